What follows belongs to an exercise in optimizing a design on an open flow for a short achievable clock period and few clock cycles per item; a production flow would make more cautious choices. At most, simulation tests tie the RTL to the original design; equivalence was not proved. The runs stand in the order in which they began. Some may have run side by side, so a run need not build on the results above it, and the first need not be the original design. The series may have gaps, and a smaller design here may also do less where the tests do not look. Only the layout flow was run in runs 5 to 7, 9 to 11, 13, 14, 16 and 18; the RTL was not checked for function there. Power figures rest on the tool's default switching activity, not on a simulated workload.

--- flow/run.sh ---
#!/bin/bash
# synth_recipe.tcl (not shown) runs the flow's synth.tcl, then flattens the netlist and writes it again
# the make line also repeats each setting of config.mk as NAME=value (left out here)
make -C /OpenROAD-flow-scripts/flow DESIGN_CONFIG=/design/flow/config.mk WORK_HOME=/design/flow/orfs CLKGATE_MAP_FILE= SYNTH_SCRIPT=/design/flow/synth_recipe.tcl finish
--- flow/config.mk ---
export PLATFORM = sky130hd
export DESIGN_NAME = CPU
export DESIGN_NICKNAME = CPU
export VERILOG_FILES = /design/flow/design.v
export SDC_FILE = /design/flow/constraint.sdc
export NUM_CORES = 4
export LEC_CHECK = 0
export CAP_MARGIN = 20
export CORE_MARGIN = 2
export CORE_UTILIZATION = 40
export SLEW_MARGIN = 20
--- flow/constraint.sdc ---
create_clock -name core_clock -period 7.0 [get_ports {clk}]
set_input_delay 1.4000 -clock core_clock [delete_from_list [all_inputs] [get_ports {clk}]]
set_output_delay 1.4000 -clock core_clock [all_outputs]
set_load 0.01 [all_outputs]
--- flow/design.v ---
module reg_load (a, b, load, clk);
	parameter n = 16;
	input [n-1:0] a;
	input load, clk;
	output logic [n-1:0] b;
	always @ (posedge clk) begin
		if (load) 
			b <= a;
	end
endmodule
module decoder (a, b);
	parameter n = 3;
	parameter m = 8;
	input [n-1:0] a;
	output [m-1:0] b;
	assign b = 1 << a; 
endmodule 
module mux_8in (a0, a1, a2, a3, a4, a5, a6, a7, sel, b);
	parameter k = 16; 
	input [k-1:0] a0, a1, a2, a3, a4, a5, a6, a7; 
	input [7:0] sel;
	output [k-1:0] b;
	assign b = ({k{sel[0]}} & a0) |
			 ({k{sel[1]}} & a1) |
			 ({k{sel[2]}} & a2) |
			 ({k{sel[3]}} & a3) |
			 ({k{sel[4]}} & a4) |
			 ({k{sel[5]}} & a5) |
			 ({k{sel[6]}} & a6) |
			 ({k{sel[7]}} & a7) ;
endmodule  
module regfile (data_in, writenum, write, readnum, clk, data_out, reg_out);
	input [15:0] data_in;
	input [2:0] writenum, readnum;
	input write, clk;
	output logic [15:0] data_out;
	logic [7:0] write_dec_out, read_dec_out, load;
	output logic [127:0] reg_out;
	decoder #(3,8) Dec1 (writenum, write_dec_out);
	decoder #(3,8) Dec2 (readnum, read_dec_out);
	genvar i;  
	generate 
		for (i = 0; i < 8; i = i + 1) begin: Regs
			reg_load #(16) Reg (.clk (clk), .load (load [i]), .a (data_in), .b (reg_out [((1+i)*16)-1 : i*16]));
		end
	endgenerate 
	mux_8in # (16) Mux (
	.sel (read_dec_out), 
	.b (data_out),
	.a0 (reg_out [15:0]),
	.a1 (reg_out [31:16]),
	.a2 (reg_out [47:32]),
	.a3 (reg_out [63:48]),
	.a4 (reg_out [79:64]),
	.a5 (reg_out [95:80]),
	.a6 (reg_out [111:96]),
	.a7 (reg_out [127:112])
	);
	always_comb begin  
		load = write_dec_out & {8{write}};
	end
endmodule
module shifter (in,shift,sout);
	input [15:0] in;
	input [1:0] shift;
	output logic [15:0] sout;
	always_comb begin
		case (shift)
			2'b00: sout = in;
			2'b01: sout = in << 1;
			2'b10: sout = in >> 1;
			2'b11: sout = {in[15], in[15:1]};  
			default: sout = 16'b0; 
		endcase
	end
endmodule 
module Mubi_adder (a, b, cin, cout, s);
	parameter n = 8;
	input [n-1:0] a, b;
	input cin;
	output logic [n-1:0] s;
	output logic cout;
	assign {cout, s} = a + b + cin; 
endmodule 
module AddSubOvf (a, b, sub, s, ovf);
	parameter n = 8;
	input [n-1:0] a, b;
	input sub;  
	output logic [n-1:0] s;
	output logic ovf;  
	logic c1, c2;  
	assign ovf = c1 ^ c2;   
	Mubi_adder # (1) as (a[n-1],b[n-1]^sub, c1, c2, s[n-1]);  
	Mubi_adder # (n-1) ai (a[n-2:0], b[n-2:0]^{n-1{sub}}, sub, c1, s[n-2:0]);  
endmodule
module alu (Ain, Bin, ALUop, out, Z, V, N);
	input [15:0] Ain, Bin;
	input [1:0] ALUop;
	output logic [15:0] out;
	output logic Z, V, N;  
	logic [15:0] add_sub_out, and_out, notB_out;  
	logic [3:0] ALUop_1hot;  
	AddSubOvf #(16) add_sub_ovf (
	.a (Ain), 
	.b (Bin), 
	.sub (ALUop_1hot[1]), 
	.s (add_sub_out), 
	.ovf (V)
	);
	assign and_out = Ain & Bin;
	assign notB_out = ~Bin;
	assign N = out[15]; 
	assign Z = (out == 16'b0); 
	decoder #(2, 4) dec (.a(ALUop), .b(ALUop_1hot)); 
	always_comb begin
		case (ALUop_1hot)
			4'b0001: out = add_sub_out;
			4'b0010: out = add_sub_out;
			4'b0100: out = and_out;
			4'b1000: out = notB_out;
			default: out = 16'b0; 
		endcase
	end
endmodule
module Ins_Dec (in, nsel, ALUop, sximm5, sximm8, shift, readnum, writenum, opcode, op, branch_condition);
	input [15:0] in; 
	input [2:0] nsel; 
	output logic [1:0] ALUop, shift, op; 
	output logic [15:0] sximm5, sximm8; 
	output logic [2:0] readnum, writenum, opcode, branch_condition;
	logic [2:0] Rn, Rd, Rm, mux_out; 
	logic [4:0] imm5; 
	logic [7:0] imm8; 
	assign Rm = in[2:0]; 
	assign Rd = in[7:5];
	assign Rn = in[10:8];
	assign shift = in[4:3];
	assign imm8 = in[7:0];
	assign imm5 = in[4:0];
	assign ALUop = in[12:11];
	assign op = in[12:11];
	assign opcode = in[15:13]; 
	assign readnum = mux_out;
	assign writenum = mux_out;
	assign branch_condition = in[10:8]; 
	always_comb begin
		case (nsel)
			3'b001: mux_out = Rn;
			3'b010: mux_out = Rd;
			3'b100: mux_out = Rm; 
			default: mux_out = 3'b0; 
		endcase
	end
	assign sximm5 = $signed({imm5, 11'b0}) >>> 11; 
	assign sximm8 = $signed({imm8, 8'b0}) >>> 8; 
endmodule
module Datapath (clk, readnum, vsel, loada, loadb, shift, asel, bsel, ALUop, loadc, loads,
				writenum, write, mdata, sximm8, PC, sximm5, status_out, datapath_out, reg_out);
	input clk;
	input [2:0] readnum, writenum;
	input loada, loadb,  loadc, loads, write;
	input [1:0] ALUop, shift, vsel, asel, bsel; 
 	input [15:0] mdata, sximm8, sximm5;
	input [7:0] PC;
	output logic [2:0] status_out;
	output logic [15:0] datapath_out;
	output logic [127:0] reg_out; 
	logic [15:0] data_in, data_out, a_out, b_out, ALU_out, sout, Ain, Bin;
	logic Z, V, N; 
	always_comb begin
		case (vsel)
			2'b00: data_in = datapath_out;
			2'b01: data_in = mdata;
			2'b10: data_in = sximm8;
			2'b11: data_in = {8'b0, PC};
			default: data_in = 16'b0; 
		endcase
	end
	regfile RF (data_in, writenum, write, readnum, clk, data_out, reg_out);
	reg_load #(16) REG_A (data_out, a_out, loada, clk);  
	reg_load #(16) REG_B (data_out, b_out, loadb, clk);
	reg_load #(16) REG_C (ALU_out, datapath_out, loadc, clk);
	reg_load #(3) REG_S ({Z, V, N}, status_out, loads, clk);  
	shifter SF (b_out, shift, sout); 
	always_comb begin
		case (asel)
			2'b00: Ain = a_out;
			2'b01: Ain = 16'b0;
			2'b10: Ain = {8'b0, PC};
			default: Ain = 16'b0; 
		endcase
	end
	always_comb begin
		case (bsel)
			2'b00: Bin = sout;
			2'b01: Bin = sximm5;
			2'b10: Bin = sximm8; 
			default: Bin = 16'b0; 
		endcase
	end
	alu ALU (Ain, Bin, ALUop, ALU_out, Z, V, N);
endmodule
module FSM (clk, rst, w, opcode, op, loada, loadb, loadc, asel, bsel, loads, write, vsel, nsel, load_pc, load_ir, addr_sel, mem_cmd, load_addr, Z, V, N, branch_condition, sel_pc, ALUop_zero);
    input clk, rst;
    input [2:0] opcode, branch_condition;
    input [1:0] op;
    input Z, V, N; 
    output logic w, loada, loadb, loadc, loads, write, load_pc, load_ir, addr_sel, load_addr, ALUop_zero;
    output logic [2:0] nsel;
    output logic [1:0] vsel, mem_cmd, asel, bsel, sel_pc;
    enum {
        decode,
        move_save,
        read_rm_load_b,
        shift_b,
        feedback_save_rd,
        read_rn_load_a,
        add_and_ab,
        sub_ab, 
        reset, 
        if1, 
        if2, 
        update_pc, 
        add_a_sximm5, 
        load_data_addr,
        get_mem_data,
        save_mem_rd, 
        read_rd_load_b, 
        b_to_output,
        write_mem, 
        halt,
        BEQ,  
        BNE,
        BLT, 
        BLE,
        compute_branch_pc, 
        update_branch_pc,
        reload_branch_pc, 
        dummy2, 
        BL
    } state;
    always_ff @ (posedge clk) begin
        if (rst) begin
            loada <= 0;
            loadb <= 0;
            loadc <= 0;
            loads <= 0;
            asel <= 2'b0;
            bsel <= 2'b0;
            vsel <= 2'b0;
            nsel <= 3'b0; 
            addr_sel <= 0;
            write <= 0; 
            w <= 0;
            ALUop_zero <= 0; 
            sel_pc <= 2'b0;
            load_pc <= 1;
            load_ir <= 0;
            load_addr <= 0;
            mem_cmd <= 2'b00;
            state <= reset;
        end
        else begin
            case (state)
                reset: 
                begin
                    loada <= 0;
                    loadb <= 0;
                    loadc <= 0;
                    loads <= 0;
                    asel <= 2'b0;
                    bsel <= 2'b0;
                    vsel <= 2'b0;
                    nsel <= 3'b0; 
                    addr_sel <= 0;
                    write <= 0; 
                    w <= 0;
                    ALUop_zero <= 0; 
                    sel_pc <= 2'b0;
                    load_pc <= 1;
                    load_ir <= 0;
                    load_addr <= 0;
                    mem_cmd <= 2'b00;  
                    state <= if1; 
                end
                if1:
                begin
                    loada <= 0;
                    loadb <= 0;
                    loadc <= 0;
                    loads <= 0;
                    asel <= 2'b0;
                    bsel <= 2'b0;
                    vsel <= 2'b0;
                    nsel <= 3'b0; 
                    write <= 0; 
                    w <= 0;
                    ALUop_zero <= 0; 
                    sel_pc <= 2'b01;
                    load_pc <= 0; 
                    addr_sel <= 1;
                    load_addr <= 0;
                    mem_cmd <= 2'b01;  
                    state <= if2;
                end
                if2:
                begin
                    load_ir <= 1;
                    state <= update_pc;
                end
                update_pc:
                begin
                    load_pc <= 1; 
                    load_ir <= 0; 
                    mem_cmd <= 2'b00;  
                    state <= decode;
                end
                decode:
                begin
                    load_pc <= 0; 
                    w <= 0;
                    if ({opcode, op} == 5'b11010)
                        state <= move_save;
                    else if ({opcode, op} == 5'b01100 || {opcode, op} == 5'b10000)
                        state <= read_rn_load_a;
                    else if (opcode == 3'b111)
                        state <= halt;
                    else if ({opcode, branch_condition} == 6'b001000)  
                        state <= compute_branch_pc;
                    else if ({opcode, branch_condition} == 6'b001001)
                        state <= BEQ;
                    else if ({opcode, branch_condition} == 6'b001010)
                        state <= BNE;
                    else if ({opcode, branch_condition} == 6'b001011)
                        state <= BLT;
                    else if ({opcode, branch_condition} == 6'b001100)
                        state <= BLE;
                    else if ({opcode, op} == 5'b01011)
                        state <= BL; 
                    else if ({opcode, op} == 5'b01000)  
                        state <= read_rd_load_b; 
                    else 
                        state <= read_rm_load_b;
                end
                move_save:  
                begin
                    nsel <= 3'b001;
                    write <= 1;
                    vsel <= 2'b10; 
                    state <= if1;
                end
                read_rm_load_b:
                begin
                    nsel <= 3'b100;
                    loadb <= 1;
                    if ({opcode, op} == 5'b11000 || {opcode, op} == 5'b10111)
                        state <= shift_b; 
                    else 
                        state <= read_rn_load_a;
                end
                shift_b:
                begin
                    loadb <= 0;
                    bsel <= 2'b0;
                    asel <= 2'b01;
                    loadc <= 1;
                    state <= feedback_save_rd;
                end
                feedback_save_rd:
                begin
                    vsel <= 2'b0;
                    nsel <= 3'b010;
                    write <= 1;
                    loadc <= 0;
                    state <= if1;
                end
                read_rn_load_a: 
                begin
                    nsel <= 3'b001;
                    loada <= 1;
                    loadb <= 0;
                    if ({opcode,op} == 5'b10101)
                        state <= sub_ab;
                    else if ({opcode, op} == 5'b01100 || {opcode, op} == 5'b10000)
                        state <= add_a_sximm5;
                    else
                        state <= add_and_ab;
                end
                add_and_ab:
                begin
                    loada <= 0;
                    asel <= 2'b00;
                    bsel <= 2'b0;
                    loadc <= 1;
                    state <= feedback_save_rd;
                end
                sub_ab:
                begin
                    loada <= 0;
                    asel <= 2'b0;
                    bsel <= 2'b0;
                    loadc <= 1;
                    loads <= 1;
                    state <= if1;
                end
                add_a_sximm5:
                begin
                    loada <= 0;
                    asel <= 2'b0;
                    bsel <= 2'b01;
                    loadc <= 1;
                    state <= load_data_addr; 
                end
                load_data_addr:
                begin
                    loadc <= 0;
                    load_addr <= 1;
                    addr_sel <= 0;  
                    mem_cmd <= 2'b00;  
                    if ({opcode,op} == 5'b10000)
                        state <= read_rd_load_b;
                    else if ({opcode,op} == 5'b01100)
                        state <= get_mem_data; 
                end
                get_mem_data:
                begin
                    load_addr <= 0;
                    state <= save_mem_rd; 
                end
                save_mem_rd:
                begin
                    mem_cmd <= 2'b01; 
                    vsel <= 2'b01;
                    nsel <= 3'b010;
                    write <= 1;
                    state <= if1;
                end
                read_rd_load_b:
                begin
                    nsel <= 3'b010;
                    loadb <= 1;
                    load_addr <= 0;
                    if ({opcode, op} == 5'b01000)
                        vsel <= 2'b11; 
                    state <= b_to_output;
                end
                b_to_output:  
                begin
                    loadb <= 0;
                    asel <= 2'b01;  
                    bsel <= 2'b0;
                    loadc <= 1;
                    if ({opcode, op} == 5'b01000)
                        state <= reload_branch_pc;
                    else 
                        state <= write_mem;
                end
                write_mem:  
                begin
                    loadc <= 0;
                    addr_sel <= 0;
                    mem_cmd <= 2'b10;
                    state <= if1; 
                end 
                halt:
                begin
                    w <= 1; 
                    sel_pc <= 2'b0;
                    state <= halt;
                end
                compute_branch_pc: 
                begin
                    write <= 0;
                    asel <= 2'b10;
                    bsel <= 2'b10; 
                    state <= update_branch_pc;
                end
                update_branch_pc:
                begin
                    loadc <= 1;
                    state <= reload_branch_pc;
                end
                reload_branch_pc:
                begin
                    sel_pc <= 2'b10;
                    loadc <= 0;
                    load_pc <= 1;
                    state <= dummy2;
                end
                dummy2:
                begin
                    load_pc <= 0; 
                    state <= if1; 
                end
                BEQ:
                begin
                    if (Z == 1) 
                        state <= compute_branch_pc;
                    else 
                        state <= if1; 
                end
                BNE:
                begin
                    if (Z == 0) 
                        state <= compute_branch_pc;
                    else 
                        state <= if1;
                end
                BLT:
                begin
                    if (N != V)
                        state <= compute_branch_pc;
                    else 
                        state <= if1;
                end
                BLE:
                begin
                    if (N != V || Z == 1)
                        state <= compute_branch_pc;
                    else 
                        state <= if1; 
                end
                BL:  
                begin
                    vsel <= 2'b11;  
                    write <= 1;
                    nsel <= 3'b001;  
                    ALUop_zero <= 1;
                    state <= compute_branch_pc;
                end
            endcase 
        end
    end
endmodule 
module CPU (clk, reset, in, out, N, V, Z, w, mem_cmd, mem_addr, reg_out);
	input clk, reset; 
	input [15:0] in;
	output logic [15:0] out;
	output logic N, V, Z, w;
	output logic [1:0] mem_cmd;  
	output logic [8:0] mem_addr; 
	output logic [127:0] reg_out; 
	logic [15:0] ins_out;
	logic [1:0] ALUop, shift, op, vsel, sel_pc, asel, bsel, ALUop_dp;
	logic [15:0] sximm5, sximm8;
	logic [2:0] readnum, writenum, opcode, nsel, branch_condition;
	logic loada, loadb, loadc, loads, write, load_pc, load_ir, addr_sel, load_addr, ALUop_zero;
	logic [8:0] pc_out, next_pc, data_addr_out, data_addr_in; 
	reg_load ins_reg (
		.a (in), 
		.b (ins_out), 
		.load (load_ir), 
		.clk (clk)
	);  
	Ins_Dec ins_dec (
		.in (ins_out),
		.nsel (nsel),
		.ALUop (ALUop),
		.sximm5 (sximm5),
		.sximm8 (sximm8),
		.shift (shift),
		.readnum (readnum),
		.writenum (writenum),
		.opcode (opcode),
		.op (op), 
		.branch_condition (branch_condition)
	);
	FSM fsm (
		.clk (clk),
		.rst (reset),
		.w (w),
		.opcode (opcode),
		.op (op),
		.loada (loada),
		.loadb (loadb),
		.loadc (loadc),
		.loads (loads),
		.asel (asel),
		.bsel (bsel),
		.vsel (vsel),
		.nsel (nsel),
		.write (write),
		.load_ir (load_ir),
		.load_pc (load_pc),
		.addr_sel (addr_sel),
		.mem_cmd (mem_cmd),
		.load_addr (load_addr), 
		.Z (Z), 
		.V (V), 
		.N (N), 
		.branch_condition (branch_condition),
		.sel_pc (sel_pc),
		.ALUop_zero (ALUop_zero)
	);
	Datapath datapath (
		.clk (clk),
		.readnum (readnum),
		.vsel (vsel),
		.loada (loada),
		.loadb (loadb),
		.shift (shift),
		.asel (asel),
		.bsel (bsel),
		.ALUop (ALUop_dp),
		.loadc (loadc),
		.loads (loads),
		.writenum (writenum),
		.write (write),
		.mdata (in),
		.sximm8 (sximm8),
		.sximm5 (sximm5),
		.PC (pc_out[7:0]),
		.status_out ({Z, V, N}),
		.datapath_out (out),
		.reg_out (reg_out)
	);
	always_ff @(posedge clk) begin
		if (load_pc) 
			pc_out <= next_pc; 
	end
	always_comb begin : pc_mux
		case (sel_pc)
			2'b00: next_pc = 9'b0;
			2'b01: next_pc = pc_out + 9'b000000001;
			2'b10: next_pc = out[8:0];  
			default: next_pc = 9'b0; 
		endcase
	end
	always_comb begin : addr_mux
		case (addr_sel)
			1'b0: mem_addr = data_addr_out;
			1'b1: mem_addr = pc_out; 
			default: mem_addr = 9'b0; 
		endcase
	end
	assign data_addr_in = out[8:0]; 
	always_ff @ (posedge clk) begin
		if (reset)
			data_addr_out <= 9'b0;
		else if (load_addr)
			data_addr_out <= data_addr_in; 
	end
	always_comb begin: ALUop_Mux
		case (ALUop_zero)
			1'b0: ALUop_dp = ALUop;
			1'b1: ALUop_dp = 2'b0; 
			default: ALUop_dp = 2'b0; 
		endcase
	end
endmodule
==> impl_metrics.ini, run 1 <==
[cts]
clock_tree.htree_level_count = 1
ctsResizeCount = 0
cts_setup_buffers = 0
cts.reportedPaths.clkPinSlew_ns = 0.06
clock_tree.buffer_depth = 3
tritoncts = yes
clk_latency_ns = 0.54
clock_tree.root_cell = sky130_fd_sc_hd__clkbuf_16
cts_sinks = 242
cts_hold_buffers = 0
numCtsBuffers = 27

[logic_synthesis]
ys.flop_type = sky130_fd_sc_hd__edfxtp_1
ys_seq_elements = 242
synth_enable_flop_cells = 204
distinct_cell_type_count_of_the_synthesized_netlist = 71
synth.net_count = 1174
syn_inst = 1137
synth_top_area_frac = 0.4893
synth-seq-area-share = 0.5501
most_common_cell_in_the_synthesized_netlist = sky130_fd_sc_hd__edfxtp_1
ys_async_sr_fraction = 0
ys_top_cells_by_area = sky130_fd_sc_hd__edfxtp_1, sky130_fd_sc_hd__dfxtp_1, sky130_fd_sc_hd__nor2_1
synthTopCellsByCount = sky130_fd_sc_hd__edfxtp_1, sky130_fd_sc_hd__nor2_1, sky130_fd_sc_hd__a21oi_1, sky130_fd_sc_hd__nand2_1, sky130_fd_sc_hd__o21ai_0
ys.warnings.count = 10
synth_area_mm2 = 0.01252
synthDominantAreaCellType = sky130_fd_sc_hd__edfxtp_1
post_synth.cell_area_avg_um2 = 11.01

[global_route]
grt_antenna_before_repair = 0
grt_pass1_vias = 9904
grt_start_max_net_pins = 59
gr_util_all_layers = 0.2553
overflow = 0
grt_pass1_wl_um = 64000

[timing]
fin_worst_skew_ns = 0.008645
report.final.slew_viol_count = 0
period_share = 0.8857
max_slew_margin = 0.2165
rsz_0062_raised_after_global_routing = no
hold_vio_cnt_final = 0
finalSetupTns_ns = 0
finalSetupViolations = 0
tightest_slew_ns = 1.175
fmaxAchievable_ghz = 0.1613
min_period_ns = 6.200

[route]
drt_first_pass_iters = 5
via_count_of_the_routed_design = 10300
first_drt_iteration_drcs = 1032
route.final.wire_length_um = 43160
detail-route-antenna-nets = 0
drc = 0
avgRoutedWirePerCell_um = 25.39
routed_via_density = 6.059

[power_and_ir_drop]
internal-power_w = 0.003153
clkPwrFrac = 0.290
post-layout-total-power_w = 0.004862
netSwitchingFraction = 0.3515
power.density_cell_area_mw_per_mm2 = 313.4
share_comb_of_total_power = 0.314
netSwitchingPower_w = 0.001709
power_leakage_nw = 5.238
irDropWorstVdd_mv = 0.1879
p_seq_frac = 0.396

[setup_path]
cp_data_required_time_ns = 7.34
cp-end-kind = flip-flop
worstSetupStartpointType = flip-flop
worst-r2r-cell-count = 19
timing.setup.critical_path_class = reg2reg
worstPathMaxFanout = 16
timing.critical_path.arrival_ns = 6.54

[floorplan]
die_area_mm2 = 0.03273
floorplan.rows = 64
core_area_mm2 = 0.03067
die_x_um = 180.9
floorplan.initialDensity = 0.4082
io_pins = 177
die_height_um = 180.9

[final_layout]
final_nets = 1324
area_delta_synth_final_pct = 23.94
fillerInstances = 2725
post_route_cells_drive_above_1_share = 0.08206
layoutNonFillerInstCount = 1700
antennaDiodeCount = 0

[place]
detailedPlacementHpwl_um = 30740
place_congestion = 0.9172
dp_cells = 1653
place.port_buffers = 176

[worst_hold_path]
min_delay_path_depth = 2
hold_path_class = reg2reg

[status]
run_status = complete, no violations

[job]
drv_cap = 0
==> stage by stage <==
step / worst slack (ns) / hold WS (ns) / utilization / instance area [um^2]
final: 0.8001 / 0.4689 / 0.5059 / 15520
after global routing: 0.4512 / 0.5028 / 0.5059 / 15520
after CTS: 0.8116 / 0.4734 / 0.5058 / 15510
after detailed placement: 0.8383 / 0.4645 / 0.4777 / 14650
after global placement: 1.064 / 0.4568 / 0.4777 / 14650
after floorplan: 1.804 / 0.4561 / - / 12520
==> kinds of logic after synthesis <==
kind of cell / Yosys count / synth area share
buffers and inverters: 99 / 0.03098
adder cells (fa/ha/maj): 20 / 0.02099
flip-flops: 242 / 0.5501
XOR/XNOR: 36 / 0.02518
AO/OA/AOI/OAI: 332 / 0.1771
multiplexers: 73 / 0.06936
AND/OR/NAND/NOR: 335 / 0.1263
==> area by class of cell <==
type                       instances  area [um^2]  share of cell area
multi-input combinational        796         5256              0.3388
timing repair buffer             201         1947              0.1255
clock buffer                      33        698.2             0.04500
inverter                          19        71.32            0.004596
sequential                       242         6887              0.4438
tap                              396        495.5             0.03193
clock inverter                    13        161.4             0.01040
==> power groups by stage <==
| stage | clock [W] | combinational [W] | sequential [W] |
|---|---|---|---|
| 6_report | 0.00141 | 0.00153 | 0.00192 |
| 3_5_place_dp | 0 | 0.00149 | 0.00195 |
| 3_3_place_gp | 0 | 0.00150 | 0.00195 |
| 4_1_cts | 0.00143 | 0.00151 | 0.00192 |
| 5_1_grt | 0.00149 | 0.00165 | 0.00194 |
| 2_1_floorplan | 0 | 0.00105 | 0.00187 |
==> critical path, cell delays in order (launching register included) <==
cell,delay (ns)
sky130_fd_sc_hd__dfxtp_1,0.61
sky130_fd_sc_hd__or2_0,0.47
sky130_fd_sc_hd__nor2_1,0.19
sky130_fd_sc_hd__a221oi_1,0.56
sky130_fd_sc_hd__xnor2_1,0.13
sky130_fd_sc_hd__ha_1,0.36
sky130_fd_sc_hd__o21ai_0,0.15
sky130_fd_sc_hd__nand2_1,0.11
sky130_fd_sc_hd__a21oi_1,0.06
sky130_fd_sc_hd__a311oi_1,0.41
sky130_fd_sc_hd__o21ai_0,0.24
sky130_fd_sc_hd__o21ai_0,0.20
sky130_fd_sc_hd__a21oi_1,0.14
sky130_fd_sc_hd__fa_1,0.55
sky130_fd_sc_hd__a211oi_1,0.12
sky130_fd_sc_hd__a211o_1,0.25
sky130_fd_sc_hd__a2111o_1,0.37
sky130_fd_sc_hd__a2111o_1,0.29
sky130_fd_sc_hd__or4b_1,0.50
sky130_fd_sc_hd__nor4_1,0.29
==> layout by cell type (no fill, tap or decap), drive strengths merged, types with 34 or more instances in the layout <==
master | synthesis | routed
nor2 | 123 | 123
a22oi | 55 | 55
dfxtp | 38 | 38
a21oi | 84 | 84
nand2 | 77 | 77
clkbuf | 63 | 34
edfxtp | 204 | 204
mux2i | 35 | 35
clkdlybuf4s50 | 0 | 176
o21ai | 67 | 67
==> path summary, 6_finish.rpt <==
| path | start | to | slack, ns |
|---|---|---|---|
| max | fsm.bsel[1]$_SDFFE_PP0P_ | datapath.REG_S.b[2]$_DFFE_PP_ | 0.80 |
| min | fsm.mem_cmd[1]$_SDFFE_PP0P_ | fsm.mem_cmd[1]$_SDFFE_PP0P_ | 0.47 |
| max reg2reg | fsm.bsel[1]$_SDFFE_PP0P_ | datapath.REG_S.b[2]$_DFFE_PP_ | 0.80 |
| min reg2reg | fsm.mem_cmd[1]$_SDFFE_PP0P_ | fsm.mem_cmd[1]$_SDFFE_PP0P_ | 0.47 |
==> flip-flops by register name, indices dropped and copies added (netlist names), 2 cells and up <==
register and flops:
ins_reg.b 16, fsm.nsel 3, fsm.vsel 2, data_addr_out 9
datapath.RF.Regs.Reg.b 128, fsm.state 5, fsm.asel 2, fsm.mem_cmd 2
datapath.REG_C.b 16, datapath.REG_S.b 3, fsm.bsel 2, datapath.REG_A.b 16
datapath.REG_B.b 16, fsm.sel_pc 2, pc_out 9
==> per-layer routing <==
layer	GRT usage	routed length (um)
met4	0.04645	625
met3	0.06753	4270
met2	0.4120	20090
met5	0	0
met1	0.3497	18170
Testbench counts, summed over its fixed seeds: cycles 50,165, instrs 6,884.
==> run 2: changes to the inputs <==
==> flow/design.v (replaced) <==
module CPU (clk, reset, in, out, N, V, Z, w, mem_cmd, mem_addr, reg_out);
	input clk, reset;
	input [15:0] in;
	output logic [15:0] out;
	output logic N, V, Z, w;
	output logic [1:0] mem_cmd;
	output logic [8:0] mem_addr;
	output logic [127:0] reg_out;
	logic [15:0] R [0:7];
	logic halted;
	logic [8:0] fa;         
	logic [8:0] ia;         
	logic       inv;        
	logic [15:0] IR;
	logic        IRv;
	logic [8:0]  tgt;       
	logic [7:0]  pp;        
	logic       ldwb;
	logic [2:0] ld_rd;
	genvar gi;
	generate
		for (gi = 0; gi < 8; gi = gi + 1) begin : g_ro
			assign reg_out[gi*16 +: 16] = R[gi];
		end
	endgenerate
	wire [2:0] opcode = IR[15:13];
	wire [1:0] op     = IR[12:11];
	wire [2:0] rn     = IR[10:8];
	wire [2:0] rd     = IR[7:5];
	wire [2:0] rm     = IR[2:0];
	wire [1:0] sh     = IR[4:3];
	wire ex      = IRv & ~halted & ~ldwb;
	wire is_movi = (opcode == 3'b110) & (op == 2'b10);
	wire is_movr = (opcode == 3'b110) & (op != 2'b10);
	wire is_alu  = (opcode == 3'b101);
	wire is_cmp  = is_alu & (op == 2'b01);
	wire is_ldr  = (opcode == 3'b011);
	wire is_str  = (opcode == 3'b100);
	wire is_b    = (opcode == 3'b001);
	wire is_bl   = (opcode == 3'b010) & op[0];
	wire is_bx   = (opcode == 3'b010) & ~op[0];
	wire is_halt = (opcode == 3'b111);
	wire [15:0] rn_v = R[rn];
	wire [15:0] rd_v = R[rd];
	wire [15:0] rm_v = R[rm];
	function automatic [15:0] shf(input [15:0] x, input [1:0] s);
		case (s)
			2'b00: shf = x;
			2'b01: shf = {x[14:0], 1'b0};
			2'b10: shf = {1'b0, x[15:1]};
			default: shf = {x[15], x[15:1]};
		endcase
	endfunction
	wire [15:0] bv = shf(rm_v, sh);
	wire [15:0] sum  = rn_v + bv;
	wire [15:0] diff = rn_v - bv;
	logic [15:0] res;
	always_comb begin
		if (is_movi)               res = {{8{IR[7]}}, IR[7:0]};
		else if (is_movr)          res = bv;
		else if (op == 2'b10)      res = rn_v & bv;
		else if (op == 2'b11)      res = ~bv;
		else                       res = sum;
	end
	logic cond;
	always_comb begin
		case (rn)
			3'b000: cond = 1'b1;
			3'b001: cond = Z;
			3'b010: cond = ~Z;
			3'b011: cond = N ^ V;
			3'b100: cond = (N ^ V) | Z;
			default: cond = 1'b0;
		endcase
	end
	wire take_b  = ex & ((is_b & cond) | is_bl);
	wire take_bx = ex & is_bx;
	wire do_ldr  = ex & is_ldr;
	wire do_str  = ex & is_str;
	wire [8:0] saddr = rn_v[8:0] + {{4{IR[4]}}, IR[4:0]};
	always_comb begin
		if (do_ldr | do_str) mem_addr = saddr;
		else if (take_b)     mem_addr = tgt;
		else if (take_bx)    mem_addr = rd_v[8:0];
		else                 mem_addr = fa;
	end
	assign mem_cmd = do_str ? 2'b10 : 2'b01;
	assign out = shf(rd_v, sh);
	assign w = halted | (IRv & ~ldwb & is_halt);
	logic       we;
	logic [2:0] wa;
	logic [15:0] wd;
	always_comb begin
		we = 1'b0; wa = rd; wd = res;
		if (ldwb) begin
			we = 1'b1; wa = ld_rd; wd = in;
		end else if (ex) begin
			if (is_movi)               begin we = 1'b1; wa = rn; end
			else if (is_movr)          begin we = 1'b1; wa = rd; end
			else if (is_alu & ~is_cmp) begin we = 1'b1; wa = rd; end
			else if (is_bl)            begin we = 1'b1; wa = rn; wd = {8'b0, pp}; end
		end
	end
	always_ff @(posedge clk) begin
		if (we) R[wa] <= wd;
		if (ex & is_cmp) begin
			N <= diff[15];
			Z <= (diff == 16'b0);
			V <= (rn_v[15] ^ bv[15]) & (diff[15] ^ rn_v[15]);
		end
	end
	wire [7:0] in_p   = ia[7:0] + 8'd1;
	wire [8:0] in_tgt = {1'b0, in_p} + {in[7], in[7:0]};
	always_ff @(posedge clk) begin
		if (reset) begin
			fa     <= 9'd0;
			inv    <= 1'b0;
			IRv    <= 1'b0;
			ldwb   <= 1'b0;
			halted <= 1'b0;
		end else begin
			ldwb <= do_ldr;
			if (ex & is_halt) halted <= 1'b1;
			if (do_str) begin
				inv <= 1'b0;
				IRv <= 1'b0;
				if (inv) fa <= ia;
			end else if (do_ldr) begin
				inv <= 1'b0;
				IRv <= inv;
			end else if (take_b | take_bx) begin
				fa  <= mem_addr + 9'd1;
				inv <= 1'b1;
				IRv <= 1'b0;
			end else begin
				fa  <= fa + 9'd1;
				inv <= 1'b1;
				if (!ldwb) IRv <= inv;
			end
		end
	end
	always_ff @(posedge clk) begin
		if (do_ldr) ld_rd <= rd;
		if (!(do_str | do_ldr | take_b | take_bx)) ia <= fa;
		else if (take_b | take_bx) ia <= mem_addr;
		if (~ldwb) begin
			IR  <= in;
			tgt <= in_tgt;
			pp  <= in_p;
		end
	end
endmodule
==> run 2 against run 1 <==
Net effect:
- routed wire length grew 6.3%
- count of clock-buffer cells in the layout fell by 15
- register-to-register slack improved by 0.78 ns
- synthesized area rose by 6.4%
- final cell count rose by 1.1%
- largest cell class is now multi-input gates
- highest routed layer unchanged
==> impl_metrics.ini, run 2 <==
[route]
route.final.wire_length_um = 45870
via_count_of_the_routed_design = 10560
routed_via_density = 6.144
first_drt_iteration_drcs = 1148
drc = 0
detail-route-antenna-nets = 0
drt_first_pass_iters = 6
avgRoutedWirePerCell_um = 26.69

[setup_path]
r2r-end = R[5][11]$_DFFE_PP_
cp_data_required_time_ns = 5.60
timing.critical_path.arrival_ns = 4.54
crit_chain = mux4_2 -> mux2i_1 -> inv_1 -> ha_1 -> fa_1 -> a21o_1 -> a21oi_1 -> o21bai_1 -> a21oi_1 -> o21bai_1 -> a21oi_1 -> xor3_1 -> o21ai_0 -> clkdlybuf4s50_1
worstPathMaxFanout = 11
timing.setup.critical_path_class = reg2out
rrSetupSlack_ns = 1.58
cp-endpoint = mem_addr[8]
critical-path-max-stage-delay_ns = 0.56
worst-r2r-cell-count = 18
cp-end-kind = output port
critical-path-slowest-cell = sky130_fd_sc_hd__dfxtp_2
critPathMostFrequentCell = sky130_fd_sc_hd__a21oi_1
worstSetupStartpointType = flip-flop

[floorplan]
floorplan.initialDensity = 0.4075
die_height_um = 186.5
core_area_mm2 = 0.03270
die_area_mm2 = 0.03479
io_pins = 177
floorplan.rows = 66
die_x_um = 186.5

[global_route]
grt_start_max_net_pins = 50
grt_pass1_wl_um = 68340
gr_util_all_layers = 0.2636
overflow = 0
grt_antenna_before_repair = 1
grt_pass1_vias = 10300

[final_layout]
most-common-layout-cells = sky130_fd_sc_hd__edfxtp_1, sky130_fd_sc_hd__clkdlybuf4s50_1, sky130_fd_sc_hd__mux4_2, sky130_fd_sc_hd__nand2_1, sky130_fd_sc_hd__a21oi_1
fillerInstances = 2933
final_nets = 1337
antennaDiodeCount = 0
area_delta_synth_final_pct = 21.54
top_regs = R: 128 flops, IR: 16 flops
registers.top_by_ff_count = R
largest_register_ff_count = 128
utilization = 0.4953
post_route_cells_drive_above_1_share = 0.1864

[timing]
finalSetupTns_ns = 0
rsz_0062_raised_after_global_routing = no
period_share = 0.8491
hold_vio_cnt_final = 0
min_period_ns = 5.944
finalSetupViolations = 0
fin_worst_skew_ns = 0.01117
max_slew_margin = 0.2514
fmaxAchievable_ghz = 0.1682
tightest_slew_ns = 1.111
report.final.slew_viol_count = 0

[logic_synthesis]
syn_inst = 1112
synth_top_area_frac = 0.3966
most_common_cell_in_the_synthesized_netlist = sky130_fd_sc_hd__edfxtp_1
ys_top_cells_by_area = sky130_fd_sc_hd__edfxtp_1, sky130_fd_sc_hd__mux4_2, sky130_fd_sc_hd__ha_1
synthDominantAreaCellType = sky130_fd_sc_hd__edfxtp_1
synth_enable_flop_cells = 176
synthTopCellsByCount = sky130_fd_sc_hd__edfxtp_1, sky130_fd_sc_hd__mux4_2, sky130_fd_sc_hd__nand2_1, sky130_fd_sc_hd__nor2_1, sky130_fd_sc_hd__a21oi_1
ys.warnings.count = 1
distinct_cell_type_count_of_the_synthesized_netlist = 79
ys.flop_type = sky130_fd_sc_hd__edfxtp_1
ys_seq_elements = 198
synth-seq-area-share = 0.4296
post_synth.cell_area_avg_um2 = 11.98
ys_async_sr_fraction = 0
synth.net_count = 1185
synth_area_mm2 = 0.01333

[status]
run_status = complete, no violations

[power_and_ir_drop]
power_leakage_nw = 5.745
irDropWorstVdd_mv = 0.1464
power.density_cell_area_mw_per_mm2 = 211.3

[cts]
clk_latency_ns = 0.45
tritoncts = yes
numCtsBuffers = 17
clock_tree.buffer_depth = 2
cts_hold_buffers = 0
cts_sinks = 198
cts_setup_buffers = 0
clock_tree.root_cell = sky130_fd_sc_hd__clkbuf_16
cts.reportedPaths.clkPinSlew_ns = 0.08
ctsResizeCount = 0
clock_tree.htree_level_count = 4

[place]
detailedPlacementHpwl_um = 34060
place.port_buffers = 176
place_congestion = 0.9634

[job]
drv_cap = 0

[worst_hold_path]
hold_path_class = reg2reg
run 2: cell types whose count changed after synthesis, sizes merged, moves of 10 or more:
cell    delta
o21bai    +10
ha        +34
a22oi     -52
nor2      -37
dfxtp     -16
clkbuf    -18
mux4      +88
a221oi    -15
xnor2     +11
mux2      +17
edfxtp    -28
and2      -15
inv       +27
run 2: worst min path at each step:
stage,startpoint,endpoint,slack [ns],cells after the start
after floorplan,fa[3]$_SDFFE_PP0P_,fa[3]$_SDFFE_PP0P_,0.43,2
after global routing,fa[3]$_SDFFE_PP0P_,fa[3]$_SDFFE_PP0P_,0.52,2
after global placement,fa[3]$_SDFFE_PP0P_,fa[3]$_SDFFE_PP0P_,0.48,2
after detailed placement,fa[3]$_SDFFE_PP0P_,fa[3]$_SDFFE_PP0P_,0.48,2
after CTS,fa[3]$_SDFFE_PP0P_,fa[3]$_SDFFE_PP0P_,0.50,2
final,fa[3]$_SDFFE_PP0P_,fa[3]$_SDFFE_PP0P_,0.50,2
run 2: layer usage:
metal / up-vias / wire, um / global-route usage
met5: - / 0 / 0
met4: 0 / 1195 / 0.08425
met2: 539 / 21280 / 0.4129
met3: 64 / 3836 / 0.04984
li1: 4629 / - / -
met1: 5330 / 19560 / 0.3719
run 2: area by class of cell:
cell class | instances | area [um^2] | share of cell area
Clock inverter | 14 | 187.7 | 0.01159
Sequential cell | 198 | 5731 | 0.3538
Timing Repair Buffer | 204 | 1972 | 0.1217
Multi-Input combinational cell | 799 | 7159 | 0.4420
Inverter | 44 | 165.2 | 0.01020
Clock buffer | 18 | 429.2 | 0.02650
Tap cell | 442 | 553.0 | 0.03414
run 2: power breakdown:
part	leakage, nW	switching (W)	internal [W]
combinational	3.59	0.000528	0.000378
sequential	1.85	0.0000648	0.00141
clock	0.302	0.000497	0.000548
run 2: cells by family after synthesis:
family,after synthesis,synth area share
DFF,198,0.4296
adders and majority gates,55,0.05389
muxes,181,0.2305
buffers and inverters,115,0.03596
and+or+nand+nor,252,0.08844
xor gates and xnor gates,48,0.03267
AOI/OAI and AO/OA,263,0.1289
run 2: stage by stage:
step | power (W) | instances | hold slack (ns) | cell area (um^2) | setup WS, ns
floorplan | 0.002082 | 1112 | 0.4319 | 13330 | 1.272
global placement | 0.002378 | 1687 | 0.4766 | 15580 | 1.574
detailed placement | 0.002385 | 1687 | 0.4762 | 15580 | 1.546
CTS | 0.003419 | 1719 | 0.4979 | 16200 | 1.046
global route | 0.003563 | 1719 | 0.5239 | 16200 | 0.7511
finish | 0.003423 | 1719 | 0.5022 | 16200 | 1.056
run 2: worst max-delay path, delay by kind of cell (launching register included):
kind            cells  cell delay [ns]
compound gates      7             1.18
xor+xnor            1             0.26
fa+ha+maj           2             0.66
buf+inv             2             0.66
flops               1             0.56
mux                 2             0.77
Testbench counts for the RTL of run 2, summed over its fixed seeds: cycles 9,396, instrs 6,884.
==> run 3: changes to the inputs <==
==> flow/design.v (replaced) <==
module CPU (clk, reset, in, out, N, V, Z, w, mem_cmd, mem_addr, reg_out);
	input clk, reset;
	input [15:0] in;
	output logic [15:0] out;
	output logic N, V, Z, w;
	output logic [1:0] mem_cmd;
	output logic [8:0] mem_addr;
	output logic [127:0] reg_out;
	logic [15:0] R [0:7];
	logic halted;
	logic [8:0] MA;         
	logic       MST;        
	logic       FT;         
	logic       W;
	logic [8:0] fa;         
	logic [8:0] ia;         
	logic       inv;        
	logic [15:0] IR;
	logic        IRv;
	logic [15:0] A;         
	logic [15:0] B;         
	logic [15:0] SD;        
	logic [8:0]  SADDR;     
	logic [8:0]  TGT;       
	logic [7:0]  PP;        
	logic        TK;        
	logic       ldwb;
	logic [2:0] ld_rd;
	assign mem_addr = MA;
	assign mem_cmd  = MST ? 2'b10 : 2'b01;
	assign out      = SD;
	assign w        = W;
	genvar gi;
	generate
		for (gi = 0; gi < 8; gi = gi + 1) begin : g_ro
			assign reg_out[gi*16 +: 16] = R[gi];
		end
	endgenerate
	function automatic [15:0] shf(input [15:0] x, input [1:0] s);
		case (s)
			2'b00: shf = x;
			2'b01: shf = {x[14:0], 1'b0};
			2'b10: shf = {1'b0, x[15:1]};
			default: shf = {x[15], x[15:1]};
		endcase
	endfunction
	function automatic cond_true(input [2:0] c, input n, input v, input z);
		case (c)
			3'b000: cond_true = 1'b1;
			3'b001: cond_true = z;
			3'b010: cond_true = ~z;
			3'b011: cond_true = n ^ v;
			3'b100: cond_true = (n ^ v) | z;
			default: cond_true = 1'b0;
		endcase
	endfunction
	wire [2:0] e_opc = IR[15:13];
	wire [1:0] e_op  = IR[12:11];
	wire [2:0] e_rn  = IR[10:8];
	wire [2:0] e_rd  = IR[7:5];
	wire [2:0] e_rm  = IR[2:0];
	wire exE     = IRv & ~ldwb & ~halted;
	wire e_movi  = (e_opc == 3'b110) & (e_op == 2'b10);
	wire e_movr  = (e_opc == 3'b110) & (e_op != 2'b10);
	wire e_alu   = (e_opc == 3'b101);
	wire e_cmp   = e_alu & (e_op == 2'b01);
	wire e_ldr   = (e_opc == 3'b011);
	wire e_str   = (e_opc == 3'b100);
	wire e_bl    = (e_opc == 3'b010) & e_op[0];
	wire e_bx    = (e_opc == 3'b010) & ~e_op[0];
	wire e_halt  = (e_opc == 3'b111);
	wire e_redir = TK | e_bx;           
	wire [15:0] sum  = A + B;
	wire [15:0] diff = A - B;
	logic [15:0] res;
	always_comb begin
		if (e_movi)              res = {{8{IR[7]}}, IR[7:0]};
		else if (e_movr)         res = B;
		else if (e_op == 2'b10)  res = A & B;
		else if (e_op == 2'b11)  res = ~B;
		else                     res = sum;
	end
	wire c_n = diff[15];
	wire c_z = (diff == 16'b0);
	wire c_v = (A[15] ^ B[15]) & (diff[15] ^ A[15]);
	logic       e_we;
	logic [2:0] e_wa;
	logic [15:0] e_wd;
	always_comb begin
		e_we = 1'b0; e_wa = e_rd; e_wd = res;
		if (exE) begin
			if (e_movi)                begin e_we = 1'b1; e_wa = e_rn; end
			else if (e_movr)           begin e_we = 1'b1; end
			else if (e_alu & ~e_cmp)   begin e_we = 1'b1; end
			else if (e_bl)             begin e_we = 1'b1; e_wa = e_rn; e_wd = {8'b0, PP}; end
		end
	end
	wire f_n = (exE & e_cmp) ? c_n : N;
	wire f_v = (exE & e_cmp) ? c_v : V;
	wire f_z = (exE & e_cmp) ? c_z : Z;
	wire squash  = exE & (e_str | e_redir);
	wire from_in = ~ldwb & ~squash;
	wire halted_n = halted | (exE & e_halt);
	wire ldwb_n   = exE & e_ldr;
	wire [2:0] d_rn = in[10:8];
	wire [2:0] d_rd = in[7:5];
	wire [2:0] d_rm = in[2:0];
	wire [1:0] d_sh = in[4:3];
	function automatic [15:0] rd_fwd(input [2:0] a);
		rd_fwd = (e_we && e_wa == a) ? e_wd : R[a];
	endfunction
	wire [15:0] d_a  = rd_fwd(d_rn);
	wire [15:0] d_b  = shf(rd_fwd(d_rm), d_sh);
	wire [15:0] d_sd = shf(rd_fwd(d_rd), d_sh);
	wire [8:0]  d_saddr = d_a[8:0] + {{4{in[4]}}, in[4:0]};
	wire [7:0]  d_pp  = ia[7:0] + 8'd1;
	wire [8:0]  d_tgt = {1'b0, d_pp} + {in[7], in[7:0]};
	wire [2:0]  d_opc = in[15:13];
	wire [1:0]  d_op  = in[12:11];
	wire d_mem  = (d_opc == 3'b011) | (d_opc == 3'b100);
	wire d_str  = (d_opc == 3'b100);
	wire d_bx   = (d_opc == 3'b010) & ~d_op[0];
	wire d_tk   = ((d_opc == 3'b001) & cond_true(d_rn, f_n, f_v, f_z)) | ((d_opc == 3'b010) & d_op[0]);
	wire d_halt = (d_opc == 3'b111);
	wire p_a  = (e_rn == ld_rd);
	wire p_b  = (e_rm == ld_rd);
	wire p_sd = (e_rd == ld_rd);
	wire [15:0] s_a  = p_a  ? in : A;
	wire [15:0] s_b  = p_b  ? shf(in, IR[4:3]) : B;
	wire [15:0] s_sd = p_sd ? shf(in, IR[4:3]) : SD;
	wire [8:0]  s_saddr = p_a ? in[8:0] + {{4{IR[4]}}, IR[4:0]} : SADDR;
	logic        x_exec, x_mem, x_str, x_redir, x_halt;
	logic [8:0]  x_addr;
	always_comb begin
		if (ldwb) begin
			x_exec  = IRv & ~halted;
			x_mem   = e_ldr | e_str;
			x_str   = e_str;
			x_redir = TK | e_bx;
			x_halt  = e_halt;
			x_addr  = (e_ldr | e_str) ? s_saddr : TK ? TGT : s_sd[8:0];
		end else begin
			x_exec  = from_in & inv & ~ldwb_n & ~halted_n;
			x_mem   = d_mem;
			x_str   = d_str;
			x_redir = d_tk | d_bx;
			x_halt  = d_halt;
			x_addr  = d_mem ? d_saddr : d_tk ? d_tgt : d_sd[8:0];
		end
	end
	wire x_need = x_exec & (x_mem | x_redir);
	always_ff @(posedge clk) begin
		if (reset) begin
			MA     <= 9'd0;
			MST    <= 1'b0;
			FT     <= 1'b1;
			fa     <= 9'd1;
			inv    <= 1'b0;
			IRv    <= 1'b0;
			ldwb   <= 1'b0;
			halted <= 1'b0;
			W      <= 1'b0;
		end else begin
			inv    <= FT;
			ia     <= MA;
			ldwb   <= ldwb_n;
			halted <= halted_n;
			W      <= halted_n | (x_exec & x_halt);
			MST    <= x_exec & x_str;
			if (ldwb) IRv <= IRv;
			else if (squash) IRv <= 1'b0;
			else IRv <= inv;
			if (exE & e_ldr) begin
				MA <= fa;            fa <= fa + 9'd1;  FT <= 1'b1;
			end else if (exE & e_str) begin
				MA <= inv ? ia : fa; fa <= inv ? fa : fa + 9'd1; FT <= 1'b1;
			end else if (exE & e_redir) begin
				MA <= MA + 9'd1;     fa <= MA + 9'd2;  FT <= 1'b1;
			end else if (x_need) begin
				MA <= x_addr;                          FT <= ~x_mem;
			end else begin
				MA <= fa;            fa <= fa + 9'd1;  FT <= 1'b1;
			end
		end
	end
	always_ff @(posedge clk) begin
		if (e_we) R[e_wa] <= e_wd;
		if (ldwb) R[ld_rd] <= in;
		if (exE & e_cmp) begin
			N <= c_n; V <= c_v; Z <= c_z;
		end
		if (ldwb_n) ld_rd <= e_rd;
		if (ldwb) begin
			A <= s_a; B <= s_b; SD <= s_sd; SADDR <= s_saddr;
		end else begin
			IR <= in;
			A <= d_a; B <= d_b; SD <= d_sd; SADDR <= d_saddr;
			TGT <= d_tgt; PP <= d_pp; TK <= d_tk;
		end
	end
endmodule
--- a/flow/config.mk
+++ b/flow/config.mk
@@ -5,7 +5,10 @@
 export SDC_FILE = /design/flow/constraint.sdc
 export NUM_CORES = 4
 export LEC_CHECK = 0
+export ABC_CLOCK_PERIOD_IN_PS = 2500
 export CAP_MARGIN = 20
 export CORE_MARGIN = 2
 export CORE_UTILIZATION = 40
+export SETUP_SLACK_MARGIN = 4.5
 export SLEW_MARGIN = 20
+export TNS_END_PERCENT = 100
==> run 3 against run 2 <==
Net effect:
- still clean
- clock power rose by 63%
- utilization rose by 8.2 points
- non-clock buffer count rose by 338
- worst setup slack improved by 1.5 ns
- via count rose by 63%
- hold slack got worse by 0.049 ns
- register-to-register slack improved by 1.0 ns
- critical path type is now reg2reg
- critical endpoint is now MA[1]$_SDFF_PP0_
- largest cell class unchanged
- largest power group unchanged
==> impl_metrics.ini, run 3 <==
[floorplan]
die_area_mm2 = 0.04765
die_x_um = 218.3
die_height_um = 218.3
floorplan.initialDensity = 0.4048
floorplan.rows = 78
core_area_mm2 = 0.04538
io_pins = 177

[logic_synthesis]
synth-seq-area-share = 0.3983
ys_top_cells_by_area = sky130_fd_sc_hd__edfxtp_1, sky130_fd_sc_hd__mux4_2, sky130_fd_sc_hd__dfxtp_1
synth_top_area_frac = 0.3482
synthTopCellsByCount = sky130_fd_sc_hd__edfxtp_1, sky130_fd_sc_hd__nand2_1, sky130_fd_sc_hd__o21ai_0, sky130_fd_sc_hd__a21oi_1, sky130_fd_sc_hd__nor2_1
syn_inst = 1758
synth.net_count = 1841
ys.flop_type = sky130_fd_sc_hd__edfxtp_1
synth_enable_flop_cells = 213
post_synth.cell_area_avg_um2 = 10.45
distinct_cell_type_count_of_the_synthesized_netlist = 98
synth_area_mm2 = 0.01837
ys_seq_elements = 259
most_common_cell_in_the_synthesized_netlist = sky130_fd_sc_hd__edfxtp_1
ys.warnings.count = 1
synthDominantAreaCellType = sky130_fd_sc_hd__edfxtp_1
ys_async_sr_fraction = 0

[timing]
final.hold.worst_slack_ns = 0.4531
finalSetupTns_ns = 0
fin_worst_skew_ns = 0.02802
tightest_slew_ns = 1.148
min_period_ns = 4.399
fmaxAchievable_ghz = 0.2273
max_slew_margin = 0.2349
rsz_0062_raised_after_global_routing = yes
period_share = 0.6284
finalSetupViolations = 0
report.final.slew_viol_count = 0
hold_vio_cnt_final = 0

[setup_path]
cp-end-kind = flip-flop
crit_chain = buf_6 -> buf_6 -> ha_4 -> fa_2 -> nand2b_4 -> a21oi_4 -> o2111a_2 -> a2111oi_4 -> a311o_1 -> or4b_4 -> o31ai_4 -> o211a_4 -> buf_12 -> nand3_4 -> buf_6 -> mux2i_1 -> a211oi_2 -> o221a_1
cpLargestDelayFamily = compound AO/OA/AOI/OAI gates
critical-path-max-stage-delay_ns = 0.53
critical_path.startpoint = B[0]$_DFFE_PP_
worstPathMaxFanout = 6
timing.critical_path.arrival_ns = 4.88
cp_data_required_time_ns = 7.48
worstSetupStartpointType = flip-flop
timing.critical_path.buf_inv = 4
reg2reg_from = B[0]$_DFFE_PP_
critPathMostFrequentCell = sky130_fd_sc_hd__buf_6
critical-path-slowest-cell = sky130_fd_sc_hd__edfxtp_1
timing.setup.critical_path_class = reg2reg

[global_route]
overflow = 0
grt_start_max_net_pins = 94
grt_antenna_before_repair = 2
gr_util_all_layers = 0.2903
grt_pass1_vias = 16500
grt_pass1_wl_um = 104200

[cts]
clock_tree.buffer_depth = 3
tritoncts = yes
clock_tree.root_cell = sky130_fd_sc_hd__clkbuf_16
cts_sinks = 259
clock_tree.htree_level_count = 2
cts.reportedPaths.clkPinSlew_ns = 0.06
numCtsBuffers = 34
clk_latency_ns = 0.56

[final_layout]
utilization = 0.5771
final_nets = 2295
antennaDiodeCount = 0
largest_register_ff_count = 128
area_delta_synth_final_pct = 42.59
most-common-layout-cells = sky130_fd_sc_hd__buf_4, sky130_fd_sc_hd__edfxtp_1, sky130_fd_sc_hd__buf_6, sky130_fd_sc_hd__nand2_1, sky130_fd_sc_hd__nor2_1
registers.top_by_ff_count = R
final_common_cell = sky130_fd_sc_hd__buf_4
post_route_cells_drive_above_1_share = 0.4242

[route]
routed_via_density = 6.077
via_count_of_the_routed_design = 17230
route.final.wire_length_um = 72260
first_drt_iteration_drcs = 1722
avgRoutedWirePerCell_um = 25.49
drc = 0
drt_first_pass_iters = 7
detail-route-antenna-nets = 0

[power_and_ir_drop]
power.density_cell_area_mw_per_mm2 = 199.7
irDropWorstVdd_mv = 0.1727
power_leakage_nw = 10.37

[place]
detailedPlacementHpwl_um = 45620
place_congestion = 0.8993
place.port_buffers = 176

[status]
run_status = complete, no violations

[worst_hold_path]
hold_path.startpoint = FT$_SDFF_PP1_
hold_path_class = reg2reg

[job]
drv_cap = 0
-- run 3: cell count changes in the layout (fill, tap and decap cells not counted), sizes merged, moves of 24 or more --
cell,previous run,this run
clkbuf,18,50
dfxtp,22,46
edfxtp,176,213
buf,28,519
nand2,84,144
nor2,86,133
nor2b,8,34
a21oi,81,136
clkdlybuf4s50,176,4
mux2i,38,93
o21ai,65,144
nand3,13,41
-- run 3: per-stage QoR --
step	cells	worst slack, ns	power [W]	cell area [um^2]
6_report	2835	2.601	0.005231	26190
5_1_grt	2835	2.464	0.005410	26190
4_1_cts	2772	2.697	0.005088	25090
3_5_place_dp	2442	1.530	0.003203	21070
3_3_place_gp	2442	1.604	0.003186	21070
2_1_floorplan	1758	2.350	0.002830	19120
-- run 3: repair_timing --
item,in CTS,in global routing
pin swaps,86,49
gates resized for setup,942,147
setup endpoints to repair,517,478
buffers inserted,262,58
gates cloned,9,4
hold buffers,0,0
-- run 3: area by class of cell --
cell class | count | area [um^2]
repair buffers | 542 | 5077
multi-input cells | 1312 | 11720
clock buffers | 43 | 904.6
well taps | 600 | 750.7
inverters | 63 | 239.0
flip-flops and latches | 259 | 7373
fillers | 3673 | 19190
clock inverters | 16 | 126.4
-- run 3: kinds of logic after synthesis --
logic type	count (synthesis)	synth area share
muxes	220	0.1880
adders and majority gates	65	0.04632
xor gates and xnor gates	78	0.03719
DFF	259	0.3983
buffers and inverters	189	0.04053
AOI/OAI and AO/OA	459	0.1576
and+or+nand+nor	488	0.1320
-- run 3: power breakdown --
part,switching (W),internal [W]
clock network,0.000733,0.000956
logic,0.000927,0.000701
registers,0.0000845,0.00183
-- run 3: final timing paths --
kind                                          to  slack (ns)  cells past startpoint
worst max-delay path            MA[1]$_SDFF_PP0_        2.60                     18
worst min-delay path              inv$_SDFF_PP0_        0.45                      1
worst max register to register  MA[1]$_SDFF_PP0_        2.60                     18
worst min register to register    inv$_SDFF_PP0_        0.45                      1
-- run 3: layer usage --
layer | vias to the layer above | wire length (um) | GRT usage
li1 | 7596 | - | -
met1 | 8489 | 29160 | 0.3969
met2 | 964 | 33210 | 0.4519
met3 | 176 | 6799 | 0.05832
met4 | 4 | 3065 | 0.1168
met5 | - | 22 | 0
Testbench counts for the RTL of run 3, summed over its fixed seeds: cycles 9,396, instrs 6,884.
==> run 4: changes to the inputs <==
==> flow/config.mk (replaced) <==
export PLATFORM = sky130hd
export DESIGN_NAME = CPU
export DESIGN_NICKNAME = CPU
export VERILOG_FILES = /design/flow/design.v
export SDC_FILE = /design/flow/constraint.sdc
export NUM_CORES = 4
export LEC_CHECK = 0
export ABC_CLOCK_PERIOD_IN_PS = 3000
export CAP_MARGIN = 20
export CORE_MARGIN = 2
export CORE_UTILIZATION = 40
export SETUP_SLACK_MARGIN = 4.0
export SLEW_MARGIN = 20
export TNS_END_PERCENT = 100
==> run 4 against run 3 <==
Net effect:
- still clean
- via count decreased by 4.1%
- register-to-register slack worse by 0.23 ns
- first-iteration DRC count is 5.2% lower
- largest cell class unchanged
- largest power group unchanged
- highest routed layer is now met4
==> impl_metrics.ini, run 4 <==
[setup_path]
worst-r2r-cell-count = 25
cp_data_required_time_ns = 7.47
worstSetupStartpointType = flip-flop
timing.critical_path.arrival_ns = 5.09
rrSetupSlack_ns = 2.38
worstPathMaxFanout = 3
cp-end-kind = flip-flop
critical-path-max-stage-delay_ns = 0.43
timing.critical_path.buf_inv = 4
reg2reg_from = IR[11]$_DFFE_PN_
r2r-end = MA[8]$_SDFF_PP0_
critical_path.startpoint = IR[11]$_DFFE_PN_
cpLargestDelayFamily = compound AO/OA/AOI/OAI gates
timing.setup.critical_path_class = reg2reg
critical-path-slowest-cell = sky130_fd_sc_hd__edfxtp_1

[cts]
cts_sinks = 259
clock_tree.root_cell = sky130_fd_sc_hd__clkbuf_16
clock_tree.buffer_depth = 3
cts.reportedPaths.clkPinSlew_ns = 0.06
cts_hold_buffers = 0
clk_latency_ns = 0.60
numCtsBuffers = 31
clock_tree.htree_level_count = 1
tritoncts = yes

[timing]
setup_ws_ns = 2.376
hold_vio_cnt_final = 0
fin_worst_skew_ns = 0.02546
max_slew_margin = 0.2544
fmaxAchievable_ghz = 0.2163
tightest_slew_ns = 1.117
report.final.slew_viol_count = 0
finalSetupViolations = 0
min_period_ns = 4.624
rsz_0062_raised_after_global_routing = yes
period_share = 0.6606
final.hold.worst_slack_ns = 0.4429
finalSetupTns_ns = 0

[logic_synthesis]
ys.warnings.count = 1
synth_top_area_frac = 0.3482
ys_async_sr_fraction = 0
ys_top_cells_by_area = sky130_fd_sc_hd__edfxtp_1, sky130_fd_sc_hd__mux4_2, sky130_fd_sc_hd__dfxtp_1
syn_inst = 1758
synth_area_mm2 = 0.01837
synthTopCellsByCount = sky130_fd_sc_hd__edfxtp_1, sky130_fd_sc_hd__nand2_1, sky130_fd_sc_hd__o21ai_0, sky130_fd_sc_hd__a21oi_1, sky130_fd_sc_hd__nor2_1
post_synth.cell_area_avg_um2 = 10.45
synth-seq-area-share = 0.3983
synthDominantAreaCellType = sky130_fd_sc_hd__edfxtp_1
most_common_cell_in_the_synthesized_netlist = sky130_fd_sc_hd__edfxtp_1
ys.flop_type = sky130_fd_sc_hd__edfxtp_1
ys_seq_elements = 259
synth.net_count = 1841
distinct_cell_type_count_of_the_synthesized_netlist = 98
synth_enable_flop_cells = 213

[route]
first_drt_iteration_drcs = 1633
avgRoutedWirePerCell_um = 25.09
via_count_of_the_routed_design = 16520
drc = 0
drt_first_pass_iters = 6
detail-route-antenna-nets = 0
routed_via_density = 6.122
route.final.wire_length_um = 67700

[power_and_ir_drop]
irDropWorstVdd_mv = 0.2094
power.density_cell_area_mw_per_mm2 = 205.5
power_leakage_nw = 9.670

[floorplan]
io_pins = 177
die_area_mm2 = 0.04765
floorplan.rows = 78
core_area_mm2 = 0.04538
die_height_um = 218.3
floorplan.initialDensity = 0.4048
die_x_um = 218.3

[global_route]
grt_antenna_before_repair = 0
busiest_layer = met2
overflow = 0
grt_pass1_vias = 15300
gr_util_all_layers = 0.2702
grt_pass1_wl_um = 97550
grt.met1_usage = 0.3824
grt.met2_usage = 0.4255
grt.met3_usage = 0.03869
grt_start_max_net_pins = 60

[worst_hold_path]
hold_path.startpoint = FT$_SDFF_PP1_
min_delay_path_depth = 1
hold_end = inv$_SDFF_PP0_
hold_path_class = reg2reg

[place]
place_congestion = 0.9018
place.port_buffers = 176
detailedPlace.worstSlack_ns = 1.699
dp_cells = 2450
detailedPlacementHpwl_um = 45160

[status]
run_status = complete, no violations

[final_layout]
post_route_cells_drive_above_1_share = 0.3046
largest_register_ff_count = 128
area_delta_synth_final_pct = 36.46
antennaDiodeCount = 0
layoutNonFillerInstCount = 2698
most-common-layout-cells = sky130_fd_sc_hd__edfxtp_1, sky130_fd_sc_hd__buf_4, sky130_fd_sc_hd__nand2_1, sky130_fd_sc_hd__nor2_1, sky130_fd_sc_hd__clkdlybuf4s50_1
final_nets = 2158
registers.top_by_ff_count = R
final_common_cell = sky130_fd_sc_hd__edfxtp_1

[job]
drv_cap = 0
run 4: per-layer routing:
layer	wire length, um	vias up
li1	-	7315
met4	2368	0
met3	5584	137
met2	31580	850
met1	28170	8215
met5	0	-
run 4: worst max-delay path by stage:
stage,slack [ns],cells after the start,to
final,2.38,25,MA[8]$_SDFF_PP0_
after global placement,1.72,17,MA[8]$_SDFF_PP0_
after floorplan,2.35,20,MA[8]$_SDFF_PP0_
after detailed placement,1.70,17,MA[8]$_SDFF_PP0_
after CTS,2.52,25,MA[8]$_SDFF_PP0_
after global routing,2.19,23,MA[8]$_SDFF_PP0_
run 4: metrics by stage:
stage | area, um^2 | total power, W | util
floorplan | 18830 | 0.002797 | -
global placement | 20920 | 0.003164 | 0.4611
detailed placement | 20920 | 0.003175 | 0.4611
CTS | 23600 | 0.005024 | 0.5201
global route | 25070 | 0.005341 | 0.5523
finish | 25070 | 0.005152 | 0.5523
run 4: area by class of cell:
class / instances / area, um^2
Clock buffer: 39 / 827.0
Timing Repair Buffer: 409 / 4050
Multi-Input combinational cell: 1311 / 11640
Clock inverter: 17 / 209.0
Sequential cell: 259 / 7348
Fill cell: 3802 / 20320
Inverter: 63 / 239.0
Tap cell: 600 / 750.7
run 4: cell families after synthesis:
logic type | count (synthesis) | synth area share
AO/OA/AOI/OAI | 459 | 0.1576
flip-flops | 259 | 0.3983
XOR/XNOR | 78 | 0.03719
adder cells (fa/ha/maj) | 65 | 0.04632
buffers and inverters | 189 | 0.04053
multiplexers | 220 | 0.1880
AND/OR/NAND/NOR | 488 | 0.1320
run 4: where the power goes:
| part | leakage, nW | switching [W] | internal, W |
|---|---|---|---|
| clock network | 0.494 | 0.000684 | 0.000984 |
| registers | 2.44 | 0.0000893 | 0.00183 |
| logic | 6.73 | 0.000889 | 0.000677 |
run 4: timing repair:
action | CTS | global route
pin swaps | 40 | 55
buffers inserted | 100 | 84
cloned | 6 | 2
endpoints found under the setup margin | 325 | 310
hold endpoints to repair | 0 | 0
gates resized for setup | 238 | 183
==> run 5: changes to the inputs <==
==> flow/design.v (replaced) <==
module CPU (clk, reset, in, out, N, V, Z, w, mem_cmd, mem_addr, reg_out);
	input clk, reset;
	input [15:0] in;
	output logic [15:0] out;
	output logic N, V, Z, w;
	output logic [1:0] mem_cmd;
	output logic [8:0] mem_addr;
	output logic [127:0] reg_out;
	logic [15:0] R [0:7];
	logic halted;
	logic [8:0] MA;         
	logic       MST;        
	logic       FT;         
	logic       W;
	logic [8:0] fa;         
	logic [8:0] ia;         
	logic       inv;        
	logic [15:0] IR;
	logic        IRv;
	logic [15:0] A;         
	logic [15:0] B;         
	logic [15:0] SD;        
	logic [8:0]  TGT;       
	logic [7:0]  PP;        
	logic        TK;        
	logic E_LDR, E_STR, E_REDIR, E_CMP, E_HALT, E_WE, E_WSLOW;
	logic [2:0] E_WA;
	logic [8:0] E_FV;       
	logic       ldwb;       
	logic       STL;        
	logic [2:0] ld_rd;
	assign mem_addr = MA;
	assign mem_cmd  = MST ? 2'b10 : 2'b01;
	assign out      = SD;
	assign w        = W;
	genvar gi;
	generate
		for (gi = 0; gi < 8; gi = gi + 1) begin : g_ro
			assign reg_out[gi*16 +: 16] = R[gi];
		end
	endgenerate
	function automatic [15:0] shf(input [15:0] x, input [1:0] s);
		case (s)
			2'b00: shf = x;
			2'b01: shf = {x[14:0], 1'b0};
			2'b10: shf = {1'b0, x[15:1]};
			default: shf = {x[15], x[15:1]};
		endcase
	endfunction
	function automatic cond_true(input [2:0] c, input lt, input z);
		case (c)
			3'b000: cond_true = 1'b1;
			3'b001: cond_true = z;
			3'b010: cond_true = ~z;
			3'b011: cond_true = lt;
			3'b100: cond_true = lt | z;
			default: cond_true = 1'b0;
		endcase
	endfunction
	wire [2:0] e_opc = IR[15:13];
	wire [1:0] e_op  = IR[12:11];
	wire e_movi = (e_opc == 3'b110) & (e_op == 2'b10);
	wire e_movr = (e_opc == 3'b110) & (e_op != 2'b10);
	wire e_bl   = (e_opc == 3'b010) & e_op[0];
	wire [15:0] diff = A - B;
	logic [15:0] sum;
	ks_add #(16) u_sum (.a(A), .b(B), .cin(1'b0), .s(sum), .cout());
	logic [15:0] dif2;
	logic dif_c;
	ks_add #(16) u_lt (.a(A), .b(~B), .cin(1'b1), .s(dif2), .cout(dif_c));
	logic [15:0] e_wd;
	always_comb begin
		if (e_movi)              e_wd = {{8{IR[7]}}, IR[7:0]};
		else if (e_bl)           e_wd = {8'b0, PP};
		else if (e_movr)         e_wd = B;
		else if (e_op == 2'b10)  e_wd = A & B;
		else if (e_op == 2'b11)  e_wd = ~B;
		else                     e_wd = sum;
	end
	wire c_z  = (A == B);
	wire c_lt = dif2[15] ^ ((A[15] ^ B[15]) & (dif2[15] ^ A[15]));
	wire f_z  = E_CMP ? c_z  : Z;
	wire f_lt = E_CMP ? c_lt : (N ^ V);
	wire halted_n = halted | E_HALT;
	wire squash   = E_STR | E_REDIR;
	wire hold     = ldwb | STL;
	wire [2:0] d_rn = in[10:8];
	wire [2:0] d_rd = in[7:5];
	wire [2:0] d_rm = in[2:0];
	wire [1:0] d_sh = in[4:3];
	function automatic [15:0] rd_fwd(input [2:0] a);
		rd_fwd = (E_WE && E_WA == a) ? e_wd : R[a];
	endfunction
	function automatic [8:0] rd_fast(input [2:0] a);
		rd_fast = (E_WE && E_WA == a) ? E_FV : R[a][8:0];
	endfunction
	wire [2:0] d_opc = in[15:13];
	wire [1:0] d_op  = in[12:11];
	wire d_ldr  = (d_opc == 3'b011);
	wire d_str  = (d_opc == 3'b100);
	wire d_mem  = d_ldr | d_str;
	wire d_bx   = (d_opc == 3'b010) & ~d_op[0];
	wire d_bl   = (d_opc == 3'b010) & d_op[0];
	wire d_halt = (d_opc == 3'b111);
	wire d_movi = (d_opc == 3'b110) & (d_op == 2'b10);
	wire d_movr = (d_opc == 3'b110) & (d_op != 2'b10);
	wire d_alu  = (d_opc == 3'b101);
	wire d_cmp  = d_alu & (d_op == 2'b01);
	wire d_tk   = ((d_opc == 3'b001) & cond_true(d_rn, f_lt, f_z)) | d_bl;
	wire [15:0] d_a  = rd_fwd(d_rn);
	wire [15:0] d_b  = shf(rd_fwd(d_rm), d_sh);
	wire [15:0] d_sd = shf(rd_fwd(d_rd), d_sh);
	function automatic [8:0] add_im5(input [8:0] r, input [4:0] im);
		logic [5:0] lo;
		logic [3:0] hi;
		lo = {1'b0, r[4:0]} + {1'b0, im};
		if (lo[5] == im[4])  hi = r[8:5];
		else if (lo[5])      hi = r[8:5] + 4'd1;
		else                 hi = r[8:5] - 4'd1;
		add_im5 = {hi, lo[4:0]};
	endfunction
	logic [8:0] d_sk [0:7];
	generate
		for (gi = 0; gi < 8; gi = gi + 1) begin : g_sk
			assign d_sk[gi] = add_im5(R[gi][8:0], in[4:0]);
		end
	endgenerate
	wire [8:0] d_sf = add_im5(E_FV, in[4:0]);
	wire [8:0]  d_saddr = (E_WE && E_WA == d_rn) ? d_sf : d_sk[d_rn];
	wire [8:0]  d_bxt   = rd_fast(d_rd);
	wire [7:0]  d_pp  = ia[7:0] + 8'd1;
	logic [8:0] d_tgt;
	ks_add #(9) u_tgt (.a({1'b0, d_pp}), .b({in[7], in[7:0]}), .cin(1'b0), .s(d_tgt), .cout());
	wire d_dep = E_WSLOW & ((d_mem & (E_WA == d_rn)) | (d_bx & (E_WA == d_rd)));
	wire [2:0] h_rn = IR[10:8];
	wire [2:0] h_rd = IR[7:5];
	wire [2:0] h_rm = IR[2:0];
	wire p_a  = ldwb & (h_rn == ld_rd);
	wire p_b  = ldwb & (h_rm == ld_rd);
	wire p_sd = ldwb & (h_rd == ld_rd);
	wire [15:0] h_a  = p_a  ? in : A;
	wire [15:0] h_b  = p_b  ? shf(in, IR[4:3]) : B;
	wire [15:0] h_sd = p_sd ? shf(in, IR[4:3]) : SD;
	wire h_ldr  = (e_opc == 3'b011);
	wire h_str  = (e_opc == 3'b100);
	wire h_mem  = h_ldr | h_str;
	wire h_bx   = (e_opc == 3'b010) & ~e_op[0];
	wire h_halt = (e_opc == 3'b111);
	wire h_cmp  = (e_opc == 3'b101) & (e_op == 2'b01);
	wire h_wslow = e_movr | ((e_opc == 3'b101) & (e_op != 2'b01));
	wire h_we   = h_wslow | e_movi | e_bl;
	wire [2:0] h_wa = (e_movi | e_bl) ? h_rn : h_rd;
	wire [8:0] h_fv = e_bl ? {1'b0, PP} : {IR[7], IR[7:0]};
	wire [8:0] h_saddr = h_a[8:0] + {{4{IR[4]}}, IR[4:0]};
	logic        x_exec, x_ldr, x_str, x_mem, x_redir, x_halt, x_cmp, x_we, x_wslow, x_stl;
	logic [2:0]  x_wa;
	logic [8:0]  x_fv, x_maddr, x_raddr;
	always_comb begin
		if (hold) begin
			x_exec  = IRv & ~halted;
			x_stl   = 1'b0;
			x_ldr   = h_ldr;
			x_str   = h_str;
			x_mem   = h_mem;
			x_redir = TK | h_bx;
			x_halt  = h_halt;
			x_cmp   = h_cmp;
			x_we    = h_we;
			x_wslow = h_wslow;
			x_wa    = h_wa;
			x_fv    = h_fv;
			x_maddr = h_saddr;
			x_raddr = TK ? TGT : h_sd[8:0];
		end else begin
			x_exec  = inv & ~squash & ~E_LDR & ~halted_n & ~d_dep;
			x_stl   = inv & ~squash & ~E_LDR & ~halted_n & d_dep;
			x_ldr   = d_ldr;
			x_str   = d_str;
			x_mem   = d_mem;
			x_redir = d_tk | d_bx;
			x_halt  = d_halt;
			x_cmp   = d_cmp;
			x_wslow = d_movr | (d_alu & ~d_cmp);
			x_we    = x_wslow | d_movi | d_bl;
			x_wa    = (d_movi | d_bl) ? d_rn : d_rd;
			x_fv    = d_bl ? {1'b0, d_pp} : {in[7], in[7:0]};
			x_maddr = d_saddr;
			x_raddr = d_tk ? d_tgt : d_bxt;
		end
	end
	always_ff @(posedge clk) begin
		if (reset) begin
			MA      <= 9'd0;
			MST     <= 1'b0;
			FT      <= 1'b1;
			fa      <= 9'd1;
			inv     <= 1'b0;
			IRv     <= 1'b0;
			ldwb    <= 1'b0;
			STL     <= 1'b0;
			halted  <= 1'b0;
			W       <= 1'b0;
			E_LDR   <= 1'b0;
			E_STR   <= 1'b0;
			E_REDIR <= 1'b0;
			E_CMP   <= 1'b0;
			E_HALT  <= 1'b0;
			E_WE    <= 1'b0;
			E_WSLOW <= 1'b0;
		end else begin
			inv     <= FT;
			ia      <= MA;
			ldwb    <= E_LDR;
			STL     <= x_stl;
			halted  <= halted_n;
			W       <= halted_n | (x_exec & x_halt);
			MST     <= x_exec & x_str;
			E_LDR   <= x_exec & x_ldr;
			E_STR   <= x_exec & x_str;
			E_REDIR <= x_exec & x_redir;
			E_CMP   <= x_exec & x_cmp;
			E_HALT  <= x_exec & x_halt;
			E_WE    <= x_exec & x_we;
			E_WSLOW <= x_exec & x_wslow;
			if (!hold) IRv <= inv & ~squash;
			MA <= ma_n;
			fa <= fa_n;
			FT <= ~x_memop;
		end
	end
	wire x_exec_h = hold & IRv & ~halted;
	wire sel_d    = ~hold & inv & ~squash & ~E_LDR & ~halted_n & ~d_dep;
	wire x_memop  = (sel_d & d_mem) | (x_exec_h & h_mem);
	logic [8:0] ma_early, ma_n, fa_n;
	always_comb begin
		if (E_LDR)                        ma_early = fa;
		else if (E_STR)                   ma_early = inv ? ia : fa;
		else if (E_REDIR)                 ma_early = MA + 9'd1;
		else if (x_exec_h & h_mem)        ma_early = h_saddr;
		else if (x_exec_h & TK)           ma_early = TGT;
		else if (x_exec_h & h_bx)         ma_early = h_sd[8:0];
		else if (x_stl)                   ma_early = MA;
		else                              ma_early = fa;
		if (sel_d & d_mem)                ma_n = d_saddr;
		else if (sel_d & d_tk)            ma_n = d_tgt;
		else if (sel_d & d_bx)            ma_n = d_bxt;
		else                              ma_n = ma_early;
		if (E_REDIR)                      fa_n = MA + 9'd2;
		else if ((E_STR & inv) | x_stl | (x_exec_h & (h_mem | TK | h_bx)) | (sel_d & (d_mem | d_tk | d_bx)))
		                                  fa_n = fa;
		else                              fa_n = fa + 9'd1;
	end
	always_ff @(posedge clk) begin
		if (E_WE) R[E_WA] <= e_wd;
		if (ldwb) R[ld_rd] <= in;
		if (E_CMP) begin
			N <= diff[15];
			V <= (A[15] ^ B[15]) & (diff[15] ^ A[15]);
			Z <= c_z;
		end
		E_WA <= x_wa;
		E_FV <= x_fv;
		if (E_LDR) ld_rd <= IR[7:5];
		if (hold) begin
			A <= h_a; B <= h_b; SD <= h_sd;
		end else begin
			IR <= in;
			A <= d_a; B <= d_b; SD <= d_sd;
			TGT <= d_tgt; PP <= d_pp; TK <= d_tk;
		end
	end
endmodule
module ks_add #(parameter W = 16) (
	input  [W-1:0] a, b,
	input          cin,
	output [W-1:0] s,
	output         cout
);
	localparam L = $clog2(W) + 1;
	logic [W-1:0] g [0:L];
	logic [W-1:0] p [0:L];
	wire  [W-1:0] p0 = a ^ b;
	genvar i, k;
	generate
		for (i = 0; i < W; i = i + 1) begin : g_init
			if (i == 0) begin : g_c0
				assign g[0][i] = (a[i] & b[i]) | (p0[i] & cin);
			end else begin : g_cn
				assign g[0][i] = a[i] & b[i];
			end
			assign p[0][i] = p0[i];
		end
		for (k = 0; k < L; k = k + 1) begin : g_lvl
			for (i = 0; i < W; i = i + 1) begin : g_bit
				if (i >= (1 << k)) begin : g_op
					assign g[k+1][i] = g[k][i] | (p[k][i] & g[k][i - (1 << k)]);
					assign p[k+1][i] = p[k][i] & p[k][i - (1 << k)];
				end else begin : g_pass
					assign g[k+1][i] = g[k][i];
					assign p[k+1][i] = p[k][i];
				end
			end
		end
	endgenerate
	assign s[0] = p0[0] ^ cin;
	generate
		for (i = 1; i < W; i = i + 1) begin : g_sum
			assign s[i] = p0[i] ^ g[L][i-1];
		end
	endgenerate
	assign cout = g[L][W-1];
endmodule
==> flow/config.mk (replaced) <==
export PLATFORM = sky130hd
export DESIGN_NAME = CPU
export DESIGN_NICKNAME = CPU
export VERILOG_FILES = /design/flow/design.v
export SDC_FILE = /design/flow/constraint.sdc
export NUM_CORES = 4
export LEC_CHECK = 0
export ABC_CLOCK_PERIOD_IN_PS = 2500
export CAP_MARGIN = 20
export CORE_MARGIN = 2
export CORE_UTILIZATION = 40
export SETUP_SLACK_MARGIN = 4.5
export SLEW_MARGIN = 20
export TNS_END_PERCENT = 100
==> run 5 against run 4 <==
Net effect:
- utilization grew 5.4 points
- synthesized cell count grew 39%
- clock power grew 17%
- routed wire length increased by 79%
- sequential cell count grew 10
- register-to-register slack gained 0.72 ns
- hold slack worse by 0.00062 ns
- fmax rose by 16%
- sequential share of layout area down 7.3 points
- die area increased by 23%
- critical path type is now in2reg
- largest cell class unchanged
==> impl_metrics.ini, run 5 <==
[final_layout]
area_used_by_sequential_logic_in_the_layout_mm2 = 0.007512
multi_input_gate_area_in_the_final_layout_mm2 = 0.01743
fillerInstances = 4564
largest_register_ff_count = 128
registers.top_by_ff_count = R
final_common_cell = sky130_fd_sc_hd__buf_4
final_nets = 3135
most-common-layout-cells = sky130_fd_sc_hd__buf_4, sky130_fd_sc_hd__nand2_1, sky130_fd_sc_hd__edfxtp_1, sky130_fd_sc_hd__nor2_1, sky130_fd_sc_hd__buf_6
area_delta_synth_final_pct = 50.28
final_cell_area_mm2 = 0.03411
layoutNonFillerInstCount = 3764
post_route_cells_drive_above_1_share = 0.4564

[logic_synthesis]
synth_enable_flop_cells = 206
synth.net_count = 2599
ys.warnings.count = 8
ys_async_sr_fraction = 0
distinct_cell_type_count_of_the_synthesized_netlist = 90
syn_inst = 2445
synth_area_mm2 = 0.02270
synthTopCellsByCount = sky130_fd_sc_hd__nand2_1, sky130_fd_sc_hd__a21oi_1, sky130_fd_sc_hd__edfxtp_1, sky130_fd_sc_hd__nor2_1, sky130_fd_sc_hd__o21ai_0
most_common_cell_in_the_synthesized_netlist = sky130_fd_sc_hd__nand2_1
ys_top_cells_by_area = sky130_fd_sc_hd__edfxtp_1, sky130_fd_sc_hd__mux4_2, sky130_fd_sc_hd__ha_1
ys_seq_elements = 269
synthDominantAreaCellType = sky130_fd_sc_hd__edfxtp_1
ys.flop_type = sky130_fd_sc_hd__edfxtp_1
post_synth.cell_area_avg_um2 = 9.282
synth_top_area_frac = 0.2726
synth-seq-area-share = 0.3281

[route]
route.final.wire_length_um = 121000
drt_first_pass_iters = 6
drc = 0
via_count_of_the_routed_design = 25350
avgRoutedWirePerCell_um = 32.14
first_drt_iteration_drcs = 3964
routed_via_density = 6.734
detail-route-antenna-nets = 0

[worst_hold_path]
hold_path_class = reg2reg

[floorplan]
die_area_mm2 = 0.05866
core_area_mm2 = 0.05628
die_x_um = 242.2
floorplan.initialDensity = 0.4033
die_height_um = 242.2
floorplan.rows = 87
io_pins = 177

[timing]
setup_ws_ns = 3.013
fmaxAchievable_ghz = 0.2508
finalSetupViolations = 0
max_slew_margin = 0.1349
report.final.slew_viol_count = 0
tightest_slew_ns = 1.293
fin_worst_skew_ns = 0.03564
hold_vio_cnt_final = 0
rsz_0062_raised_after_global_routing = yes
finalSetupTns_ns = 0
min_period_ns = 3.987
period_share = 0.5695

[cts]
clock_tree.htree_level_count = 2
tritoncts = yes
clock_tree.root_cell = sky130_fd_sc_hd__clkbuf_16
clock_tree.buffer_depth = 3
cts_hold_buffers = 0
cts_sinks = 269
cts.reportedPaths.clkPinSlew_ns = 0.06
numCtsBuffers = 34
clk_latency_ns = 0.58

[global_route]
overflow = 0
grt_antenna_before_repair = 4
grt_start_max_net_pins = 71
gr_util_all_layers = 0.3939
grt_pass1_vias = 23510
grt_pass1_wl_um = 167900

[place]
dp_cells = 3255
place.port_buffers = 176
detailedPlace.worstSlack_ns = 1.770
place_congestion = 1.001
detailedPlacementHpwl_um = 76530
dpl_cell_area_mm2 = 0.02597

[setup_path]
cpLargestDelayFamily = compound AO/OA/AOI/OAI gates
timing.setup.critical_path_class = in2reg
critical-path-max-stage-delay_ns = 0.35
worstSetupStartpointType = input pin
critical-path-slowest-cell = sky130_fd_sc_hd__a2111oi_2
timing.critical_path.arrival_ns = 4.45
critPathMostFrequentCell = sky130_fd_sc_hd__a21o_1
crit_chain = buf_16 -> ha_4 -> a211oi_4 -> o21bai_2 -> a21o_1 -> inv_2 -> ha_4 -> a21o_1 -> a21o_1 -> o221ai_2 -> mux2i_1 -> nand3_1 -> a2111oi_2 -> o21ai_2 -> a221oi_2 -> a211oi_1
timing.critical_path.buf_inv = 2
worstPathMaxFanout = 6
cp-end-kind = flip-flop
cp_data_required_time_ns = 7.46

[power_and_ir_drop]
power_leakage_nw = 13.58
internal-power_w = 0.004092
netSwitchingFraction = 0.3510
share_comb_of_total_power = 0.375
clkPwrFrac = 0.311
p_seq_frac = 0.314
netSwitchingPower_w = 0.002213
irDropWorstVdd_mv = 0.1682
power.density_cell_area_mw_per_mm2 = 184.9

[job]
drv_cap = 0

[status]
run_status = complete, no violations
-- run 5: cell types whose count changed after synthesis, sizes merged, moves of 20 or more --
cell    previous run  this run
a211oi            33        57
a21o              17        45
a21oi            136       224
a221oi             6        26
clkbuf            95       140
ha                60       114
inv               62        97
mux2i             93        73
nand2            144       252
nor2             132       198
nor3              21        42
o21ai            143       174
xnor2             55        86
-- run 5: power by group through the flow --
stage               registers (W)  clock network (W)  logic (W)
detailed placement        0.00202                  0    0.00150
global route              0.00199            0.00199    0.00245
global placement          0.00202                  0    0.00148
finish                    0.00198            0.00196    0.00237
CTS                       0.00197            0.00194    0.00203
floorplan                 0.00196                  0    0.00103
-- run 5: stage by stage --
step | util | hold slack, ns | total power (W)
floorplan | - | 0.4138 | 0.002992
global placement | 0.4614 | 0.4162 | 0.003491
detailed placement | 0.4615 | 0.4278 | 0.003513
CTS | 0.5728 | 0.4457 | 0.005941
global route | 0.6060 | 0.4661 | 0.006431
finish | 0.6061 | 0.4423 | 0.006305
-- run 5: final timing paths --
path | cells past startpoint | to | slack, ns | start
worst min register to register | 1 | inv$_SDFF_PP0_ | 0.44 | FT$_SDFF_PP1_
worst max register to register | 22 | MA[4]$_SDFFE_PP0P_ | 3.10 | B[1]$_DFFE_PP_
worst max-delay path | 16 | MA[8]$_SDFFE_PP0P_ | 3.01 | in[1]
worst min-delay path | 1 | inv$_SDFF_PP0_ | 0.44 | FT$_SDFF_PP1_
-- run 5: what timing repair did --
item                                   4_1_cts  5_1_grt
gates resized for setup                   1205      308
gates cloned                                23        1
pin swaps                                  115      116
setup buffers                              334       88
endpoints found under the hold margin        0        0
setup endpoints to repair                  493      433
-- run 5: layout make-up --
| cell class | count | area share |
|---|---|---|
| Clock inverter | 18 | 0.007190 |
| Multi-Input combinational cell | 1901 | 0.5111 |
| Timing Repair inverter | 1 | 0.0002201 |
| Inverter | 99 | 0.01174 |
| Timing Repair Buffer | 675 | 0.1939 |
| Antenna cell | 2 | 0.0001467 |
| Tap cell | 756 | 0.02773 |
| Clock buffer | 43 | 0.02777 |
| Sequential cell | 269 | 0.2202 |
-- run 5: kinds of logic after synthesis --
group | Yosys count | synth area share
adders and majority gates | 136 | 0.08225
buffers and inverters | 278 | 0.04730
xor gates and xnor gates | 121 | 0.04669
AOI/OAI and AO/OA | 742 | 0.2082
muxes | 207 | 0.1468
DFF | 269 | 0.3281
and+or+nand+nor | 692 | 0.1406
-- run 5: per-layer routing --
layer,up-vias,wire (um),GRT usage
li1,10320,-,-
met1,12340,45090,0.5252
met2,2166,50140,0.5691
met3,519,17040,0.1240
met4,4,8686,0.2115
met5,-,25,0
==> run 6: changes to the inputs <==
--- a/flow/design.v
+++ b/flow/design.v
@@ -15,6 +15,9 @@
 	logic [8:0] fa;         
 	logic [8:0] ia;         
 	logic       inv;        
+	logic        SBV;
+	logic [8:0]  SBA;
+	logic [15:0] SBD;       
 	logic [15:0] IR;
 	logic        IRv;
 	logic [15:0] A;         
@@ -23,15 +26,17 @@
 	logic [8:0]  TGT;       
 	logic [7:0]  PP;        
 	logic        TK;        
+	logic [8:0]  RT;        
 	logic E_LDR, E_STR, E_REDIR, E_CMP, E_HALT, E_WE, E_WSLOW;
 	logic [2:0] E_WA;
 	logic [8:0] E_FV;       
 	logic       ldwb;       
+	logic       LDF;        
 	logic       STL;        
 	logic [2:0] ld_rd;
 	assign mem_addr = MA;
 	assign mem_cmd  = MST ? 2'b10 : 2'b01;
-	assign out      = SD;
+	assign out      = SBD;
 	assign w        = W;
 	genvar gi;
 	generate
@@ -57,6 +62,15 @@
 			default: cond_true = 1'b0;
 		endcase
 	endfunction
+	function automatic [8:0] add_im5(input [8:0] r, input [4:0] im);
+		logic [5:0] lo;
+		logic [3:0] hi;
+		lo = {1'b0, r[4:0]} + {1'b0, im};
+		if (lo[5] == im[4])  hi = r[8:5];
+		else if (lo[5])      hi = r[8:5] + 4'd1;
+		else                 hi = r[8:5] - 4'd1;
+		add_im5 = {hi, lo[4:0]};
+	endfunction
 	wire [2:0] e_opc = IR[15:13];
 	wire [1:0] e_op  = IR[12:11];
 	wire e_movi = (e_opc == 3'b110) & (e_op == 2'b10);
@@ -66,8 +80,7 @@
 	logic [15:0] sum;
 	ks_add #(16) u_sum (.a(A), .b(B), .cin(1'b0), .s(sum), .cout());
 	logic [15:0] dif2;
-	logic dif_c;
-	ks_add #(16) u_lt (.a(A), .b(~B), .cin(1'b1), .s(dif2), .cout(dif_c));
+	ks_add #(16) u_lt (.a(A), .b(~B), .cin(1'b1), .s(dif2), .cout());
 	logic [15:0] e_wd;
 	always_comb begin
 		if (e_movi)              e_wd = {{8{IR[7]}}, IR[7:0]};
@@ -81,8 +94,12 @@
 	wire c_lt = dif2[15] ^ ((A[15] ^ B[15]) & (dif2[15] ^ A[15]));
 	wire f_z  = E_CMP ? c_z  : Z;
 	wire f_lt = E_CMP ? c_lt : (N ^ V);
+	wire [8:0] e_saddr = add_im5(A[8:0], IR[4:0]);
+	wire       sbv_n   = E_STR | (SBV & ~MST);
+	wire [8:0] sba_n   = E_STR ? e_saddr : SBA;
+	wire [15:0] ldd = LDF ? SBD : in;
 	wire halted_n = halted | E_HALT;
-	wire squash   = E_STR | E_REDIR;
+	wire squash   = MST | E_REDIR;
 	wire hold     = ldwb | STL;
 	wire [2:0] d_rn = in[10:8];
 	wire [2:0] d_rd = in[7:5];
@@ -98,7 +115,6 @@
 	wire [1:0] d_op  = in[12:11];
 	wire d_ldr  = (d_opc == 3'b011);
 	wire d_str  = (d_opc == 3'b100);
-	wire d_mem  = d_ldr | d_str;
 	wire d_bx   = (d_opc == 3'b010) & ~d_op[0];
 	wire d_bl   = (d_opc == 3'b010) & d_op[0];
 	wire d_halt = (d_opc == 3'b111);
@@ -110,15 +126,6 @@
 	wire [15:0] d_a  = rd_fwd(d_rn);
 	wire [15:0] d_b  = shf(rd_fwd(d_rm), d_sh);
 	wire [15:0] d_sd = shf(rd_fwd(d_rd), d_sh);
-	function automatic [8:0] add_im5(input [8:0] r, input [4:0] im);
-		logic [5:0] lo;
-		logic [3:0] hi;
-		lo = {1'b0, r[4:0]} + {1'b0, im};
-		if (lo[5] == im[4])  hi = r[8:5];
-		else if (lo[5])      hi = r[8:5] + 4'd1;
-		else                 hi = r[8:5] - 4'd1;
-		add_im5 = {hi, lo[4:0]};
-	endfunction
 	logic [8:0] d_sk [0:7];
 	generate
 		for (gi = 0; gi < 8; gi = gi + 1) begin : g_sk
@@ -131,19 +138,18 @@
 	wire [7:0]  d_pp  = ia[7:0] + 8'd1;
 	logic [8:0] d_tgt;
 	ks_add #(9) u_tgt (.a({1'b0, d_pp}), .b({in[7], in[7:0]}), .cin(1'b0), .s(d_tgt), .cout());
-	wire d_dep = E_WSLOW & ((d_mem & (E_WA == d_rn)) | (d_bx & (E_WA == d_rd)));
+	wire d_dep = E_WSLOW & ((d_ldr & (E_WA == d_rn)) | (d_bx & (E_WA == d_rd)));
 	wire [2:0] h_rn = IR[10:8];
 	wire [2:0] h_rd = IR[7:5];
 	wire [2:0] h_rm = IR[2:0];
 	wire p_a  = ldwb & (h_rn == ld_rd);
 	wire p_b  = ldwb & (h_rm == ld_rd);
 	wire p_sd = ldwb & (h_rd == ld_rd);
-	wire [15:0] h_a  = p_a  ? in : A;
-	wire [15:0] h_b  = p_b  ? shf(in, IR[4:3]) : B;
-	wire [15:0] h_sd = p_sd ? shf(in, IR[4:3]) : SD;
+	wire [15:0] h_a  = p_a  ? ldd : A;
+	wire [15:0] h_b  = p_b  ? shf(ldd, IR[4:3]) : B;
+	wire [15:0] h_sd = p_sd ? shf(ldd, IR[4:3]) : SD;
 	wire h_ldr  = (e_opc == 3'b011);
 	wire h_str  = (e_opc == 3'b100);
-	wire h_mem  = h_ldr | h_str;
 	wire h_bx   = (e_opc == 3'b010) & ~e_op[0];
 	wire h_halt = (e_opc == 3'b111);
 	wire h_cmp  = (e_opc == 3'b101) & (e_op == 2'b01);
@@ -151,17 +157,18 @@
 	wire h_we   = h_wslow | e_movi | e_bl;
 	wire [2:0] h_wa = (e_movi | e_bl) ? h_rn : h_rd;
 	wire [8:0] h_fv = e_bl ? {1'b0, PP} : {IR[7], IR[7:0]};
-	wire [8:0] h_saddr = h_a[8:0] + {{4{IR[4]}}, IR[4:0]};
-	logic        x_exec, x_ldr, x_str, x_mem, x_redir, x_halt, x_cmp, x_we, x_wslow, x_stl;
+	wire [8:0] h_saddr = add_im5(h_a[8:0], IR[4:0]);
+	wire x_exec_h = hold & IRv & ~halted;
+	wire sel_d    = ~hold & inv & ~squash & ~E_LDR & ~halted_n & ~d_dep;
+	wire x_stl    = ~hold & inv & ~squash & ~E_LDR & ~halted_n & d_dep;
+	wire x_exec   = x_exec_h | sel_d;
+	logic        x_ldr, x_str, x_redir, x_halt, x_cmp, x_we, x_wslow;
 	logic [2:0]  x_wa;
-	logic [8:0]  x_fv, x_maddr, x_raddr;
+	logic [8:0]  x_fv, x_raddr;
 	always_comb begin
 		if (hold) begin
-			x_exec  = IRv & ~halted;
-			x_stl   = 1'b0;
 			x_ldr   = h_ldr;
 			x_str   = h_str;
-			x_mem   = h_mem;
 			x_redir = TK | h_bx;
 			x_halt  = h_halt;
 			x_cmp   = h_cmp;
@@ -169,14 +176,10 @@
 			x_wslow = h_wslow;
 			x_wa    = h_wa;
 			x_fv    = h_fv;
-			x_maddr = h_saddr;
 			x_raddr = TK ? TGT : h_sd[8:0];
 		end else begin
-			x_exec  = inv & ~squash & ~E_LDR & ~halted_n & ~d_dep;
-			x_stl   = inv & ~squash & ~E_LDR & ~halted_n & d_dep;
 			x_ldr   = d_ldr;
 			x_str   = d_str;
-			x_mem   = d_mem;
 			x_redir = d_tk | d_bx;
 			x_halt  = d_halt;
 			x_cmp   = d_cmp;
@@ -184,10 +187,34 @@
 			x_we    = x_wslow | d_movi | d_bl;
 			x_wa    = (d_movi | d_bl) ? d_rn : d_rd;
 			x_fv    = d_bl ? {1'b0, d_pp} : {in[7], in[7:0]};
-			x_maddr = d_saddr;
 			x_raddr = d_tk ? d_tgt : d_bxt;
 		end
 	end
+	wire x_drain = x_exec & sbv_n & (x_str | x_redir | x_halt);
+	wire d_drain = sel_d & sbv_n & (d_str | d_tk | d_bx | d_halt);
+	logic [8:0] ma_early, ma_n, fa_n;
+	always_comb begin
+		if (E_LDR)                             ma_early = fa;
+		else if (MST & E_REDIR)                ma_early = RT;
+		else if (MST)                          ma_early = inv ? ia : fa;
+		else if (E_REDIR)                      ma_early = MA + 9'd1;
+		else if (x_exec_h & h_ldr)             ma_early = h_saddr;
+		else if (x_exec_h & SBV & (h_str | TK | h_bx | h_halt)) ma_early = SBA;
+		else if (x_exec_h & TK)                ma_early = TGT;
+		else if (x_exec_h & h_bx)              ma_early = h_sd[8:0];
+		else if (x_stl)                        ma_early = MA;
+		else                                   ma_early = fa;
+		if (sel_d & d_ldr)                     ma_n = d_saddr;
+		else if (d_drain)                      ma_n = sba_n;
+		else if (sel_d & d_tk)                 ma_n = d_tgt;
+		else if (sel_d & d_bx)                 ma_n = d_bxt;
+		else                                   ma_n = ma_early;
+		if (MST & E_REDIR)                     fa_n = RT + 9'd1;
+		else if (E_REDIR)                      fa_n = MA + 9'd2;
+		else if ((MST & inv) | x_stl | (x_exec & (x_ldr | x_drain | x_redir)))
+		                                       fa_n = fa;
+		else                                   fa_n = fa + 9'd1;
+	end
 	always_ff @(posedge clk) begin
 		if (reset) begin
 			MA      <= 9'd0;
@@ -200,6 +227,7 @@
 			STL     <= 1'b0;
 			halted  <= 1'b0;
 			W       <= 1'b0;
+			SBV     <= 1'b0;
 			E_LDR   <= 1'b0;
 			E_STR   <= 1'b0;
 			E_REDIR <= 1'b0;
@@ -213,8 +241,9 @@
 			ldwb    <= E_LDR;
 			STL     <= x_stl;
 			halted  <= halted_n;
-			W       <= halted_n | (x_exec & x_halt);
-			MST     <= x_exec & x_str;
+			W       <= halted_n | (x_exec & x_halt & ~x_drain);
+			MST     <= x_drain;
+			SBV     <= sbv_n;
 			E_LDR   <= x_exec & x_ldr;
 			E_STR   <= x_exec & x_str;
 			E_REDIR <= x_exec & x_redir;
@@ -225,41 +254,25 @@
 			if (!hold) IRv <= inv & ~squash;
 			MA <= ma_n;
 			fa <= fa_n;
-			FT <= ~x_memop;
+			FT <= ~(x_exec & (x_ldr | x_drain));
 		end
 	end
-	wire x_exec_h = hold & IRv & ~halted;
-	wire sel_d    = ~hold & inv & ~squash & ~E_LDR & ~halted_n & ~d_dep;
-	wire x_memop  = (sel_d & d_mem) | (x_exec_h & h_mem);
-	logic [8:0] ma_early, ma_n, fa_n;
-	always_comb begin
-		if (E_LDR)                        ma_early = fa;
-		else if (E_STR)                   ma_early = inv ? ia : fa;
-		else if (E_REDIR)                 ma_early = MA + 9'd1;
-		else if (x_exec_h & h_mem)        ma_early = h_saddr;
-		else if (x_exec_h & TK)           ma_early = TGT;
-		else if (x_exec_h & h_bx)         ma_early = h_sd[8:0];
-		else if (x_stl)                   ma_early = MA;
-		else                              ma_early = fa;
-		if (sel_d & d_mem)                ma_n = d_saddr;
-		else if (sel_d & d_tk)            ma_n = d_tgt;
-		else if (sel_d & d_bx)            ma_n = d_bxt;
-		else                              ma_n = ma_early;
-		if (E_REDIR)                      fa_n = MA + 9'd2;
-		else if ((E_STR & inv) | x_stl | (x_exec_h & (h_mem | TK | h_bx)) | (sel_d & (d_mem | d_tk | d_bx)))
-		                                  fa_n = fa;
-		else                              fa_n = fa + 9'd1;
-	end
 	always_ff @(posedge clk) begin
 		if (E_WE) R[E_WA] <= e_wd;
-		if (ldwb) R[ld_rd] <= in;
+		if (ldwb) R[ld_rd] <= ldd;
 		if (E_CMP) begin
 			N <= diff[15];
 			V <= (A[15] ^ B[15]) & (diff[15] ^ A[15]);
 			Z <= c_z;
 		end
+		if (E_STR) begin
+			SBA <= e_saddr;
+			SBD <= SD;
+		end
+		LDF <= SBV & (SBA == MA);
 		E_WA <= x_wa;
 		E_FV <= x_fv;
+		RT <= x_raddr;
 		if (E_LDR) ld_rd <= IR[7:5];
 		if (hold) begin
 			A <= h_a; B <= h_b; SD <= h_sd;
==> run 6 against run 5 <==
Net effect:
- synthesized cell count up 12%
- clock skew barely moved
- sequential power increased by 15%
==> impl_metrics.ini, run 6 <==
[route]
routed_via_density = 6.599
drt_first_pass_iters = 9
avgRoutedWirePerCell_um = 33.25
via_count_of_the_routed_design = 27330
drc = 0
detail-route-antenna-nets = 0
top_layer_used = met5
met2_length_um = 58530
wirelength_met1_um = 49630
first_drt_iteration_drcs = 3635
route.met3.wl_um = 16730
route.final.wire_length_um = 137700

[timing]
finalSetupTns_ns = 0
rsz_0062_raised_after_global_routing = yes
period_share = 0.6108
min_period_ns = 4.276
hold_vio_cnt_final = 0
fin_worst_skew_ns = 0.03565
report.final.slew_viol_count = 0
tightest_slew_ns = 1.085
fmaxAchievable_ghz = 0.2339
max_slew_margin = 0.2689
finalSetupViolations = 0
setup_ws_ns = 2.724

[global_route]
grt_pass1_vias = 25490
gr_util_all_layers = 0.4009
grt_pass1_wl_um = 189300
grt_antenna_before_repair = 11
overflow = 0
grt_start_max_net_pins = 52

[power_and_ir_drop]
irDropWorstVdd_mv = 0.1719
power.density_cell_area_mw_per_mm2 = 186.8
power_leakage_nw = 14.27

[final_layout]
post_route_cells_drive_above_1_share = 0.3980
utilization = 0.5734
registers.top_by_ff_count = R
final_cell_area_mm2 = 0.03610
area_delta_synth_final_pct = 41.97
most-common-layout-cells = sky130_fd_sc_hd__buf_4, sky130_fd_sc_hd__nand2_1, sky130_fd_sc_hd__edfxtp_1, sky130_fd_sc_hd__buf_6, sky130_fd_sc_hd__nor2_1
largest_register_ff_count = 128
final_common_cell = sky130_fd_sc_hd__buf_4
final_nets = 3429

[floorplan]
die_area_mm2 = 0.06561
io_pins = 177
die_x_um = 256.2
floorplan.rows = 92
floorplan.initialDensity = 0.4039
core_area_mm2 = 0.06297
die_height_um = 256.2

[logic_synthesis]
synth_top_area_frac = 0.2621
synthDominantAreaCellType = sky130_fd_sc_hd__edfxtp_1
most_common_cell_in_the_synthesized_netlist = sky130_fd_sc_hd__nand2_1
distinct_cell_type_count_of_the_synthesized_netlist = 108
syn_inst = 2738
synth_enable_flop_cells = 222
ys.warnings.count = 8
ys_seq_elements = 306
synth_area_mm2 = 0.02543
ys_top_cells_by_area = sky130_fd_sc_hd__edfxtp_1, sky130_fd_sc_hd__mux4_2, sky130_fd_sc_hd__dfxtp_1
synth.net_count = 2902
ys_async_sr_fraction = 0
post_synth.cell_area_avg_um2 = 9.288
synth-seq-area-share = 0.3282
synthTopCellsByCount = sky130_fd_sc_hd__nand2_1, sky130_fd_sc_hd__edfxtp_1, sky130_fd_sc_hd__o21ai_0, sky130_fd_sc_hd__a21oi_1, sky130_fd_sc_hd__nor2_1
ys.flop_type = sky130_fd_sc_hd__edfxtp_1

[setup_path]
reg2reg_from = ld_rd[0]$_DFFE_PP_
timing.critical_path.arrival_ns = 4.75
r2r-end = MA[8]$_SDFFE_PP0P_
cp_data_required_time_ns = 7.47
worstPathMaxFanout = 3
timing.setup.critical_path_class = in2reg
cp-end-kind = flip-flop
worst-r2r-cell-count = 16
worstSetupStartpointType = input pin
rrSetupSlack_ns = 2.84

[place]
detailedPlace.worstSlack_ns = 1.536
place_congestion = 1.009
dpl_cell_area_mm2 = 0.02853
place.port_buffers = 176
detailedPlacementHpwl_um = 90040

[cts]
tritoncts = yes
cts_hold_buffers = 0
clock_tree.root_cell = sky130_fd_sc_hd__clkbuf_16
clock_tree.buffer_depth = 3
clk_latency_ns = 0.58
cts.reportedPaths.clkPinSlew_ns = 0.06
numCtsBuffers = 38
cts_sinks = 306
clock_tree.htree_level_count = 2

[worst_hold_path]
hold_end = SBD[14]$_DFFE_PP_
min_delay_path_depth = 0
hold_path.startpoint = SD[14]$_DFFE_PP_
hold_path_class = reg2reg

[status]
run_status = complete, no violations

[job]
drv_cap = 0
==> run 6: per-stage QoR <==
step                hold slack [ns]  cells  power [W]
global placement             0.4051   3624   0.003955
finish                       0.4244   4142   0.006746
CTS                          0.4279   4031   0.006398
floorplan                    0.4003   2738   0.003383
global route                 0.4398   4141   0.006912
detailed placement           0.4068   3624   0.003969
==> run 6: how the worst max path moves through the flow <==
stage	start	end	cells after the start
after floorplan	in[2]	MA[8]$_SDFFE_PP0P_	17
after global placement	in[4]	MA[7]$_SDFFE_PP0P_	14
after detailed placement	in[4]	MA[7]$_SDFFE_PP0P_	14
after CTS	in[2]	MA[8]$_SDFFE_PP0P_	17
after global routing	in[2]	MA[8]$_SDFFE_PP0P_	17
final	in[2]	MA[8]$_SDFFE_PP0P_	17
==> run 6: cells by family after synthesis <==
group,after synthesis,share of synthesized area
adders and majority gates,147,0.07960
xor gates and xnor gates,136,0.04684
muxes,234,0.1460
AOI/OAI and AO/OA,812,0.2055
DFF,306,0.3282
and+or+nand+nor,777,0.1417
buffers and inverters,326,0.05215
==> run 6: repair_timing <==
| action | 4_1_cts | 5_1_grt |
|---|---|---|
| setup endpoints to repair | 491 | 433 |
| gates cloned | 14 | 3 |
| setup buffers | 324 | 106 |
| gates resized for setup | 1172 | 261 |
| pin swaps | 124 | 110 |
==> run 6: final cells by class <==
| cell class | count | area, um^2 |
|---|---|---|
| fill | 5334 | 26860 |
| tap | 846 | 1059 |
| sequential | 306 | 8392 |
| clock buffer | 48 | 1030 |
| antenna | 2 | 5.005 |
| inverter | 116 | 469.2 |
| clock inverter | 21 | 252.7 |
| multi-input combinational | 2110 | 18250 |
| timing repair buffer | 693 | 6648 |
==> run 6: critical path, cell delays in order <==
cell	delay (ns)
sky130_fd_sc_hd__buf_12	0.11
sky130_fd_sc_hd__buf_12	0.12
sky130_fd_sc_hd__mux2_4	0.28
sky130_fd_sc_hd__mux2_4	0.28
sky130_fd_sc_hd__ha_4	0.28
sky130_fd_sc_hd__o21ai_2	0.05
sky130_fd_sc_hd__o21bai_1	0.19
sky130_fd_sc_hd__a21oi_2	0.11
sky130_fd_sc_hd__ha_1	0.32
sky130_fd_sc_hd__nor2b_1	0.14
sky130_fd_sc_hd__a211o_1	0.28
sky130_fd_sc_hd__a21oi_2	0.13
sky130_fd_sc_hd__mux2i_1	0.25
sky130_fd_sc_hd__mux2i_2	0.13
sky130_fd_sc_hd__o311ai_2	0.29
sky130_fd_sc_hd__a21oi_2	0.12
sky130_fd_sc_hd__a211o_1	0.25
==> run 6: layer usage <==
| layer | vias up | global-route usage |
|---|---|---|
| met1 | 13310 | 0.4996 |
| met2 | 2103 | 0.5949 |
| met3 | 583 | 0.1056 |
| met4 | 12 | 0.3021 |
| met5 | - | 0 |
| li1 | 11330 | - |
==> run 6: power breakdown <==
part | internal, W | switching, W | leakage [nW]
clock | 0.00123 | 0.000872 | 0.614
sequential | 0.00212 | 0.000152 | 2.82
combinational | 0.00104 | 0.00133 | 10.8
==> run 7: changes to the inputs <==
==> flow/config.mk (replaced) <==
export PLATFORM = sky130hd
export DESIGN_NAME = CPU
export DESIGN_NICKNAME = CPU
export VERILOG_FILES = /design/flow/design.v
export SDC_FILE = /design/flow/constraint.sdc
export NUM_CORES = 4
export LEC_CHECK = 0
export ABC_CLOCK_PERIOD_IN_PS = 2000
export CAP_MARGIN = 20
export CORE_MARGIN = 2
export CORE_UTILIZATION = 40
export SETUP_SLACK_MARGIN = 3.8
export SLEW_MARGIN = 20
export TNS_END_PERCENT = 100
==> run 7 against run 6 <==
Net effect:
- highest routed layer is now met4
- synthesized cell count is the same
- utilization shrank 5.6 points
- non-clock buffer count down 257
- worst setup slack improved by 0.048 ns
- critical path depth decreased by 1
- sequential cell count is the same
- critical path type unchanged
- largest power group is now registers
- hold slack got worse by 0.0062 ns
==> impl_metrics.ini, run 7 <==
[power_and_ir_drop]
irDropWorstVdd_mv = 0.1743
post-layout-total-power_w = 0.006250
power.density_cell_area_mw_per_mm2 = 192.0
power_leakage_nw = 12.29

[logic_synthesis]
synthTopCellsByCount = sky130_fd_sc_hd__nand2_1, sky130_fd_sc_hd__edfxtp_1, sky130_fd_sc_hd__o21ai_0, sky130_fd_sc_hd__a21oi_1, sky130_fd_sc_hd__nor2_1
synth_top_area_frac = 0.2621
ys_top_cells_by_area = sky130_fd_sc_hd__edfxtp_1, sky130_fd_sc_hd__mux4_2, sky130_fd_sc_hd__dfxtp_1
ys.flop_type = sky130_fd_sc_hd__edfxtp_1
ys_async_sr_fraction = 0
ys.warnings.count = 8
synth_area_mm2 = 0.02543
synth.net_count = 2902
synth_enable_flop_cells = 222
synthDominantAreaCellType = sky130_fd_sc_hd__edfxtp_1
most_common_cell_in_the_synthesized_netlist = sky130_fd_sc_hd__nand2_1
synth-seq-area-share = 0.3282
syn_inst = 2738
ys_seq_elements = 306
distinct_cell_type_count_of_the_synthesized_netlist = 108
post_synth.cell_area_avg_um2 = 9.288

[setup_path]
cp_data_required_time_ns = 7.51
rrSetupSlack_ns = 2.82
cp-end-kind = flip-flop
timing.critical_path.arrival_ns = 4.74
cp-endpoint = MA[8]$_SDFFE_PP0P_
reg2reg_from = IR[9]$_DFFE_PP_
worstPathMaxFanout = 10
worstSetupStartpointType = input pin
worst-r2r-cell-count = 16
timing.setup.critical_path_class = in2reg
critical_path.startpoint = in[3]
r2r-end = MA[8]$_SDFFE_PP0P_

[timing]
max_slew_margin = 0.2302
report.final.slew_viol_count = 0
finalSetupTns_ns = 0
tightest_slew_ns = 1.155
fin_worst_skew_ns = 0.04034
hold_vio_cnt_final = 0
min_period_ns = 4.228
fmaxAchievable_ghz = 0.2365
finalSetupViolations = 0
rsz_0062_raised_after_global_routing = yes
period_share = 0.6040
setup_ws_ns = 2.772

[global_route]
gr_util_all_layers = 0.3608
grt_antenna_before_repair = 3
grt_start_max_net_pins = 59
overflow = 0
grt_pass1_vias = 24120
grt_pass1_wl_um = 173200

[final_layout]
registers.top_by_ff_count = R
final_common_cell = sky130_fd_sc_hd__nand2_1
fillerInstances = 5669
post_route_cells_drive_above_1_share = 0.2444
layoutNonFillerInstCount = 3884
most-common-layout-cells = sky130_fd_sc_hd__nand2_1, sky130_fd_sc_hd__edfxtp_1, sky130_fd_sc_hd__buf_4, sky130_fd_sc_hd__o21ai_0, sky130_fd_sc_hd__a21oi_1
largest_register_ff_count = 128
area_delta_synth_final_pct = 28.03
final_nets = 3170

[floorplan]
floorplan.initialDensity = 0.4039
core_area_mm2 = 0.06297
io_pins = 177
die_x_um = 256.2
die_area_mm2 = 0.06561
floorplan.rows = 92
die_height_um = 256.2

[status]
run_status = complete, no violations

[place]
detailedPlacementHpwl_um = 88570
place.port_buffers = 176
place_congestion = 1.071
detailedPlace.worstSlack_ns = 1.683
dp_cells = 3620

[cts]
numCtsBuffers = 37
clk_latency_ns = 0.60
cts_hold_buffers = 0
clock_tree.htree_level_count = 2
clock_tree.buffer_depth = 3
clock_tree.root_cell = sky130_fd_sc_hd__clkbuf_16
cts_sinks = 306
tritoncts = yes
cts.reportedPaths.clkPinSlew_ns = 0.06

[route]
via_count_of_the_routed_design = 25550
route.final.wire_length_um = 122700
drt_first_pass_iters = 9
first_drt_iteration_drcs = 3845
routed_via_density = 6.577
drc = 0
detail-route-antenna-nets = 0
avgRoutedWirePerCell_um = 31.58

[worst_hold_path]
hold_path.startpoint = SD[14]$_DFFE_PP_
hold_path_class = reg2reg

[job]
drv_cap = 0
## run 7: worst min-delay path by stage
| stage | to | cells past startpoint | slack (ns) |
|---|---|---|---|
| after floorplan | SBD[10]$_DFFE_PP_ | 0 | 0.40 |
| after global placement | SBD[12]$_DFFE_PP_ | 0 | 0.41 |
| after detailed placement | SBD[14]$_DFFE_PP_ | 0 | 0.40 |
| after CTS | SBD[14]$_DFFE_PP_ | 0 | 0.42 |
| after global routing | SBD[14]$_DFFE_PP_ | 0 | 0.42 |
| final | SBD[14]$_DFFE_PP_ | 0 | 0.42 |
## run 7: worst max-delay path: stages
cell and delay (ns):
sky130_fd_sc_hd__buf_8 0.15, sky130_fd_sc_hd__mux2_4 0.29, sky130_fd_sc_hd__mux2_4 0.29, sky130_fd_sc_hd__ha_4 0.27, sky130_fd_sc_hd__o21ai_2 0.05, sky130_fd_sc_hd__o21bai_1 0.18
sky130_fd_sc_hd__a21oi_2 0.10, sky130_fd_sc_hd__ha_1 0.32, sky130_fd_sc_hd__nor2b_1 0.14, sky130_fd_sc_hd__a211o_1 0.28, sky130_fd_sc_hd__a21oi_2 0.16, sky130_fd_sc_hd__mux2i_2 0.26
sky130_fd_sc_hd__mux2i_2 0.31, sky130_fd_sc_hd__o311ai_1 0.12, sky130_fd_sc_hd__a21oi_1 0.27, sky130_fd_sc_hd__a211o_1 0.13
## run 7: kinds of logic (layout without fill, tap and decap cells)
group / count (synthesis) / after routing / synth area share
mux: 234 / 234 / 0.1460
simple gates: 777 / 779 / 0.1417
compound gates: 812 / 813 / 0.2055
flops: 306 / 306 / 0.3282
buf+inv: 326 / 617 / 0.05215
fa+ha+maj: 147 / 147 / 0.07960
other cells: 0 / 6 / 0
xor+xnor: 136 / 136 / 0.04684
## run 7: cell type report
cell class	instances	area, um^2	area share
clock buffer	48	988.4	0.03036
inverter	116	445.4	0.01368
sequential	306	8373	0.2572
timing repair buffer	436	4184	0.1285
tap	846	1059	0.03251
clock inverter	17	203.9	0.006264
multi-input combinational	2109	17290	0.5311
antenna	6	15.01	0.0004611
## run 7: stage by stage
stage	util	hold WS [ns]	area, um^2
2_1_floorplan	-	0.4003	25760
3_3_place_gp	0.4461	0.4080	28090
3_5_place_dp	0.4461	0.4045	28090
4_1_cts	0.4985	0.4176	31390
5_1_grt	0.5169	0.4235	32550
6_report	0.5171	0.4182	32560
## run 7: layer usage
metal | vias to the layer above | global-route usage | part of all wire
met2 | 1898 | 0.5501 | 0.43
met4 | 0 | 0.2424 | 0.084
met1 | 12390 | 0.4648 | 0.38
li1 | 10790 | - | -
met5 | - | 0 | 0
met3 | 470 | 0.07001 | 0.11
## run 7: power breakdown
group | switching [W] | total, W | internal, W
registers | 0.000174 | 0.00229 | 0.00212
clock network | 0.000869 | 0.00196 | 0.00109
logic | 0.00118 | 0.00200 | 0.000822
## run 7: repair_timing
action / CTS / global route
setup buffers: 133 / 53
gates cloned: 5 / 1
endpoints found under the setup margin: 181 / 108
pin swaps: 79 / 81
resized for setup: 252 / 171
hold endpoints to repair: 0 / 0
==> run 8: changes to the inputs <==
==> flow/design.v (replaced) <==
module CPU (clk, reset, in, out, N, V, Z, w, mem_cmd, mem_addr, reg_out);
	input clk, reset;
	input [15:0] in;
	output logic [15:0] out;
	output logic N, V, Z, w;
	output logic [1:0] mem_cmd;
	output logic [8:0] mem_addr;
	output logic [127:0] reg_out;
	logic [15:0] R [0:7];
	logic halted;
	logic [8:0] MA;         
	logic       MST;        
	logic       FT;         
	logic       W;
	logic [8:0] fa;         
	logic [8:0] ia;         
	logic       inv;        
	logic [15:0] IR;
	logic        IRv;
	logic [15:0] A;         
	logic [15:0] B;         
	logic [15:0] SD;        
	logic [8:0]  TGT;       
	logic [7:0]  PP;        
	logic        TK;        
	logic E_LDR, E_STR, E_REDIR, E_CMP, E_HALT, E_WE, E_WSLOW;
	logic [2:0] E_WA;
	logic [8:0] E_FV;       
	logic       ldwb;       
	logic       STL;        
	logic [2:0] ld_rd;
	assign mem_addr = MA;
	assign mem_cmd  = MST ? 2'b10 : 2'b01;
	assign out      = SD;
	assign w        = W;
	genvar gi;
	generate
		for (gi = 0; gi < 8; gi = gi + 1) begin : g_ro
			assign reg_out[gi*16 +: 16] = R[gi];
		end
	endgenerate
	function automatic [15:0] shf(input [15:0] x, input [1:0] s);
		case (s)
			2'b00: shf = x;
			2'b01: shf = {x[14:0], 1'b0};
			2'b10: shf = {1'b0, x[15:1]};
			default: shf = {x[15], x[15:1]};
		endcase
	endfunction
	function automatic cond_true(input [2:0] c, input lt, input z);
		case (c)
			3'b000: cond_true = 1'b1;
			3'b001: cond_true = z;
			3'b010: cond_true = ~z;
			3'b011: cond_true = lt;
			3'b100: cond_true = lt | z;
			default: cond_true = 1'b0;
		endcase
	endfunction
	wire [2:0] e_opc = IR[15:13];
	wire [1:0] e_op  = IR[12:11];
	wire e_movi = (e_opc == 3'b110) & (e_op == 2'b10);
	wire e_movr = (e_opc == 3'b110) & (e_op != 2'b10);
	wire e_bl   = (e_opc == 3'b010) & e_op[0];
	wire [15:0] diff = A - B;
	logic [15:0] e_wd;
	always_comb begin
		if (e_movi)              e_wd = {{8{IR[7]}}, IR[7:0]};
		else if (e_bl)           e_wd = {8'b0, PP};
		else if (e_movr)         e_wd = B;
		else if (e_op == 2'b10)  e_wd = A & B;
		else if (e_op == 2'b11)  e_wd = ~B;
		else                     e_wd = A + B;
	end
	wire c_z  = (A == B);
	wire c_lt = ($signed(A) < $signed(B));
	wire f_z  = E_CMP ? c_z  : Z;
	wire f_lt = E_CMP ? c_lt : (N ^ V);
	wire halted_n = halted | E_HALT;
	wire squash   = E_STR | E_REDIR;
	wire hold     = ldwb | STL;
	wire [2:0] d_rn = in[10:8];
	wire [2:0] d_rd = in[7:5];
	wire [2:0] d_rm = in[2:0];
	wire [1:0] d_sh = in[4:3];
	function automatic [15:0] rd_fwd(input [2:0] a);
		rd_fwd = (E_WE && E_WA == a) ? e_wd : R[a];
	endfunction
	function automatic [8:0] rd_fast(input [2:0] a);
		rd_fast = (E_WE && E_WA == a) ? E_FV : R[a][8:0];
	endfunction
	wire [2:0] d_opc = in[15:13];
	wire [1:0] d_op  = in[12:11];
	wire d_ldr  = (d_opc == 3'b011);
	wire d_str  = (d_opc == 3'b100);
	wire d_mem  = d_ldr | d_str;
	wire d_bx   = (d_opc == 3'b010) & ~d_op[0];
	wire d_bl   = (d_opc == 3'b010) & d_op[0];
	wire d_halt = (d_opc == 3'b111);
	wire d_movi = (d_opc == 3'b110) & (d_op == 2'b10);
	wire d_movr = (d_opc == 3'b110) & (d_op != 2'b10);
	wire d_alu  = (d_opc == 3'b101);
	wire d_cmp  = d_alu & (d_op == 2'b01);
	wire d_tk   = ((d_opc == 3'b001) & cond_true(d_rn, f_lt, f_z)) | d_bl;
	wire [15:0] d_a  = rd_fwd(d_rn);
	wire [15:0] d_b  = shf(rd_fwd(d_rm), d_sh);
	wire [15:0] d_sd = shf(rd_fwd(d_rd), d_sh);
	wire [8:0]  d_saddr = rd_fast(d_rn) + {{4{in[4]}}, in[4:0]};
	wire [8:0]  d_bxt   = rd_fast(d_rd);
	wire [7:0]  d_pp  = ia[7:0] + 8'd1;
	wire [8:0]  d_tgt = {1'b0, d_pp} + {in[7], in[7:0]};
	wire d_dep = E_WSLOW & ((d_mem & (E_WA == d_rn)) | (d_bx & (E_WA == d_rd)));
	wire [2:0] h_rn = IR[10:8];
	wire [2:0] h_rd = IR[7:5];
	wire [2:0] h_rm = IR[2:0];
	wire p_a  = ldwb & (h_rn == ld_rd);
	wire p_b  = ldwb & (h_rm == ld_rd);
	wire p_sd = ldwb & (h_rd == ld_rd);
	wire [15:0] h_a  = p_a  ? in : A;
	wire [15:0] h_b  = p_b  ? shf(in, IR[4:3]) : B;
	wire [15:0] h_sd = p_sd ? shf(in, IR[4:3]) : SD;
	wire h_ldr  = (e_opc == 3'b011);
	wire h_str  = (e_opc == 3'b100);
	wire h_mem  = h_ldr | h_str;
	wire h_bx   = (e_opc == 3'b010) & ~e_op[0];
	wire h_halt = (e_opc == 3'b111);
	wire h_cmp  = (e_opc == 3'b101) & (e_op == 2'b01);
	wire h_wslow = e_movr | ((e_opc == 3'b101) & (e_op != 2'b01));
	wire h_we   = h_wslow | e_movi | e_bl;
	wire [2:0] h_wa = (e_movi | e_bl) ? h_rn : h_rd;
	wire [8:0] h_fv = e_bl ? {1'b0, PP} : {IR[7], IR[7:0]};
	wire [8:0] h_saddr = h_a[8:0] + {{4{IR[4]}}, IR[4:0]};
	logic        x_exec, x_ldr, x_str, x_mem, x_redir, x_halt, x_cmp, x_we, x_wslow, x_stl;
	logic [2:0]  x_wa;
	logic [8:0]  x_fv, x_maddr, x_raddr;
	always_comb begin
		if (hold) begin
			x_exec  = IRv & ~halted;
			x_stl   = 1'b0;
			x_ldr   = h_ldr;
			x_str   = h_str;
			x_mem   = h_mem;
			x_redir = TK | h_bx;
			x_halt  = h_halt;
			x_cmp   = h_cmp;
			x_we    = h_we;
			x_wslow = h_wslow;
			x_wa    = h_wa;
			x_fv    = h_fv;
			x_maddr = h_saddr;
			x_raddr = TK ? TGT : h_sd[8:0];
		end else begin
			x_exec  = inv & ~squash & ~E_LDR & ~halted_n & ~d_dep;
			x_stl   = inv & ~squash & ~E_LDR & ~halted_n & d_dep;
			x_ldr   = d_ldr;
			x_str   = d_str;
			x_mem   = d_mem;
			x_redir = d_tk | d_bx;
			x_halt  = d_halt;
			x_cmp   = d_cmp;
			x_wslow = d_movr | (d_alu & ~d_cmp);
			x_we    = x_wslow | d_movi | d_bl;
			x_wa    = (d_movi | d_bl) ? d_rn : d_rd;
			x_fv    = d_bl ? {1'b0, d_pp} : {in[7], in[7:0]};
			x_maddr = d_saddr;
			x_raddr = d_tk ? d_tgt : d_bxt;
		end
	end
	always_ff @(posedge clk) begin
		if (reset) begin
			MA      <= 9'd0;
			MST     <= 1'b0;
			FT      <= 1'b1;
			fa      <= 9'd1;
			inv     <= 1'b0;
			IRv     <= 1'b0;
			ldwb    <= 1'b0;
			STL     <= 1'b0;
			halted  <= 1'b0;
			W       <= 1'b0;
			E_LDR   <= 1'b0;
			E_STR   <= 1'b0;
			E_REDIR <= 1'b0;
			E_CMP   <= 1'b0;
			E_HALT  <= 1'b0;
			E_WE    <= 1'b0;
			E_WSLOW <= 1'b0;
		end else begin
			inv     <= FT;
			ia      <= MA;
			ldwb    <= E_LDR;
			STL     <= x_stl;
			halted  <= halted_n;
			W       <= halted_n | (x_exec & x_halt);
			MST     <= x_exec & x_str;
			E_LDR   <= x_exec & x_ldr;
			E_STR   <= x_exec & x_str;
			E_REDIR <= x_exec & x_redir;
			E_CMP   <= x_exec & x_cmp;
			E_HALT  <= x_exec & x_halt;
			E_WE    <= x_exec & x_we;
			E_WSLOW <= x_exec & x_wslow;
			if (!hold) IRv <= inv & ~squash;
			if (E_LDR) begin
				MA <= fa;            fa <= fa + 9'd1;  FT <= 1'b1;
			end else if (E_STR) begin
				MA <= inv ? ia : fa; fa <= inv ? fa : fa + 9'd1; FT <= 1'b1;
			end else if (E_REDIR) begin
				MA <= MA + 9'd1;     fa <= MA + 9'd2;  FT <= 1'b1;
			end else if (x_stl) begin
				MA <= MA;                              FT <= 1'b1;
			end else if (x_exec & x_mem) begin
				MA <= x_maddr;                         FT <= 1'b0;
			end else if (x_exec & x_redir) begin
				MA <= x_raddr;                         FT <= 1'b1;
			end else begin
				MA <= fa;            fa <= fa + 9'd1;  FT <= 1'b1;
			end
		end
	end
	always_ff @(posedge clk) begin
		if (E_WE) R[E_WA] <= e_wd;
		if (ldwb) R[ld_rd] <= in;
		if (E_CMP) begin
			N <= diff[15];
			V <= (A[15] ^ B[15]) & (diff[15] ^ A[15]);
			Z <= c_z;
		end
		E_WA <= x_wa;
		E_FV <= x_fv;
		if (E_LDR) ld_rd <= IR[7:5];
		if (hold) begin
			A <= h_a; B <= h_b; SD <= h_sd;
		end else begin
			IR <= in;
			A <= d_a; B <= d_b; SD <= d_sd;
			TGT <= d_tgt; PP <= d_pp; TK <= d_tk;
		end
	end
endmodule
==> flow/config.mk (replaced) <==
export PLATFORM = sky130hd
export DESIGN_NAME = CPU
export DESIGN_NICKNAME = CPU
export VERILOG_FILES = /design/flow/design.v
export SDC_FILE = /design/flow/constraint.sdc
export NUM_CORES = 4
export LEC_CHECK = 0
export ABC_CLOCK_PERIOD_IN_PS = 2500
export CAP_MARGIN = 20
export CORE_MARGIN = 2
export CORE_UTILIZATION = 40
export SETUP_SLACK_MARGIN = 4.5
export SLEW_MARGIN = 20
export TNS_END_PERCENT = 100
==> run 8 against run 7 <==
Net effect:
- final area is 8.3% lower
- clock power down 9%
- critical path type unchanged
- synthesized area down 22%
- combinational power hardly changed
- register-to-register slack better by 0.48 ns
- via count is 16% lower
- critical endpoint is now MA[5]$_SDFFE_PP0N_
- global-route usage down 1.4 points
- clock skew down 0.029 ns
- sequential cell count down 37
- first-iteration DRC count fell by 22%
- fmax rose by 9.0%
- highest routed layer is now met5
- largest cell class unchanged
==> impl_metrics.ini, run 8 <==
[global_route]
overflow = 0
grt_antenna_before_repair = 4
gr_util_all_layers = 0.3473
grt_pass1_vias = 19990
grt_pass1_wl_um = 131600
grt_start_max_net_pins = 59

[route]
avgRoutedWirePerCell_um = 28.33
detail-route-antenna-nets = 0
first_drt_iteration_drcs = 3000
drc = 0
drt_first_pass_iters = 6
routed_via_density = 6.479
via_count_of_the_routed_design = 21410
route.final.wire_length_um = 93640

[logic_synthesis]
synthTopCellsByCount = sky130_fd_sc_hd__nand2_1, sky130_fd_sc_hd__edfxtp_1, sky130_fd_sc_hd__nor2_1, sky130_fd_sc_hd__o21ai_0, sky130_fd_sc_hd__a21oi_1
synth_enable_flop_cells = 206
ys.flop_type = sky130_fd_sc_hd__edfxtp_1
synthDominantAreaCellType = sky130_fd_sc_hd__edfxtp_1
ys_async_sr_fraction = 0
distinct_cell_type_count_of_the_synthesized_netlist = 83
post_synth.cell_area_avg_um2 = 9.261
ys.warnings.count = 1
synth-seq-area-share = 0.3777
synth_area_mm2 = 0.01972
synth_top_area_frac = 0.3137
ys_top_cells_by_area = sky130_fd_sc_hd__edfxtp_1, sky130_fd_sc_hd__mux4_2, sky130_fd_sc_hd__dfxtp_1
ys_seq_elements = 269
synth.net_count = 2211
most_common_cell_in_the_synthesized_netlist = sky130_fd_sc_hd__nand2_1
syn_inst = 2129

[timing]
fin_worst_skew_ns = 0.01130
finalSetupTns_ns = 0
max_slew_margin = 0.2216
tightest_slew_ns = 1.168
final.hold.worst_slack_ns = 0.4378
finalSetupViolations = 0
fmaxAchievable_ghz = 0.2578
period_share = 0.5542
min_period_ns = 3.879
report.final.slew_viol_count = 0
hold_vio_cnt_final = 0
rsz_0062_raised_after_global_routing = yes

[cts]
clock_tree.buffer_depth = 3
tritoncts = yes
clock_tree.root_cell = sky130_fd_sc_hd__clkbuf_16
clock_tree.htree_level_count = 1
cts.reportedPaths.clkPinSlew_ns = 0.07
clk_latency_ns = 0.61
numCtsBuffers = 31
cts_sinks = 269

[setup_path]
worst-r2r-cell-count = 15
cp-end-kind = flip-flop
worstSetupStartpointType = input pin
r2r-end = MA[5]$_SDFFE_PP0N_
timing.setup.critical_path_class = in2reg
critical_path.startpoint = in[8]
timing.critical_path.arrival_ns = 4.36
reg2reg_from = ld_rd[0]$_DFFE_PP_
rrSetupSlack_ns = 3.30
cp-endpoint = MA[5]$_SDFFE_PP0N_
worstPathMaxFanout = 5
cp_data_required_time_ns = 7.48

[power_and_ir_drop]
irDropWorstVdd_mv = 0.2251
power.density_cell_area_mw_per_mm2 = 193.2
power_leakage_nw = 11.67

[job]
drv_cap = 0

[floorplan]
core_area_mm2 = 0.04885
die_area_mm2 = 0.05109
floorplan.rows = 81
floorplan.initialDensity = 0.4036
io_pins = 177
die_x_um = 226.0
die_height_um = 226.0

[final_layout]
layoutNonFillerInstCount = 3305
registers.top_by_ff_count = R
area_delta_synth_final_pct = 51.46
final_nets = 2697
most-common-layout-cells = sky130_fd_sc_hd__buf_4, sky130_fd_sc_hd__nand2_1, sky130_fd_sc_hd__edfxtp_1, sky130_fd_sc_hd__nor2_1, sky130_fd_sc_hd__buf_6
post_route_cells_drive_above_1_share = 0.4651
final_common_cell = sky130_fd_sc_hd__buf_4
largest_register_ff_count = 128

[worst_hold_path]
hold_path_class = reg2reg

[place]
place_congestion = 0.9873
detailedPlacementHpwl_um = 58460
place.port_buffers = 176
dp_cells = 2838

[status]
run_status = complete, no violations
[run 8: per-layer routing]
| layer | routed length, um | track usage | up-vias |
|---|---|---|---|
| met4 | 6379 | 0.1902 | 2 |
| met3 | 11540 | 0.06609 | 413 |
| met1 | 34570 | 0.4618 | 10300 |
| li1 | - | - | 8989 |
| met5 | 8 | 0.006843 | - |
| met2 | 41150 | 0.5341 | 1706 |
[run 8: kinds of logic after synthesis]
group | Yosys count | synth area share
AO/OA/AOI/OAI | 635 | 0.1974
XOR/XNOR | 55 | 0.02443
adder cells (fa/ha/maj) | 64 | 0.04213
buffers and inverters | 235 | 0.04588
flip-flops | 269 | 0.3777
multiplexers | 180 | 0.1534
AND/OR/NAND/NOR | 691 | 0.1591
[run 8: what timing repair did]
action                     4_1_cts  5_1_grt
setup buffers                  303       83
hold buffers                     0        0
pin swaps                      136      104
setup endpoints to repair      502      442
cloned                          16        4
gates resized for setup       1166      272
[run 8: final cells by class]
type                    instances  area [um^2]
repair buffers                626         6088
diodes                          3        7.507
well taps                     664        830.8
multi-input cells            1627        14100
clock buffers                  34        787.0
fillers                      3874        18980
inverters                      60        247.7
clock inverters                22        289.0
flip-flops and latches        269         7517
[run 8: worst max-delay path, cell delays in order]
cell	delay (ns)
sky130_fd_sc_hd__buf_12	0.12
sky130_fd_sc_hd__buf_12	0.14
sky130_fd_sc_hd__buf_6	0.11
sky130_fd_sc_hd__mux4_2	0.52
sky130_fd_sc_hd__nand2_2	0.13
sky130_fd_sc_hd__nand3_4	0.17
sky130_fd_sc_hd__o21a_4	0.18
sky130_fd_sc_hd__ha_4	0.26
sky130_fd_sc_hd__o21ai_2	0.11
sky130_fd_sc_hd__o21ba_4	0.18
sky130_fd_sc_hd__o22ai_4	0.18
sky130_fd_sc_hd__xnor2_2	0.10
sky130_fd_sc_hd__a211oi_2	0.25
sky130_fd_sc_hd__o21bai_1	0.14
sky130_fd_sc_hd__o21ai_1	0.09
sky130_fd_sc_hd__a31oi_1	0.17
sky130_fd_sc_hd__a21oi_1	0.09
[run 8: worst min path at each step]
stage | start | end | slack (ns) | depth (start not counted)
3_5_place_dp | FT$_SDFF_PP1_ | inv$_SDFF_PP0_ | 0.43 | 1
3_3_place_gp | FT$_SDFF_PP1_ | inv$_SDFF_PP0_ | 0.42 | 1
4_1_cts | FT$_SDFF_PP1_ | inv$_SDFF_PP0_ | 0.44 | 1
5_1_grt | FT$_SDFF_PP1_ | inv$_SDFF_PP0_ | 0.48 | 1
2_1_floorplan | FT$_SDFF_PP1_ | inv$_SDFF_PP0_ | 0.41 | 1
6_report | FT$_SDFF_PP1_ | inv$_SDFF_PP0_ | 0.44 | 1
[run 8: report_power, final]
part           switching [W]  total, W  internal, W
clock network       0.000732   0.00179      0.00106
registers           0.000108   0.00197      0.00186
logic                0.00106   0.00200     0.000946
[run 8: through the flow]
step / util / total power [W] / area, um^2 / worst slack, ns
after floorplan: - / 0.002815 / 20630 / 2.888
after global placement: 0.4605 / 0.003218 / 22500 / 1.974
after detailed placement: 0.4610 / 0.003231 / 22520 / 1.891
after CTS: 0.5744 / 0.005447 / 28060 / 3.284
after global routing: 0.6113 / 0.005914 / 29860 / 3.054
final: 0.6114 / 0.005770 / 29860 / 3.121
Testbench counts for the RTL of run 8, summed over its fixed seeds: cycles 9,405, instrs 6,884.
==> run 9: changes to the inputs <==
==> flow/design.v (replaced) <==
module CPU (clk, reset, in, out, N, V, Z, w, mem_cmd, mem_addr, reg_out);
	input clk, reset;
	input [15:0] in;
	output logic [15:0] out;
	output logic N, V, Z, w;
	output logic [1:0] mem_cmd;
	output logic [8:0] mem_addr;
	output logic [127:0] reg_out;
	logic [15:0] R [0:7];
	logic halted;
	logic [8:0] MAS, MAT, MAO;
	logic       SEL_S, SEL_T;
	wire  [8:0] MA = SEL_S ? MAS : SEL_T ? MAT : MAO;
	logic       MST;        
	logic       FT;         
	logic       W;
	logic [8:0] fa;         
	logic [8:0] ia;         
	logic       inv;        
	logic        SBV;
	logic [8:0]  SBA;
	logic [15:0] SBD;       
	logic [15:0] IR;
	logic        IRv;
	logic [15:0] A;         
	logic [15:0] B;         
	logic [15:0] SD;        
	logic [8:0]  TGT;       
	logic [7:0]  PP;        
	logic        TK;        
	logic [8:0]  RT;        
	logic E_LDR, E_STR, E_REDIR, E_CMP, E_HALT, E_WE, E_WSLOW;
	logic [2:0] E_WA;
	logic [8:0] E_FV;       
	logic       ldwb;       
	logic       LDF;        
	logic       STL;        
	logic [2:0] ld_rd;
	assign mem_addr = MA;
	assign mem_cmd  = MST ? 2'b10 : 2'b01;
	assign out      = SBD;
	assign w        = W;
	genvar gi;
	generate
		for (gi = 0; gi < 8; gi = gi + 1) begin : g_ro
			assign reg_out[gi*16 +: 16] = R[gi];
		end
	endgenerate
	function automatic [15:0] shf(input [15:0] x, input [1:0] s);
		case (s)
			2'b00: shf = x;
			2'b01: shf = {x[14:0], 1'b0};
			2'b10: shf = {1'b0, x[15:1]};
			default: shf = {x[15], x[15:1]};
		endcase
	endfunction
	function automatic cond_true(input [2:0] c, input lt, input z);
		case (c)
			3'b000: cond_true = 1'b1;
			3'b001: cond_true = z;
			3'b010: cond_true = ~z;
			3'b011: cond_true = lt;
			3'b100: cond_true = lt | z;
			default: cond_true = 1'b0;
		endcase
	endfunction
	wire [2:0] e_opc = IR[15:13];
	wire [1:0] e_op  = IR[12:11];
	wire e_movi = (e_opc == 3'b110) & (e_op == 2'b10);
	wire e_movr = (e_opc == 3'b110) & (e_op != 2'b10);
	wire e_bl   = (e_opc == 3'b010) & e_op[0];
	wire [15:0] diff = A - B;
	logic [15:0] sum;
	ks_add #(16) u_sum (.a(A), .b(B), .cin(1'b0), .s(sum), .cout());
	logic [15:0] dif2;
	ks_add #(16) u_lt (.a(A), .b(~B), .cin(1'b1), .s(dif2), .cout());
	logic [15:0] e_wd;
	always_comb begin
		if (e_movi)              e_wd = {{8{IR[7]}}, IR[7:0]};
		else if (e_bl)           e_wd = {8'b0, PP};
		else if (e_movr)         e_wd = B;
		else if (e_op == 2'b10)  e_wd = A & B;
		else if (e_op == 2'b11)  e_wd = ~B;
		else                     e_wd = sum;
	end
	wire c_z  = (A == B);
	wire c_lt = dif2[15] ^ ((A[15] ^ B[15]) & (dif2[15] ^ A[15]));
	wire f_z  = E_CMP ? c_z  : Z;
	wire f_lt = E_CMP ? c_lt : (N ^ V);
	logic [8:0] e_saddr;
	add_im5 u_es (.r(A[8:0]), .im(IR[4:0]), .s(e_saddr));
	wire       sbv_n   = E_STR | (SBV & ~MST);
	wire [8:0] sba_n   = E_STR ? e_saddr : SBA;
	wire [15:0] ldd = LDF ? SBD : in;
	wire halted_n = halted | E_HALT;
	wire squash   = MST | E_REDIR;
	wire hold     = ldwb | STL;
	wire [2:0] d_rn = in[10:8];
	wire [2:0] d_rd = in[7:5];
	wire [2:0] d_rm = in[2:0];
	wire [1:0] d_sh = in[4:3];
	function automatic [15:0] rd_fwd(input [2:0] a);
		rd_fwd = (E_WE && E_WA == a) ? e_wd : R[a];
	endfunction
	function automatic [8:0] rd_fast(input [2:0] a);
		rd_fast = (E_WE && E_WA == a) ? E_FV : R[a][8:0];
	endfunction
	wire [2:0] d_opc = in[15:13];
	wire [1:0] d_op  = in[12:11];
	wire d_ldr  = (d_opc == 3'b011);
	wire d_str  = (d_opc == 3'b100);
	wire d_bx   = (d_opc == 3'b010) & ~d_op[0];
	wire d_bl   = (d_opc == 3'b010) & d_op[0];
	wire d_halt = (d_opc == 3'b111);
	wire d_movi = (d_opc == 3'b110) & (d_op == 2'b10);
	wire d_movr = (d_opc == 3'b110) & (d_op != 2'b10);
	wire d_alu  = (d_opc == 3'b101);
	wire d_cmp  = d_alu & (d_op == 2'b01);
	wire d_tk   = ((d_opc == 3'b001) & cond_true(d_rn, f_lt, f_z)) | d_bl;
	wire [15:0] d_a  = rd_fwd(d_rn);
	wire [15:0] d_b  = shf(rd_fwd(d_rm), d_sh);
	wire [15:0] d_sd = shf(rd_fwd(d_rd), d_sh);
	logic [8:0] d_sk [0:8];
	generate
		for (gi = 0; gi < 9; gi = gi + 1) begin : g_sk
			wire [8:0] base = (gi == 8) ? E_FV : R[gi % 8][8:0];
			add_im5 u_sk (.r(base), .im(in[4:0]), .s(d_sk[gi]));
		end
	endgenerate
	wire [8:0] d_sf = d_sk[8];
	wire d_fwn = E_WE & (E_WA == d_rn);
	logic [8:0] d_saddr;
	always_comb begin
		d_saddr = {9{d_fwn}} & d_sf;
		for (int k = 0; k < 8; k = k + 1)
			d_saddr = d_saddr | ({9{~d_fwn & (d_rn == k)}} & d_sk[k]);
	end
	wire [8:0]  d_bxt   = rd_fast(d_rd);
	wire [7:0]  d_pp  = ia[7:0] + 8'd1;
	logic [8:0] d_tgt;
	ks_add #(9) u_tgt (.a({1'b0, d_pp}), .b({in[7], in[7:0]}), .cin(1'b0), .s(d_tgt), .cout());
	wire d_dep = E_WSLOW & ((d_ldr & (E_WA == d_rn)) | (d_bx & (E_WA == d_rd)));
	wire [2:0] h_rn = IR[10:8];
	wire [2:0] h_rd = IR[7:5];
	wire [2:0] h_rm = IR[2:0];
	wire p_a  = ldwb & (h_rn == ld_rd);
	wire p_b  = ldwb & (h_rm == ld_rd);
	wire p_sd = ldwb & (h_rd == ld_rd);
	wire [15:0] h_a  = p_a  ? ldd : A;
	wire [15:0] h_b  = p_b  ? shf(ldd, IR[4:3]) : B;
	wire [15:0] h_sd = p_sd ? shf(ldd, IR[4:3]) : SD;
	wire h_ldr  = (e_opc == 3'b011);
	wire h_str  = (e_opc == 3'b100);
	wire h_bx   = (e_opc == 3'b010) & ~e_op[0];
	wire h_halt = (e_opc == 3'b111);
	wire h_cmp  = (e_opc == 3'b101) & (e_op == 2'b01);
	wire h_wslow = e_movr | ((e_opc == 3'b101) & (e_op != 2'b01));
	wire h_we   = h_wslow | e_movi | e_bl;
	wire [2:0] h_wa = (e_movi | e_bl) ? h_rn : h_rd;
	wire [8:0] h_fv = e_bl ? {1'b0, PP} : {IR[7], IR[7:0]};
	wire ld_dep = ldwb & ((h_ldr & p_a) | (h_bx & p_sd));
	logic [8:0] a_saddr;
	add_im5 u_hs (.r(A[8:0]), .im(IR[4:0]), .s(a_saddr));
	wire x_exec_h = hold & IRv & ~halted & ~ld_dep;
	wire sel_d    = ~hold & inv & ~squash & ~E_LDR & ~halted_n & ~d_dep;
	wire x_stl    = (~hold & inv & ~squash & ~E_LDR & ~halted_n & d_dep) | (hold & IRv & ~halted & ld_dep);
	wire x_exec   = x_exec_h | sel_d;
	logic        x_ldr, x_str, x_redir, x_halt, x_cmp, x_we, x_wslow;
	logic [2:0]  x_wa;
	logic [8:0]  x_fv, x_raddr;
	always_comb begin
		if (hold) begin
			x_ldr   = h_ldr;
			x_str   = h_str;
			x_redir = TK | h_bx;
			x_halt  = h_halt;
			x_cmp   = h_cmp;
			x_we    = h_we;
			x_wslow = h_wslow;
			x_wa    = h_wa;
			x_fv    = h_fv;
			x_raddr = TK ? TGT : SD[8:0];
		end else begin
			x_ldr   = d_ldr;
			x_str   = d_str;
			x_redir = d_tk | d_bx;
			x_halt  = d_halt;
			x_cmp   = d_cmp;
			x_wslow = d_movr | (d_alu & ~d_cmp);
			x_we    = x_wslow | d_movi | d_bl;
			x_wa    = (d_movi | d_bl) ? d_rn : d_rd;
			x_fv    = d_bl ? {1'b0, d_pp} : {in[7], in[7:0]};
			x_raddr = d_tk ? d_tgt : d_bxt;
		end
	end
	wire x_drain = x_exec & sbv_n & (x_str | x_redir | x_halt);
	wire d_drain = sel_d & sbv_n & (d_str | d_tk | d_bx | d_halt);
	logic [8:0] ma_early, mao_n, fa_n;
	wire sel_s_n = (sel_d & d_ldr) | (x_exec_h & h_ldr);
	wire sel_t_n = sel_d & d_tk & ~d_drain;
	wire [8:0] mas_n = hold ? (STL ? a_saddr : MAS) : d_saddr;
	always_comb begin
		if (E_LDR)                             ma_early = fa;
		else if (MST & E_REDIR)                ma_early = RT;
		else if (MST)                          ma_early = inv ? ia : fa;
		else if (E_REDIR)                      ma_early = MA + 9'd1;
		else if (x_exec_h & SBV & (h_str | TK | h_bx | h_halt)) ma_early = SBA;
		else if (x_exec_h & TK)                ma_early = TGT;
		else if (x_exec_h & h_bx)              ma_early = SD[8:0];
		else if (x_stl)                        ma_early = MA;
		else                                   ma_early = fa;
		if (d_drain)                           mao_n = sba_n;
		else if (sel_d & d_bx)                 mao_n = d_bxt;
		else                                   mao_n = ma_early;
		if (MST & E_REDIR)                     fa_n = RT + 9'd1;
		else if (E_REDIR)                      fa_n = MA + 9'd2;
		else if ((MST & inv) | x_stl | (x_exec & (x_ldr | x_drain | x_redir)))
		                                       fa_n = fa;
		else                                   fa_n = fa + 9'd1;
	end
	always_ff @(posedge clk) begin
		if (reset) begin
			MAO     <= 9'd0;
			SEL_S   <= 1'b0;
			SEL_T   <= 1'b0;
			MST     <= 1'b0;
			FT      <= 1'b1;
			fa      <= 9'd1;
			inv     <= 1'b0;
			IRv     <= 1'b0;
			ldwb    <= 1'b0;
			STL     <= 1'b0;
			halted  <= 1'b0;
			W       <= 1'b0;
			SBV     <= 1'b0;
			E_LDR   <= 1'b0;
			E_STR   <= 1'b0;
			E_REDIR <= 1'b0;
			E_CMP   <= 1'b0;
			E_HALT  <= 1'b0;
			E_WE    <= 1'b0;
			E_WSLOW <= 1'b0;
		end else begin
			inv     <= FT;
			ia      <= MA;
			ldwb    <= E_LDR;
			STL     <= x_stl;
			halted  <= halted_n;
			W       <= halted_n | (x_exec & x_halt & ~x_drain);
			MST     <= x_drain;
			SBV     <= sbv_n;
			E_LDR   <= x_exec & x_ldr;
			E_STR   <= x_exec & x_str;
			E_REDIR <= x_exec & x_redir;
			E_CMP   <= x_exec & x_cmp;
			E_HALT  <= x_exec & x_halt;
			E_WE    <= x_exec & x_we;
			E_WSLOW <= x_exec & x_wslow;
			if (!hold) IRv <= inv & ~squash;
			MAO <= mao_n;
			SEL_S <= sel_s_n;
			SEL_T <= sel_t_n;
			fa <= fa_n;
			FT <= ~(x_exec & (x_ldr | x_drain));
		end
	end
	always_ff @(posedge clk) begin
		if (E_WE) R[E_WA] <= e_wd;
		if (ldwb) R[ld_rd] <= ldd;
		if (E_CMP) begin
			N <= diff[15];
			V <= (A[15] ^ B[15]) & (diff[15] ^ A[15]);
			Z <= c_z;
		end
		if (E_STR) begin
			SBA <= e_saddr;
			SBD <= SD;
		end
		LDF <= SBV & (SBA == MA);
		E_WA <= x_wa;
		E_FV <= x_fv;
		RT <= x_raddr;
		MAS <= mas_n;
		MAT <= d_tgt;
		if (E_LDR) ld_rd <= IR[7:5];
		if (hold) begin
			A <= h_a; B <= h_b; SD <= h_sd;
		end else begin
			IR <= in;
			A <= d_a; B <= d_b; SD <= d_sd;
			TGT <= d_tgt; PP <= d_pp; TK <= d_tk;
		end
	end
endmodule
module ks_add #(parameter W = 16) (
	input  [W-1:0] a, b,
	input          cin,
	output [W-1:0] s,
	output         cout
);
	localparam L = $clog2(W) + 1;
	logic [W-1:0] g [0:L];
	logic [W-1:0] p [0:L];
	wire  [W-1:0] p0 = a ^ b;
	genvar i, k;
	generate
		for (i = 0; i < W; i = i + 1) begin : g_init
			if (i == 0) begin : g_c0
				assign g[0][i] = (a[i] & b[i]) | (p0[i] & cin);
			end else begin : g_cn
				assign g[0][i] = a[i] & b[i];
			end
			assign p[0][i] = p0[i];
		end
		for (k = 0; k < L; k = k + 1) begin : g_lvl
			for (i = 0; i < W; i = i + 1) begin : g_bit
				if (i >= (1 << k)) begin : g_op
					assign g[k+1][i] = g[k][i] | (p[k][i] & g[k][i - (1 << k)]);
					assign p[k+1][i] = p[k][i] & p[k][i - (1 << k)];
				end else begin : g_pass
					assign g[k+1][i] = g[k][i];
					assign p[k+1][i] = p[k][i];
				end
			end
		end
	endgenerate
	assign s[0] = p0[0] ^ cin;
	generate
		for (i = 1; i < W; i = i + 1) begin : g_sum
			assign s[i] = p0[i] ^ g[L][i-1];
		end
	endgenerate
	assign cout = g[L][W-1];
endmodule
module add_im5 (
	input  [8:0] r,
	input  [4:0] im,
	output [8:0] s
);
	wire [4:0] lo;
	wire       c5;
	ks_add #(5) u_lo (.a(r[4:0]), .b(im), .cin(1'b0), .s(lo), .cout(c5));
	wire [3:0] hp = r[8:5] + 4'd1;
	wire [3:0] hm = r[8:5] - 4'd1;
	assign s = {(c5 == im[4]) ? r[8:5] : c5 ? hp : hm, lo};
endmodule
==> run 9 against run 8 <==
Net effect:
- non-clock buffer count grew 66
- critical path type is now reg2reg
- clock power grew 17%
- power grew 23%
==> impl_metrics.ini, run 9 <==
[timing]
hold_vio_cnt_final = 0
period_share = 0.5909
max_slew_margin = 0.2622
min_period_ns = 4.136
report.final.slew_viol_count = 0
finalSetupTns_ns = 0
finalSetupViolations = 0
fmaxAchievable_ghz = 0.2418
fin_worst_skew_ns = 0.01853
tightest_slew_ns = 1.095
rsz_0062_raised_after_global_routing = yes

[floorplan]
floorplan.rows = 93
floorplan.initialDensity = 0.4025
die_height_um = 258.2
die_area_mm2 = 0.06668
io_pins = 177
core_area_mm2 = 0.06423
die_x_um = 258.2

[setup_path]
worst-r2r-cell-count = 20
r2r-end = MAO[0]$_SDFF_PP0_
worstSetupStartpointType = flip-flop
cp_data_required_time_ns = 7.51
reg2reg_from = A[1]$_DFFE_PP_
worstPathMaxFanout = 4
cp-end-kind = flip-flop
timing.critical_path.arrival_ns = 4.64
timing.setup.critical_path_class = reg2reg
rrSetupSlack_ns = 2.86

[logic_synthesis]
distinct_cell_type_count_of_the_synthesized_netlist = 103
synth_enable_flop_cells = 249
ys_seq_elements = 326
synth.net_count = 2854
synthTopCellsByCount = sky130_fd_sc_hd__edfxtp_1, sky130_fd_sc_hd__a21oi_1, sky130_fd_sc_hd__nand2_1, sky130_fd_sc_hd__nor2_1, sky130_fd_sc_hd__o21ai_0
ys.warnings.count = 11
syn_inst = 2699
post_synth.cell_area_avg_um2 = 9.578
most_common_cell_in_the_synthesized_netlist = sky130_fd_sc_hd__edfxtp_1
ys_async_sr_fraction = 0
ys_top_cells_by_area = sky130_fd_sc_hd__edfxtp_1, sky130_fd_sc_hd__mux4_2, sky130_fd_sc_hd__dfxtp_1
ys.flop_type = sky130_fd_sc_hd__edfxtp_1
synthDominantAreaCellType = sky130_fd_sc_hd__edfxtp_1
synth-seq-area-share = 0.3489
synth_area_mm2 = 0.02585
synth_top_area_frac = 0.2892

[cts]
clock_tree.root_cell = sky130_fd_sc_hd__clkbuf_16
cts_sinks = 326
numCtsBuffers = 39
clock_tree.htree_level_count = 2
cts.reportedPaths.clkPinSlew_ns = 0.06
clk_latency_ns = 0.59
clock_tree.buffer_depth = 3
tritoncts = yes
cts_hold_buffers = 0

[job]
drv_cap = 0

[route]
detail-route-antenna-nets = 0
first_drt_iteration_drcs = 3361
via_count_of_the_routed_design = 26810
avgRoutedWirePerCell_um = 31.76
route.final.wire_length_um = 130900
routed_via_density = 6.505
drt_first_pass_iters = 5
drc = 0

[global_route]
grt_antenna_before_repair = 0
grt_pass1_vias = 25540
overflow = 0
gr_util_all_layers = 0.3757
grt_start_max_net_pins = 49
grt_pass1_wl_um = 181900

[final_layout]
post_route_cells_drive_above_1_share = 0.4434
most-common-layout-cells = sky130_fd_sc_hd__buf_4, sky130_fd_sc_hd__edfxtp_1, sky130_fd_sc_hd__nand2_1, sky130_fd_sc_hd__nor2_1, sky130_fd_sc_hd__buf_6
multi_input_gate_area_in_the_final_layout_mm2 = 0.01936
final_nets = 3395
area_used_by_sequential_logic_in_the_layout_mm2 = 0.009032
final_common_cell = sky130_fd_sc_hd__buf_4
registers.top_by_ff_count = R
antennaDiodeCount = 0
fillerInstances = 5368
largest_register_ff_count = 128
area_delta_synth_final_pct = 46.07

[place]
place_congestion = 1.020
place.port_buffers = 176
detailedPlacementHpwl_um = 86600

[power_and_ir_drop]
post-layout-total-power_w = 0.007074
power_leakage_nw = 14.86
power.density_cell_area_mw_per_mm2 = 187.3
irDropWorstVdd_mv = 0.1677

[worst_hold_path]
min_delay_path_depth = 0
hold_end = SBD[14]$_DFFE_PP_
hold_path.startpoint = SD[14]$_DFFE_PP_
hold_path_class = reg2reg

[status]
run_status = complete, no violations
==> run 9: where the power goes <==
group / leakage, nW / switching, W / internal, W
Clock: 0.610 / 0.000889 / 0.00121
Combinational: 11.2 / 0.00135 / 0.00115
Sequential: 3.06 / 0.000178 / 0.00229
==> run 9: repair_timing <==
item                                     CTS  global route
pin swaps                                160           158
buffers inserted                         343            90
gates cloned                              14             2
endpoints found under the setup margin   580           413
resized for setup                       1165           314
==> run 9: how the worst max path moves through the flow <==
stage          slack, ns            from                 end
6_report            2.86  A[1]$_DFFE_PP_   MAO[0]$_SDFF_PP0_
5_1_grt             2.81  A[1]$_DFFE_PP_  fa[5]$_SDFFE_PP0P_
4_1_cts             2.92  A[1]$_DFFE_PP_   MAO[3]$_SDFF_PP0_
3_5_place_dp        2.16           in[8]   MAO[1]$_SDFF_PP0_
3_3_place_gp        2.24           in[8]   MAO[1]$_SDFF_PP0_
2_1_floorplan       3.37           in[1]    MAS[8]$_DFFE_PP_
==> run 9: critical path, stage by stage (launching register included) <==
cell,delay (ns)
sky130_fd_sc_hd__edfxtp_1,0.48
sky130_fd_sc_hd__ha_4,0.32
sky130_fd_sc_hd__nor2b_4,0.12
sky130_fd_sc_hd__o21a_1,0.11
sky130_fd_sc_hd__o21ai_1,0.06
sky130_fd_sc_hd__a21oi_1,0.16
sky130_fd_sc_hd__o21a_1,0.16
sky130_fd_sc_hd__o21ai_1,0.07
sky130_fd_sc_hd__nand2b_1,0.20
sky130_fd_sc_hd__a2111oi_4,0.12
sky130_fd_sc_hd__fa_2,0.40
sky130_fd_sc_hd__nand2b_4,0.16
sky130_fd_sc_hd__o221a_4,0.12
sky130_fd_sc_hd__a311oi_4,0.36
sky130_fd_sc_hd__a311oi_4,0.17
sky130_fd_sc_hd__buf_4,0.18
sky130_fd_sc_hd__o311ai_4,0.37
sky130_fd_sc_hd__buf_6,0.19
sky130_fd_sc_hd__buf_6,0.12
sky130_fd_sc_hd__o211ai_1,0.08
sky130_fd_sc_hd__o2bb2ai_1,0.14
==> run 9: logic make-up (layout without fill, tap and decap cells) <==
logic type / count (synthesis) / count (layout) / synth area share
AND/OR/NAND/NOR: 778 / 778 / 0.1446
flip-flops: 326 / 326 / 0.3489
XOR/XNOR: 133 / 133 / 0.04506
buffers and inverters: 285 / 852 / 0.04443
AO/OA/AOI/OAI: 792 / 792 / 0.1997
multiplexers: 248 / 248 / 0.1443
adder cells (fa/ha/maj): 137 / 137 / 0.07299
==> run 9: through the flow <==
stage	hold slack, ns	util	area (um^2)	setup WS (ns)	std cells
2_1_floorplan	0.4003	-	27390	3.370	2699
3_3_place_gp	0.4036	0.4580	29420	2.236	3604
3_5_place_dp	0.4072	0.4586	29460	2.160	3605
4_1_cts	0.4210	0.5535	35550	2.923	4029
5_1_grt	0.4334	0.5879	37760	2.807	4121
6_report	0.4206	0.5879	37760	2.864	4121
==> run 9: area by class of cell <==
class	count	area share
repair buffers	692	0.1767
well taps	855	0.02833
flip-flops and latches	326	0.2392
inverters	93	0.009874
clock buffers	50	0.02800
multi-input cells	2088	0.5127
clock inverters	17	0.005202
==> run 9: routing by layer <==
metal  GRT usage  up-vias  wire (um)
met5           0        -          0
li1            -    11250          -
met1      0.4726    13200      48340
met2      0.6075     1843      59750
met4      0.2312        0      10330
met3     0.06054      520      12480
==> run 10: changes to the inputs <==
--- a/flow/design.v
+++ b/flow/design.v
@@ -72,8 +72,8 @@
 	wire [15:0] diff = A - B;
 	logic [15:0] sum;
 	ks_add #(16) u_sum (.a(A), .b(B), .cin(1'b0), .s(sum), .cout());
-	logic [15:0] dif2;
-	ks_add #(16) u_lt (.a(A), .b(~B), .cin(1'b1), .s(dif2), .cout());
+	logic c_z, c_lt;
+	cmp16 u_cmp (.a(A), .b(B), .eq(c_z), .lt(c_lt));
 	logic [15:0] e_wd;
 	always_comb begin
 		if (e_movi)              e_wd = {{8{IR[7]}}, IR[7:0]};
@@ -83,8 +83,6 @@
 		else if (e_op == 2'b11)  e_wd = ~B;
 		else                     e_wd = sum;
 	end
-	wire c_z  = (A == B);
-	wire c_lt = dif2[15] ^ ((A[15] ^ B[15]) & (dif2[15] ^ A[15]));
 	wire f_z  = E_CMP ? c_z  : Z;
 	wire f_lt = E_CMP ? c_lt : (N ^ V);
 	logic [8:0] e_saddr;
@@ -340,7 +338,36 @@
 	wire [4:0] lo;
 	wire       c5;
 	ks_add #(5) u_lo (.a(r[4:0]), .b(im), .cin(1'b0), .s(lo), .cout(c5));
-	wire [3:0] hp = r[8:5] + 4'd1;
-	wire [3:0] hm = r[8:5] - 4'd1;
-	assign s = {(c5 == im[4]) ? r[8:5] : c5 ? hp : hm, lo};
+	wire [3:0] h = r[8:5];
+	wire [3:0] hp = {h[3] ^ (&h[2:0]), h[2] ^ (&h[1:0]), h[1] ^ h[0], ~h[0]};
+	wire [3:0] hm = {h[3] ^ ~(|h[2:0]), h[2] ^ ~(|h[1:0]), h[1] ^ ~h[0], ~h[0]};
+	wire up = c5 & ~im[4];
+	wire dn = ~c5 & im[4];
+	assign s = {({4{up}} & hp) | ({4{dn}} & hm) | ({4{~up & ~dn}} & h), lo};
+endmodule
+module cmp16 (
+	input  [15:0] a, b,
+	output        eq, lt
+);
+	logic [15:0] l [0:4];
+	logic [15:0] e [0:4];
+	genvar i, k;
+	generate
+		for (i = 0; i < 16; i = i + 1) begin : g_leaf
+			if (i == 15) begin : g_sign
+				assign l[0][i] = a[i] & ~b[i];
+			end else begin : g_mag
+				assign l[0][i] = ~a[i] & b[i];
+			end
+			assign e[0][i] = ~(a[i] ^ b[i]);
+		end
+		for (k = 0; k < 4; k = k + 1) begin : g_lvl
+			for (i = 0; i < (16 >> (k + 1)); i = i + 1) begin : g_node
+				assign l[k+1][i] = l[k][2*i+1] | (e[k][2*i+1] & l[k][2*i]);
+				assign e[k+1][i] = e[k][2*i+1] & e[k][2*i];
+			end
+		end
+	endgenerate
+	assign eq = e[4][0];
+	assign lt = l[4][0];
 endmodule
==> flow/config.mk (replaced) <==
export PLATFORM = sky130hd
export DESIGN_NAME = CPU
export DESIGN_NICKNAME = CPU
export VERILOG_FILES = /design/flow/design.v
export SDC_FILE = /design/flow/constraint.sdc
export NUM_CORES = 4
export LEC_CHECK = 0
export ABC_CLOCK_PERIOD_IN_PS = 2000
export CAP_MARGIN = 20
export CORE_MARGIN = 2
export CORE_UTILIZATION = 40
export SETUP_SLACK_MARGIN = 3.8
export SLEW_MARGIN = 20
export TNS_END_PERCENT = 100
==> run 10 against run 9 <==
Net effect:
- sequential share of layout area is 2.7 points higher
- final area is 10% lower
- worst setup slack better by 0.49 ns
- power is 8.0% lower
- clock power hardly changed
- combinational power is 21% lower
- sequential cell count stayed put
- critical path depth is 5 lower
- fmax is 13% higher
- critical path type is now in2reg
- critical endpoint is now MAS[6]$_DFFE_PP_
==> impl_metrics.ini, run 10 <==
[status]
run_status = complete, no violations

[worst_hold_path]
hold_path_class = reg2reg

[final_layout]
final_nets = 3270
largest_register_ff_count = 128
post_route_cells_drive_above_1_share = 0.2508
layoutNonFillerInstCount = 3956
final_common_cell = sky130_fd_sc_hd__edfxtp_1
final_cell_area_mm2 = 0.03395
most-common-layout-cells = sky130_fd_sc_hd__edfxtp_1, sky130_fd_sc_hd__nand2_1, sky130_fd_sc_hd__buf_4, sky130_fd_sc_hd__nor2_1, sky130_fd_sc_hd__a21oi_1
area_delta_synth_final_pct = 30.61
registers.top_by_ff_count = R
fillerInstances = 5618
utilization = 0.5276

[route]
avgRoutedWirePerCell_um = 29.99
route.final.wire_length_um = 118600
routed_via_density = 6.499
via_count_of_the_routed_design = 25710
drt_first_pass_iters = 6
detail-route-antenna-nets = 0
drc = 0
first_drt_iteration_drcs = 3498

[floorplan]
core_area_mm2 = 0.06435
io_pins = 177
die_area_mm2 = 0.06704
die_height_um = 258.9
floorplan.rows = 93
die_x_um = 258.9
floorplan.initialDensity = 0.4040

[timing]
period_share = 0.5211
min_period_ns = 3.648
rsz_0062_raised_after_global_routing = yes
finalSetupViolations = 0
hold_vio_cnt_final = 0
tightest_slew_ns = 1.162
fin_worst_skew_ns = 0.02866
finalSetupTns_ns = 0
fmaxAchievable_ghz = 0.2741
max_slew_margin = 0.2253
report.final.slew_viol_count = 0

[place]
detailedPlacementHpwl_um = 78790
place.port_buffers = 176
dp_cells = 3646
place_congestion = 0.9639
dpl_cell_area_mm2 = 0.02896

[setup_path]
critical-path-max-stage-delay_ns = 0.56
timing.critical_path.arrival_ns = 3.93
crit_chain = buf_16 -> ha_4 -> a21o_1 -> a21oi_2 -> nor2b_1 -> o21ai_1 -> nand2b_1 -> ha_4 -> a22oi_2 -> o21ai_1 -> o21ai_2 -> o22ai_1 -> or4_1 -> nor2_1 -> a21oi_1
rrSetupSlack_ns = 3.68
timing.critical_path.buf_inv = 1
timing.setup.critical_path_class = in2reg
critical-path-slowest-cell = sky130_fd_sc_hd__or4_1
cpLargestDelayFamily = compound AO/OA/AOI/OAI gates
cp_data_required_time_ns = 7.28
cp-end-kind = flip-flop
worstSetupStartpointType = input pin
worstPathMaxFanout = 6

[power_and_ir_drop]
irDropWorstVdd_mv = 0.1675
post-layout-total-power_w = 0.006507
power_leakage_nw = 12.93
power.density_cell_area_mw_per_mm2 = 191.7

[logic_synthesis]
synthTopCellsByCount = sky130_fd_sc_hd__nand2_1, sky130_fd_sc_hd__edfxtp_1, sky130_fd_sc_hd__a21oi_1, sky130_fd_sc_hd__nor2_1, sky130_fd_sc_hd__o21ai_0
synth.net_count = 2955
post_synth.cell_area_avg_um2 = 9.436
ys.flop_type = sky130_fd_sc_hd__edfxtp_1
most_common_cell_in_the_synthesized_netlist = sky130_fd_sc_hd__nand2_1
distinct_cell_type_count_of_the_synthesized_netlist = 94
ys.warnings.count = 14
synthDominantAreaCellType = sky130_fd_sc_hd__edfxtp_1
synth_top_area_frac = 0.2876
ys_seq_elements = 326
synth-seq-area-share = 0.3469
synth_enable_flop_cells = 249
ys_async_sr_fraction = 0
syn_inst = 2755
synth_area_mm2 = 0.02599
ys_top_cells_by_area = sky130_fd_sc_hd__edfxtp_1, sky130_fd_sc_hd__mux4_2, sky130_fd_sc_hd__ha_1

[global_route]
grt_pass1_wl_um = 168000
overflow = 0
grt_pass1_vias = 24180
grt_start_max_net_pins = 83
grt_antenna_before_repair = 5
gr_util_all_layers = 0.3412

[cts]
cts_hold_buffers = 0
clock_tree.root_cell = sky130_fd_sc_hd__clkbuf_16
cts_sinks = 326
numCtsBuffers = 38
cts.reportedPaths.clkPinSlew_ns = 0.07
clk_latency_ns = 0.58
tritoncts = yes
clock_tree.buffer_depth = 3
clock_tree.htree_level_count = 2

[job]
drv_cap = 0
## run 10: cell types whose count changed after synthesis, sizes merged, moves of 9 or more
cell    change
o21ai      +44
mux2        +9
fa         -11
xnor2      -28
a221oi     +20
clkbuf     +19
ha         +56
buf        -21
mux2i      -30
a21o       -13
inv        +43
a21oi      -13
nor2b      +11
## run 10: final cells by class
cell class	instances	area [um^2]	share of cell area
Timing Repair inverter	1	5.005	0.0001474
Inverter	138	556.8	0.01640
Clock inverter	17	211.5	0.006228
Tap cell	855	1070	0.03151
Multi-Input combinational cell	2102	17410	0.5128
Sequential cell	326	9026	0.2659
Timing Repair Buffer	463	4634	0.1365
Clock buffer	51	1031	0.03037
Antenna cell	3	7.507	0.0002211
## run 10: power breakdown
part           switching (W)  internal [W]  leakage (nW)
sequential          0.000160       0.00230          3.05
combinational        0.00113      0.000849          9.27
clock               0.000884       0.00119         0.607
## run 10: kinds of logic after synthesis
logic type                 after synthesis  share of synthesized area
and+or+nand+nor                        774                     0.1404
AOI/OAI and AO/OA                      813                     0.2011
muxes                                  228                     0.1367
buffers and inverters                  328                    0.04876
xor gates and xnor gates               104                    0.03504
DFF                                    326                     0.3469
adders and majority gates              182                    0.09107
## run 10: repair_timing
action | in CTS | in global routing
resized for setup | 269 | 123
gates cloned | 14 | 4
setup endpoints to repair | 271 | 120
setup buffers | 159 | 60
pin swaps | 67 | 57
## run 10: layer usage
layer	GRT usage	vias to the layer above	share of wire
li1	-	10960	-
met1	0.4469	12460	0.38
met2	0.5169	1866	0.43
met3	0.08514	425	0.12
met4	0.1874	6	0.069
met5	0	-	0.00039
## run 10: per-stage QoR
step           worst slack [ns]  hold slack (ns)
2_1_floorplan             3.306           0.4003
3_3_place_gp              2.077           0.4037
4_1_cts                   3.453           0.4105
5_1_grt                   3.281           0.4296
6_report                  3.352           0.4130
3_5_place_dp              2.059           0.4045
## run 10: worst paths after layout
path                                        from                  to  depth (start not counted)
worst max register to register    B[9]$_DFFE_PP_  fa[8]$_SDFFE_PP0P_                          9
worst max-delay path                       in[1]    MAS[6]$_DFFE_PP_                         15
worst min-delay path            SD[12]$_DFFE_PP_   SBD[12]$_DFFE_PP_                          0
worst min register to register  SD[12]$_DFFE_PP_   SBD[12]$_DFFE_PP_                          0
==> run 11: changes to the inputs <==
--- a/flow/design.v
+++ b/flow/design.v
@@ -33,6 +33,9 @@
 	logic [2:0] E_WA;
 	logic [8:0] E_FV;       
 	logic       ldwb;       
+	logic       BV;
+	logic [8:0] BPC, BTGT;
+	logic       PF;
 	logic       LDF;        
 	logic       STL;        
 	logic [2:0] ld_rd;
@@ -54,6 +57,23 @@
 			default: shf = {x[15], x[15:1]};
 		endcase
 	endfunction
+	function automatic [8:0] inc9(input [8:0] x);
+		logic c;
+		c = 1'b1;
+		for (int i = 0; i < 9; i = i + 1) begin
+			inc9[i] = x[i] ^ c;
+			c = c & x[i];
+		end
+	endfunction
+	function automatic [8:0] inc9b(input [8:0] x);
+		logic c;
+		c = 1'b1;
+		inc9b[0] = x[0];
+		for (int i = 1; i < 9; i = i + 1) begin
+			inc9b[i] = x[i] ^ c;
+			c = c & x[i];
+		end
+	endfunction
 	function automatic cond_true(input [2:0] c, input lt, input z);
 		case (c)
 			3'b000: cond_true = 1'b1;
@@ -181,27 +201,37 @@
 		end else begin
 			x_ldr   = d_ldr;
 			x_str   = d_str;
-			x_redir = d_tk | d_bx;
+			x_redir = PF ? ~d_tk : (d_tk | d_bx);
 			x_halt  = d_halt;
 			x_cmp   = d_cmp;
 			x_wslow = d_movr | (d_alu & ~d_cmp);
 			x_we    = x_wslow | d_movi | d_bl;
 			x_wa    = (d_movi | d_bl) ? d_rn : d_rd;
 			x_fv    = d_bl ? {1'b0, d_pp} : {in[7], in[7:0]};
-			x_raddr = d_tk ? d_tgt : d_bxt;
+			x_raddr = PF ? ia_p1 : d_tk ? d_tgt : d_bxt;
 		end
 	end
 	wire x_drain = x_exec & sbv_n & (x_str | x_redir | x_halt);
-	wire d_drain = sel_d & sbv_n & (d_str | d_tk | d_bx | d_halt);
+	wire [8:0] ia_p1 = inc9(ia);
+	wire [8:0] ma_p1 = inc9(MA);
+	wire [8:0] ma_p2 = inc9b(MA);
+	wire [8:0] rt_p1 = inc9(RT);
+	wire [8:0] btgt_p1 = inc9(BTGT);
+	wire [8:0] fa_p1 = inc9(fa);
+	wire d_miss  = PF & ~d_tk;          
+	wire d_drain = sel_d & sbv_n & (d_str | d_halt | (PF ? ~d_tk : (d_tk | d_bx)));
+	wire pred_hit = FT & BV & (MA == BPC);
+	wire seq = ~E_REDIR & ~(MST & inv) & ~x_stl & ~(x_exec & (x_ldr | x_drain | x_redir));
+	wire pf_n = pred_hit & seq;
 	logic [8:0] ma_early, mao_n, fa_n;
 	wire sel_s_n = (sel_d & d_ldr) | (x_exec_h & h_ldr);
-	wire sel_t_n = sel_d & d_tk & ~d_drain;
+	wire sel_t_n = sel_d & d_tk & ~PF & ~d_drain;
 	wire [8:0] mas_n = hold ? (STL ? a_saddr : MAS) : d_saddr;
 	always_comb begin
 		if (E_LDR)                             ma_early = fa;
 		else if (MST & E_REDIR)                ma_early = RT;
 		else if (MST)                          ma_early = inv ? ia : fa;
-		else if (E_REDIR)                      ma_early = MA + 9'd1;
+		else if (E_REDIR)                      ma_early = ma_p1;
 		else if (x_exec_h & SBV & (h_str | TK | h_bx | h_halt)) ma_early = SBA;
 		else if (x_exec_h & TK)                ma_early = TGT;
 		else if (x_exec_h & h_bx)              ma_early = SD[8:0];
@@ -209,12 +239,15 @@
 		else                                   ma_early = fa;
 		if (d_drain)                           mao_n = sba_n;
 		else if (sel_d & d_bx)                 mao_n = d_bxt;
+		else if (sel_d & d_miss)               mao_n = ia_p1;
+		else if (pf_n)                         mao_n = BTGT;
 		else                                   mao_n = ma_early;
-		if (MST & E_REDIR)                     fa_n = RT + 9'd1;
-		else if (E_REDIR)                      fa_n = MA + 9'd2;
+		if (MST & E_REDIR)                     fa_n = rt_p1;
+		else if (E_REDIR)                      fa_n = ma_p2;
 		else if ((MST & inv) | x_stl | (x_exec & (x_ldr | x_drain | x_redir)))
 		                                       fa_n = fa;
-		else                                   fa_n = fa + 9'd1;
+		else if (pf_n)                         fa_n = btgt_p1;
+		else                                   fa_n = fa_p1;
 	end
 	always_ff @(posedge clk) begin
 		if (reset) begin
@@ -231,6 +264,8 @@
 			halted  <= 1'b0;
 			W       <= 1'b0;
 			SBV     <= 1'b0;
+			BV      <= 1'b0;
+			PF      <= 1'b0;
 			E_LDR   <= 1'b0;
 			E_STR   <= 1'b0;
 			E_REDIR <= 1'b0;
@@ -247,6 +282,10 @@
 			W       <= halted_n | (x_exec & x_halt & ~x_drain);
 			MST     <= x_drain;
 			SBV     <= sbv_n;
+			PF      <= pf_n;
+			if (sel_d & (d_opc == 3'b001) & d_tk & ~PF & in[7]) begin
+				BV <= 1'b1;
+			end
 			E_LDR   <= x_exec & x_ldr;
 			E_STR   <= x_exec & x_str;
 			E_REDIR <= x_exec & x_redir;
@@ -278,6 +317,10 @@
 		E_WA <= x_wa;
 		E_FV <= x_fv;
 		RT <= x_raddr;
+		if (sel_d & (d_opc == 3'b001) & d_tk & ~PF & in[7]) begin
+			BPC  <= ia;
+			BTGT <= d_tgt;
+		end
 		MAS <= mas_n;
 		MAT <= d_tgt;
 		if (E_LDR) ld_rd <= IR[7:5];
==> run 11 against run 10 <==
Net effect:
- still clean on timing, DRC and antenna
- count of clock-buffer cells in the layout is 8 higher
- power increased by 13%
- critical path depth shrank 3
- sequential power increased by 7%
- register-to-register slack worse by 0.42 ns
- routed wire length rose by 13%
- synthesized area grew 3.6%
- global-route usage grew 3.2 points
- synthesized cell count grew 2.0%
- clock power grew 12%
- combinational power up 22%
==> impl_metrics.ini, run 11 <==
[final_layout]
largest_register_ff_count = 128
post_route_cells_drive_above_1_share = 0.3181
registers.top_by_ff_count = R
antennaDiodeCount = 0
final_nets = 3421
utilization = 0.5503
final_cell_area_mm2 = 0.03682
final_common_cell = sky130_fd_sc_hd__edfxtp_1
most-common-layout-cells = sky130_fd_sc_hd__edfxtp_1, sky130_fd_sc_hd__buf_4, sky130_fd_sc_hd__nor2_1, sky130_fd_sc_hd__nand2_1, sky130_fd_sc_hd__a21oi_1
area_delta_synth_final_pct = 36.79

[global_route]
grt_antenna_before_repair = 6
gr_util_all_layers = 0.3731
grt_pass1_vias = 25320
grt_start_max_net_pins = 66
overflow = 0
grt_pass1_wl_um = 186900

[route]
route.final.wire_length_um = 133500
drc = 0
first_drt_iteration_drcs = 3597
detail-route-antenna-nets = 0
drt_first_pass_iters = 8
via_count_of_the_routed_design = 26830
avgRoutedWirePerCell_um = 32.63
routed_via_density = 6.556

[floorplan]
io_pins = 177
die_height_um = 263.4
core_area_mm2 = 0.06692
floorplan.initialDensity = 0.4023
die_x_um = 263.4
die_area_mm2 = 0.06939
floorplan.rows = 95

[timing]
hold_vio_cnt_final = 0
finalSetupTns_ns = 0
rsz_0062_raised_after_global_routing = yes
period_share = 0.5337
tightest_slew_ns = 1.111
finalSetupViolations = 0
fmaxAchievable_ghz = 0.2677
fin_worst_skew_ns = 0.01999
max_slew_margin = 0.2593
min_period_ns = 3.736
report.final.slew_viol_count = 0

[cts]
clock_tree.root_cell = sky130_fd_sc_hd__clkbuf_16
tritoncts = yes
cts_sinks = 346
cts.reportedPaths.clkPinSlew_ns = 0.06
clock_tree.buffer_depth = 3
clk_latency_ns = 0.60
clock_tree.htree_level_count = 2
numCtsBuffers = 43

[worst_hold_path]
hold_path_class = reg2reg
min_delay_path_depth = 0
hold_path.startpoint = SD[14]$_DFFE_PP_
hold_end = SBD[14]$_DFFE_PP_

[logic_synthesis]
ys.flop_type = sky130_fd_sc_hd__edfxtp_1
syn_inst = 2810
synth.net_count = 3046
distinct_cell_type_count_of_the_synthesized_netlist = 90
ys.warnings.count = 14
ys_seq_elements = 346
synth_enable_flop_cells = 267
synth-seq-area-share = 0.3566
post_synth.cell_area_avg_um2 = 9.580
synthDominantAreaCellType = sky130_fd_sc_hd__edfxtp_1
synthTopCellsByCount = sky130_fd_sc_hd__edfxtp_1, sky130_fd_sc_hd__a21oi_1, sky130_fd_sc_hd__nor2_1, sky130_fd_sc_hd__nand2_1, sky130_fd_sc_hd__o21ai_0
synth_area_mm2 = 0.02692
synth_top_area_frac = 0.2978
most_common_cell_in_the_synthesized_netlist = sky130_fd_sc_hd__edfxtp_1
ys_top_cells_by_area = sky130_fd_sc_hd__edfxtp_1, sky130_fd_sc_hd__ha_1, sky130_fd_sc_hd__mux4_2
ys_async_sr_fraction = 0

[setup_path]
critPathMostFrequentCell = sky130_fd_sc_hd__o211ai_1
timing.critical_path.arrival_ns = 4.03
timing.setup.critical_path_class = reg2reg
reg2reg_from = A[0]$_DFFE_PP_
worstPathMaxFanout = 3
critical-path-max-stage-delay_ns = 0.58
rrSetupSlack_ns = 3.26
cp-end-kind = flip-flop
r2r-end = B[14]$_DFFE_PP_
worst-r2r-cell-count = 12
worstSetupStartpointType = flip-flop
crit_chain = ha_4 -> fa_2 -> nand2b_4 -> a221o_1 -> a211oi_2 -> o211ai_1 -> a2111oi_1 -> or3_4 -> o21ai_4 -> nor2_1 -> a21oi_1 -> o211ai_1
cp_data_required_time_ns = 7.29
critical-path-slowest-cell = sky130_fd_sc_hd__o211ai_1

[power_and_ir_drop]
irDropWorstVdd_mv = 0.1977
post-layout-total-power_w = 0.007364
power.density_cell_area_mw_per_mm2 = 200.0
power_leakage_nw = 14.27

[place]
place.port_buffers = 176
place_congestion = 0.9821
dpl_cell_area_mm2 = 0.02993
detailedPlacementHpwl_um = 93660

[job]
drv_cap = 0

[status]
run_status = complete, no violations
-- run 11: cell types whose count changed in the layout (fill, tap and decap cells not counted), sizes merged, moves of 22 or more --
cell and delta:
ha +36, mux2i +23, nor2 +22, a21oi +31, buf +78, nand2 -28, xnor2 -23
-- run 11: worst max path at each step --
stage,start,to,slack (ns),cells after the start
floorplan,in[1],MAS[6]$_DFFE_PP_,3.26,12
global placement,in[15],MAO[5]$_SDFF_PP0_,1.90,11
detailed placement,in[15],MAO[5]$_SDFF_PP0_,1.82,11
CTS,in[11],MAO[0]$_SDFF_PP0_,3.25,13
global route,A[2]$_DFFE_PP_,B[13]$_DFFE_PP_,3.24,15
finish,A[0]$_DFFE_PP_,B[14]$_DFFE_PP_,3.26,12
-- run 11: cell families (layout without fill, tap and decap cells) --
family          Yosys count  count (layout)  synth area share
simple gates            752             752            0.1300
mux                     256             256            0.1423
flops                   346             346            0.3566
fa+ha+maj               218             218            0.1047
compound gates          809             809            0.1883
buf+inv                 337             746           0.04825
xor+xnor                 92              92           0.02993
-- run 11: layer usage --
metal,vias up,wire (um),GRT usage
li1,11250,-,-
met1,13170,51100,0.4953
met2,1981,57710,0.5645
met3,425,16840,0.1010
met4,4,7841,0.1765
met5,-,27,0
-- run 11: area by class of cell --
type	count	area [um^2]
clock inverter	20	180.2
timing repair buffer	530	5268
inverter	137	545.5
fill	5789	30100
tap	873	1092
clock buffer	59	1260
sequential	346	9608
multi-input combinational	2127	18870
-- run 11: worst max-delay path, delay by kind of cell (launching register included) --
kind | cells | cell delay [ns]
compound gates | 7 | 1.95
fa+ha+maj | 2 | 0.46
flops | 1 | 0.52
simple gates | 3 | 0.48
-- run 11: through the flow --
| stage | worst slack (ns) | hold WS, ns | cells |
|---|---|---|---|
| floorplan | 3.264 | 0.4003 | 2810 |
| global placement | 1.901 | 0.4058 | 3723 |
| detailed placement | 1.821 | 0.4074 | 3723 |
| CTS | 3.251 | 0.4205 | 4031 |
| global route | 3.236 | 0.4398 | 4092 |
| finish | 3.264 | 0.4188 | 4092 |
-- run 11: timing repair --
action	in CTS	in global routing
endpoints found under the setup margin	317	205
hold buffers	0	0
endpoints found under the hold margin	0	0
setup buffers	220	60
gates resized for setup	493	236
pin swaps	165	142
cloned	9	0
-- run 11: where the power goes --
| part | internal, W | switching [W] |
|---|---|---|
| Clock | 0.00134 | 0.000982 |
| Sequential | 0.00244 | 0.000199 |
| Combinational | 0.00106 | 0.00135 |
| Total | 0.00483 | 0.00253 |
==> run 12: changes to the inputs <==
--- a/flow/design.v
+++ b/flow/design.v
@@ -33,9 +33,6 @@
 	logic [2:0] E_WA;
 	logic [8:0] E_FV;       
 	logic       ldwb;       
-	logic       BV;
-	logic [8:0] BPC, BTGT;
-	logic       PF;
 	logic       LDF;        
 	logic       STL;        
 	logic [2:0] ld_rd;
@@ -57,23 +54,6 @@
 			default: shf = {x[15], x[15:1]};
 		endcase
 	endfunction
-	function automatic [8:0] inc9(input [8:0] x);
-		logic c;
-		c = 1'b1;
-		for (int i = 0; i < 9; i = i + 1) begin
-			inc9[i] = x[i] ^ c;
-			c = c & x[i];
-		end
-	endfunction
-	function automatic [8:0] inc9b(input [8:0] x);
-		logic c;
-		c = 1'b1;
-		inc9b[0] = x[0];
-		for (int i = 1; i < 9; i = i + 1) begin
-			inc9b[i] = x[i] ^ c;
-			c = c & x[i];
-		end
-	endfunction
 	function automatic cond_true(input [2:0] c, input lt, input z);
 		case (c)
 			3'b000: cond_true = 1'b1;
@@ -201,37 +181,27 @@
 		end else begin
 			x_ldr   = d_ldr;
 			x_str   = d_str;
-			x_redir = PF ? ~d_tk : (d_tk | d_bx);
+			x_redir = d_tk | d_bx;
 			x_halt  = d_halt;
 			x_cmp   = d_cmp;
 			x_wslow = d_movr | (d_alu & ~d_cmp);
 			x_we    = x_wslow | d_movi | d_bl;
 			x_wa    = (d_movi | d_bl) ? d_rn : d_rd;
 			x_fv    = d_bl ? {1'b0, d_pp} : {in[7], in[7:0]};
-			x_raddr = PF ? ia_p1 : d_tk ? d_tgt : d_bxt;
+			x_raddr = d_tk ? d_tgt : d_bxt;
 		end
 	end
 	wire x_drain = x_exec & sbv_n & (x_str | x_redir | x_halt);
-	wire [8:0] ia_p1 = inc9(ia);
-	wire [8:0] ma_p1 = inc9(MA);
-	wire [8:0] ma_p2 = inc9b(MA);
-	wire [8:0] rt_p1 = inc9(RT);
-	wire [8:0] btgt_p1 = inc9(BTGT);
-	wire [8:0] fa_p1 = inc9(fa);
-	wire d_miss  = PF & ~d_tk;          
-	wire d_drain = sel_d & sbv_n & (d_str | d_halt | (PF ? ~d_tk : (d_tk | d_bx)));
-	wire pred_hit = FT & BV & (MA == BPC);
-	wire seq = ~E_REDIR & ~(MST & inv) & ~x_stl & ~(x_exec & (x_ldr | x_drain | x_redir));
-	wire pf_n = pred_hit & seq;
+	wire d_drain = sel_d & sbv_n & (d_str | d_tk | d_bx | d_halt);
 	logic [8:0] ma_early, mao_n, fa_n;
 	wire sel_s_n = (sel_d & d_ldr) | (x_exec_h & h_ldr);
-	wire sel_t_n = sel_d & d_tk & ~PF & ~d_drain;
+	wire sel_t_n = sel_d & d_tk & ~d_drain;
 	wire [8:0] mas_n = hold ? (STL ? a_saddr : MAS) : d_saddr;
 	always_comb begin
 		if (E_LDR)                             ma_early = fa;
 		else if (MST & E_REDIR)                ma_early = RT;
 		else if (MST)                          ma_early = inv ? ia : fa;
-		else if (E_REDIR)                      ma_early = ma_p1;
+		else if (E_REDIR)                      ma_early = MA + 9'd1;
 		else if (x_exec_h & SBV & (h_str | TK | h_bx | h_halt)) ma_early = SBA;
 		else if (x_exec_h & TK)                ma_early = TGT;
 		else if (x_exec_h & h_bx)              ma_early = SD[8:0];
@@ -239,15 +209,12 @@
 		else                                   ma_early = fa;
 		if (d_drain)                           mao_n = sba_n;
 		else if (sel_d & d_bx)                 mao_n = d_bxt;
-		else if (sel_d & d_miss)               mao_n = ia_p1;
-		else if (pf_n)                         mao_n = BTGT;
 		else                                   mao_n = ma_early;
-		if (MST & E_REDIR)                     fa_n = rt_p1;
-		else if (E_REDIR)                      fa_n = ma_p2;
+		if (MST & E_REDIR)                     fa_n = RT + 9'd1;
+		else if (E_REDIR)                      fa_n = MA + 9'd2;
 		else if ((MST & inv) | x_stl | (x_exec & (x_ldr | x_drain | x_redir)))
 		                                       fa_n = fa;
-		else if (pf_n)                         fa_n = btgt_p1;
-		else                                   fa_n = fa_p1;
+		else                                   fa_n = fa + 9'd1;
 	end
 	always_ff @(posedge clk) begin
 		if (reset) begin
@@ -264,8 +231,6 @@
 			halted  <= 1'b0;
 			W       <= 1'b0;
 			SBV     <= 1'b0;
-			BV      <= 1'b0;
-			PF      <= 1'b0;
 			E_LDR   <= 1'b0;
 			E_STR   <= 1'b0;
 			E_REDIR <= 1'b0;
@@ -282,10 +247,6 @@
 			W       <= halted_n | (x_exec & x_halt & ~x_drain);
 			MST     <= x_drain;
 			SBV     <= sbv_n;
-			PF      <= pf_n;
-			if (sel_d & (d_opc == 3'b001) & d_tk & ~PF & in[7]) begin
-				BV <= 1'b1;
-			end
 			E_LDR   <= x_exec & x_ldr;
 			E_STR   <= x_exec & x_str;
 			E_REDIR <= x_exec & x_redir;
@@ -317,10 +278,6 @@
 		E_WA <= x_wa;
 		E_FV <= x_fv;
 		RT <= x_raddr;
-		if (sel_d & (d_opc == 3'b001) & d_tk & ~PF & in[7]) begin
-			BPC  <= ia;
-			BTGT <= d_tgt;
-		end
 		MAS <= mas_n;
 		MAT <= d_tgt;
 		if (E_LDR) ld_rd <= IR[7:5];
@@ -339,7 +296,12 @@
 	output [W-1:0] s,
 	output         cout
 );
-	localparam L = $clog2(W) + 1;
+	function automatic integer lg(input integer n);
+		lg = 0;
+		for (int i = 0; i < 16; i = i + 1)
+			if ((1 << i) < n) lg = i + 1;
+	endfunction
+	localparam L = lg(W) + 1;
 	logic [W-1:0] g [0:L];
 	logic [W-1:0] p [0:L];
 	wire  [W-1:0] p0 = a ^ b;
==> run 12 against run 11 <==
Net effect:
- clock power decreased by about 10%
- sequential cell count down 20
- register-to-register slack gained 0.42 ns
- hold slack worse by 0.0058 ns
- utilization decreased by 2.3 points
- first-iteration DRC count decreased by 2.8%
- power fell by 12%
- still clean
- global-route usage is 3.2 points lower
- clock skew grew 0.0087 ns
- worst setup slack better by 0.088 ns
- combinational power down 18%
- sequential power shrank 7%
- highest routed layer unchanged
==> impl_metrics.ini, run 12 <==
[route]
detail-route-antenna-nets = 0
via_count_of_the_routed_design = 25710
route.final.wire_length_um = 118600
first_drt_iteration_drcs = 3498
routed_via_density = 6.499
drc = 0
drt_first_pass_iters = 6
avgRoutedWirePerCell_um = 29.99

[worst_hold_path]
hold_path_class = reg2reg
hold_path.startpoint = SD[12]$_DFFE_PP_

[floorplan]
die_height_um = 258.9
die_x_um = 258.9
core_area_mm2 = 0.06435
floorplan.initialDensity = 0.4040
die_area_mm2 = 0.06704
io_pins = 177
floorplan.rows = 93

[setup_path]
critical-path-slowest-cell = sky130_fd_sc_hd__or4_1
worstSetupStartpointType = input pin
cp-endpoint = MAS[6]$_DFFE_PP_
timing.setup.critical_path_class = in2reg
worst-r2r-cell-count = 9
crit_chain = buf_16 -> ha_4 -> a21o_1 -> a21oi_2 -> nor2b_1 -> o21ai_1 -> nand2b_1 -> ha_4 -> a22oi_2 -> o21ai_1 -> o21ai_2 -> o22ai_1 -> or4_1 -> nor2_1 -> a21oi_1
timing.critical_path.arrival_ns = 3.93
cp_data_required_time_ns = 7.28
r2r-end = fa[8]$_SDFFE_PP0P_
worstPathMaxFanout = 6
cp-end-kind = flip-flop
critical_path.startpoint = in[1]
critical-path-max-stage-delay_ns = 0.56
rrSetupSlack_ns = 3.68
reg2reg_from = B[9]$_DFFE_PP_

[final_layout]
multi_input_gate_area_in_the_final_layout_mm2 = 0.01741
final_common_cell = sky130_fd_sc_hd__edfxtp_1
fillerInstances = 5618
post_route_cells_drive_above_1_share = 0.2508
final_nets = 3270
largest_register_ff_count = 128
utilization = 0.5276
area_delta_synth_final_pct = 30.61
final_cell_area_mm2 = 0.03395
most-common-layout-cells = sky130_fd_sc_hd__edfxtp_1, sky130_fd_sc_hd__nand2_1, sky130_fd_sc_hd__buf_4, sky130_fd_sc_hd__nor2_1, sky130_fd_sc_hd__a21oi_1
registers.top_by_ff_count = R
area_used_by_sequential_logic_in_the_layout_mm2 = 0.009026

[logic_synthesis]
synthTopCellsByCount = sky130_fd_sc_hd__nand2_1, sky130_fd_sc_hd__edfxtp_1, sky130_fd_sc_hd__a21oi_1, sky130_fd_sc_hd__nor2_1, sky130_fd_sc_hd__o21ai_0
ys_seq_elements = 326
ys_async_sr_fraction = 0
synthDominantAreaCellType = sky130_fd_sc_hd__edfxtp_1
synth_area_mm2 = 0.02599
ys.flop_type = sky130_fd_sc_hd__edfxtp_1
synth-seq-area-share = 0.3469
distinct_cell_type_count_of_the_synthesized_netlist = 94
ys_top_cells_by_area = sky130_fd_sc_hd__edfxtp_1, sky130_fd_sc_hd__mux4_2, sky130_fd_sc_hd__ha_1
synth_enable_flop_cells = 249
syn_inst = 2755
post_synth.cell_area_avg_um2 = 9.436
ys.warnings.count = 14
synth_top_area_frac = 0.2876
most_common_cell_in_the_synthesized_netlist = sky130_fd_sc_hd__nand2_1
synth.net_count = 2955

[cts]
tritoncts = yes
numCtsBuffers = 38
clock_tree.buffer_depth = 3
clk_latency_ns = 0.58
clock_tree.htree_level_count = 2
clock_tree.root_cell = sky130_fd_sc_hd__clkbuf_16
cts_hold_buffers = 0
cts_sinks = 326
cts.reportedPaths.clkPinSlew_ns = 0.07

[power_and_ir_drop]
post-layout-total-power_w = 0.006507
internal-power_w = 0.004337
p_seq_frac = 0.377
clkPwrFrac = 0.319
power.density_cell_area_mw_per_mm2 = 191.7
netSwitchingPower_w = 0.002170
power_leakage_nw = 12.93
netSwitchingFraction = 0.3335
share_comb_of_total_power = 0.304
irDropWorstVdd_mv = 0.1675

[timing]
min_period_ns = 3.648
fmaxAchievable_ghz = 0.2741
finalSetupTns_ns = 0
fin_worst_skew_ns = 0.02866
max_slew_margin = 0.2253
finalSetupViolations = 0
period_share = 0.5211
tightest_slew_ns = 1.162
rsz_0062_raised_after_global_routing = yes
report.final.slew_viol_count = 0
hold_vio_cnt_final = 0
setup_ws_ns = 3.352

[global_route]
grt_pass1_wl_um = 168000
grt_start_max_net_pins = 83
gr_util_all_layers = 0.3412
grt_pass1_vias = 24180
grt_antenna_before_repair = 5
overflow = 0

[status]
run_status = complete, no violations

[place]
place.port_buffers = 176
dpl_cell_area_mm2 = 0.02896
place_congestion = 0.9639
detailedPlace.worstSlack_ns = 2.059
detailedPlacementHpwl_um = 78790

[job]
drv_cap = 0
run 12: cell types whose count changed in the layout (fill, tap and decap cells not counted), sizes merged, moves of 12 or more:
cell,delta
ha,-36
edfxtp,-18
and3,-12
a211oi,+13
nor2b,+12
buf,-78
mux2i,-23
nor2,-22
nand2,+28
xnor2,+23
a21oi,-31
o21ai,-16
run 12: critical path, delay by kind of cell:
family | cells | cell delay (ns)
AO/OA/AOI/OAI | 8 | 1.01
AND/OR/NAND/NOR | 4 | 0.90
adder cells (fa/ha/maj) | 2 | 0.49
buffers and inverters | 1 | 0.13
run 12: metal layers:
metal  share of wire  vias to the layer above  global-route usage
met1            0.38                    12460              0.4469
met3            0.12                      425             0.08514
li1                -                    10960                   -
met2            0.43                     1866              0.5169
met5         0.00039                        -                   0
met4           0.069                        6              0.1874
run 12: stage by stage:
stage / cells / hold WS, ns
4_1_cts: 3887 / 0.4105
6_report: 3956 / 0.4130
5_1_grt: 3954 / 0.4296
3_3_place_gp: 3644 / 0.4037
2_1_floorplan: 2755 / 0.4003
3_5_place_dp: 3646 / 0.4045
run 12: power by group through the flow:
stage	clock network [W]	registers, W	logic [W]
finish	0.00208	0.00246	0.00198
global route	0.00214	0.00247	0.00209
CTS	0.00208	0.00245	0.00179
detailed placement	0	0.00250	0.00151
global placement	0	0.00250	0.00148
floorplan	0	0.00241	0.00106
run 12: worst min path at each step:
stage                   endpoint  cells after the start
3_3_place_gp   SBD[13]$_DFFE_PP_                      0
3_5_place_dp   SBD[12]$_DFFE_PP_                      0
5_1_grt        SBD[12]$_DFFE_PP_                      0
2_1_floorplan  SBD[10]$_DFFE_PP_                      0
6_report       SBD[12]$_DFFE_PP_                      0
4_1_cts        SBD[12]$_DFFE_PP_                      0
run 12: cells by family (layout without fill, tap and decap cells):
kind of cell / Yosys count / after routing / synth area share
adder cells (fa/ha/maj): 182 / 182 / 0.09107
flip-flops: 326 / 326 / 0.3469
XOR/XNOR: 104 / 104 / 0.03504
other: 0 / 3 / 0
AO/OA/AOI/OAI: 813 / 813 / 0.2011
buffers and inverters: 328 / 670 / 0.04876
multiplexers: 228 / 228 / 0.1367
AND/OR/NAND/NOR: 774 / 775 / 0.1404
run 12: final cells by class:
type / instances / area share
multi-input cells: 2102 / 0.5128
repair inverters: 1 / 0.0001474
clock buffers: 51 / 0.03037
repair buffers: 463 / 0.1365
flip-flops and latches: 326 / 0.2659
clock inverters: 17 / 0.006228
well taps: 855 / 0.03151
diodes: 3 / 0.0002211
inverters: 138 / 0.01640
run 12: what timing repair did:
item | 4_1_cts | 5_1_grt
resized for setup | 269 | 123
pin swaps | 67 | 57
buffers inserted | 159 | 60
cloned | 14 | 4
endpoints found under the setup margin | 271 | 120
Testbench counts for the RTL of run 12, summed over its fixed seeds: cycles 9,102, instrs 6,884.
==> run 13: changes to the inputs <==
--- a/flow/design.v
+++ b/flow/design.v
@@ -33,6 +33,9 @@
 	logic [2:0] E_WA;
 	logic [8:0] E_FV;       
 	logic       ldwb;       
+	logic       BV;
+	logic [8:0] BPC, BTGT;
+	logic       PF;
 	logic       LDF;        
 	logic       STL;        
 	logic [2:0] ld_rd;
@@ -54,6 +57,23 @@
 			default: shf = {x[15], x[15:1]};
 		endcase
 	endfunction
+	function automatic [8:0] inc9(input [8:0] x);
+		logic c;
+		c = 1'b1;
+		for (int i = 0; i < 9; i = i + 1) begin
+			inc9[i] = x[i] ^ c;
+			c = c & x[i];
+		end
+	endfunction
+	function automatic [8:0] inc9b(input [8:0] x);
+		logic c;
+		c = 1'b1;
+		inc9b[0] = x[0];
+		for (int i = 1; i < 9; i = i + 1) begin
+			inc9b[i] = x[i] ^ c;
+			c = c & x[i];
+		end
+	endfunction
 	function automatic cond_true(input [2:0] c, input lt, input z);
 		case (c)
 			3'b000: cond_true = 1'b1;
@@ -100,9 +120,6 @@
 	function automatic [15:0] rd_fwd(input [2:0] a);
 		rd_fwd = (E_WE && E_WA == a) ? e_wd : R[a];
 	endfunction
-	function automatic [8:0] rd_fast(input [2:0] a);
-		rd_fast = (E_WE && E_WA == a) ? E_FV : R[a][8:0];
-	endfunction
 	wire [2:0] d_opc = in[15:13];
 	wire [1:0] d_op  = in[12:11];
 	wire d_ldr  = (d_opc == 3'b011);
@@ -118,22 +135,23 @@
 	wire [15:0] d_a  = rd_fwd(d_rn);
 	wire [15:0] d_b  = shf(rd_fwd(d_rm), d_sh);
 	wire [15:0] d_sd = shf(rd_fwd(d_rd), d_sh);
-	logic [8:0] d_sk [0:8];
+	logic [8:0] R9 [0:7];
+	logic [8:0] d_sk [0:7];
 	generate
-		for (gi = 0; gi < 9; gi = gi + 1) begin : g_sk
-			wire [8:0] base = (gi == 8) ? E_FV : R[gi % 8][8:0];
-			add_im5 u_sk (.r(base), .im(in[4:0]), .s(d_sk[gi]));
+		for (gi = 0; gi < 8; gi = gi + 1) begin : g_sk
+			assign R9[gi] = (E_WE && E_WA == gi) ? E_FV : R[gi][8:0];
+			add_im5 u_sk (.r(R9[gi]), .im(in[4:0]), .s(d_sk[gi]));
 		end
 	endgenerate
-	wire [8:0] d_sf = d_sk[8];
-	wire d_fwn = E_WE & (E_WA == d_rn);
-	logic [8:0] d_saddr;
+	logic [8:0] d_saddr, d_bxt;
 	always_comb begin
-		d_saddr = {9{d_fwn}} & d_sf;
-		for (int k = 0; k < 8; k = k + 1)
-			d_saddr = d_saddr | ({9{~d_fwn & (d_rn == k)}} & d_sk[k]);
+		d_saddr = 9'd0;
+		d_bxt = 9'd0;
+		for (int k = 0; k < 8; k = k + 1) begin
+			d_saddr = d_saddr | ({9{d_rn == k}} & d_sk[k]);
+			d_bxt = d_bxt | ({9{d_rd == k}} & R9[k]);
+		end
 	end
-	wire [8:0]  d_bxt   = rd_fast(d_rd);
 	wire [7:0]  d_pp  = ia[7:0] + 8'd1;
 	logic [8:0] d_tgt;
 	ks_add #(9) u_tgt (.a({1'b0, d_pp}), .b({in[7], in[7:0]}), .cin(1'b0), .s(d_tgt), .cout());
@@ -181,27 +199,37 @@
 		end else begin
 			x_ldr   = d_ldr;
 			x_str   = d_str;
-			x_redir = d_tk | d_bx;
+			x_redir = PF ? ~d_tk : (d_tk | d_bx);
 			x_halt  = d_halt;
 			x_cmp   = d_cmp;
 			x_wslow = d_movr | (d_alu & ~d_cmp);
 			x_we    = x_wslow | d_movi | d_bl;
 			x_wa    = (d_movi | d_bl) ? d_rn : d_rd;
 			x_fv    = d_bl ? {1'b0, d_pp} : {in[7], in[7:0]};
-			x_raddr = d_tk ? d_tgt : d_bxt;
+			x_raddr = PF ? ia_p1 : d_tk ? d_tgt : d_bxt;
 		end
 	end
 	wire x_drain = x_exec & sbv_n & (x_str | x_redir | x_halt);
-	wire d_drain = sel_d & sbv_n & (d_str | d_tk | d_bx | d_halt);
+	wire [8:0] ia_p1 = inc9(ia);
+	wire [8:0] ma_p1 = inc9(MA);
+	wire [8:0] ma_p2 = inc9b(MA);
+	wire [8:0] rt_p1 = inc9(RT);
+	wire [8:0] btgt_p1 = inc9(BTGT);
+	wire [8:0] fa_p1 = inc9(fa);
+	wire d_miss  = PF & ~d_tk;          
+	wire d_drain = sel_d & sbv_n & (d_str | d_halt | (PF ? ~d_tk : (d_tk | d_bx)));
+	wire pred_hit = FT & BV & (MA == BPC);
+	wire seq = ~E_REDIR & ~(MST & inv) & ~x_stl & ~(x_exec & (x_ldr | x_drain | x_redir));
+	wire pf_n = pred_hit & seq;
 	logic [8:0] ma_early, mao_n, fa_n;
 	wire sel_s_n = (sel_d & d_ldr) | (x_exec_h & h_ldr);
-	wire sel_t_n = sel_d & d_tk & ~d_drain;
+	wire sel_t_n = sel_d & d_tk & ~PF & ~d_drain;
 	wire [8:0] mas_n = hold ? (STL ? a_saddr : MAS) : d_saddr;
 	always_comb begin
 		if (E_LDR)                             ma_early = fa;
 		else if (MST & E_REDIR)                ma_early = RT;
 		else if (MST)                          ma_early = inv ? ia : fa;
-		else if (E_REDIR)                      ma_early = MA + 9'd1;
+		else if (E_REDIR)                      ma_early = ma_p1;
 		else if (x_exec_h & SBV & (h_str | TK | h_bx | h_halt)) ma_early = SBA;
 		else if (x_exec_h & TK)                ma_early = TGT;
 		else if (x_exec_h & h_bx)              ma_early = SD[8:0];
@@ -209,12 +237,15 @@
 		else                                   ma_early = fa;
 		if (d_drain)                           mao_n = sba_n;
 		else if (sel_d & d_bx)                 mao_n = d_bxt;
+		else if (sel_d & d_miss)               mao_n = ia_p1;
+		else if (pf_n)                         mao_n = BTGT;
 		else                                   mao_n = ma_early;
-		if (MST & E_REDIR)                     fa_n = RT + 9'd1;
-		else if (E_REDIR)                      fa_n = MA + 9'd2;
+		if (MST & E_REDIR)                     fa_n = rt_p1;
+		else if (E_REDIR)                      fa_n = ma_p2;
 		else if ((MST & inv) | x_stl | (x_exec & (x_ldr | x_drain | x_redir)))
 		                                       fa_n = fa;
-		else                                   fa_n = fa + 9'd1;
+		else if (pf_n)                         fa_n = btgt_p1;
+		else                                   fa_n = fa_p1;
 	end
 	always_ff @(posedge clk) begin
 		if (reset) begin
@@ -231,6 +262,8 @@
 			halted  <= 1'b0;
 			W       <= 1'b0;
 			SBV     <= 1'b0;
+			BV      <= 1'b0;
+			PF      <= 1'b0;
 			E_LDR   <= 1'b0;
 			E_STR   <= 1'b0;
 			E_REDIR <= 1'b0;
@@ -247,6 +280,10 @@
 			W       <= halted_n | (x_exec & x_halt & ~x_drain);
 			MST     <= x_drain;
 			SBV     <= sbv_n;
+			PF      <= pf_n;
+			if (sel_d & (d_opc == 3'b001) & d_tk & ~PF & in[7]) begin
+				BV <= 1'b1;
+			end
 			E_LDR   <= x_exec & x_ldr;
 			E_STR   <= x_exec & x_str;
 			E_REDIR <= x_exec & x_redir;
@@ -278,6 +315,10 @@
 		E_WA <= x_wa;
 		E_FV <= x_fv;
 		RT <= x_raddr;
+		if (sel_d & (d_opc == 3'b001) & d_tk & ~PF & in[7]) begin
+			BPC  <= ia;
+			BTGT <= d_tgt;
+		end
 		MAS <= mas_n;
 		MAT <= d_tgt;
 		if (E_LDR) ld_rd <= IR[7:5];
==> run 13 against run 12 <==
Net effect:
- clock power rose by 13%
- register-to-register slack lost 0.63 ns
- final area grew 8.0%
- routed wire length is 5.7% higher
- fmax shrank 7.6%
- power rose by 11%
- hold slack better by 0.0056 ns
- combinational power up 11%
- critical path depth is the same
- largest cell class unchanged
==> impl_metrics.ini, run 13 <==
[status]
run_status = complete, no violations

[cts]
clock_tree.buffer_depth = 3
cts_sinks = 346
tritoncts = yes
numCtsBuffers = 43
clk_latency_ns = 0.62
cts.reportedPaths.clkPinSlew_ns = 0.06
clock_tree.htree_level_count = 2
clock_tree.root_cell = sky130_fd_sc_hd__clkbuf_16

[logic_synthesis]
distinct_cell_type_count_of_the_synthesized_netlist = 95
most_common_cell_in_the_synthesized_netlist = sky130_fd_sc_hd__nor2_1
ys_top_cells_by_area = sky130_fd_sc_hd__edfxtp_1, sky130_fd_sc_hd__mux4_2, sky130_fd_sc_hd__ha_1
ys_async_sr_fraction = 0
xor_xnor_portion_of_the_synthesized_cell_area = 0.03291
post_synth.cell_area_avg_um2 = 9.889
ys.warnings.count = 16
ys.flop_type = sky130_fd_sc_hd__edfxtp_1
synth-compound-area-share = 0.1671
synth_enable_flop_cells = 267
synth_area_mm2 = 0.02821
synth.mux.area_fraction = 0.1986
ys_seq_elements = 346
synth.net_count = 3077
synth_top_family_by_area = multiplexers
synth_fa_ha_area_frac = 0.09428
synthDominantAreaCellType = sky130_fd_sc_hd__edfxtp_1
syn_inst = 2853
synthesized_area_fraction_occupied_by_and_or_nand_nor_cells = 0.1133
synth_top_area_frac = 0.2842
synthTopCellsByCount = sky130_fd_sc_hd__nor2_1, sky130_fd_sc_hd__edfxtp_1, sky130_fd_sc_hd__a21oi_1, sky130_fd_sc_hd__nand2_1, sky130_fd_sc_hd__ha_1
synth-seq-area-share = 0.3402

[timing]
tightest_slew_ns = 1.160
hold_vio_cnt_final = 0
finalSetupTns_ns = 0
rsz_0062_raised_after_global_routing = yes
finalSetupViolations = 0
report.final.slew_viol_count = 0
min_period_ns = 3.948
fin_worst_skew_ns = 0.03857
period_share = 0.5641
max_slew_margin = 0.2266
fmaxAchievable_ghz = 0.2533

[setup_path]
timing.critical_path.buf_inv = 3
crit_chain = buf_8 -> nand4b_1 -> buf_4 -> mux2i_2 -> inv_1 -> ha_1 -> a21o_1 -> a21oi_2 -> o21bai_1 -> a21o_1 -> ha_1 -> a222oi_1 -> o221ai_1 -> o21ai_1 -> a31oi_1
timing.setup.critical_path_class = reg2reg
critical-path-slowest-cell = sky130_fd_sc_hd__a222oi_1
worst-r2r-cell-count = 15
rrSetupSlack_ns = 3.05
critical-path-max-stage-delay_ns = 0.60
critical_path.startpoint = E_WA[2]$_DFF_P_
cp-end-kind = flip-flop
cpLargestDelayFamily = compound AO/OA/AOI/OAI gates
timing.critical_path.arrival_ns = 4.24
r2r-end = MAS[8]$_DFFE_PP_
cp-endpoint = MAS[8]$_DFFE_PP_
cp_data_required_time_ns = 7.29
worstSetupStartpointType = flip-flop
worstPathMaxFanout = 7
reg2reg_from = E_WA[2]$_DFF_P_
timing.critical_path.depth = 15

[route]
avgRoutedWirePerCell_um = 30.37
drc = 0
via_count_of_the_routed_design = 26400
route.final.wire_length_um = 125400
drt_first_pass_iters = 8
detail-route-antenna-nets = 0
first_drt_iteration_drcs = 3842
routed_via_density = 6.394

[place]
detailedPlacementHpwl_um = 87250
place_congestion = 0.9736
place.port_buffers = 176
dp_cells = 3825

[floorplan]
die_x_um = 269.6
die_area_mm2 = 0.07267
io_pins = 177
floorplan.initialDensity = 0.4036
core_area_mm2 = 0.06991
floorplan.rows = 97
die_height_um = 269.6

[final_layout]
area_delta_synth_final_pct = 29.97
layoutNonFillerInstCount = 4129
utilization = 0.5246
post_route_cells_drive_above_1_share = 0.2981
most-common-layout-cells = sky130_fd_sc_hd__edfxtp_1, sky130_fd_sc_hd__nor2_1, sky130_fd_sc_hd__a21oi_1, sky130_fd_sc_hd__buf_4, sky130_fd_sc_hd__nand2_1
largest_register_ff_count = 128
fillerInstances = 6173
final_common_cell = sky130_fd_sc_hd__edfxtp_1
final_nets = 3377
registers.top_by_ff_count = R

[power_and_ir_drop]
post-layout-total-power_w = 0.007198
power.density_cell_area_mw_per_mm2 = 196.3
irDropWorstVdd_mv = 0.2000
power_leakage_nw = 14.24

[global_route]
grt_pass1_vias = 25050
overflow = 0
grt_pass1_wl_um = 176000
grt_antenna_before_repair = 6
grt_start_max_net_pins = 87
gr_util_all_layers = 0.3279

[worst_hold_path]
hold_path.startpoint = SD[11]$_DFFE_PP_
hold_path_class = reg2reg

[job]
drv_cap = 0
==> run 13: cell count changes in the layout (fill, tap and decap cells not counted), sizes merged, moves of 35 or more <==
cell,delta
a21oi,+36
inv,+35
mux2,+66
mux2i,+67
nand2,-52
nor2,+42
==> run 13: final cells by class <==
class,count,area (um^2),area share
antenna,2,5.005,0.0001365
clock buffer,55,1212,0.03306
clock inverter,24,275.3,0.007506
inverter,170,663.1,0.01808
multi-input combinational,2132,19190,0.5233
sequential,346,9625,0.2625
tap,940,1176,0.03207
timing repair buffer,460,4523,0.1233
==> run 13: how the worst min path moves through the flow <==
| stage | depth (start not counted) | slack [ns] | to |
|---|---|---|---|
| after CTS | 0 | 0.42 | SBD[11]$_DFFE_PP_ |
| after detailed placement | 0 | 0.41 | SBD[11]$_DFFE_PP_ |
| final | 0 | 0.42 | SBD[11]$_DFFE_PP_ |
| after global placement | 0 | 0.41 | SBD[11]$_DFFE_PP_ |
| after floorplan | 0 | 0.40 | SBD[10]$_DFFE_PP_ |
| after global routing | 0 | 0.42 | SBD[10]$_DFFE_PP_ |
==> run 13: kinds of logic after synthesis <==
logic type	count (synthesis)
buf+inv	376
xor+xnor	106
flops	346
mux	389
fa+ha+maj	206
simple gates	691
compound gates	739
==> run 13: through the flow <==
| step | worst slack [ns] | area, um^2 | hold WS (ns) |
|---|---|---|---|
| 5_1_grt | 3.025 | 36670 | 0.4223 |
| 2_1_floorplan | 3.262 | 28740 | 0.4003 |
| 4_1_cts | 3.158 | 35120 | 0.4208 |
| 3_5_place_dp | 1.954 | 31020 | 0.4062 |
| 3_3_place_gp | 1.890 | 30980 | 0.4051 |
| 6_report | 3.052 | 36670 | 0.4186 |
==> run 13: repair_timing <==
item / 4_1_cts / 5_1_grt
hold buffers: 0 / 0
gates cloned: 5 / 4
setup buffers: 146 / 67
setup endpoints to repair: 296 / 146
pin swaps: 72 / 105
resized for setup: 358 / 194
==> run 13: power by group <==
| group | internal, W | leakage, nW | switching [W] |
|---|---|---|---|
| clock network | 0.00136 | 0.721 | 0.00101 |
| registers | 0.00244 | 3.23 | 0.000208 |
| logic | 0.000948 | 10.3 | 0.00124 |
| total | 0.00474 | 14.2 | 0.00246 |
==> run 13: per-layer routing <==
metal | wire [um] | up-vias | global-route usage
met5 | 30 | - | 0
met4 | 6118 | 6 | 0.1322
met3 | 13940 | 369 | 0.06822
met2 | 55150 | 1814 | 0.5036
met1 | 50140 | 13000 | 0.4512
li1 | - | 11210 | -
==> run 14: changes to the inputs <==
--- a/flow/config.mk
+++ b/flow/config.mk
@@ -9,6 +9,6 @@
 export CAP_MARGIN = 20
 export CORE_MARGIN = 2
 export CORE_UTILIZATION = 40
-export SETUP_SLACK_MARGIN = 3.8
+export SETUP_SLACK_MARGIN = 3.4
 export SLEW_MARGIN = 20
-export TNS_END_PERCENT = 100
+export TNS_END_PERCENT = 20
==> run 14 against run 13 <==
Net effect:
- still clean
- sequential share of layout area rose by 2.6 points
- sequential cell count unchanged
- first-iteration DRC count shrank 1.9%
- sequential power about the same
- combinational power is about 20% lower
- utilization is 4.7 points lower
- synthesized area unchanged
==> impl_metrics.ini, run 14 <==
[final_layout]
area_used_by_sequential_logic_in_the_layout_mm2 = 0.009624
most-common-layout-cells = sky130_fd_sc_hd__nor2_1, sky130_fd_sc_hd__edfxtp_1, sky130_fd_sc_hd__a21oi_1, sky130_fd_sc_hd__nand2_1, sky130_fd_sc_hd__ha_1
final_common_cell = sky130_fd_sc_hd__nor2_1
area_delta_synth_final_pct = 18.30
fillerInstances = 6530
final_cell_area_mm2 = 0.03338
multi_input_gate_area_in_the_final_layout_mm2 = 0.01783
largest_register_ff_count = 128
post_route_cells_drive_above_1_share = 0.1932
final_nets = 3215
registers.top_by_ff_count = R

[global_route]
grt_pass1_vias = 23510
overflow = 0
grt_pass1_wl_um = 166900
grt_antenna_before_repair = 2
gr_util_all_layers = 0.3103
grt_start_max_net_pins = 80

[setup_path]
worstPathMaxFanout = 4
critical-path-slowest-cell = sky130_fd_sc_hd__a222oi_1
timing.setup.critical_path_class = reg2reg
timing.critical_path.buf_inv = 3
timing.critical_path.arrival_ns = 4.28
cpLargestDelayFamily = compound AO/OA/AOI/OAI gates
cp-end-kind = flip-flop
worstSetupStartpointType = flip-flop
cp_data_required_time_ns = 7.26
crit_chain = nand2b_4 -> buf_4 -> nor3_4 -> buf_4 -> mux2i_4 -> inv_1 -> ha_1 -> a21o_1 -> a21oi_2 -> nor2b_1 -> o21ai_1 -> nand2b_1 -> ha_4 -> a222oi_1 -> mux4_2 -> mux2i_1 -> nor2_1 -> a21oi_1
critPathMostFrequentCell = sky130_fd_sc_hd__buf_4
critical-path-max-stage-delay_ns = 0.64

[logic_synthesis]
synth.net_count = 3077
synth_enable_flop_cells = 267
synthTopCellsByCount = sky130_fd_sc_hd__nor2_1, sky130_fd_sc_hd__edfxtp_1, sky130_fd_sc_hd__a21oi_1, sky130_fd_sc_hd__nand2_1, sky130_fd_sc_hd__ha_1
synth_top_area_frac = 0.2842
synthDominantAreaCellType = sky130_fd_sc_hd__edfxtp_1
most_common_cell_in_the_synthesized_netlist = sky130_fd_sc_hd__nor2_1
ys_async_sr_fraction = 0
synth_area_mm2 = 0.02821
ys_seq_elements = 346
syn_inst = 2853
synth-seq-area-share = 0.3402
ys.warnings.count = 16
distinct_cell_type_count_of_the_synthesized_netlist = 95
post_synth.cell_area_avg_um2 = 9.889
ys_top_cells_by_area = sky130_fd_sc_hd__edfxtp_1, sky130_fd_sc_hd__mux4_2, sky130_fd_sc_hd__ha_1
ys.flop_type = sky130_fd_sc_hd__edfxtp_1

[timing]
finalSetupViolations = 0
finalSetupTns_ns = 0
period_share = 0.5746
fin_worst_skew_ns = 0.06005
fmaxAchievable_ghz = 0.2486
rsz_0062_raised_after_global_routing = yes
hold_vio_cnt_final = 0
tightest_slew_ns = 1.139
max_slew_margin = 0.2409
min_period_ns = 4.022
report.final.slew_viol_count = 0

[floorplan]
core_area_mm2 = 0.06991
floorplan.initialDensity = 0.4036
floorplan.rows = 97
die_height_um = 269.6
io_pins = 177
die_x_um = 269.6
die_area_mm2 = 0.07267

[cts]
cts_sinks = 346
clk_latency_ns = 0.61
numCtsBuffers = 40
cts.reportedPaths.clkPinSlew_ns = 0.06
clock_tree.root_cell = sky130_fd_sc_hd__clkbuf_16
cts_hold_buffers = 0
tritoncts = yes
clock_tree.buffer_depth = 3
clock_tree.htree_level_count = 2

[route]
routed_via_density = 6.350
drc = 0
detail-route-antenna-nets = 0
first_drt_iteration_drcs = 3770
avgRoutedWirePerCell_um = 29.52
via_count_of_the_routed_design = 25170
route.final.wire_length_um = 117000
drt_first_pass_iters = 8

[power_and_ir_drop]
irDropWorstVdd_mv = 0.1797
power.density_cell_area_mw_per_mm2 = 193.3
power_leakage_nw = 12.93

[place]
place_congestion = 1.023
dpl_cell_area_mm2 = 0.03068
detailedPlacementHpwl_um = 86700
place.port_buffers = 176

[worst_hold_path]
hold_path_class = reg2reg

[status]
run_status = complete, no violations

[job]
drv_cap = 0
-- run 14: cell counts after synthesis --
No cell type changed its count.
-- run 14: cell families (layout without fill, tap and decap cells) --
family	after synthesis	after routing	synth area share
AO/OA/AOI/OAI	739	739	0.1671
AND/OR/NAND/NOR	691	691	0.1133
adder cells (fa/ha/maj)	206	206	0.09428
buffers and inverters	376	546	0.05357
multiplexers	389	389	0.1986
XOR/XNOR	106	106	0.03291
other	0	1	0
flip-flops	346	346	0.3402
-- run 14: power by group --
part	switching, W	internal (W)	leakage [nW]
combinational	0.00106	0.000696	9.10
sequential	0.000207	0.00244	3.23
clock	0.000942	0.00111	0.601
-- run 14: layer usage --
layer  part of all wire  vias up  wire [um]  GRT usage
met1               0.41    12350      48550     0.4367
li1                   -    10880          -          -
met3               0.10      246      12270    0.05985
met5            0.00021        -         24          0
met2               0.44     1696      51420     0.4757
met4              0.041        4       4754     0.1092
-- run 14: what timing repair did --
item                                   4_1_cts  5_1_grt
endpoints found under the hold margin        0        0
gates cloned                                 1        0
setup endpoints to repair                  159      125
buffers inserted                            47       28
pin swaps                                   24       12
gates resized for setup                    129       68
-- run 14: cell type report --
| type | count | share of cell area |
|---|---|---|
| multi-input cells | 2131 | 0.5343 |
| flip-flops and latches | 346 | 0.2884 |
| repair buffers | 302 | 0.08517 |
| well taps | 940 | 0.03524 |
| clock buffers | 49 | 0.03100 |
| inverters | 170 | 0.01942 |
| clock inverters | 25 | 0.006410 |
| diodes | 1 | 0.00007498 |
-- run 14: path summary, 6_finish.rpt --
path / start / endpoint / slack (ns) / cells after the start
setup / recovery: E_WA[0]$_DFF_P_ / MAS[7]$_DFFE_PP_ / 2.98 / 18
hold / removal: SD[15]$_DFFE_PP_ / SBD[15]$_DFFE_PP_ / 0.43 / 0
setup reg to reg: E_WA[0]$_DFF_P_ / MAS[7]$_DFFE_PP_ / 2.98 / 18
hold reg to reg: SD[15]$_DFFE_PP_ / SBD[15]$_DFFE_PP_ / 0.43 / 0
-- run 14: worst register-to-register path, stage by stage (launching register included) --
cell and delay [ns]:
sky130_fd_sc_hd__dfxtp_4 0.35, sky130_fd_sc_hd__nand2b_4 0.15, sky130_fd_sc_hd__buf_4 0.14, sky130_fd_sc_hd__nor3_4 0.12
sky130_fd_sc_hd__buf_4 0.15, sky130_fd_sc_hd__mux2i_4 0.26, sky130_fd_sc_hd__inv_1 0.09, sky130_fd_sc_hd__ha_1 0.27
sky130_fd_sc_hd__a21o_1 0.18, sky130_fd_sc_hd__a21oi_2 0.15, sky130_fd_sc_hd__nor2b_1 0.06, sky130_fd_sc_hd__o21ai_1 0.13
sky130_fd_sc_hd__nand2b_1 0.17, sky130_fd_sc_hd__ha_4 0.23, sky130_fd_sc_hd__a222oi_1 0.64, sky130_fd_sc_hd__mux4_2 0.37
sky130_fd_sc_hd__mux2i_1 0.07, sky130_fd_sc_hd__nor2_1 0.11, sky130_fd_sc_hd__a21oi_1 0.05
-- run 14: through the flow --
stage                     worst slack (ns)  cells  total power [W]  hold WS [ns]    util
after global routing                 2.837   3963         0.006662        0.4386  0.4774
after global placement               2.062   3811         0.004215        0.4072  0.4385
after detailed placement             1.961   3812         0.004240        0.4090  0.4388
after CTS                            2.967   3934         0.006328        0.4280  0.4699
after floorplan                      3.254   2853         0.003657        0.4003       -
final                                2.978   3964         0.006450        0.4267  0.4774
==> run 15: changes to the inputs <==
--- a/flow/design.v
+++ b/flow/design.v
@@ -120,6 +120,9 @@
 	function automatic [15:0] rd_fwd(input [2:0] a);
 		rd_fwd = (E_WE && E_WA == a) ? e_wd : R[a];
 	endfunction
+	function automatic [8:0] rd_fast(input [2:0] a);
+		rd_fast = (E_WE && E_WA == a) ? E_FV : R[a][8:0];
+	endfunction
 	wire [2:0] d_opc = in[15:13];
 	wire [1:0] d_op  = in[12:11];
 	wire d_ldr  = (d_opc == 3'b011);
@@ -135,23 +138,22 @@
 	wire [15:0] d_a  = rd_fwd(d_rn);
 	wire [15:0] d_b  = shf(rd_fwd(d_rm), d_sh);
 	wire [15:0] d_sd = shf(rd_fwd(d_rd), d_sh);
-	logic [8:0] R9 [0:7];
-	logic [8:0] d_sk [0:7];
+	logic [8:0] d_sk [0:8];
 	generate
-		for (gi = 0; gi < 8; gi = gi + 1) begin : g_sk
-			assign R9[gi] = (E_WE && E_WA == gi) ? E_FV : R[gi][8:0];
-			add_im5 u_sk (.r(R9[gi]), .im(in[4:0]), .s(d_sk[gi]));
+		for (gi = 0; gi < 9; gi = gi + 1) begin : g_sk
+			wire [8:0] base = (gi == 8) ? E_FV : R[gi % 8][8:0];
+			add_im5 u_sk (.r(base), .im(in[4:0]), .s(d_sk[gi]));
 		end
 	endgenerate
-	logic [8:0] d_saddr, d_bxt;
+	wire [8:0] d_sf = d_sk[8];
+	wire d_fwn = E_WE & (E_WA == d_rn);
+	logic [8:0] d_saddr;
 	always_comb begin
-		d_saddr = 9'd0;
-		d_bxt = 9'd0;
-		for (int k = 0; k < 8; k = k + 1) begin
-			d_saddr = d_saddr | ({9{d_rn == k}} & d_sk[k]);
-			d_bxt = d_bxt | ({9{d_rd == k}} & R9[k]);
-		end
+		d_saddr = {9{d_fwn}} & d_sf;
+		for (int k = 0; k < 8; k = k + 1)
+			d_saddr = d_saddr | ({9{~d_fwn & (d_rn == k)}} & d_sk[k]);
 	end
+	wire [8:0]  d_bxt   = rd_fast(d_rd);
 	wire [7:0]  d_pp  = ia[7:0] + 8'd1;
 	logic [8:0] d_tgt;
 	ks_add #(9) u_tgt (.a({1'b0, d_pp}), .b({in[7], in[7:0]}), .cin(1'b0), .s(d_tgt), .cout());
--- a/flow/config.mk
+++ b/flow/config.mk
@@ -9,6 +9,6 @@
 export CAP_MARGIN = 20
 export CORE_MARGIN = 2
 export CORE_UTILIZATION = 40
-export SETUP_SLACK_MARGIN = 3.4
+export SETUP_SLACK_MARGIN = 4.5
 export SLEW_MARGIN = 20
-export TNS_END_PERCENT = 20
+export TNS_END_PERCENT = 100
==> run 15 against run 14 <==
Net effect:
- sequential share of layout area fell by 5.2 points
- synthesized cell count fell by 1.5%
- combinational power rose by 58%
- synthesized area fell by 4.6%
- clock power rose by about 20%
- still clean
- largest power group is now combinational logic
- critical path type unchanged
- critical endpoint is now B[6]$_DFFE_PP_
==> impl_metrics.ini, run 15 <==
[setup_path]
crit_chain = buf_4 -> buf_6 -> ha_4 -> fa_2 -> nand2b_4 -> a221o_1 -> buf_6 -> buf_6 -> a211o_1 -> and3b_2 -> o41a_4 -> nor2_2 -> a21oi_2 -> mux2i_1 -> mux2i_1 -> o21ai_1
timing.critical_path.arrival_ns = 4.06
critical-path-max-stage-delay_ns = 0.52
critical-path-slowest-cell = sky130_fd_sc_hd__edfxtp_1
worstPathMaxFanout = 4
timing.setup.critical_path_class = reg2reg
worstSetupStartpointType = flip-flop
cpLargestDelayFamily = compound AO/OA/AOI/OAI gates
cp_data_required_time_ns = 7.45
timing.critical_path.buf_inv = 4
critPathMostFrequentCell = sky130_fd_sc_hd__buf_6
cp-end-kind = flip-flop

[power_and_ir_drop]
power.density_cell_area_mw_per_mm2 = 192.7
netSwitchingPower_w = 0.002671
clkPwrFrac = 0.314
internal-power_w = 0.005168
netSwitchingFraction = 0.3407
power_leakage_nw = 16.36
share_comb_of_total_power = 0.352
irDropWorstVdd_mv = 0.1690
p_seq_frac = 0.335

[timing]
hold_vio_cnt_final = 0
finalSetupViolations = 0
rsz_0062_raised_after_global_routing = yes
max_slew_margin = 0.1740
period_share = 0.5152
fmaxAchievable_ghz = 0.2773
report.final.slew_viol_count = 0
tightest_slew_ns = 1.215
min_period_ns = 3.606
fin_worst_skew_ns = 0.03312
finalSetupTns_ns = 0

[global_route]
overflow = 0
gr_util_all_layers = 0.3642
grt_start_max_net_pins = 67
grt_pass1_wl_um = 185600
grt_antenna_before_repair = 9
grt_pass1_vias = 26460

[route]
avgRoutedWirePerCell_um = 31.16
route.final.wire_length_um = 135500
routed_via_density = 6.572
drt_first_pass_iters = 9
drc = 0
detail-route-antenna-nets = 0
first_drt_iteration_drcs = 4305
via_count_of_the_routed_design = 28580

[logic_synthesis]
distinct_cell_type_count_of_the_synthesized_netlist = 90
synth_area_mm2 = 0.02692
xor_xnor_portion_of_the_synthesized_cell_area = 0.02993
ys_async_sr_fraction = 0
synth_top_area_frac = 0.2978
synth-compound-area-share = 0.1883
synthesized_area_fraction_occupied_by_and_or_nand_nor_cells = 0.1300
synth_top_family_by_area = compound AO/OA/AOI/OAI gates
synth.mux.area_fraction = 0.1423
post_synth.cell_area_avg_um2 = 9.580
ys.warnings.count = 14
ys.flop_type = sky130_fd_sc_hd__edfxtp_1
ys_seq_elements = 346
synth_fa_ha_area_frac = 0.1047
synth-seq-area-share = 0.3566
synth_enable_flop_cells = 267
most_common_cell_in_the_synthesized_netlist = sky130_fd_sc_hd__edfxtp_1
syn_inst = 2810
synthTopCellsByCount = sky130_fd_sc_hd__edfxtp_1, sky130_fd_sc_hd__a21oi_1, sky130_fd_sc_hd__nor2_1, sky130_fd_sc_hd__nand2_1, sky130_fd_sc_hd__o21ai_0
synthDominantAreaCellType = sky130_fd_sc_hd__edfxtp_1
synth.net_count = 3046
ys_top_cells_by_area = sky130_fd_sc_hd__edfxtp_1, sky130_fd_sc_hd__ha_1, sky130_fd_sc_hd__mux4_2

[cts]
clk_latency_ns = 0.61
tritoncts = yes
clock_tree.root_cell = sky130_fd_sc_hd__clkbuf_16
cts_sinks = 346
numCtsBuffers = 42
clock_tree.htree_level_count = 2
clock_tree.buffer_depth = 3
cts.reportedPaths.clkPinSlew_ns = 0.07

[floorplan]
floorplan.rows = 95
floorplan.initialDensity = 0.4023
die_x_um = 263.4
core_area_mm2 = 0.06692
die_height_um = 263.4
die_area_mm2 = 0.06939
io_pins = 177

[final_layout]
most-common-layout-cells = sky130_fd_sc_hd__buf_4, sky130_fd_sc_hd__edfxtp_1, sky130_fd_sc_hd__nor2_1, sky130_fd_sc_hd__buf_6, sky130_fd_sc_hd__nand2_1
final_common_cell = sky130_fd_sc_hd__buf_4
area_delta_synth_final_pct = 51.10
largest_register_ff_count = 128
registers.top_by_ff_count = R
final_nets = 3676
post_route_cells_drive_above_1_share = 0.4683
utilization = 0.6078
fillerInstances = 5189

[job]
drv_cap = 0

[worst_hold_path]
hold_path_class = reg2reg

[place]
place.port_buffers = 176
detailedPlacementHpwl_um = 82400
place_congestion = 0.9890

[status]
run_status = complete, no violations
[run 15: final cells by class]
cell class,count,area [um^2],share of cell area
clock buffer,46,1076,0.02645
sequential,346,9612,0.2363
clock inverter,32,435.4,0.01070
antenna,2,5.005,0.0001230
timing repair buffer,782,7670,0.1886
tap,873,1092,0.02685
inverter,137,539.3,0.01326
multi-input combinational,2131,20250,0.4977
[run 15: what timing repair did]
item | CTS | global route
cloned | 25 | 7
resized for setup | 1266 | 405
buffers inserted | 397 | 122
setup endpoints to repair | 512 | 455
pin swaps | 209 | 167
hold buffers | 0 | 0
[run 15: kinds of logic after synthesis]
group                    count (synthesis)
AND/OR/NAND/NOR                        752
adder cells (fa/ha/maj)                218
XOR/XNOR                                92
multiplexers                           256
flip-flops                             346
AO/OA/AOI/OAI                          809
buffers and inverters                  337
[run 15: stage by stage]
step / power (W) / std cells / setup slack, ns / area [um^2] / hold slack (ns)
after floorplan: 0.003755 / 2810 / 3.264 / 28550 / 0.4003
after CTS: 0.007297 / 4218 / 3.554 / 37760 / 0.4253
final: 0.007839 / 4349 / 3.394 / 40680 / 0.4236
after global placement: 0.004261 / 3717 / 2.021 / 30400 / 0.4014
after detailed placement: 0.004298 / 3718 / 1.958 / 30420 / 0.4054
after global routing: 0.008017 / 4348 / 3.346 / 40670 / 0.4343
[run 15: worst reg2reg max path: cells and delay by family (launching register included)]
kind	cells	cell delay, ns
flip-flops	1	0.52
AND/OR/NAND/NOR	3	0.42
adder cells (fa/ha/maj)	2	0.40
buffers and inverters	4	0.53
AO/OA/AOI/OAI	5	1.29
multiplexers	2	0.31
[run 15: path summary, 6_finish.rpt]
check	slack (ns)	endpoint	from	depth (start not counted)
hold reg to reg	0.42	SBD[11]$_DFFE_PP_	SD[11]$_DFFE_PP_	0
setup / recovery	3.39	B[6]$_DFFE_PP_	A[0]$_DFFE_PP_	16
setup reg to reg	3.39	B[6]$_DFFE_PP_	A[0]$_DFFE_PP_	16
hold / removal	0.42	SBD[11]$_DFFE_PP_	SD[11]$_DFFE_PP_	0
[run 15: layer usage]
layer / vias to the layer above / global-route usage / wire (um)
li1: 11800 / - / -
met1: 13870 / 0.4683 / 48760
met2: 2321 / 0.5485 / 58250
met3: 582 / 0.09073 / 17810
met4: 12 / 0.2295 / 10610
met5: - / 0 / 111
[run 15: power by group through the flow]
stage | Sequential (W) | Combinational, W | Clock, W
2_1_floorplan | 0.00256 | 0.00120 | 0
6_report | 0.00262 | 0.00276 | 0.00246
3_3_place_gp | 0.00266 | 0.00161 | 0
5_1_grt | 0.00263 | 0.00287 | 0.00252
3_5_place_dp | 0.00266 | 0.00164 | 0
4_1_cts | 0.00261 | 0.00224 | 0.00245
Testbench counts for the RTL of run 15, summed over its fixed seeds: cycles 8,963, instrs 6,884.
==> run 16: changes to the inputs <==
--- a/flow/design.v
+++ b/flow/design.v
@@ -120,9 +120,6 @@
 	function automatic [15:0] rd_fwd(input [2:0] a);
 		rd_fwd = (E_WE && E_WA == a) ? e_wd : R[a];
 	endfunction
-	function automatic [8:0] rd_fast(input [2:0] a);
-		rd_fast = (E_WE && E_WA == a) ? E_FV : R[a][8:0];
-	endfunction
 	wire [2:0] d_opc = in[15:13];
 	wire [1:0] d_op  = in[12:11];
 	wire d_ldr  = (d_opc == 3'b011);
@@ -138,22 +135,23 @@
 	wire [15:0] d_a  = rd_fwd(d_rn);
 	wire [15:0] d_b  = shf(rd_fwd(d_rm), d_sh);
 	wire [15:0] d_sd = shf(rd_fwd(d_rd), d_sh);
-	logic [8:0] d_sk [0:8];
+	logic [8:0] R9 [0:7];
+	logic [8:0] d_sk [0:7];
 	generate
-		for (gi = 0; gi < 9; gi = gi + 1) begin : g_sk
-			wire [8:0] base = (gi == 8) ? E_FV : R[gi % 8][8:0];
-			add_im5 u_sk (.r(base), .im(in[4:0]), .s(d_sk[gi]));
+		for (gi = 0; gi < 8; gi = gi + 1) begin : g_sk
+			assign R9[gi] = (E_WE && E_WA == gi) ? E_FV : R[gi][8:0];
+			add_im5 u_sk (.r(R9[gi]), .im(in[4:0]), .s(d_sk[gi]));
 		end
 	endgenerate
-	wire [8:0] d_sf = d_sk[8];
-	wire d_fwn = E_WE & (E_WA == d_rn);
-	logic [8:0] d_saddr;
+	logic [8:0] d_saddr, d_bxt;
 	always_comb begin
-		d_saddr = {9{d_fwn}} & d_sf;
-		for (int k = 0; k < 8; k = k + 1)
-			d_saddr = d_saddr | ({9{~d_fwn & (d_rn == k)}} & d_sk[k]);
+		d_saddr = 9'd0;
+		d_bxt = 9'd0;
+		for (int k = 0; k < 8; k = k + 1) begin
+			d_saddr = d_saddr | ({9{d_rn == k}} & d_sk[k]);
+			d_bxt = d_bxt | ({9{d_rd == k}} & R9[k]);
+		end
 	end
-	wire [8:0]  d_bxt   = rd_fast(d_rd);
 	wire [7:0]  d_pp  = ia[7:0] + 8'd1;
 	logic [8:0] d_tgt;
 	ks_add #(9) u_tgt (.a({1'b0, d_pp}), .b({in[7], in[7:0]}), .cin(1'b0), .s(d_tgt), .cout());
==> run 16 against run 15 <==
Net effect:
- sequential power is essentially flat
- register-to-register slack lost 0.15 ns
- die area grew 4.7%
- final area grew 4.5%
- global-route usage shrank 0.21 points
- synthesized cell count grew 1.5%
- count of clock-buffer cells in the layout grew 6
- clock skew grew 0.030 ns
==> impl_metrics.ini, run 16 <==
[status]
run_status = complete, no violations

[setup_path]
timing.critical_path.depth = 16
critical-path-max-stage-delay_ns = 0.38
cp_data_required_time_ns = 7.31
worstPathMaxFanout = 6
crit_chain = nand2b_4 -> nor3b_4 -> buf_6 -> mux2_2 -> ha_1 -> a21oi_2 -> nor2b_1 -> o21ai_1 -> nand2b_1 -> inv_1 -> ha_2 -> a222oi_1 -> mux4_2 -> mux2i_1 -> nor2_1 -> a21oi_1
critical-path-slowest-cell = sky130_fd_sc_hd__mux2_2
r2r-end = MAS[7]$_DFFE_PP_
worstSetupStartpointType = flip-flop
critical_path.startpoint = E_WA[0]$_DFF_P_
timing.critical_path.arrival_ns = 4.07
timing.setup.critical_path_class = reg2reg
cpLargestDelayFamily = simple AND/OR/NAND/NOR gates
worst-r2r-cell-count = 16
rrSetupSlack_ns = 3.24
cp-end-kind = flip-flop
reg2reg_from = E_WA[0]$_DFF_P_
timing.critical_path.buf_inv = 2

[timing]
fin_worst_skew_ns = 0.06339
max_slew_margin = 0.1147
hold_vio_cnt_final = 0
min_period_ns = 3.757
report.final.slew_viol_count = 0
finalSetupTns_ns = 0
tightest_slew_ns = 1.323
rsz_0062_raised_after_global_routing = yes
period_share = 0.5367
finalSetupViolations = 0
fmaxAchievable_ghz = 0.2662

[logic_synthesis]
distinct_cell_type_count_of_the_synthesized_netlist = 95
synth_area_mm2 = 0.02821
synth-seq-area-share = 0.3402
syn_inst = 2853
ys_async_sr_fraction = 0
synthTopCellsByCount = sky130_fd_sc_hd__nor2_1, sky130_fd_sc_hd__edfxtp_1, sky130_fd_sc_hd__a21oi_1, sky130_fd_sc_hd__nand2_1, sky130_fd_sc_hd__ha_1
synth_enable_flop_cells = 267
synthDominantAreaCellType = sky130_fd_sc_hd__edfxtp_1
synth.net_count = 3077
ys.warnings.count = 16
post_synth.cell_area_avg_um2 = 9.889
synth_top_area_frac = 0.2842
ys_seq_elements = 346
ys.flop_type = sky130_fd_sc_hd__edfxtp_1
most_common_cell_in_the_synthesized_netlist = sky130_fd_sc_hd__nor2_1
ys_top_cells_by_area = sky130_fd_sc_hd__edfxtp_1, sky130_fd_sc_hd__mux4_2, sky130_fd_sc_hd__ha_1

[worst_hold_path]
hold_path.startpoint = SD[11]$_DFFE_PP_
min_delay_path_depth = 0
hold_path_class = reg2reg
hold_end = SBD[11]$_DFFE_PP_

[floorplan]
die_x_um = 269.6
die_area_mm2 = 0.07267
io_pins = 177
floorplan.initialDensity = 0.4036
floorplan.rows = 97
die_height_um = 269.6
core_area_mm2 = 0.06991

[place]
detailedPlacementHpwl_um = 88180
place.port_buffers = 176
place_congestion = 0.9506
dpl_cell_area_mm2 = 0.03157

[cts]
clock_tree.htree_level_count = 2
clock_tree.root_cell = sky130_fd_sc_hd__clkbuf_16
cts.reportedPaths.clkPinSlew_ns = 0.06
clk_latency_ns = 0.63
cts_hold_buffers = 0
cts_sinks = 346
clock_tree.buffer_depth = 3
tritoncts = yes
numCtsBuffers = 43

[route]
via_count_of_the_routed_design = 29160
routed_via_density = 6.436
avgRoutedWirePerCell_um = 31.37
drt_first_pass_iters = 12
route.final.wire_length_um = 142100
first_drt_iteration_drcs = 4379
detail-route-antenna-nets = 0
drc = 0

[final_layout]
final_common_cell = sky130_fd_sc_hd__buf_4
final_nets = 3777
registers.top_by_ff_count = R
most-common-layout-cells = sky130_fd_sc_hd__buf_4, sky130_fd_sc_hd__edfxtp_1, sky130_fd_sc_hd__buf_6, sky130_fd_sc_hd__nor2_1, sky130_fd_sc_hd__nand2_1
area_delta_synth_final_pct = 50.71
largest_register_ff_count = 128
final_cell_area_mm2 = 0.04252
post_route_cells_drive_above_1_share = 0.5047

[power_and_ir_drop]
netSwitchingFraction = 0.3476
internal-power_w = 0.005149
post-layout-total-power_w = 0.007893
irDropWorstVdd_mv = 0.1821
netSwitchingPower_w = 0.002743
p_seq_frac = 0.334
share_comb_of_total_power = 0.361
clkPwrFrac = 0.305
power.density_cell_area_mw_per_mm2 = 185.6
power_leakage_nw = 17.12

[job]
drv_cap = 0

[global_route]
grt_start_max_net_pins = 69
grt_antenna_before_repair = 6
grt_pass1_vias = 27780
grt_pass1_wl_um = 193600
overflow = 0
gr_util_all_layers = 0.3621
==> run 16: layout make-up <==
type / instances / area, um^2
antenna: 2 / 5.005
clock buffer: 52 / 1141
clock inverter: 28 / 336.6
fill: 5507 / 27390
inverter: 170 / 685.7
multi-input combinational: 2134 / 21340
sequential: 346 / 9632
tap: 940 / 1176
timing repair buffer: 858 / 8200
==> run 16: kinds of logic (layout without fill, tap and decap cells) <==
family / after synthesis / count (layout) / synth area share
and+or+nand+nor: 691 / 693 / 0.1133
muxes: 389 / 389 / 0.1986
DFF: 346 / 346 / 0.3402
buffers and inverters: 376 / 1108 / 0.05357
adders and majority gates: 206 / 206 / 0.09428
AOI/OAI and AO/OA: 739 / 740 / 0.1671
other: 0 / 2 / 0
xor gates and xnor gates: 106 / 106 / 0.03291
==> run 16: worst max-delay path by stage <==
stage,to,slack [ns]
after detailed placement,MAO[0]$_SDFF_PP0_,2.02
after CTS,MAS[7]$_DFFE_PP_,3.36
after global routing,MAS[8]$_DFFE_PP_,3.13
final,MAS[7]$_DFFE_PP_,3.24
after floorplan,MAS[4]$_DFFE_PP_,3.26
after global placement,MAO[0]$_SDFF_PP0_,2.16
==> run 16: worst register-to-register path, cell delays in order, from the launching register on <==
cell and delay, ns:
sky130_fd_sc_hd__dfxtp_4 0.37, sky130_fd_sc_hd__nand2b_4 0.18, sky130_fd_sc_hd__nor3b_4 0.25, sky130_fd_sc_hd__buf_6 0.18, sky130_fd_sc_hd__mux2_2 0.38, sky130_fd_sc_hd__ha_1 0.38
sky130_fd_sc_hd__a21oi_2 0.09, sky130_fd_sc_hd__nor2b_1 0.15, sky130_fd_sc_hd__o21ai_1 0.09, sky130_fd_sc_hd__nand2b_1 0.17, sky130_fd_sc_hd__inv_1 0.07, sky130_fd_sc_hd__ha_2 0.19
sky130_fd_sc_hd__a222oi_1 0.37, sky130_fd_sc_hd__mux4_2 0.33, sky130_fd_sc_hd__mux2i_1 0.07, sky130_fd_sc_hd__nor2_1 0.12, sky130_fd_sc_hd__a21oi_1 0.05
==> run 16: metal layers <==
metal	wire (um)	vias to the layer above	GRT usage
li1	-	12040	-
met1	51700	14260	0.4622
met2	63100	2229	0.5646
met3	17720	613	0.09226
met4	9540	6	0.1923
met5	36	-	0
==> run 16: power groups by stage <==
stage               combinational [W]  clock (W)  sequential [W]
floorplan                     0.00122          0         0.00257
global placement              0.00164          0         0.00267
detailed placement            0.00168          0         0.00268
CTS                           0.00236    0.00240         0.00262
global route                  0.00296    0.00248         0.00264
finish                        0.00285    0.00241         0.00264
==> run 16: through the flow <==
stage          hold slack [ns]    util  worst slack, ns  cells
5_1_grt                 0.4263  0.6082            3.126   4528
3_5_place_dp            0.4119  0.4516            2.022   3821
3_3_place_gp            0.4060  0.4513            2.158   3820
4_1_cts                 0.4152  0.5679            3.356   4395
2_1_floorplan           0.4003       -            3.262   2853
6_report                0.4133  0.6082            3.243   4530
==> run 16: timing repair <==
item                                    in CTS  in global routing
buffers inserted                           478                126
endpoints found under the setup margin     642                536
gates cloned                                16                  7
pin swaps                                  145                207
gates resized for setup                   1384                358
==> run 17: changes to the inputs <==
--- a/flow/design.v
+++ b/flow/design.v
@@ -120,6 +120,9 @@
 	function automatic [15:0] rd_fwd(input [2:0] a);
 		rd_fwd = (E_WE && E_WA == a) ? e_wd : R[a];
 	endfunction
+	function automatic [8:0] rd_fast(input [2:0] a);
+		rd_fast = (E_WE && E_WA == a) ? E_FV : R[a][8:0];
+	endfunction
 	wire [2:0] d_opc = in[15:13];
 	wire [1:0] d_op  = in[12:11];
 	wire d_ldr  = (d_opc == 3'b011);
@@ -135,23 +138,22 @@
 	wire [15:0] d_a  = rd_fwd(d_rn);
 	wire [15:0] d_b  = shf(rd_fwd(d_rm), d_sh);
 	wire [15:0] d_sd = shf(rd_fwd(d_rd), d_sh);
-	logic [8:0] R9 [0:7];
-	logic [8:0] d_sk [0:7];
+	logic [8:0] d_sk [0:8];
 	generate
-		for (gi = 0; gi < 8; gi = gi + 1) begin : g_sk
-			assign R9[gi] = (E_WE && E_WA == gi) ? E_FV : R[gi][8:0];
-			add_im5 u_sk (.r(R9[gi]), .im(in[4:0]), .s(d_sk[gi]));
+		for (gi = 0; gi < 9; gi = gi + 1) begin : g_sk
+			wire [8:0] base = (gi == 8) ? E_FV : R[gi % 8][8:0];
+			add_im5 u_sk (.r(base), .im(in[4:0]), .s(d_sk[gi]));
 		end
 	endgenerate
-	logic [8:0] d_saddr, d_bxt;
+	wire [8:0] d_sf = d_sk[8];
+	wire d_fwn = E_WE & (E_WA == d_rn);
+	logic [8:0] d_saddr;
 	always_comb begin
-		d_saddr = 9'd0;
-		d_bxt = 9'd0;
-		for (int k = 0; k < 8; k = k + 1) begin
-			d_saddr = d_saddr | ({9{d_rn == k}} & d_sk[k]);
-			d_bxt = d_bxt | ({9{d_rd == k}} & R9[k]);
-		end
+		d_saddr = {9{d_fwn}} & d_sf;
+		for (int k = 0; k < 8; k = k + 1)
+			d_saddr = d_saddr | ({9{~d_fwn & (d_rn == k)}} & d_sk[k]);
 	end
+	wire [8:0]  d_bxt   = rd_fast(d_rd);
 	wire [7:0]  d_pp  = ia[7:0] + 8'd1;
 	logic [8:0] d_tgt;
 	ks_add #(9) u_tgt (.a({1'b0, d_pp}), .b({in[7], in[7:0]}), .cin(1'b0), .s(d_tgt), .cout());
--- a/flow/config.mk
+++ b/flow/config.mk
@@ -9,6 +9,6 @@
 export CAP_MARGIN = 20
 export CORE_MARGIN = 2
 export CORE_UTILIZATION = 40
-export SETUP_SLACK_MARGIN = 4.5
+export SETUP_SLACK_MARGIN = 5.0
 export SLEW_MARGIN = 20
 export TNS_END_PERCENT = 100
==> run 17 against run 16 <==
Net effect:
- fmax rose by 0.47%
- register-to-register slack improved by 0.13 ns
- critical path depth fell by 3
==> impl_metrics.ini, run 17 <==
[setup_path]
timing.critical_path.depth = 13
worstSetupStartpointType = input pin
cp_data_required_time_ns = 7.32
r2r-end = B[6]$_DFFE_PP_
cpLargestDelayFamily = simple AND/OR/NAND/NOR gates
cp-end-kind = flip-flop
worst-r2r-cell-count = 16
cp-endpoint = MAS[6]$_DFFE_PP_
crit_chain = buf_16 -> ha_4 -> a21o_1 -> a21oi_2 -> nor2b_1 -> o21ai_1 -> nand2b_1 -> ha_4 -> a221oi_4 -> o22ai_2 -> or4_4 -> nor3_4 -> a21oi_2
timing.critical_path.buf_inv = 1
critical-path-slowest-cell = sky130_fd_sc_hd__or4_4
rrSetupSlack_ns = 3.37
timing.setup.critical_path_class = in2reg
timing.critical_path.arrival_ns = 4.06
reg2reg_from = B[1]$_DFFE_PP_
critical_path.startpoint = in[1]
worstPathMaxFanout = 7
critical-path-max-stage-delay_ns = 0.55

[logic_synthesis]
synth-seq-area-share = 0.3566
ys_async_sr_fraction = 0
ys.flop_type = sky130_fd_sc_hd__edfxtp_1
ys_top_cells_by_area = sky130_fd_sc_hd__edfxtp_1, sky130_fd_sc_hd__ha_1, sky130_fd_sc_hd__mux4_2
synth_enable_flop_cells = 267
ys_seq_elements = 346
synthDominantAreaCellType = sky130_fd_sc_hd__edfxtp_1
synth_top_area_frac = 0.2978
ys.warnings.count = 14
synthTopCellsByCount = sky130_fd_sc_hd__edfxtp_1, sky130_fd_sc_hd__a21oi_1, sky130_fd_sc_hd__nor2_1, sky130_fd_sc_hd__nand2_1, sky130_fd_sc_hd__o21ai_0
synth.net_count = 3046
syn_inst = 2810
synth_area_mm2 = 0.02692
post_synth.cell_area_avg_um2 = 9.580
most_common_cell_in_the_synthesized_netlist = sky130_fd_sc_hd__edfxtp_1
distinct_cell_type_count_of_the_synthesized_netlist = 90

[route]
drc = 0
first_drt_iteration_drcs = 3957
via_count_of_the_routed_design = 28860
drt_first_pass_iters = 9
routed_via_density = 6.563
detail-route-antenna-nets = 0
route.final.wire_length_um = 142800
avgRoutedWirePerCell_um = 32.47

[status]
run_status = complete, no violations

[power_and_ir_drop]
netSwitchingFraction = 0.3444
netSwitchingPower_w = 0.002751
clkPwrFrac = 0.299
power_leakage_nw = 16.85
irDropWorstVdd_mv = 0.1975
p_seq_frac = 0.330
share_comb_of_total_power = 0.371
internal-power_w = 0.005236
power.density_cell_area_mw_per_mm2 = 191.1

[final_layout]
area_delta_synth_final_pct = 55.23
final_nets = 3725
most-common-layout-cells = sky130_fd_sc_hd__buf_4, sky130_fd_sc_hd__edfxtp_1, sky130_fd_sc_hd__buf_6, sky130_fd_sc_hd__nand2_1, sky130_fd_sc_hd__nor2_1
fillerInstances = 5175
largest_register_ff_count = 128
utilization = 0.6244
layoutNonFillerInstCount = 4397
registers.top_by_ff_count = R
post_route_cells_drive_above_1_share = 0.4882
final_common_cell = sky130_fd_sc_hd__buf_4

[global_route]
grt_start_max_net_pins = 41
grt_antenna_before_repair = 7
gr_util_all_layers = 0.3891
grt_pass1_wl_um = 195900
grt_pass1_vias = 27560
overflow = 0

[timing]
period_share = 0.5341
fmaxAchievable_ghz = 0.2675
report.final.slew_viol_count = 0
max_slew_margin = 0.1253
rsz_0062_raised_after_global_routing = yes
finalSetupTns_ns = 0
min_period_ns = 3.739
hold_vio_cnt_final = 0
fin_worst_skew_ns = 0.03129
tightest_slew_ns = 1.287
finalSetupViolations = 0

[floorplan]
io_pins = 177
floorplan.initialDensity = 0.4023
core_area_mm2 = 0.06692
die_height_um = 263.4
floorplan.rows = 95
die_area_mm2 = 0.06939
die_x_um = 263.4

[place]
place.port_buffers = 176
place_congestion = 0.9827
dp_cells = 3723
detailedPlacementHpwl_um = 91510

[cts]
cts.reportedPaths.clkPinSlew_ns = 0.06
clk_latency_ns = 0.60
clock_tree.root_cell = sky130_fd_sc_hd__clkbuf_16
clock_tree.htree_level_count = 2
clock_tree.buffer_depth = 3
numCtsBuffers = 41
tritoncts = yes
cts_sinks = 346

[job]
drv_cap = 0

[worst_hold_path]
hold_path_class = reg2reg
## run 17: cell count changes in the layout (fill, tap and decap cells not counted), moves of 23 or more
cell / delta
sky130_fd_sc_hd__nor2_1: -34
sky130_fd_sc_hd__xnor2_1: -30
sky130_fd_sc_hd__mux4_2: -29
sky130_fd_sc_hd__a21oi_1: +23
sky130_fd_sc_hd__mux2i_1: -33
sky130_fd_sc_hd__buf_4: -46
sky130_fd_sc_hd__mux2_2: -46
## run 17: metal layers
metal	routed length [um]	global-route usage	vias to the layer above	share of wire
li1	-	-	11900	-
met3	16230	0.08138	663	0.11
met5	10	0	-	0.000070
met1	50360	0.4764	14100	0.35
met4	13500	0.2837	2	0.095
met2	62680	0.6088	2192	0.44
## run 17: repair_timing
action | CTS | global route
pin swaps | 233 | 195
gates resized for setup | 1360 | 426
buffers inserted | 438 | 132
cloned | 21 | 5
hold buffers | 0 | 0
endpoints found under the setup margin | 656 | 583
## run 17: logic make-up (layout without fill, tap and decap cells)
family | after synthesis | in the layout | synth area share
adders and majority gates | 218 | 218 | 0.1047
xor gates and xnor gates | 92 | 92 | 0.02993
AOI/OAI and AO/OA | 809 | 809 | 0.1883
other | 0 | 3 | 0
muxes | 256 | 256 | 0.1423
buffers and inverters | 337 | 1044 | 0.04825
DFF | 346 | 346 | 0.3566
and+or+nand+nor | 752 | 756 | 0.1300
## run 17: power groups by stage
stage / Clock (W) / Combinational, W / Sequential, W
after floorplan: 0 / 0.00124 / 0.00257
after global placement: 0 / 0.00171 / 0.00268
after detailed placement: 0 / 0.00174 / 0.00268
after CTS: 0.00237 / 0.00249 / 0.00262
after global routing: 0.00245 / 0.00308 / 0.00264
final: 0.00239 / 0.00296 / 0.00264
## run 17: how the worst min path moves through the flow
| stage | from | to | slack, ns | cells past startpoint |
|---|---|---|---|---|
| 3_5_place_dp | SD[12]$_DFFE_PP_ | SBD[12]$_DFFE_PP_ | 0.40 | 0 |
| 3_3_place_gp | SD[15]$_DFFE_PP_ | SBD[15]$_DFFE_PP_ | 0.40 | 0 |
| 6_report | SD[15]$_DFFE_PP_ | SBD[15]$_DFFE_PP_ | 0.42 | 0 |
| 4_1_cts | SD[12]$_DFFE_PP_ | SBD[12]$_DFFE_PP_ | 0.42 | 0 |
| 2_1_floorplan | SD[10]$_DFFE_PP_ | SBD[10]$_DFFE_PP_ | 0.40 | 0 |
| 5_1_grt | SD[9]$_DFFE_PP_ | SBD[9]$_DFFE_PP_ | 0.43 | 0 |
## run 17: final cells by class
type	count	area [um^2]	share of cell area
Clock buffer	53	1122	0.02686
Inverter	137	581.8	0.01392
Antenna cell	3	7.507	0.0001797
Sequential cell	346	9619	0.2302
Timing Repair Buffer	830	8232	0.1970
Tap cell	873	1092	0.02614
Clock inverter	22	317.8	0.007605
Timing Repair inverter	2	17.52	0.0004192
Multi-Input combinational cell	2131	20800	0.4977
## run 17: through the flow
stage | cell area [um^2] | worst slack (ns) | power, W | hold slack (ns)
floorplan | 29050 | 3.272 | 0.003807 | 0.4003
global placement | 30800 | 1.595 | 0.004390 | 0.4042
detailed placement | 30810 | 1.582 | 0.004414 | 0.4045
CTS | 38860 | 3.377 | 0.007484 | 0.4192
global route | 41780 | 3.178 | 0.008170 | 0.4290
finish | 41790 | 3.261 | 0.007987 | 0.4186
Testbench counts for the RTL of run 17, summed over its fixed seeds: cycles 8,963, instrs 6,884.
==> run 18: changes to the inputs <==
--- a/flow/design.v
+++ b/flow/design.v
@@ -36,6 +36,8 @@
 	logic       BV;
 	logic [8:0] BPC, BTGT;
 	logic       PF;
+	logic       E_ALLOC;    
+	logic [8:0] IPC;        
 	logic       LDF;        
 	logic       STL;        
 	logic [2:0] ld_rd;
@@ -164,9 +166,9 @@
 	wire p_a  = ldwb & (h_rn == ld_rd);
 	wire p_b  = ldwb & (h_rm == ld_rd);
 	wire p_sd = ldwb & (h_rd == ld_rd);
-	wire [15:0] h_a  = p_a  ? ldd : A;
-	wire [15:0] h_b  = p_b  ? shf(ldd, IR[4:3]) : B;
-	wire [15:0] h_sd = p_sd ? shf(ldd, IR[4:3]) : SD;
+	wire [15:0] h_a  = p_a  ? ldd : R[h_rn];
+	wire [15:0] h_b  = shf(p_b  ? ldd : R[h_rm], IR[4:3]);
+	wire [15:0] h_sd = shf(p_sd ? ldd : R[h_rd], IR[4:3]);
 	wire h_ldr  = (e_opc == 3'b011);
 	wire h_str  = (e_opc == 3'b100);
 	wire h_bx   = (e_opc == 3'b010) & ~e_op[0];
@@ -178,7 +180,7 @@
 	wire [8:0] h_fv = e_bl ? {1'b0, PP} : {IR[7], IR[7:0]};
 	wire ld_dep = ldwb & ((h_ldr & p_a) | (h_bx & p_sd));
 	logic [8:0] a_saddr;
-	add_im5 u_hs (.r(A[8:0]), .im(IR[4:0]), .s(a_saddr));
+	add_im5 u_hs (.r(R[h_rn][8:0]), .im(IR[4:0]), .s(a_saddr));
 	wire x_exec_h = hold & IRv & ~halted & ~ld_dep;
 	wire sel_d    = ~hold & inv & ~squash & ~E_LDR & ~halted_n & ~d_dep;
 	wire x_stl    = (~hold & inv & ~squash & ~E_LDR & ~halted_n & d_dep) | (hold & IRv & ~halted & ld_dep);
@@ -226,7 +228,7 @@
 	logic [8:0] ma_early, mao_n, fa_n;
 	wire sel_s_n = (sel_d & d_ldr) | (x_exec_h & h_ldr);
 	wire sel_t_n = sel_d & d_tk & ~PF & ~d_drain;
-	wire [8:0] mas_n = hold ? (STL ? a_saddr : MAS) : d_saddr;
+	wire [8:0] mas_n = hold ? a_saddr : d_saddr;
 	always_comb begin
 		if (E_LDR)                             ma_early = fa;
 		else if (MST & E_REDIR)                ma_early = RT;
@@ -265,6 +267,7 @@
 			W       <= 1'b0;
 			SBV     <= 1'b0;
 			BV      <= 1'b0;
+			E_ALLOC <= 1'b0;
 			PF      <= 1'b0;
 			E_LDR   <= 1'b0;
 			E_STR   <= 1'b0;
@@ -283,9 +286,8 @@
 			MST     <= x_drain;
 			SBV     <= sbv_n;
 			PF      <= pf_n;
-			if (sel_d & (d_opc == 3'b001) & d_tk & ~PF & in[7]) begin
-				BV <= 1'b1;
-			end
+			E_ALLOC <= sel_d & (d_opc == 3'b001) & d_tk & ~PF & in[7];
+			if (E_ALLOC) BV <= 1'b1;
 			E_LDR   <= x_exec & x_ldr;
 			E_STR   <= x_exec & x_str;
 			E_REDIR <= x_exec & x_redir;
@@ -317,9 +319,10 @@
 		E_WA <= x_wa;
 		E_FV <= x_fv;
 		RT <= x_raddr;
-		if (sel_d & (d_opc == 3'b001) & d_tk & ~PF & in[7]) begin
-			BPC  <= ia;
-			BTGT <= d_tgt;
+		IPC <= ia;
+		if (E_ALLOC) begin
+			BPC  <= IPC;
+			BTGT <= RT;
 		end
 		MAS <= mas_n;
 		MAT <= d_tgt;
--- a/flow/config.mk
+++ b/flow/config.mk
@@ -9,6 +9,6 @@
 export CAP_MARGIN = 20
 export CORE_MARGIN = 2
 export CORE_UTILIZATION = 40
-export SETUP_SLACK_MARGIN = 5.0
+export SETUP_SLACK_MARGIN = 4.5
 export SLEW_MARGIN = 20
 export TNS_END_PERCENT = 100
==> run 18 against run 17 <==
Net effect:
- highest routed layer unchanged
- first-iteration DRC count rose by 12%
- critical endpoint is now MAO[8]$_SDFF_PP0_
- clock power barely moved
- die area increased by 13%
- largest cell class unchanged
- still clean
- final cell count rose by 9.5%
==> impl_metrics.ini, run 18 <==
[setup_path]
cp_data_required_time_ns = 7.48
cp-end-kind = flip-flop
worstSetupStartpointType = input pin
timing.setup.critical_path_class = in2reg
worstPathMaxFanout = 7
timing.critical_path.arrival_ns = 4.17

[final_layout]
fillerInstances = 6319
registers.top_by_ff_count = R
most-common-layout-cells = sky130_fd_sc_hd__buf_4, sky130_fd_sc_hd__nand2_1, sky130_fd_sc_hd__buf_6, sky130_fd_sc_hd__edfxtp_1, sky130_fd_sc_hd__nor2_1
final_common_cell = sky130_fd_sc_hd__buf_4
final_nets = 4048
post_route_cells_drive_above_1_share = 0.4512
area_delta_synth_final_pct = 43.44
largest_register_ff_count = 128

[floorplan]
die_area_mm2 = 0.07857
io_pins = 177
die_x_um = 280.3
floorplan.rows = 101
die_height_um = 280.3
floorplan.initialDensity = 0.4027
core_area_mm2 = 0.07582

[global_route]
grt_pass1_wl_um = 209300
grt_start_max_net_pins = 62
gr_util_all_layers = 0.3663
grt_antenna_before_repair = 2
grt_pass1_vias = 29860
overflow = 0

[logic_synthesis]
distinct_cell_type_count_of_the_synthesized_netlist = 85
ys_seq_elements = 365
synthDominantAreaCellType = sky130_fd_sc_hd__edfxtp_1
synth-compound-area-share = 0.1824
synth-seq-area-share = 0.3081
ys_async_sr_fraction = 0
synth_area_mm2 = 0.03054
ys_top_cells_by_area = sky130_fd_sc_hd__edfxtp_1, sky130_fd_sc_hd__mux4_2, sky130_fd_sc_hd__dfxtp_1
synth_enable_flop_cells = 210
synthesized_area_fraction_occupied_by_and_or_nand_nor_cells = 0.1225
post_synth.cell_area_avg_um2 = 9.558
synth_fa_ha_area_frac = 0.09744
ys.warnings.count = 14
synth.mux.area_fraction = 0.2116
syn_inst = 3195
most_common_cell_in_the_synthesized_netlist = sky130_fd_sc_hd__nand2_1
synth_top_area_frac = 0.2065
xor_xnor_portion_of_the_synthesized_cell_area = 0.02897
ys.flop_type = sky130_fd_sc_hd__edfxtp_1
synthTopCellsByCount = sky130_fd_sc_hd__nand2_1, sky130_fd_sc_hd__a21oi_1, sky130_fd_sc_hd__nor2_1, sky130_fd_sc_hd__o21ai_0, sky130_fd_sc_hd__ha_1
synth.net_count = 3443
synth_top_family_by_area = multiplexers

[cts]
tritoncts = yes
clock_tree.buffer_depth = 3
cts_sinks = 365
clock_tree.root_cell = sky130_fd_sc_hd__clkbuf_16
numCtsBuffers = 42
cts.reportedPaths.clkPinSlew_ns = 0.06
clk_latency_ns = 0.60
clock_tree.htree_level_count = 2

[place]
place_congestion = 0.9977
detailedPlacementHpwl_um = 94150
place.port_buffers = 176

[job]
drv_cap = 0

[timing]
period_share = 0.5270
max_slew_margin = 0.2501
hold_vio_cnt_final = 0
min_period_ns = 3.689
fmaxAchievable_ghz = 0.2711
finalSetupTns_ns = 0
rsz_0062_raised_after_global_routing = yes
report.final.slew_viol_count = 0
tightest_slew_ns = 1.125
finalSetupViolations = 0
fin_worst_skew_ns = 0.02502

[route]
route.met3.wl_um = 17410
route.final.wire_length_um = 149200
top_layer_used = met5
routed_via_density = 6.571
avgRoutedWirePerCell_um = 30.99
detail-route-antenna-nets = 0
via_count_of_the_routed_design = 31640
drc = 0
wirelength_met1_um = 52390
met2_length_um = 64350
drt_first_pass_iters = 10
first_drt_iteration_drcs = 4434

[power_and_ir_drop]
power_leakage_nw = 17.69
post-layout-total-power_w = 0.007736
irDropWorstVdd_mv = 0.1664
power.density_cell_area_mw_per_mm2 = 176.6

[worst_hold_path]
hold_path_class = reg2reg

[status]
run_status = complete, no violations
## run 18: changes by cell type after synthesis, sizes merged, moves of 28 or more
| cell | change |
|---|---|
| dfxtp | +76 |
| o211ai | +28 |
| edfxtp | -57 |
| mux2i | +39 |
| clkbuf | +30 |
| mux4 | +96 |
| nand2 | +101 |
| o21ai | +28 |
## run 18: kinds of logic after synthesis
group | Yosys count
xor gates and xnor gates | 101
adders and majority gates | 230
buffers and inverters | 392
AOI/OAI and AO/OA | 886
muxes | 398
DFF | 365
and+or+nand+nor | 823
## run 18: cell type report
class	instances	area (um^2)	area share
Antenna cell	5	12.51	0.0002857
Clock buffer	50	1155	0.02637
Clock inverter	26	301.5	0.006884
Inverter	146	571.8	0.01305
Multi-Input combinational cell	2443	23420	0.5348
Sequential cell	365	9469	0.2162
Tap cell	978	1224	0.02794
Timing Repair Buffer	802	7644	0.1745
## run 18: through the flow
step	hold slack [ns]	std cells	instance area (um^2)	setup WS (ns)	utilization
finish	0.4028	4815	43800	3.311	0.5777
global placement	0.3867	4183	33990	1.924	0.4482
floorplan	0.3855	3195	31850	3.007	-
detailed placement	0.3887	4183	33990	1.884	0.4482
CTS	0.4033	4700	41390	3.321	0.5458
global route	0.4126	4811	43790	3.259	0.5775
## run 18: critical path, cell delays in order
cell	delay, ns
sky130_fd_sc_hd__buf_8	0.10
sky130_fd_sc_hd__or4b_4	0.54
sky130_fd_sc_hd__or4b_4	0.52
sky130_fd_sc_hd__a211oi_4	0.27
sky130_fd_sc_hd__or2_4	0.25
sky130_fd_sc_hd__buf_4	0.13
sky130_fd_sc_hd__buf_6	0.11
sky130_fd_sc_hd__nor2_2	0.04
sky130_fd_sc_hd__a221oi_2	0.17
sky130_fd_sc_hd__o21ai_1	0.10
sky130_fd_sc_hd__mux2i_1	0.20
sky130_fd_sc_hd__a2111oi_2	0.09
sky130_fd_sc_hd__a31o_2	0.24
## run 18: final timing paths
kind | to | cells past startpoint | start | slack, ns
max | MAO[8]$_SDFF_PP0_ | 13 | in[11] | 3.31
min | BPC[3]$_DFFE_PP_ | 0 | IPC[3]$_DFF_P_ | 0.40
max reg2reg | MAO[1]$_SDFF_PP0_ | 12 | ldwb$_SDFF_PP0_ | 3.41
min reg2reg | BPC[3]$_DFFE_PP_ | 0 | IPC[3]$_DFF_P_ | 0.40
## run 18: repair_timing
action / CTS / global route
setup endpoints to repair: 462 / 418
resized for setup: 1389 / 342
endpoints found under the hold margin: 0 / 0
buffers inserted: 424 / 107
cloned: 17 / 3
hold buffers: 0 / 0
pin swaps: 186 / 192
## run 18: per-layer routing
metal | GRT usage | vias to the layer above
li1 | - | 13270
met1 | 0.4371 | 15190
met2 | 0.5564 | 2434
met3 | 0.1032 | 734
met4 | 0.2808 | 4
met5 | 0.02877 | -
## run 18: report_power, final
part           leakage (nW)  total, W  internal [W]  switching [W]
Sequential             3.27   0.00265       0.00247       0.000176
Combinational          13.7   0.00267       0.00125        0.00142
Clock                 0.702   0.00241       0.00140        0.00101
Total                  17.7   0.00774       0.00513        0.00261
==> run 19: changes to the inputs <==
--- a/flow/design.v
+++ b/flow/design.v
@@ -36,8 +36,6 @@
 	logic       BV;
 	logic [8:0] BPC, BTGT;
 	logic       PF;
-	logic       E_ALLOC;    
-	logic [8:0] IPC;        
 	logic       LDF;        
 	logic       STL;        
 	logic [2:0] ld_rd;
@@ -267,7 +265,6 @@
 			W       <= 1'b0;
 			SBV     <= 1'b0;
 			BV      <= 1'b0;
-			E_ALLOC <= 1'b0;
 			PF      <= 1'b0;
 			E_LDR   <= 1'b0;
 			E_STR   <= 1'b0;
@@ -286,8 +283,9 @@
 			MST     <= x_drain;
 			SBV     <= sbv_n;
 			PF      <= pf_n;
-			E_ALLOC <= sel_d & (d_opc == 3'b001) & d_tk & ~PF & in[7];
-			if (E_ALLOC) BV <= 1'b1;
+			if (sel_d & (d_opc == 3'b001) & d_tk & ~PF & in[7]) begin
+				BV <= 1'b1;
+			end
 			E_LDR   <= x_exec & x_ldr;
 			E_STR   <= x_exec & x_str;
 			E_REDIR <= x_exec & x_redir;
@@ -319,10 +317,9 @@
 		E_WA <= x_wa;
 		E_FV <= x_fv;
 		RT <= x_raddr;
-		IPC <= ia;
-		if (E_ALLOC) begin
-			BPC  <= IPC;
-			BTGT <= RT;
+		if (sel_d & (d_opc == 3'b001) & d_tk & ~PF & in[7]) begin
+			BPC  <= ia;
+			BTGT <= d_tgt;
 		end
 		MAS <= mas_n;
 		MAT <= d_tgt;
--- a/flow/config.mk
+++ b/flow/config.mk
@@ -8,7 +8,7 @@
 export ABC_CLOCK_PERIOD_IN_PS = 2000
 export CAP_MARGIN = 20
 export CORE_MARGIN = 2
-export CORE_UTILIZATION = 40
+export CORE_UTILIZATION = 30
 export SETUP_SLACK_MARGIN = 4.5
 export SLEW_MARGIN = 20
 export TNS_END_PERCENT = 100
==> run 19 against run 18 <==
Net effect:
- still clean on timing, DRC and antenna
- routed wire length is 5.7% higher
- non-clock buffer count is 52 higher
- global-route usage is 8.5 points lower
- largest cell class unchanged
==> impl_metrics.ini, run 19 <==
[setup_path]
cp_data_required_time_ns = 7.51
reg2reg_from = B[3]$_DFF_P_
timing.setup.critical_path_class = reg2reg
timing.critical_path.arrival_ns = 3.92
worstSetupStartpointType = flip-flop
worstPathMaxFanout = 7
critical_path.startpoint = B[3]$_DFF_P_
cp-end-kind = flip-flop
worst-r2r-cell-count = 11

[global_route]
grt_pass1_vias = 30680
grt_antenna_before_repair = 6
grt_pass1_wl_um = 219000
overflow = 0
grt_start_max_net_pins = 64
gr_util_all_layers = 0.2811

[worst_hold_path]
min_delay_path_depth = 0
hold_path.startpoint = SD[12]$_DFF_P_
hold_path_class = reg2reg

[route]
avgRoutedWirePerCell_um = 29.89
routed_via_density = 6.118
route.final.wire_length_um = 157600
drt_first_pass_iters = 7
detail-route-antenna-nets = 0
drc = 0
via_count_of_the_routed_design = 32260
first_drt_iteration_drcs = 4438

[logic_synthesis]
synth-seq-area-share = 0.2992
distinct_cell_type_count_of_the_synthesized_netlist = 93
ys.warnings.count = 14
synth_area_mm2 = 0.03078
synth_top_area_frac = 0.2049
ys_top_cells_by_area = sky130_fd_sc_hd__edfxtp_1, sky130_fd_sc_hd__mux4_2, sky130_fd_sc_hd__dfxtp_1
ys_async_sr_fraction = 0
ys.flop_type = sky130_fd_sc_hd__edfxtp_1
post_synth.cell_area_avg_um2 = 9.585
synthDominantAreaCellType = sky130_fd_sc_hd__edfxtp_1
synth_enable_flop_cells = 210
synthTopCellsByCount = sky130_fd_sc_hd__nand2_1, sky130_fd_sc_hd__a21oi_1, sky130_fd_sc_hd__nor2_1, sky130_fd_sc_hd__ha_1, sky130_fd_sc_hd__o21ai_0
synth.net_count = 3459
most_common_cell_in_the_synthesized_netlist = sky130_fd_sc_hd__nand2_1
ys_seq_elements = 355
syn_inst = 3211

[floorplan]
floorplan.rows = 117
die_x_um = 324.3
die_height_um = 324.3
core_area_mm2 = 0.1017
die_area_mm2 = 0.1052
floorplan.initialDensity = 0.3025
io_pins = 177

[timing]
finalSetupViolations = 0
period_share = 0.4861
rsz_0062_raised_after_global_routing = yes
fmaxAchievable_ghz = 0.2939
fin_worst_skew_ns = 0.02727
report.final.slew_viol_count = 0
final.hold.worst_slack_ns = 0.4146
hold_vio_cnt_final = 0
tightest_slew_ns = 1.175
setup_ws_ns = 3.597
min_period_ns = 3.403
max_slew_margin = 0.2159
finalSetupTns_ns = 0

[final_layout]
area_used_by_sequential_logic_in_the_layout_mm2 = 0.009304
fillerInstances = 9146
area_delta_synth_final_pct = 50.04
final_nets = 4118
largest_register_ff_count = 128
most-common-layout-cells = sky130_fd_sc_hd__buf_4, sky130_fd_sc_hd__nand2_1, sky130_fd_sc_hd__buf_6, sky130_fd_sc_hd__edfxtp_1, sky130_fd_sc_hd__nor2_1
post_route_cells_drive_above_1_share = 0.4769
final_common_cell = sky130_fd_sc_hd__buf_4
registers.top_by_ff_count = R
multi_input_gate_area_in_the_final_layout_mm2 = 0.02447
layoutNonFillerInstCount = 5274

[cts]
cts_sinks = 355
clock_tree.buffer_depth = 3
clock_tree.htree_level_count = 2
clock_tree.root_cell = sky130_fd_sc_hd__clkbuf_16
cts_hold_buffers = 0
clk_latency_ns = 0.62
numCtsBuffers = 41
tritoncts = yes
cts.reportedPaths.clkPinSlew_ns = 0.07

[place]
dp_cells = 4589
place.port_buffers = 176
detailedPlacementHpwl_um = 99580
detailedPlace.worstSlack_ns = 2.102
place_congestion = 0.9572

[power_and_ir_drop]
irDropWorstVdd_mv = 0.1795
power_leakage_nw = 18.25
power.density_cell_area_mw_per_mm2 = 170.0
post-layout-total-power_w = 0.007852

[status]
run_status = complete, no violations

[job]
drv_cap = 0
-- run 19: layout make-up --
class | count | area share
multi-input combinational | 2468 | 0.5300
tap | 1368 | 0.03706
clock inverter | 26 | 0.005717
timing repair inverter | 1 | 0.0001626
sequential | 355 | 0.2015
timing repair buffer | 854 | 0.1879
antenna | 4 | 0.0002167
clock buffer | 49 | 0.02422
inverter | 149 | 0.01328
-- run 19: per-stage QoR --
stage               area [um^2]    util
floorplan                 32110       -
global placement          34810  0.3421
detailed placement        34820  0.3422
CTS                       43350  0.4260
global route              46170  0.4538
finish                    46180  0.4539
-- run 19: repair_timing --
action | CTS | global route
buffers inserted | 455 | 114
setup endpoints to repair | 502 | 461
pin swaps | 241 | 180
gates resized for setup | 1471 | 401
gates cloned | 26 | 10
-- run 19: path summary, 6_finish.rpt --
check / slack (ns) / endpoint
max: 3.60 / MAO[0]$_SDFF_PP0_
min: 0.41 / SBD[12]$_DFFE_PP_
max reg2reg: 3.60 / MAO[0]$_SDFF_PP0_
min reg2reg: 0.41 / SBD[12]$_DFFE_PP_
-- run 19: cell families (layout without fill, tap and decap cells) --
kind of cell    count (synthesis)  in the layout  share of synthesized area
compound gates                895            896                     0.1849
simple gates                  831            834                     0.1265
mux                           409            409                     0.2144
buf+inv                       392           1079                    0.05012
flops                         355            355                     0.2992
fa+ha+maj                     230            230                    0.09667
xor+xnor                       99             99                    0.02817
other cells                     0              4                          0
-- run 19: worst max-delay path: stages (launching register included) --
cell	delay, ns
sky130_fd_sc_hd__dfxtp_1	0.52
sky130_fd_sc_hd__ha_4	0.30
sky130_fd_sc_hd__a21oi_1	0.22
sky130_fd_sc_hd__nor2b_1	0.11
sky130_fd_sc_hd__o32ai_2	0.47
sky130_fd_sc_hd__a211oi_4	0.15
sky130_fd_sc_hd__nor3_4	0.28
sky130_fd_sc_hd__a2111oi_4	0.10
sky130_fd_sc_hd__buf_4	0.19
sky130_fd_sc_hd__or3_4	0.35
sky130_fd_sc_hd__or4_1	0.52
sky130_fd_sc_hd__o221ai_1	0.08
-- run 19: power breakdown --
group	internal [W]	total [W]	switching, W	leakage (nW)
Combinational	0.00138	0.00290	0.00152	14.4
Clock	0.00130	0.00232	0.00102	0.661
Sequential	0.00242	0.00263	0.000210	3.18
Total	0.00510	0.00785	0.00275	18.2
-- run 19: layer usage --
layer / up-vias / part of all wire / track usage
li1: 13480 / - / -
met1: 15590 / 0.35 / 0.3391
met2: 2473 / 0.44 / 0.4457
met3: 710 / 0.12 / 0.07676
met4: 8 / 0.088 / 0.1721
met5: - / 0.00039 / 0
Testbench counts for the RTL of run 19, summed over its fixed seeds: cycles 8,963, instrs 6,884.
==> run 20: changes to the inputs <==
--- a/flow/config.mk
+++ b/flow/config.mk
@@ -8,7 +8,7 @@
 export ABC_CLOCK_PERIOD_IN_PS = 2000
 export CAP_MARGIN = 20
 export CORE_MARGIN = 2
-export CORE_UTILIZATION = 30
+export CORE_UTILIZATION = 22
 export SETUP_SLACK_MARGIN = 4.5
 export SLEW_MARGIN = 20
 export TNS_END_PERCENT = 100
==> run 20 against run 19 <==
Net effect:
- still clean on timing, DRC and antenna
- critical path depth up 1
- synthesized cell count unchanged
- first-iteration DRC count up 5.6%
- power down 0.64%
- hold slack worse by 0.011 ns
- register-to-register slack worse by 0.03 ns
- fmax down 0.87%
- worst setup slack worse by 0.030 ns
==> impl_metrics.ini, run 20 <==
[final_layout]
final_cell_area_mm2 = 0.04699
final_common_cell = sky130_fd_sc_hd__buf_4
final_nets = 4148
fillerInstances = 13800
registers.top_by_ff_count = R
multi_input_gate_area_in_the_final_layout_mm2 = 0.02420
most-common-layout-cells = sky130_fd_sc_hd__buf_4, sky130_fd_sc_hd__nand2_1, sky130_fd_sc_hd__buf_6, sky130_fd_sc_hd__nor2_1, sky130_fd_sc_hd__edfxtp_1
utilization = 0.3376
post_route_cells_drive_above_1_share = 0.4714
area_used_by_sequential_logic_in_the_layout_mm2 = 0.009316
largest_register_ff_count = 128
area_delta_synth_final_pct = 52.68

[timing]
tightest_slew_ns = 1.116
setup_ws_ns = 3.567
fin_worst_skew_ns = 0.02192
period_share = 0.4904
min_period_ns = 3.433
fmaxAchievable_ghz = 0.2913
finalSetupTns_ns = 0
report.final.slew_viol_count = 0
hold_vio_cnt_final = 0
finalSetupViolations = 0
max_slew_margin = 0.2555
rsz_0062_raised_after_global_routing = yes

[route]
drt_first_pass_iters = 8
avgRoutedWirePerCell_um = 28.84
drc = 0
via_count_of_the_routed_design = 32920
route.final.wire_length_um = 167900
routed_via_density = 5.655
first_drt_iteration_drcs = 4685
detail-route-antenna-nets = 0

[global_route]
overflow = 0
grt_start_max_net_pins = 65
grt_antenna_before_repair = 11
grt_pass1_wl_um = 228700
grt_pass1_vias = 30420
gr_util_all_layers = 0.2216

[setup_path]
cpLargestDelayFamily = simple AND/OR/NAND/NOR gates
worstSetupStartpointType = flip-flop
critical-path-max-stage-delay_ns = 0.45
timing.critical_path.buf_inv = 1
timing.setup.critical_path_class = reg2reg
cp_data_required_time_ns = 7.52
critical-path-slowest-cell = sky130_fd_sc_hd__or4_4
cp-end-kind = flip-flop
timing.critical_path.arrival_ns = 3.95
crit_chain = inv_2 -> ha_4 -> nand4_1 -> or2_4 -> a221oi_4 -> a21o_1 -> a31oi_4 -> or2_4 -> a221oi_4 -> mux2i_1 -> or4_4 -> o221ai_4
worstPathMaxFanout = 5

[power_and_ir_drop]
power.density_cell_area_mw_per_mm2 = 166.0
irDropWorstVdd_mv = 0.1951
post-layout-total-power_w = 0.007802
power_leakage_nw = 18.42

[cts]
cts.reportedPaths.clkPinSlew_ns = 0.06
clk_latency_ns = 0.62
clock_tree.buffer_depth = 3
clock_tree.htree_level_count = 2
cts_sinks = 355
numCtsBuffers = 41
tritoncts = yes
clock_tree.root_cell = sky130_fd_sc_hd__clkbuf_16

[floorplan]
die_area_mm2 = 0.1429
floorplan.initialDensity = 0.2211
die_height_um = 378.0
die_x_um = 378.0
floorplan.rows = 137
core_area_mm2 = 0.1392
io_pins = 177

[logic_synthesis]
ys_async_sr_fraction = 0
post_synth.cell_area_avg_um2 = 9.585
most_common_cell_in_the_synthesized_netlist = sky130_fd_sc_hd__nand2_1
distinct_cell_type_count_of_the_synthesized_netlist = 93
ys_seq_elements = 355
ys_top_cells_by_area = sky130_fd_sc_hd__edfxtp_1, sky130_fd_sc_hd__mux4_2, sky130_fd_sc_hd__dfxtp_1
synthDominantAreaCellType = sky130_fd_sc_hd__edfxtp_1
synth_enable_flop_cells = 210
syn_inst = 3211
synth.net_count = 3459
synth-seq-area-share = 0.2992
synth_area_mm2 = 0.03078
synthTopCellsByCount = sky130_fd_sc_hd__nand2_1, sky130_fd_sc_hd__a21oi_1, sky130_fd_sc_hd__nor2_1, sky130_fd_sc_hd__ha_1, sky130_fd_sc_hd__o21ai_0
ys.flop_type = sky130_fd_sc_hd__edfxtp_1
synth_top_area_frac = 0.2049
ys.warnings.count = 14

[status]
run_status = complete, no violations

[place]
place_congestion = 0.9862
detailedPlacementHpwl_um = 105000
detailedPlace.worstSlack_ns = 2.223
dpl_cell_area_mm2 = 0.03546
place.port_buffers = 176

[job]
drv_cap = 0

[worst_hold_path]
hold_path_class = reg2reg
-- run 20: path summary, 6_finish.rpt --
path | start | to | slack, ns | depth (start not counted)
max reg2reg | A[10]$_DFF_P_ | MAO[0]$_SDFF_PP0_ | 3.57 | 12
min | SD[14]$_DFF_P_ | SBD[14]$_DFFE_PP_ | 0.40 | 0
min reg2reg | SD[14]$_DFF_P_ | SBD[14]$_DFFE_PP_ | 0.40 | 0
max | A[10]$_DFF_P_ | MAO[0]$_SDFF_PP0_ | 3.57 | 12
-- run 20: power breakdown --
group,internal [W],switching (W)
Sequential,0.00242,0.000214
Clock,0.00128,0.00103
Combinational,0.00134,0.00152
-- run 20: layer usage --
| layer | vias to the layer above | GRT usage | routed length [um] |
|---|---|---|---|
| li1 | 13540 | - | - |
| met1 | 16010 | 0.2709 | 59360 |
| met2 | 2679 | 0.3408 | 72680 |
| met3 | 686 | 0.06168 | 20950 |
| met4 | 2 | 0.1443 | 14920 |
| met5 | - | 0.0003431 | 11 |
-- run 20: timing repair --
| item | 4_1_cts | 5_1_grt |
|---|---|---|
| resized for setup | 1467 | 395 |
| hold buffers | 0 | 0 |
| setup endpoints to repair | 548 | 421 |
| pin swaps | 223 | 200 |
| hold endpoints to repair | 0 | 0 |
| gates cloned | 22 | 11 |
| buffers inserted | 453 | 148 |
-- run 20: logic make-up (layout without fill, tap and decap cells) --
group	count (synthesis)	count (layout)	synth area share
flip-flops	355	355	0.2992
adder cells (fa/ha/maj)	230	230	0.09667
buffers and inverters	392	1109	0.05012
XOR/XNOR	99	99	0.02817
multiplexers	409	409	0.2144
AND/OR/NAND/NOR	831	836	0.1265
other	0	13	0
AO/OA/AOI/OAI	895	895	0.1849
-- run 20: metrics by stage --
stage               hold WS [ns]  std cells
CTS                       0.4073       5650
global route              0.4148       5816
detailed placement        0.3940       5099
floorplan                 0.3855       3211
global placement          0.3932       5098
finish                    0.4038       5822
-- run 20: final cells by class --
type	count	area share
sequential	355	0.1983
inverter	149	0.01305
multi-input combinational	2469	0.5150
antenna	13	0.0006923
tap	1876	0.04995
timing repair buffer	884	0.1938
clock buffer	51	0.02327
clock inverter	25	0.005938
-- run 20: worst register-to-register path, stage by stage (launching register included) --
cell                       delay (ns)
sky130_fd_sc_hd__dfxtp_4         0.38
sky130_fd_sc_hd__inv_2           0.06
sky130_fd_sc_hd__ha_4            0.27
sky130_fd_sc_hd__nand4_1         0.26
sky130_fd_sc_hd__or2_4           0.35
sky130_fd_sc_hd__a221oi_4        0.33
sky130_fd_sc_hd__a21o_1          0.24
sky130_fd_sc_hd__a31oi_4         0.14
sky130_fd_sc_hd__or2_4           0.29
sky130_fd_sc_hd__a221oi_4        0.37
sky130_fd_sc_hd__mux2i_1         0.13
sky130_fd_sc_hd__or4_4           0.45
sky130_fd_sc_hd__o221ai_4        0.09

==> afterwards: timing with drivers on the ports <==
Ports are ideal in the flow. The routed layouts listed here were re-timed in OpenROAD. Step 1 (the two cells are an assumption about what drives the block):
set clk [get_ports {clk}]
set_driving_cell -lib_cell sky130_fd_sc_hd__clkbuf_16 $clk
set_driving_cell -lib_cell sky130_fd_sc_hd__buf_2 [delete_from_list [all_inputs] $clk]
Step 2, shift: input delay + t, output delay - t, t = (earliest + latest rising clock arrival at the registers) / 2. This alone moves slack from input paths to output paths. Three values: no drivers, after step 1, after step 2; two values: the first two.
| run | t (ns) | setup slack, ns | hold slack, ns | worst setup path at the end | cell pins on the clock port's net |
|---|---|---|---|---|---|
| run 1 | 0.583 | 0.800 / 0.800 / 0.800 | 0.469 / 0.469 / 0.469 | register to register | 1 |
| run 2 | 0.496 | 1.056 / 1.004 / 1.501 | 0.502 / 0.502 / 0.502 | register to output | 1 |
| run 3 | 0.608 | 2.601 / 2.601 / 2.134 | 0.453 / 0.453 / 0.453 | input to register | 1 |
| run 4 | 0.645 | 2.376 / 2.376 / 1.825 | 0.443 / 0.443 / 0.443 | input to register | 1 |
| run 5 | 0.629 | 3.013 / 2.960 / 2.331 | 0.442 / 0.442 / 0.442 | input to register | 1 |
| run 6 | 0.635 | 2.724 / 2.735 / 2.100 | 0.424 / 0.424 / 0.424 | input to register | 1 |
| run 7 | 0.643 | 2.772 / 2.743 / 2.100 | 0.418 / 0.418 / 0.418 | input to register | 1 |
| run 8 | 0.667 | 3.121 / 3.119 / 2.452 | 0.438 / 0.438 / 0.438 | input to register | 1 |
| run 9 | 0.641 | 2.864 / 2.864 / 2.785 | 0.421 / 0.421 / 0.421 | input to register | 1 |
| run 10 | 0.632 | 3.352 / 3.191 / 2.559 | 0.413 / 0.413 / 0.413 | input to register | 1 |
| run 11 | 0.655 | 3.264 / 3.191 / 2.536 | 0.419 / 0.419 / 0.419 | input to register | 1 |
| run 12 | 0.632 | 3.352 / 3.191 / 2.559 | 0.413 / 0.413 / 0.413 | input to register | 1 |
| run 13 | 0.663 | 3.052 / 3.052 / 2.500 | 0.419 / 0.419 / 0.419 | input to register | 1 |
| run 14 | 0.639 | 2.978 / 2.978 / 2.483 | 0.427 / 0.427 / 0.427 | input to register | 1 |
| run 15 | 0.655 | 3.394 / 3.234 / 2.579 | 0.424 / 0.424 / 0.424 | input to register | 1 |
| run 16 | 0.663 | 3.243 / 3.243 / 2.655 | 0.413 / 0.413 / 0.413 | input to register | 1 |
| run 17 | 0.655 | 3.261 / 3.123 / 2.469 | 0.419 / 0.419 / 0.419 | input to register | 1 |
| run 18 | 0.653 | 3.311 / 3.318 / 2.665 | 0.403 / 0.403 / 0.403 | input to register | 1 |
| run 19 | 0.673 | 3.597 / 3.498 / 2.824 | 0.415 / 0.415 / 0.415 | input to register | 1 |
| run 20 | 0.676 | 3.567 / 3.529 / 2.852 | 0.404 / 0.404 / 0.404 | input to register | 1 |
After both steps every run listed still meets setup and hold. The setup slack of run 15, which loses most, moves by -0.160 ns with the drivers and by -0.815 ns with both steps.
